What follows belongs to an exercise in optimizing a design on an open flow for small area; a production flow would make more cautious choices. Function was checked by simulation only, so behaviour that the tests miss may differ from the original. Order is by start time. A run may have started before the one above it ended, and the first run may already hold edits. The series may have gaps, and a smaller design here may also do less where the tests do not look. Power is estimated from default activity; no workload was simulated.

==> design.v <==
module sync_debounce #(
	parameter COUNTER_WIDTH = 15
) (
	input  logic clk, 
	input  logic d, 
	output logic q
);
	logic ff1, ff2;
	logic [COUNTER_WIDTH : 0] counter;
	always_ff @(posedge clk) begin
		ff1 <= d;  
		ff2 <= ff1;  
		if (~(ff1 ^ ff2)) begin  
		  if (~counter[COUNTER_WIDTH]) begin
		      counter <= counter + 1'b1;  
		  end else begin
		      q <= ff2;  
		  end
	    end else begin
	       counter <= '0;  
	    end
	end
endmodule
module load_reg #(
    parameter WIDTH = 8
)(
    input logic clk,
    input logic reset,
    input logic [WIDTH-1:0] data_in,
    input logic ld,
    output logic [WIDTH-1:0] data
);
    always_ff @ (posedge clk)
    begin
        if(reset == 1'b1)
        begin
            data <= {WIDTH{1'b0}};
        end
        else if(ld == 1'b1)
        begin
            data <= data_in;
        end
    end
endmodule
module sequence_checker(
    input logic [7:0] generated,
    input logic [7:0] input_sequence,
    output logic correct
);
assign correct = (input_sequence == generated);
endmodule
module sequence_generator(
    input logic [2:0] index,
    output logic [7:0] seq_out
);
logic [7:0] sequences[0:7];
assign sequences[0] = 8'b11110111;
assign sequences[1] = 8'b00000001;
assign sequences[2] = 8'b10010101;
assign sequences[3] = 8'b01010101;
assign sequences[4] = 8'b10101011;
assign sequences[5] = 8'b10111000;
assign sequences[6] = 8'b10111011;
assign sequences[7] = 8'b10111110;
assign seq_out = sequences[index];
endmodule
module HexDriver (
    input   logic           clk,
    input   logic           reset,
    input   logic   [15:0]  in,  
    output  logic   [7:0]   hex_seg,
    output  logic   [3:0]   hex_grid
);
    logic [7:0] hex [4];
    genvar i;
    generate
        for(i = 0; i < 4; i++) begin
            nibble_to_hex nibble_to_hex_(
                .nibble(in[4*(3-i) +: 4]),  
                .hex(hex[i])
            );
        end
    endgenerate
    logic [16:0] counter;
    always_ff @( posedge clk ) begin
        if (reset) begin
            counter <= '0;
        end else begin
            counter <= counter + 1;
        end
    end
    always_comb begin
        if (reset) begin
            hex_grid = '1;
            hex_seg = '1;
        end else begin
            case (counter [16:15])
            2'b00: begin
                hex_seg = ~hex[0];
                hex_grid = 4'b1110;
            end
            2'b01: begin
                hex_seg = ~hex[1];
                hex_grid = 4'b1101;
            end
            2'b10: begin
                hex_seg = ~hex[2];
                hex_grid = 4'b1011;
            end
            2'b11: begin
                hex_seg = ~hex[3];
                hex_grid = 4'b0111;
            end
            endcase
        end
    end
endmodule
module nibble_to_hex(
    input   logic   [3:0]   nibble,
    output  logic   [7:0]   hex
);
    always_comb begin
    case(nibble)
        4'b0000 : hex = 8'b00111111;  
        4'b0001 : hex = 8'b00000110;  
        4'b0010 : hex = 8'b01011011;  
        4'b0011 : hex = 8'b01001111;  
        4'b0100 : hex = 8'b01100110;  
        4'b0101 : hex = 8'b01101101;  
        4'b0110 : hex = 8'b01111101;  
        4'b0111 : hex = 8'b00000111;  
        4'b1000 : hex = 8'b01111111;  
        4'b1001 : hex = 8'b01101111;  
        4'b1010 : hex = 8'b01110111;  
        4'b1011 : hex = 8'b01111100;  
        4'b1100 : hex = 8'b00111001;  
        4'b1101 : hex = 8'b01011110;  
        4'b1110 : hex = 8'b01111001;  
        4'b1111 : hex = 8'b01110001;  
    endcase
    end
endmodule
module control_with_uart (
    input logic clk,
    input logic reset,
    input logic enter,
    input logic sequence_check,
    input logic [1:0] mistakes,
    output logic score_ld,
    output logic mistakes_ld,
    output logic sequence_ld,
    output logic [4:0] state_out,
    input logic uart_mode_enable,        
    input logic uart_rx_valid,           
    input logic [7:0] uart_rx_byte,      
    output logic uart_rx_ack,            
    output logic uart_tx_send,           
    output logic [7:0] uart_tx_byte,     
    input logic uart_tx_ready            
);
    logic enter_prev;
    logic enter_edge;
    enum logic [4:0] {
		halted = 5'h0,
        generate_sequence = 5'h1,
        pause = 5'h2,
        check_sequence = 5'h3,
        update_score = 5'h4,
        done = 5'h5
    } state, state_nxt;    
    assign state_out = state;
    always_ff @(posedge clk) begin
        if (reset)
            enter_prev <= 1'b0;
        else
            enter_prev <= enter;
    end
    assign enter_edge = enter & ~enter_prev;   
    logic uart_enter_received;      
    logic [7:0] uart_user_input;    
    logic sending_message;           
    logic [3:0] msg_char_index;      
    function automatic logic [7:0] prompt_msg(input logic [3:0] i);
        case (i)
            4'd0: prompt_msg = 8'h45;  
            4'd1: prompt_msg = 8'h6E;  
            4'd2: prompt_msg = 8'h74;  
            4'd3: prompt_msg = 8'h65;  
            4'd4: prompt_msg = 8'h72;  
            4'd5: prompt_msg = 8'h3A;  
            4'd6: prompt_msg = 8'h20;  
            4'd7: prompt_msg = 8'h0A;  
            default: prompt_msg = 8'h00;
        endcase
    endfunction
    function automatic logic [7:0] correct_msg(input logic [3:0] i);
        case (i)
            4'd0: correct_msg = 8'h4F;  
            4'd1: correct_msg = 8'h4B;  
            4'd2: correct_msg = 8'h21;  
            4'd3: correct_msg = 8'h0A;  
            default: correct_msg = 8'h00;
        endcase
    endfunction
    function automatic logic [7:0] wrong_msg(input logic [3:0] i);
        case (i)
            4'd0: wrong_msg = 8'h4E;  
            4'd1: wrong_msg = 8'h4F;  
            4'd2: wrong_msg = 8'h21;  
            4'd3: wrong_msg = 8'h0A;  
            default: wrong_msg = 8'h00;
        endcase
    endfunction
    always_ff @(posedge clk) begin
        if (reset) begin
            uart_enter_received <= 1'b0;
            uart_user_input <= 8'h00;
            uart_rx_ack <= 1'b0;
        end else begin
            uart_enter_received <= 1'b0;   
            uart_rx_ack <= 1'b0;
            if (uart_rx_valid && !uart_rx_ack) begin
                uart_rx_ack <= 1'b1;   
                if (uart_rx_byte == 8'h65 || uart_rx_byte == 8'h45) begin   
                    uart_enter_received <= 1'b1;
                end else begin
                    uart_user_input <= uart_rx_byte;   
                end
            end
        end
    end
    logic start_prompt_msg;
    logic start_correct_msg; 
    logic start_wrong_msg;
    typedef enum logic [1:0] {
        MSG_NONE = 2'b00,
        MSG_PROMPT = 2'b01,
        MSG_CORRECT = 2'b10,
        MSG_WRONG = 2'b11
    } msg_type_t;
    msg_type_t current_msg_type;
    always_ff @(posedge clk) begin
        if (reset) begin
            sending_message <= 1'b0;
            msg_char_index <= 4'd0;
            uart_tx_send <= 1'b0;
            uart_tx_byte <= 8'h00;
            current_msg_type <= MSG_NONE;
        end else begin
            uart_tx_send <= 1'b0;
            if (!sending_message) begin
                if (start_prompt_msg) begin
                    sending_message <= 1'b1;
                    msg_char_index <= 4'd0;
                    current_msg_type <= MSG_PROMPT;
                end else if (start_correct_msg) begin
                    sending_message <= 1'b1;
                    msg_char_index <= 4'd0;
                    current_msg_type <= MSG_CORRECT;
                end else if (start_wrong_msg) begin
                    sending_message <= 1'b1;
                    msg_char_index <= 4'd0;
                    current_msg_type <= MSG_WRONG;
                end
            end
            if (sending_message && uart_tx_ready && !uart_tx_send) begin
                case (current_msg_type)
                    MSG_PROMPT: begin
                        if (msg_char_index < 8) begin
                            uart_tx_byte <= prompt_msg(msg_char_index);
                            uart_tx_send <= 1'b1;
                            msg_char_index <= msg_char_index + 4'd1;
                        end else begin
                            sending_message <= 1'b0;
                            current_msg_type <= MSG_NONE;
                        end
                    end
                    MSG_CORRECT: begin
                        if (msg_char_index < 4 && correct_msg(msg_char_index) != 8'h00) begin
                            uart_tx_byte <= correct_msg(msg_char_index);
                            uart_tx_send <= 1'b1;
                            msg_char_index <= msg_char_index + 4'd1;
                        end else begin
                            sending_message <= 1'b0;
                            current_msg_type <= MSG_NONE;
                        end
                    end
                    MSG_WRONG: begin
                        if (msg_char_index < 4 && wrong_msg(msg_char_index) != 8'h00) begin
                            uart_tx_byte <= wrong_msg(msg_char_index);
                            uart_tx_send <= 1'b1;
                            msg_char_index <= msg_char_index + 4'd1;
                        end else begin
                            sending_message <= 1'b0;
                            current_msg_type <= MSG_NONE;
                        end
                    end
                    default: begin
                        sending_message <= 1'b0;
                        current_msg_type <= MSG_NONE;
                    end
                endcase
            end
        end
    end
    always_comb
    begin
        score_ld = 1'b0;
        mistakes_ld = 1'b0;
        sequence_ld = 1'b0;
        case (state)
            halted: ;
            generate_sequence:
                sequence_ld = 1'b1;
            pause:;
            check_sequence: ;
            update_score: 
                if(sequence_check == 1'b1)
                    score_ld = 1'b1;
                else
                    mistakes_ld = 1'b1;
       endcase
    end
    always_ff @ (posedge clk)  
	begin
		if (reset) 
			state <= halted;
		else 
			state <= state_nxt;
	end
    always_comb  
    begin
        if (reset)
            state_nxt = halted;
        state_nxt = state;
        start_prompt_msg = 1'b0;
        start_correct_msg = 1'b0;
        start_wrong_msg = 1'b0;
        case(state)
            halted: 
                state_nxt = generate_sequence;
            generate_sequence: begin
                state_nxt = pause;
                if (uart_mode_enable && uart_tx_ready && !sending_message) begin
                    start_prompt_msg = 1'b1;
                end
            end
            pause: begin
                if (uart_mode_enable) begin
                    if (uart_enter_received) begin
                        state_nxt = check_sequence;
                    end else begin
                        state_nxt = pause;
                    end
                end else begin
                    if (enter_edge) begin
                        state_nxt = check_sequence;
                    end else begin
                        state_nxt = pause;
                    end
                end
            end
            check_sequence:
                state_nxt = update_score;
            update_score: begin
                if (uart_mode_enable && uart_tx_ready && !sending_message) begin
                    if (sequence_check)
                        start_correct_msg = 1'b1;
                    else
                        start_wrong_msg = 1'b1;
                end
                if(mistakes == 2'h3)
                    state_nxt = done;
                else
                    state_nxt = generate_sequence;
            end
            done: begin
                if (uart_mode_enable) begin
                    if (uart_rx_valid && (uart_rx_byte == 8'h72 || uart_rx_byte == 8'h52))  
                        state_nxt = halted;
                    else
                        state_nxt = done;
                end else begin
                    if (enter_edge)
                        state_nxt = halted;
                    else
                        state_nxt = done;
                end
            end
            default: ;
        endcase
    end
endmodule
module sequence_game_top(
    input logic clk,
    input logic reset,
    input logic enter,
    input logic [15:0] sw,   
    input  logic UART_rxd,   
    output logic UART_txd,   
    output logic [7:0] hex_segA,
    output logic [3:0] hex_gridA,
    output logic [7:0] hex_segB,
    output logic [3:0] hex_gridB,
    output logic [15:0] led
);
    parameter CLK_FREQ = 100_000_000;   
    parameter BAUD = 115_200;           
    localparam CLKS_PER_BIT = CLK_FREQ / BAUD;
    localparam HALF_BIT_CLKS = CLKS_PER_BIT / 2;
    logic [7:0] uart_rx_byte;
    logic uart_rx_valid;
    logic uart_rx_ack;
    logic [7:0] uart_tx_byte;
    logic uart_tx_send;
    logic uart_tx_ready;
    logic [7:0] computer_sequence;
    logic sequence_check;
    logic [4:0] state;
    logic reset_db;
    logic enter_db;
    logic [7:0] user_sequence_db;
    logic [7:0] score;
    logic [7:0] score_next;
    logic score_ld;
    assign score_next = score + 8'b1;
    logic [1:0] mistakes;
    logic [1:0] mistakes_next;
    logic mistakes_ld;
    assign mistakes_next = mistakes + 2'b1;
    logic [2:0] index;
    logic [2:0] index_next;
    logic sequence_ld;
    assign index_next = index + 3'b1;
    assign led = {sw[15],7'b0,computer_sequence};
    logic uart_mode;
    assign uart_mode = sw[15];   
    typedef enum logic [2:0] {
        TX_IDLE,
        TX_START_BIT,
        TX_DATA_BITS,
        TX_STOP_BIT,
        TX_CLEANUP
    } tx_state_t;
    tx_state_t tx_state;
    logic [15:0] tx_clk_cnt;
    logic [2:0] tx_bit_idx;
    logic [7:0] tx_data_latch;
    assign uart_tx_ready = (tx_state == TX_IDLE);
    always_ff @(posedge clk) begin
        if (reset) begin
            tx_state <= TX_IDLE;
            tx_clk_cnt <= '0;
            tx_bit_idx <= 3'd0;
            tx_data_latch <= 8'h00;
        end else begin
            case (tx_state)
                TX_IDLE: begin
                    if (uart_tx_send) begin
                        tx_data_latch <= uart_tx_byte;
                        tx_state <= TX_START_BIT;
                        tx_clk_cnt <= CLKS_PER_BIT - 1;
                        tx_bit_idx <= 3'd0;
                    end
                end
                TX_START_BIT: begin
                    if (tx_clk_cnt == 0) begin
                        tx_state <= TX_DATA_BITS;
                        tx_clk_cnt <= CLKS_PER_BIT - 1;
                    end else begin
                        tx_clk_cnt <= tx_clk_cnt - 1;
                    end
                end
                TX_DATA_BITS: begin
                    if (tx_clk_cnt == 0) begin
                        if (tx_bit_idx == 7) begin
                            tx_state <= TX_STOP_BIT;
                            tx_clk_cnt <= CLKS_PER_BIT - 1;
                        end else begin
                            tx_bit_idx <= tx_bit_idx + 3'd1;
                            tx_clk_cnt <= CLKS_PER_BIT - 1;
                        end
                    end else begin
                        tx_clk_cnt <= tx_clk_cnt - 1;
                    end
                end
                TX_STOP_BIT: begin
                    if (tx_clk_cnt == 0) begin
                        tx_state <= TX_CLEANUP;
                    end else begin
                        tx_clk_cnt <= tx_clk_cnt - 1;
                    end
                end
                TX_CLEANUP: begin
                    tx_state <= TX_IDLE;
                end
            endcase
        end
    end
    always_comb begin
        case (tx_state)
            TX_START_BIT: UART_txd = 1'b0;
            TX_DATA_BITS: UART_txd = tx_data_latch[tx_bit_idx];
            default:      UART_txd = 1'b1;
        endcase
    end
    typedef enum logic [2:0] {
        RX_IDLE,
        RX_START_HALF,
        RX_SAMPLE_BITS,
        RX_STOP_BIT,
        RX_DONE
    } rx_state_t;
    rx_state_t rx_state;
    logic [15:0] rx_clk_cnt;
    logic [2:0] rx_bit_idx;
    logic [7:0] rx_shift_reg;
    always_ff @(posedge clk) begin
        if (reset) begin
            rx_state <= RX_IDLE;
            rx_clk_cnt <= '0;
            rx_bit_idx <= 3'd0;
            rx_shift_reg <= 8'h00;
            uart_rx_byte <= 8'h00;
            uart_rx_valid <= 1'b0;
        end else begin
            if (uart_rx_ack) begin
                uart_rx_valid <= 1'b0;
            end
            case (rx_state)
                RX_IDLE: begin
                    if (UART_rxd == 1'b0) begin
                        rx_state <= RX_START_HALF;
                        rx_clk_cnt <= HALF_BIT_CLKS;
                    end
                end
                RX_START_HALF: begin
                    if (rx_clk_cnt == 0) begin
                        rx_state <= RX_SAMPLE_BITS;
                        rx_clk_cnt <= CLKS_PER_BIT - 1;
                        rx_bit_idx <= 3'd0;
                    end else begin
                        rx_clk_cnt <= rx_clk_cnt - 1;
                    end
                end
                RX_SAMPLE_BITS: begin
                    if (rx_clk_cnt == 0) begin
                        rx_shift_reg <= {UART_rxd, rx_shift_reg[7:1]};
                        if (rx_bit_idx == 3'd7) begin
                            rx_state <= RX_STOP_BIT;
                            rx_clk_cnt <= CLKS_PER_BIT - 1;
                        end else begin
                            rx_bit_idx <= rx_bit_idx + 3'd1;
                            rx_clk_cnt <= CLKS_PER_BIT - 1;
                        end
                    end else begin
                        rx_clk_cnt <= rx_clk_cnt - 1;
                    end
                end
                RX_STOP_BIT: begin
                    if (rx_clk_cnt == 0) begin
                        rx_state <= RX_DONE;
                        uart_rx_byte <= rx_shift_reg;
                        uart_rx_valid <= 1'b1;
                    end else begin
                        rx_clk_cnt <= rx_clk_cnt - 1;
                    end
                end
                RX_DONE: begin
                    rx_state <= RX_IDLE;
                end
            endcase
        end
    end
    logic [7:0] uart_user_sequence;
    always_ff @(posedge clk) begin
        if (reset) begin
            uart_user_sequence <= 8'h00;
        end else begin
            if (uart_rx_valid && uart_mode) begin
                if (uart_rx_byte >= 8'h30 && uart_rx_byte <= 8'h37) begin
                    uart_user_sequence[uart_rx_byte[2:0]] <= ~uart_user_sequence[uart_rx_byte[2:0]];
                end
                else if (uart_rx_byte != 8'h65 && uart_rx_byte != 8'h45 &&   
                         uart_rx_byte != 8'h72 && uart_rx_byte != 8'h52) begin   
                    uart_user_sequence <= uart_rx_byte;
                end
            end
        end
    end
    sync_debounce reset_debounce(
        .clk(clk),
        .d(reset),
        .q(reset_db)
    );
    sync_debounce enter_debounce(
        .clk(clk),
        .d(enter),
        .q(enter_db)
    );
    generate
        genvar i;
        for (i = 0; i < 8; i++) begin : user_seq_debounce
            sync_debounce switch_debounce(
                .clk(clk),
                .d(sw[i]),
                .q(user_sequence_db[i])
            );
        end
    endgenerate
    logic [7:0] final_user_sequence;
    assign final_user_sequence = user_sequence_db;   
    control_with_uart control_unit(
        .clk(clk),
        .reset(reset_db),
        .enter(enter_db),
        .sequence_check(sequence_check),
        .mistakes(mistakes),
        .score_ld(score_ld),
        .mistakes_ld(mistakes_ld),
        .sequence_ld(sequence_ld),
        .state_out(state),
        .uart_mode_enable(uart_mode),
        .uart_rx_valid(uart_rx_valid),
        .uart_rx_byte(uart_rx_byte),
        .uart_rx_ack(uart_rx_ack),
        .uart_tx_send(uart_tx_send),
        .uart_tx_byte(uart_tx_byte),
        .uart_tx_ready(uart_tx_ready)
    );
    sequence_generator seq_gen(
        .index(index),
        .seq_out(computer_sequence)
    );
    sequence_checker check(
        .generated(computer_sequence),
        .input_sequence(final_user_sequence),
        .correct(sequence_check)
    );
    load_reg #(.WIDTH(8)) score_reg(
        .clk(clk),
        .reset(reset_db),
        .data_in(score_next),
        .ld(score_ld),
        .data(score)
    );
    load_reg #(.WIDTH(2)) mistakes_reg(
        .clk(clk),
        .reset(reset_db),
        .data_in(mistakes_next),
        .ld(mistakes_ld),
        .data(mistakes)
    );
    load_reg #(.WIDTH(3)) index_reg(
        .clk(clk),
        .reset(reset_db),
        .data_in(index_next),
        .ld(sequence_ld),
        .data(index)
    );
    HexDriver hexA(
        .clk(clk),
        .reset(reset_db),
        .in({4'h0, 4'h0, score[7:4], score[3:0]}),
        .hex_seg(hex_segA),
        .hex_grid(hex_gridA)
    );
    HexDriver hexB(
        .clk(clk),
        .reset(reset_db),
        .in({4'h0, 4'h0, 4'h0, state[3:0]}),
        .hex_seg(hex_segB),
        .hex_grid(hex_gridB)
    );
endmodule
==> run.sh <==
#!/bin/bash
# synth_recipe.tcl (not shown) runs the flow's synth.tcl, then flattens the netlist and writes it again
# the make line also repeats each setting of config.mk as NAME=value (left out here)
make -C /OpenROAD-flow-scripts/flow DESIGN_CONFIG=/design/flow/config.mk WORK_HOME=/design/flow/orfs CLKGATE_MAP_FILE= SYNTH_SCRIPT=/design/flow/synth_recipe.tcl finish
==> config.mk <==
export PLATFORM = sky130hd
export DESIGN_NAME = sequence_game_top
export DESIGN_NICKNAME = sequence_game_top
export VERILOG_FILES = /design/flow/design.v
export SDC_FILE = /design/flow/constraint.sdc
export NUM_CORES = 4
export LEC_CHECK = 0
export CAP_MARGIN = 20
export CORE_MARGIN = 2
export CORE_UTILIZATION = 40
export SLEW_MARGIN = 20
==> constraint.sdc <==
create_clock -name core_clock -period 10.0 [get_ports {clk}]
set_input_delay 2.0000 -clock core_clock [delete_from_list [all_inputs] [get_ports {clk}]]
set_output_delay 2.0000 -clock core_clock [all_outputs]
set_load 0.01 [all_outputs]
==> results of run 1 <==
cells in the mapped netlist (5+ instances only):
library cell and number:
nand2b_1 22, a211oi_1 11, buf_1 5, mux2_2 10, mux2i_1 41, nor3b_1 6
and3_1 38, xor2_1 139, and4_1 12, clkbuf_1 58, nand3b_1 6, dfxtp_1 343
nor2_1 297, o21bai_1 8, inv_1 54, or3_1 28, a31oi_1 13, edfxtp_1 10
nand3_1 84, or2_2 13, o31a_1 7, xnor2_1 55, and2_1 17, o21a_1 5
nor4_1 11, or4_1 5, nand2_1 146, o21ai_0 40, nand4_1 34, a21oi_1 75
buf_4 12, a21o_1 9, nor2b_1 31, nor3_1 37, ha_1 56
kinds of logic (layout without fill, tap and decap cells):
| logic type | after synthesis | in the layout |
|---|---|---|
| DFF | 353 | 353 |
| AOI/OAI and AO/OA | 209 | 209 |
| muxes | 52 | 52 |
| buffers and inverters | 135 | 173 |
| and+or+nand+nor | 807 | 807 |
| other | 2 | 9 |
| xor gates and xnor gates | 194 | 194 |
| adders and majority gates | 56 | 56 |
path summary, 6_finish.rpt:
kind | startpoint | endpoint | slack (ns)
setup / recovery | sw[15] | led[15] | 4.76
hold / removal | user_seq_debounce[7].switch_debounce.ff1$_DFF_P_ | user_seq_debounce[7].switch_debounce.ff2$_DFF_P_ | 0.38
setup reg to reg | index_reg.data[2]$_SDFFE_PP0P_ | hexA.hex[2][6]$_DFF_P_ | 5.48
hold reg to reg | user_seq_debounce[7].switch_debounce.ff1$_DFF_P_ | user_seq_debounce[7].switch_debounce.ff2$_DFF_P_ | 0.38
final cells by class:
class | count | area (um2)
Timing Repair Buffer | 49 | 473
Sequential cell | 353 | 7170
Inverter | 54 | 203
Clock inverter | 5 | 65.1
Fill cell | 3813 | 21500
Tap cell | 525 | 657
Clock buffer | 65 | 1220
Multi-Input combinational cell | 1327 | 8290
power by group through the flow:
stage | logic, W | registers (W) | clock network (W)
after CTS | 0.000157 | 0.00148 | 0.00147
after global placement | 0.000151 | 0.00151 | 0
after global routing | 0.000179 | 0.00149 | 0.00152
after floorplan | 0.000128 | 0.00150 | 0
final | 0.000154 | 0.00148 | 0.00141
after detailed placement | 0.000156 | 0.00151 | 0
stage by stage:
| step | hold slack, ns | utilization [%] |
|---|---|---|
| after floorplan | 0.349 | - |
| after global placement | 0.353 | 42.3 |
| after CTS | 0.361 | 45.7 |
| final | 0.382 | 45.7 |
| after detailed placement | 0.354 | 42.4 |
| after global routing | 0.394 | 45.7 |
routing by layer:
layer  track usage, %  wire (um)
met5                0          0
met3             3.13       1150
met2             25.0      13900
met4             3.96        526
met1             18.5      14200
worst register-to-register path, cell delays in order (launching register included):
cell       delay [ns]
dfxtp_1          0.58
inv_1            0.16
ha_1             0.33
or4_1            0.52
a21o_1           0.17
a311oi_2         0.28
nor2b_1          0.65
and3_1           0.32
nand2_1          0.08
xor2_1           0.27
nor2_1           0.13
ha_1             0.32
inv_1            0.13
nand2_1          0.07
o31a_1           0.13
a2bb2oi_1        0.13
a31oi_1          0.18
==> impl_metrics.env, run 1 <==
export IMPL_status="finished clean"
export IMPL_grt_usage_pct=14.6
export IMPL_drc=0
export IMPL_slew_headroom_pct=40.2
export IMPL_power_frac_seq_pct=48.6
export IMPL_synth_top_family_by_area="simple AND/OR/NAND/NOR gates"
export IMPL_cts_sinks=353
export IMPL_final_cell_mix="dfxtp_1, nor2_1, nand2_1"
export IMPL_io_buffers=44
export IMPL_endpoint_kind="output port"
export IMPL_tns_ns=0
export IMPL_crit_fanout=5
export IMPL_cts_tree="yes"
export IMPL_yosys_area_top_type="dfxtp_1"
export IMPL_p_switching_w=0.000684
export IMPL_drt_iter0_drc=554
export IMPL_seq_area_frac_synth_pct=45.0
export IMPL_skew_ns=0.0220
export IMPL_criticalPathCategory="in -> out"
export IMPL_synth_cells=1808
export IMPL_cts_buffers=39
export IMPL_finalHoldViolCount=0
export IMPL_largest_register_ffs=128
export IMPL_post_place_ws_ns=4.78
export IMPL_clk_latency_ns=0.53
export IMPL_post_cts_buffers=0
export IMPL_wl_per_cell_um=12.5
export IMPL_dpl_cell_count=2308
export IMPL_drive_above_1_share_pct=5.88
export IMPL_p_clk_share_pct=46.3
export IMPL_hpwlAfterDp_um=20200
export IMPL_synth_area_per_cell_um2=8.81
export IMPL_max_freq_mhz=191
export IMPL_yosys_warnings=11
export IMPL_top_regs="user_seq_debounce.switch_debounce.counter (128), hexA.counter (17), hexB.counter (17)"
export IMPL_synth_edf_count=10
export IMPL_gp_congestion=0.771
export IMPL_crit_arrival_ns=3.24
export IMPL_firstDrtPassIters=4
export IMPL_die_w_um=204
export IMPL_fin_ws_ns=4.76
export IMPL_ys_types=72
export IMPL_cap_violations=0
export IMPL_synth_compound_area_share_pct=8.31
export IMPL_dieArea_um2=41400
export IMPL_fp_coreArea_um2=39500
export IMPL_placementRows=73
export IMPL_hold_path_class="reg -> reg"
export IMPL_power_density_nw_per_um2=169
export IMPL_p_leak_nw=6.77
export IMPL_crit_required_ns=8.00
export IMPL_dpl_instance_area_um2=16800
export IMPL_finalPower_w=0.00305
export IMPL_ys_ff_latch=353
export IMPL_synthMuxAreaShare_pct=3.43
export IMPL_cts_root_buf="clkbuf_16"
export IMPL_vias=11700
export IMPL_cts_hold_buffers=0
export IMPL_clk_path_buf_depth=3
export IMPL_grt_overflow_total=0
export IMPL_antenna_found_initial=0
export IMPL_synthTopCellsByArea="dfxtp_1, xor2_1, nor2_1"
export IMPL_crit_path_max_incr_delay_ns=0.64
export IMPL_crit_family="buffers and inverters"
export IMPL_drv_slew=0
export IMPL_nets=1900
export IMPL_p_int_w=0.00237
export IMPL_clkTransAtPathRegs_ns=0.05
export IMPL_wl_um=29700
export IMPL_switching_share_pct=22.4
export IMPL_cts_htree_levels=2
export IMPL_rsz0062_at_grt="no"
export IMPL_antenna_left=0
export IMPL_final_cells=2378
export IMPL_diodes=0
export IMPL_finalCriticalPeriod_ns=5.24
export IMPL_grt_max_degree=84
export IMPL_setup_viol=0
export IMPL_pwr_share_comb_pct=5.1
export IMPL_layout_commonest_cell="dfxtp_1"
export IMPL_initial_core_util_pct=40.3
export IMPL_vias_per_cell=4.94
export IMPL_top_level_ports=61
export IMPL_synthAdderAreaFrac_pct=4.40
export IMPL_finalCritPeriodShare_pct=52.4
export IMPL_async_flop_share_pct=0
export IMPL_stdcell_area_um2=18100
export IMPL_cpMaxStageDelayCell="clkdlybuf4s50_1"
export IMPL_hold_depth=0
export IMPL_synth_xor_area_share_pct=10.7
export IMPL_regMostFlops="user_seq_debounce.switch_debounce.counter"
export IMPL_ir_drop_mv=0.122
export IMPL_cp_buffers_inverters=2
export IMPL_grt_pass1_wl_um=51600
export IMPL_ff2ff_path_depth=16
export IMPL_ctsResizeCount=0
export IMPL_worst_pin_slew_ns=0.874
export IMPL_syn_to_final_growth_pct=13.5
export IMPL_grt_pass1_vias=11400
export IMPL_syn_area_um2=15900
export IMPL_synth_simple_gate_area_share_pct=24.6
export IMPL_die_h_um=204
export IMPL_critPathLaunchType="primary input"
export IMPL_synth_main_ff_cell="dfxtp_1"
export IMPL_crit_path_frequent_cell="clkdlybuf4s50_1"
export IMPL_path_cells="clkdlybuf4s50_1 -> clkdlybuf4s50_1"
export IMPL_cp_depth=2
export IMPL_yosysTopAreaCellShare_pct=43.1
==> run 2: changes to the inputs <==
==> design.v (replaced) <==
module sync_debounce (
	input  logic clk,
	input  logic d,
	output logic q
);
	localparam logic [15:0] CLR  = 16'h05a7;
	localparam logic [15:0] MASK = 16'heabe;
	localparam logic [15:0] VAL  = 16'haaaa;
	logic ff1;
	logic [15:0] y;
	always_ff @(posedge clk) begin
		ff1 <= d;
		if (d ^ ff1)
			y <= CLR;
		else
			y <= {~y[14:0], ~(y[15] ^ y[13] ^ y[11] ^ y[0])};
		if ((y & MASK) == VAL)
			q <= ff1;
	end
endmodule
module sequence_game_top(
    input  logic        clk,
    input  logic        reset,
    input  logic        enter,
    input  logic [15:0] sw,
    input  logic        UART_rxd,
    output logic        UART_txd,
    output logic [7:0]  hex_segA,
    output logic [3:0]  hex_gridA,
    output logic [7:0]  hex_segB,
    output logic [3:0]  hex_gridB,
    output logic [15:0] led
);
    logic       reset_db, enter_db;
    logic [7:0] sw_db;
    sync_debounce reset_debounce (.clk(clk), .d(reset), .q(reset_db));
    sync_debounce enter_debounce (.clk(clk), .d(enter), .q(enter_db));
    generate
        genvar i;
        for (i = 0; i < 8; i++) begin : user_seq_debounce
            sync_debounce switch_debounce (.clk(clk), .d(sw[i]), .q(sw_db[i]));
        end
    endgenerate
    logic uart_mode;
    assign uart_mode = sw[15];
    localparam logic [9:0] BCLR       = 10'h0fb;
    localparam logic [9:0] BFULL_MASK = 10'h3d7;
    localparam logic [9:0] BFULL_VAL  = 10'h3d3;
    localparam logic [9:0] BHALF_MASK = 10'h03f;
    localparam logic [9:0] BHALF_VAL  = 10'h00f;
    function automatic logic [9:0] bstep(input logic [9:0] x);
        bstep = {~x[8:0], ~(x[9] ^ x[2])};
    endfunction
    localparam logic [2:0] S_HALT  = 3'd0;
    localparam logic [2:0] S_GEN   = 3'd1;
    localparam logic [2:0] S_PAUSE = 3'd2;
    localparam logic [2:0] S_CHECK = 3'd3;
    localparam logic [2:0] S_UPD   = 3'd4;
    localparam logic [2:0] S_DONE  = 3'd5;
    logic [2:0] state;
    logic [7:0] score;
    logic [1:0] mistakes;
    logic [2:0] index;
    logic       enter_prev;
    logic [7:0] pattern;
    logic       sequence_check;
    localparam logic [63:0] PATTERNS = {8'b10111110, 8'b10111011, 8'b10111000, 8'b10101011,
                                        8'b01010101, 8'b10010101, 8'b00000001, 8'b11110111};
    assign pattern = PATTERNS[{index, 3'b000} +: 8];
    assign sequence_check = (sw_db == pattern);
    assign led = {sw[15], 7'b0, pattern};
    localparam logic [3:0] T_IDLE  = 4'd0;
    localparam logic [3:0] T_SEND  = 4'd1;    
    localparam logic [3:0] T_START = 4'd2;
    localparam logic [3:0] T_STOP  = 4'd3;
    localparam logic [3:0] T_CLEAN = 4'd4;
    logic [3:0] tx_ph;
    logic [9:0] tx_cnt;
    logic       tx_term;
    logic       tx_ready;
    assign tx_term  = ((tx_cnt & BFULL_MASK) == BFULL_VAL);
    assign tx_ready = (tx_ph == T_IDLE);
    logic [1:0] mtype;    
    logic [3:0] midx;
    logic       sending;
    logic       msg_more;
    logic       ctl_send;
    logic       start_msg;
    assign sending  = (mtype != 2'd0);
    assign msg_more = (mtype == 2'd1) ? (midx < 4'd8) : (midx < 4'd4);
    assign ctl_send = !reset_db && sending && tx_ready && msg_more;
    assign start_msg = uart_mode && tx_ready && !sending &&
                       (state == S_GEN || state == S_UPD);
    always_ff @(posedge clk) begin
        if (reset_db) begin
            mtype <= 2'd0;
        end else if (!sending) begin
            if (start_msg)
                mtype <= (state == S_GEN) ? 2'd1 : (sequence_check ? 2'd2 : 2'd3);
        end else if (tx_ready && !msg_more) begin
            mtype <= 2'd0;
        end
        if (reset_db || !sending)
            midx <= 4'd0;
        else if (ctl_send)
            midx <= midx + 4'd1;
    end
    localparam logic [511:0] TX_TABLE = 512'h00000000000000000000000a214f4e0000000000000000000000000a214b4f00000000000000000a203a7265746e450000000000000000000000000000000000;
    logic [7:0] tx_byte;
    assign tx_byte = TX_TABLE[{mtype, midx, 3'b000} +: 8];
    always_ff @(posedge clk) begin
        if (ctl_send)
            tx_ph <= T_SEND;
        else if (reset)
            tx_ph <= T_IDLE;
        else begin
            case (tx_ph)
                T_IDLE:  ;
                T_SEND:  tx_ph <= T_START;
                T_START: if (tx_term) tx_ph <= 4'd8;
                T_STOP:  if (tx_term) tx_ph <= T_CLEAN;
                T_CLEAN: tx_ph <= T_IDLE;
                default: if (tx_term) tx_ph <= (tx_ph == 4'd15) ? T_STOP : tx_ph + 4'd1;
            endcase
        end
        if (tx_ph == T_IDLE || tx_ph == T_SEND || tx_term)
            tx_cnt <= BCLR;
        else
            tx_cnt <= bstep(tx_cnt);
    end
    always_comb begin
        if (tx_ph[3])
            UART_txd = tx_byte[tx_ph[2:0]];
        else
            UART_txd = (tx_ph != T_START);
    end
    localparam logic [3:0] R_IDLE = 4'd0;
    localparam logic [3:0] R_HALF = 4'd1;
    localparam logic [3:0] R_STOP = 4'd2;
    localparam logic [3:0] R_DONE = 4'd3;
    localparam logic [7:0] PAT_E = 8'h65;
    localparam logic [7:0] PAT_R = 8'h72;
    logic [3:0] rx_ph;
    logic [9:0] rx_cnt;
    logic       rx_term;
    logic       m_e, m_r;       
    logic       rx_is_e, rx_is_r;
    logic       rx_valid;
    logic       rx_ack;
    logic       enter_rcvd;
    assign rx_term = (rx_ph == R_HALF) ? ((rx_cnt & BHALF_MASK) == BHALF_VAL)
                                       : ((rx_cnt & BFULL_MASK) == BFULL_VAL);
    always_ff @(posedge clk) begin
        if (reset) begin
            rx_ph    <= R_IDLE;
            rx_is_e  <= 1'b0;
            rx_is_r  <= 1'b0;
            rx_valid <= 1'b0;
        end else begin
            if (rx_ack)
                rx_valid <= 1'b0;
            case (rx_ph)
                R_IDLE: if (!UART_rxd) rx_ph <= R_HALF;
                R_HALF: if (rx_term) rx_ph <= 4'd8;
                R_STOP: if (rx_term) begin
                    rx_ph    <= R_DONE;
                    rx_is_e  <= m_e;
                    rx_is_r  <= m_r;
                    rx_valid <= 1'b1;
                end
                R_DONE: rx_ph <= R_IDLE;
                default: if (rx_term) rx_ph <= (rx_ph == 4'd15) ? R_STOP : rx_ph + 4'd1;
            endcase
        end
        if (rx_ph == R_HALF) begin
            m_e <= 1'b1;
            m_r <= 1'b1;
        end else if (rx_ph[3] && rx_term && rx_ph[2:0] != 3'd5) begin
            if (UART_rxd != PAT_E[rx_ph[2:0]]) m_e <= 1'b0;
            if (UART_rxd != PAT_R[rx_ph[2:0]]) m_r <= 1'b0;
        end
        if (rx_ph == R_IDLE || rx_term)
            rx_cnt <= BCLR;
        else
            rx_cnt <= bstep(rx_cnt);
    end
    always_ff @(posedge clk) begin
        if (reset_db) begin
            enter_rcvd <= 1'b0;
            rx_ack     <= 1'b0;
        end else begin
            enter_rcvd <= rx_valid && !rx_ack && rx_is_e;
            rx_ack     <= rx_valid && !rx_ack;
        end
    end
    logic enter_edge;
    assign enter_edge = enter_db & ~enter_prev;
    logic [2:0] state_nxt;
    always_comb begin
        state_nxt = state;
        case (state)
            S_HALT:  state_nxt = S_GEN;
            S_GEN:   state_nxt = S_PAUSE;
            S_PAUSE: if (uart_mode ? enter_rcvd : enter_edge) state_nxt = S_CHECK;
            S_CHECK: state_nxt = S_UPD;
            S_UPD:   state_nxt = (mistakes == 2'd3) ? S_DONE : S_GEN;
            S_DONE:  if (uart_mode ? (rx_valid && rx_is_r) : enter_edge) state_nxt = S_HALT;
            default: ;
        endcase
    end
    always_ff @(posedge clk) begin
        if (reset_db) begin
            state      <= S_HALT;
            enter_prev <= 1'b0;
            score      <= 8'd0;
            mistakes   <= 2'd0;
            index      <= 3'd0;
        end else begin
            state      <= state_nxt;
            enter_prev <= enter_db;
            if (state == S_UPD && sequence_check)
                score <= score + 8'd1;
            if (state == S_UPD && !sequence_check)
                mistakes <= mistakes + 2'd1;
            if (state == S_GEN)
                index <= index + 3'd1;
        end
    end
    localparam logic [15:0] HCLR  = 16'h5251;
    localparam logic [15:0] HMASK = 16'heeae;
    localparam logic [15:0] HVAL  = 16'haeaa;
    logic [15:0] hcnt;
    logic [1:0]  digit;
    logic        hterm;
    assign hterm = ((hcnt & HMASK) == HVAL);
    always_ff @(posedge clk) begin
        if (reset_db || hterm)
            hcnt <= HCLR;
        else
            hcnt <= {~hcnt[14:0], ~(hcnt[15] ^ hcnt[13] ^ hcnt[11] ^ hcnt[0])};
        if (reset_db)
            digit <= 2'd0;
        else if (hterm)
            digit <= digit + 2'd1;
    end
    localparam logic [111:0] SEG7 = {
        7'b1110001, 7'b1111001, 7'b1011110, 7'b0111001,    
        7'b1111100, 7'b1110111, 7'b1101111, 7'b1111111,    
        7'b0000111, 7'b1111101, 7'b1101101, 7'b1100110,    
        7'b1001111, 7'b1011011, 7'b0000110, 7'b0111111};   
    function automatic logic [6:0] seg7(input logic [3:0] n);
        seg7 = SEG7[7*n +: 7];
    endfunction
    logic [3:0] nibA;
    assign nibA = digit[0] ? score[3:0] : score[7:4];
    always_comb begin
        if (reset_db) begin
            hex_gridA = 4'hF;
            hex_segA  = 8'hFF;
            hex_segB  = 8'hFF;
        end else begin
            hex_gridA = ~(4'b0001 << digit);
            hex_segA  = {1'b1, ~(digit[1] ? seg7(nibA) : seg7(4'h0))};
            hex_segB  = {1'b1, ~((digit == 2'd3) ? seg7({1'b0, state}) : seg7(4'h0))};
        end
    end
    assign hex_gridB = hex_gridA;
endmodule
==> run 2 against run 1 <==
Net effect: synthesized cell count down 46%; global-route usage shrank 1.5 points; sequential power shrank 18%; sequential share of layout area increased by 7.8 points; largest power group unchanged.
==> impl_metrics.env, run 2 <==
export IMPL_syn_area_um2=9480
export IMPL_die_w_um=158
export IMPL_skew_ns=0.0122
export IMPL_power_frac_seq_pct=50.6
export IMPL_synth_main_ff_cell="dfxtp_1"
export IMPL_final_util_pct=47.0
export IMPL_grt_max_degree=31
export IMPL_finalHoldViolCount=0
export IMPL_setup_viol=0
export IMPL_ff2ff_path_depth=8
export IMPL_crit_required_ns=8.00
export IMPL_pwr_share_comb_pct=10.0
export IMPL_ys_ff_latch=256
export IMPL_endpoint_kind="output port"
export IMPL_dpl_instance_area_um2=10100
export IMPL_async_flop_share_pct=0
export IMPL_wl_met1_um=8060
export IMPL_hold_path_class="reg -> reg"
export IMPL_seq_area_um2=5230
export IMPL_multi_input_area_um2=3960
export IMPL_ir_drop_mv=0.147
export IMPL_initial_core_util_pct=40.5
export IMPL_top_level_ports=61
export IMPL_synth_cells=978
export IMPL_cts_root_buf="clkbuf_16"
export IMPL_regMostFlops="user_seq_debounce.switch_debounce.y"
export IMPL_layout_commonest_cell="dfxtp_1"
export IMPL_finalCritPeriodShare_pct=51.9
export IMPL_crit_arrival_ns=3.19
export IMPL_vias_per_cell=4.72
export IMPL_wl_met2_um=6970
export IMPL_cts_hold_buffers=0
export IMPL_tns_ns=0
export IMPL_rsz0062_at_grt="no"
export IMPL_syn_to_final_growth_pct=16.0
export IMPL_hold_end="user_seq_debounce[6].switch_debounce.y[7]$_SDFF_PP1_"
export IMPL_clk_latency_ns=0.53
export IMPL_antenna_found_initial=0
export IMPL_cap_violations=0
export IMPL_largest_register_ffs=128
export IMPL_wl_per_cell_um=11.9
export IMPL_crit_fanout=12
export IMPL_fin_hold_ws_ns=0.361
export IMPL_slew_headroom_pct=32.0
export IMPL_firstDrtPassIters=4
export IMPL_routed_wl_met3_um=880
export IMPL_drt_iter0_drc=412
export IMPL_hold_depth=1
export IMPL_cts_tree="yes"
export IMPL_cts_htree_levels=1
export IMPL_grt_overflow_total=0
export IMPL_grt_pass1_vias=5947
export IMPL_post_cts_buffers=0
export IMPL_p_clk_share_pct=39.4
export IMPL_cts_buffers=27
export IMPL_synth_area_per_cell_um2=9.69
export IMPL_p_leak_nw=4.27
export IMPL_hp_start="user_seq_debounce[6].switch_debounce.y[6]$_SDFF_PP0_"
export IMPL_synth_edf_count=10
export IMPL_critPathLaunchType="register"
export IMPL_ys_types=64
export IMPL_grt_pass1_wl_um=27600
export IMPL_switching_share_pct=24.4
export IMPL_yosys_area_top_type="dfxtp_1"
export IMPL_antenna_left=0
export IMPL_final_cells=1359
export IMPL_nFillCells=2250
export IMPL_final_cell_mix="dfxtp_1, nor2_1, nand2_1"
export IMPL_criticalPathCategory="reg -> out"
export IMPL_p_int_w=0.00183
export IMPL_yosysMostFrequentCell="dfxtp_1"
export IMPL_drc=0
export IMPL_power_density_nw_per_um2=220
export IMPL_r2r_start="index[0]$_SDFFE_PP0N_"
export IMPL_grt_usage_pct=13.1
export IMPL_dpl_cell_count=1310
export IMPL_fp_coreArea_um2=23400
export IMPL_drv_slew=0
export IMPL_r2r_slack_ns=7.16
export IMPL_synth_common_cells="dfxtp_1, nor2_1, nand2_1"
export IMPL_max_freq_mhz=193
export IMPL_clkTransAtPathRegs_ns=0.06
export IMPL_status="finished clean"
export IMPL_worst_pin_slew_ns=0.992
export IMPL_diodes=0
export IMPL_die_h_um=158
export IMPL_dieArea_um2=25000
export IMPL_timing_rr_end="score[3]$_SDFFE_PP0P_"
export IMPL_yosys_warnings=2
export IMPL_cts_sinks=256
export IMPL_yosysTopAreaCellShare_pct=51.9
export IMPL_p_switching_w=0.000589
export IMPL_stdcell_area_um2=11000
export IMPL_top_layer_used="met4"
export IMPL_wl_um=16200
export IMPL_seq_area_frac_synth_pct=55.1
export IMPL_finalCriticalPeriod_ns=5.19
export IMPL_drive_above_1_share_pct=5.87
export IMPL_nets=1078
export IMPL_io_buffers=44
export IMPL_synthTopCellsByArea="dfxtp_1, nor2_1, nand2_1"
export IMPL_hpwlAfterDp_um=11100
export IMPL_gp_congestion=0.827
export IMPL_placementRows=56
export IMPL_clk_path_buf_depth=3
export IMPL_vias=6411
export IMPL_ctsResizeCount=0
==> run 2: cell types whose count changed in the layout (fill, tap and decap cells not counted), sizes merged, moves of 18 or more <==
cell    delta
a21oi     -44
and3      -37
clkbuf    -30
dfxtp     -97
ha        -18
inv       -23
mux2i     -23
nand3     -73
nand4     -24
nor2     -145
nor2b     -21
nor3      -24
or3       -25
xor2     -115
==> run 2: kinds of logic (layout without fill, tap and decap cells) <==
| family | Yosys count | after routing | synth area share (%) |
|---|---|---|---|
| AOI/OAI and AO/OA | 115 | 115 | 7.65 |
| adders and majority gates | 38 | 38 | 5.01 |
| and+or+nand+nor | 408 | 408 | 19.7 |
| other | 2 | 9 | 0.0792 |
| muxes | 26 | 26 | 3.09 |
| DFF | 256 | 256 | 55.1 |
| buffers and inverters | 69 | 124 | 3.42 |
| xor gates and xnor gates | 64 | 64 | 5.91 |
==> run 2: worst max-delay path by stage <==
stage	startpoint	endpoint	slack, ns	cells after the start
2_1_floorplan	sw[15]	led[15]	5.88	1
6_report	digit[0]$_SDFFE_PP0P_	hex_segA[3]	4.81	5
5_1_grt	digit[0]$_SDFFE_PP0P_	hex_segA[3]	4.62	5
4_1_cts	digit[0]$_SDFFE_PP0P_	hex_segA[3]	4.79	5
3_3_place_gp	sw[15]	led[15]	4.87	2
3_5_place_dp	sw[15]	led[15]	4.87	2
==> run 2: final cells by class <==
| class | instances | area share, % |
|---|---|---|
| well taps | 319 | 3.63 |
| inverters | 30 | 1.02 |
| flip-flops and latches | 256 | 47.5 |
| multi-input cells | 660 | 36.0 |
| clock inverters | 14 | 1.19 |
| clock buffers | 35 | 6.60 |
| repair buffers | 45 | 4.07 |
==> run 2: through the flow <==
step	setup WS [ns]	total power (W)
2_1_floorplan	5.88	0.00143
3_3_place_gp	4.87	0.00148
3_5_place_dp	4.87	0.00149
4_1_cts	4.79	0.00245
5_1_grt	4.62	0.00255
6_report	4.81	0.00242
==> run 2: worst max-delay path, stage by stage (launching register included) <==
cell,delay [ns]
dfxtp_1,0.56
mux2i_1,0.88
mux4_2,0.59
nand2_1,0.08
nand2_1,0.05
clkdlybuf4s50_1,0.50
==> run 2: power groups by stage <==
stage               clock (W)  combinational [W]  sequential, W
global placement            0           0.000239        0.00125
detailed placement          0           0.000244        0.00125
global route          0.00103           0.000279        0.00124
finish               0.000952           0.000242        0.00122
floorplan                   0           0.000204        0.00122
CTS                  0.000984           0.000245        0.00123
==> run 2: per-layer routing <==
metal,global-route usage [%],up-vias
met5,0,-
met4,4.03,0
met3,3.01,23
met2,20.6,105
met1,17.9,2907
li1,-,3376
==> run 3: changes to the inputs <==
--- a/design.v
+++ b/design.v
@@ -144,7 +144,6 @@
     logic [9:0] rx_cnt;
     logic       rx_term;
     logic       m_e, m_r;       
-    logic       rx_is_e, rx_is_r;
     logic       rx_valid;
     logic       rx_ack;
     logic       enter_rcvd;
@@ -153,8 +152,6 @@
     always_ff @(posedge clk) begin
         if (reset) begin
             rx_ph    <= R_IDLE;
-            rx_is_e  <= 1'b0;
-            rx_is_r  <= 1'b0;
             rx_valid <= 1'b0;
         end else begin
             if (rx_ack)
@@ -164,8 +161,6 @@
                 R_HALF: if (rx_term) rx_ph <= 4'd8;
                 R_STOP: if (rx_term) begin
                     rx_ph    <= R_DONE;
-                    rx_is_e  <= m_e;
-                    rx_is_r  <= m_r;
                     rx_valid <= 1'b1;
                 end
                 R_DONE: rx_ph <= R_IDLE;
@@ -185,14 +180,12 @@
             rx_cnt <= bstep(rx_cnt);
     end
     always_ff @(posedge clk) begin
-        if (reset_db) begin
-            enter_rcvd <= 1'b0;
-            rx_ack     <= 1'b0;
-        end else begin
-            enter_rcvd <= rx_valid && !rx_ack && rx_is_e;
-            rx_ack     <= rx_valid && !rx_ack;
-        end
-    end
+        if (reset_db)
+            rx_ack <= 1'b0;
+        else
+            rx_ack <= rx_valid && !rx_ack;
+    end
+    assign enter_rcvd = rx_ack && m_e;
     logic enter_edge;
     assign enter_edge = enter_db & ~enter_prev;
     logic [2:0] state_nxt;
@@ -204,7 +197,7 @@
             S_PAUSE: if (uart_mode ? enter_rcvd : enter_edge) state_nxt = S_CHECK;
             S_CHECK: state_nxt = S_UPD;
             S_UPD:   state_nxt = (mistakes == 2'd3) ? S_DONE : S_GEN;
-            S_DONE:  if (uart_mode ? (rx_valid && rx_is_r) : enter_edge) state_nxt = S_HALT;
+            S_DONE:  if (uart_mode ? (rx_valid && m_r) : enter_edge) state_nxt = S_HALT;
             default: ;
         endcase
     end
==> flow/run.sh (new file) <==
#!/bin/bash
# Layout flow: the standard ORFS flow, with
#  - synthesis: the standard script, but without full/half-adder extraction
#    and with an area-oriented ABC mapping script (flow/area.abc)
#  - port buffers: sky130_fd_sc_hd__buf_1
#  - CTS: small clock buffers, no dummy loads
set -uo pipefail
HERE=$(pwd)
sed "s#log_cmd abc {\*}\$abc_args#log_cmd abc -script $HERE/flow/area.abc {*}[lrange \$abc_args 2 end]#" \
    "$FLOW_HOME/scripts/synth.tcl" > "$HERE/my_orfs_synth.tcl"
grep -q "flow/area.abc" "$HERE/my_orfs_synth.tcl" || { echo "abc hook not found"; exit 1; }
sed "s#source \$::env(SCRIPTS_DIR)/synth.tcl#source $HERE/my_orfs_synth.tcl#" synth_recipe.tcl > "$HERE/my_synth.tcl"
grep -q "my_orfs_synth.tcl" "$HERE/my_synth.tcl" || { echo "synth hook not found"; exit 1; }
source "$HERE/flow/settings.sh"
bash standard.sh SYNTH_SCRIPT="$HERE/my_synth.tcl" ADDER_MAP_FILE= \
    BUFFER_PORTS_ARGS="$PORT_BUF_ARGS" CTS_ARGS="$CTS_ARGS_SET" $EXTRA finish > "$HERE/standard.log" 2>&1
==> flow/area.abc (new file) <==
strash
&get -n
&fraig -x
&put
scorr
dc2
dretime
strash
&get -n
&dch -f
&nf -a -R 1000
&put
==> flow/settings.sh (new file) <==
PORT_BUF_ARGS="-buffer_cell sky130_fd_sc_hd__buf_1"
CTS_ARGS_SET="-sink_clustering_enable -repair_clock_nets -dont_use_dummy_load -buf_list sky130_fd_sc_hd__clkbuf_8 -root_buf sky130_fd_sc_hd__clkbuf_8 -sink_clustering_size 20 -sink_clustering_max_diameter 80"
EXTRA=""
==> standard.sh (new file) <==
#!/bin/bash
# synth_recipe.tcl (not shown) runs the flow's synth.tcl, then flattens the netlist and writes it again
# the make line also repeats each setting of config.mk as NAME=value (left out here)
make -C /OpenROAD-flow-scripts/flow DESIGN_CONFIG=/design/flow/config.mk WORK_HOME=/design/flow/orfs CLKGATE_MAP_FILE= SYNTH_SCRIPT=/design/flow/synth_recipe.tcl "${@:-finish}"
removed: run.sh
==> run 3 against run 2 <==
Net effect: critical path depth grew 1; worst setup slack improved by 0.54 ns; sequential share of layout area grew 9.2 points; total power decreased by 21%; global-route usage is 0.17 points higher; sequential power about the same; area after synthesis shrank 11%; critical path type unchanged; critical endpoint is now hex_segA[5].
==> impl_metrics.env, run 3 <==
export IMPL_status="finished clean"
export IMPL_power_density_nw_per_um2=211
export IMPL_yosysTopAreaCellShare_pct=57.6
export IMPL_skew_ns=0.0703
export IMPL_clkTransAtPathRegs_ns=0.12
export IMPL_clk_latency_ns=0.53
export IMPL_slew_headroom_pct=50.6
export IMPL_grt_pass1_vias=5261
export IMPL_ff2ff_path_depth=12
export IMPL_wl_um=14600
export IMPL_cts_tree="yes"
export IMPL_vias=5795
export IMPL_grt_usage_pct=13.3
export IMPL_ys_ff_latch=253
export IMPL_tns_ns=0
export IMPL_rsz0062_at_grt="no"
export IMPL_p_int_w=0.00140
export IMPL_io_buffers=44
export IMPL_placementRows=53
export IMPL_fin_hold_ws_ns=0.310
export IMPL_p_leak_nw=3.38
export IMPL_top_level_ports=61
export IMPL_setup_viol=0
export IMPL_worst_pin_slew_ns=0.738
export IMPL_layout_commonest_cell="dfxtp_1"
export IMPL_synth_area_per_cell_um2=9.62
export IMPL_firstDrtPassIters=4
export IMPL_grt_use_met3_pct=3.18
export IMPL_yosysMostFrequentCell="dfxtp_1"
export IMPL_synth_cells=878
export IMPL_crit_path_max_incr_delay_ns=0.77
export IMPL_ys_types=44
export IMPL_grt_busiest_layer="met2"
export IMPL_path_cells="mux2i_1 -> nor2_1 -> o21ai_0 -> nand2_1 -> o21ai_0 -> buf_1"
export IMPL_power_frac_seq_pct=63.9
export IMPL_wl_per_cell_um=12.0
export IMPL_ir_drop_mv=0.114
export IMPL_clk_path_buf_depth=3
export IMPL_max_freq_mhz=215
export IMPL_regMostFlops="user_seq_debounce.switch_debounce.y"
export IMPL_r2r_slack_ns=6.72
export IMPL_crit_arrival_ns=2.64
export IMPL_die_h_um=149
export IMPL_synth_edf_count=10
export IMPL_cap_violations=0
export IMPL_nets=955
export IMPL_grt_max_degree=28
export IMPL_met1_usage_pct=18.9
export IMPL_cts_htree_levels=1
export IMPL_drt_iter0_drc=299
export IMPL_crit_required_ns=8.00
export IMPL_finalHoldViolCount=0
export IMPL_post_cts_buffers=0
export IMPL_fp_coreArea_um2=20900
export IMPL_synthTopCellsByArea="dfxtp_1, nor2_1, nand2_1"
export IMPL_pwr_share_comb_pct=12.8
export IMPL_antenna_found_initial=0
export IMPL_drc=0
export IMPL_synth_common_cells="dfxtp_1, nor2_1, nand2_1"
export IMPL_final_cell_mix="dfxtp_1, nor2_1, nand2_1"
export IMPL_drive_above_1_share_pct=2.04
export IMPL_dieArea_um2=22300
export IMPL_synth_main_ff_cell="dfxtp_1"
export IMPL_ctsResizeCount=0
export IMPL_syn_area_um2=8440
export IMPL_crit_start="digit[0]$_SDFFE_PP0P_"
export IMPL_crit_path_frequent_cell="o21ai_0"
export IMPL_grt_pass1_wl_um=24700
export IMPL_grt_overflow_total=0
export IMPL_cpMaxStageDelayCell="dfxtp_1"
export IMPL_gp_congestion=0.785
export IMPL_p_clk_share_pct=23.2
export IMPL_finalCriticalPeriod_ns=4.64
export IMPL_switching_share_pct=27.1
export IMPL_async_flop_share_pct=0
export IMPL_r2r_start="index[0]$_SDFFE_PP0N_"
export IMPL_syn_to_final_growth_pct=7.96
export IMPL_yosys_area_top_type="dfxtp_1"
export IMPL_diodes=0
export IMPL_vias_per_cell=4.80
export IMPL_nFillCells=2068
export IMPL_largest_register_ffs=128
export IMPL_hpwlAfterDp_um=10200
export IMPL_hold_path_class="reg -> reg"
export IMPL_antenna_left=0
export IMPL_timing_rr_end="score[7]$_SDFFE_PP0P_"
export IMPL_endpoint_kind="output port"
export IMPL_cts_root_buf="clkbuf_8"
export IMPL_finalCritPeriodShare_pct=46.4
export IMPL_drv_slew=0
export IMPL_seq_area_frac_synth_pct=61.2
export IMPL_criticalPathCategory="reg -> out"
export IMPL_cts_buffers=17
export IMPL_crit_fanout=15
export IMPL_cts_hold_buffers=0
export IMPL_grt_met2_usage_pct=20.2
export IMPL_critPathLaunchType="register"
export IMPL_yosys_warnings=2
export IMPL_initial_core_util_pct=40.4
export IMPL_p_switching_w=0.000521
export IMPL_cts_sinks=253
export IMPL_cp_endpoint="hex_segA[5]"
export IMPL_die_w_um=149
-- run 3: cell types whose count changed in the layout (fill, tap and decap cells not counted), sizes merged, moves of 7 or more --
cell           before  now
a21oi              31   44
buf                 1   46
clkbuf             35   17
clkdlybuf4s50      44    0
ha                 38    0
inv                32    0
mux2i              18    5
nand2             138  129
nand4b             17   10
nor3               13   28
xor2               24   17
-- run 3: how the worst min path moves through the flow --
stage,start,endpoint,slack [ns],cells past startpoint
6_report,user_seq_debounce[4].switch_debounce.y[12]$_SDFF_PP0_,user_seq_debounce[4].switch_debounce.y[13]$_SDFF_PP0_,0.31,1
3_3_place_gp,user_seq_debounce[7].switch_debounce.y[6]$_SDFF_PP0_,user_seq_debounce[7].switch_debounce.y[7]$_SDFF_PP1_,0.34,1
3_5_place_dp,tx_cnt[3]$_SDFF_PP1_,tx_cnt[4]$_SDFF_PP1_,0.35,1
2_1_floorplan,enter_debounce.y[6]$_SDFF_PP0_,enter_debounce.y[7]$_SDFF_PP1_,0.34,1
5_1_grt,user_seq_debounce[4].switch_debounce.y[12]$_SDFF_PP0_,user_seq_debounce[4].switch_debounce.y[13]$_SDFF_PP0_,0.31,1
4_1_cts,user_seq_debounce[4].switch_debounce.y[12]$_SDFF_PP0_,user_seq_debounce[4].switch_debounce.y[13]$_SDFF_PP0_,0.31,1
-- run 3: power groups by stage --
stage / combinational (W) / clock [W] / sequential [W]
2_1_floorplan: 0.000204 / 0 / 0.00123
3_3_place_gp: 0.000246 / 0 / 0.00125
3_5_place_dp: 0.000252 / 0 / 0.00125
4_1_cts: 0.000252 / 0.000470 / 0.00123
5_1_grt: 0.000290 / 0.000507 / 0.00125
6_report: 0.000247 / 0.000447 / 0.00123
-- run 3: stage by stage --
stage	utilization [%]	power (W)	cell area (um2)	setup slack, ns	std cells
2_1_floorplan	-	0.00143	8470	5.88	885
3_3_place_gp	42.5	0.00150	8880	5.59	1191
3_5_place_dp	42.5	0.00150	8880	5.60	1191
4_1_cts	43.6	0.00195	9110	5.33	1208
5_1_grt	43.6	0.00204	9110	5.06	1208
6_report	43.6	0.00192	9110	5.36	1208
-- run 3: per-layer routing --
| metal | vias to the layer above | share of wire (%) | routed length [um] |
|---|---|---|---|
| li1 | 3059 | - | - |
| met1 | 2648 | 51 | 7420 |
| met2 | 61 | 42 | 6170 |
| met5 | - | 0 | 0 |
| met4 | 0 | 2.2 | 324 |
| met3 | 27 | 4.4 | 641 |
-- run 3: area by class of cell --
cell class / instances / area, um2 / share of cell area [%]
well taps: 275 / 344 / 3.77
clock buffers: 17 / 234 / 2.57
flip-flops and latches: 253 / 5160 / 56.7
inverters: 11 / 41.3 / 0.453
repair buffers: 46 / 180 / 1.98
multi-input cells: 606 / 3150 / 34.6
-- run 3: worst max-delay path: cells and delay by family, from the launching register on --
kind / cells / cell delay, ns
flops: 1 / 0.77
compound gates: 2 / 0.43
mux: 1 / 0.55
simple gates: 2 / 0.19
buf+inv: 1 / 0.20
-- run 3: logic make-up (layout without fill, tap and decap cells) --
family,after synthesis,in the layout,synth area share (%)
buffers and inverters,26,74,1.82
other,2,9,0.0889
flip-flops,253,253,61.2
AO/OA/AOI/OAI,118,118,8.02
XOR/XNOR,53,53,5.50
AND/OR/NAND/NOR,417,417,22.3
multiplexers,9,9,1.13
==> run 4: changes to the inputs <==
==> flow/settings.sh (replaced) <==
PORT_BUF_ARGS="-buffer_cell sky130_fd_sc_hd__buf_1"
CTS_ARGS_SET="-sink_clustering_enable -repair_clock_nets -dont_use_dummy_load -buf_list sky130_fd_sc_hd__clkbuf_4 -root_buf sky130_fd_sc_hd__clkbuf_8 -sink_clustering_size 10 -sink_clustering_max_diameter 50"
EXTRA=""
==> run 4 against run 3 <==
Net effect: still clean; routed wire length grew 0.41%; core utilization is essentially flat; first-iteration DRC count shrank 5.4%; sequential cell count is the same; total power grew 0.19%; highest routed layer unchanged.
==> impl_metrics.env, run 4 <==
export IMPL_synth_cells=878
export IMPL_yosysTopAreaCellShare_pct=57.6
export IMPL_die_w_um=149
export IMPL_dpl_cell_count=1191
export IMPL_rsz0062_at_grt="no"
export IMPL_top_level_ports=61
export IMPL_r2r_start="index[0]$_SDFFE_PP0N_"
export IMPL_layout_commonest_cell="dfxtp_1"
export IMPL_fin_hold_ws_ns=0.340
export IMPL_max_freq_mhz=215
export IMPL_synth_area_per_cell_um2=9.62
export IMPL_io_buffers=44
export IMPL_seq_area_frac_synth_pct=61.2
export IMPL_fp_coreArea_um2=20900
export IMPL_post_cts_buffers=0
export IMPL_cts_sinks=253
export IMPL_yosys_warnings=2
export IMPL_synth_common_cells="dfxtp_1, nor2_1, nand2_1"
export IMPL_vias=5828
export IMPL_crit_fanout=15
export IMPL_vias_per_cell=4.77
export IMPL_status="finished clean"
export IMPL_dpl_instance_area_um2=8880
export IMPL_gp_congestion=0.785
export IMPL_final_cells=1221
export IMPL_placementRows=53
export IMPL_cts_htree_levels=1
export IMPL_ys_types=44
export IMPL_syn_to_final_growth_pct=8.08
export IMPL_crit_arrival_ns=2.66
export IMPL_critPathLaunchType="register"
export IMPL_yosysMostFrequentCell="dfxtp_1"
export IMPL_drt_iter0_drc=283
export IMPL_ctsResizeCount=0
export IMPL_fin_ws_ns=5.34
export IMPL_diodes=0
export IMPL_cts_hold_buffers=0
export IMPL_synth_main_ff_cell="dfxtp_1"
export IMPL_regMostFlops="user_seq_debounce.switch_debounce.y"
export IMPL_drv_slew=0
export IMPL_clk_path_buf_depth=3
export IMPL_wl_um=14600
export IMPL_syn_area_um2=8440
export IMPL_cap_violations=0
export IMPL_p_leak_nw=3.40
export IMPL_synth_edf_count=10
export IMPL_crit_required_ns=8.00
export IMPL_skew_ns=0.0314
export IMPL_cts_root_buf="clkbuf_8"
export IMPL_finalCritPeriodShare_pct=46.6
export IMPL_grt_pass1_wl_um=25000
export IMPL_hpwlAfterDp_um=10200
export IMPL_dieArea_um2=22300
export IMPL_firstDrtPassIters=4
export IMPL_antenna_left=0
export IMPL_finalHoldViolCount=0
export IMPL_power_density_nw_per_um2=211
export IMPL_hold_path_class="reg -> reg"
export IMPL_die_h_um=149
export IMPL_antenna_found_initial=0
export IMPL_ir_drop_mv=0.124
export IMPL_cts_tree="yes"
export IMPL_drc=0
export IMPL_drive_above_1_share_pct=3.38
export IMPL_endpoint_kind="output port"
export IMPL_synthTopCellsByArea="dfxtp_1, nor2_1, nand2_1"
export IMPL_clkTransAtPathRegs_ns=0.11
export IMPL_finalCriticalPeriod_ns=4.66
export IMPL_slew_headroom_pct=50.5
export IMPL_grt_overflow_total=0
export IMPL_initial_core_util_pct=40.4
export IMPL_clk_latency_ns=0.53
export IMPL_hp_start="hcnt[8]$_SDFF_PP0_"
export IMPL_nets=968
export IMPL_wl_per_cell_um=12.0
export IMPL_cts_buffers=30
export IMPL_final_cell_mix="dfxtp_1, nor2_1, nand2_1"
export IMPL_ys_ff_latch=253
export IMPL_post_place_ws_ns=5.60
export IMPL_grt_usage_pct=13.4
export IMPL_tns_ns=0
export IMPL_setup_viol=0
export IMPL_async_flop_share_pct=0
export IMPL_largest_register_ffs=128
export IMPL_stdcell_area_um2=9130
export IMPL_worst_pin_slew_ns=0.739
export IMPL_grt_max_degree=28
export IMPL_crit_start="digit[0]$_SDFFE_PP0P_"
export IMPL_yosys_area_top_type="dfxtp_1"
export IMPL_criticalPathCategory="reg -> out"
export IMPL_grt_pass1_vias=5407
## run 4: cell counts after synthesis
Identical to the previous run, type by type.
## run 4: worst paths after layout
kind | cells past startpoint | slack [ns] | endpoint
worst max-delay path | 7 | 5.34 | hex_segA[3]
worst min-delay path | 1 | 0.34 | hcnt[9]$_SDFF_PP1_
worst max register to register | 12 | 6.76 | score[7]$_SDFFE_PP0P_
worst min register to register | 1 | 0.34 | hcnt[9]$_SDFF_PP1_
## run 4: power by group
part / internal (W) / total (W) / switching [W]
Clock: 0.000153 / 0.000450 / 0.000298
Sequential: 0.00114 / 0.00123 / 0.0000845
Combinational: 0.000103 / 0.000247 / 0.000144
Total: 0.00140 / 0.00193 / 0.000526
## run 4: kinds of logic (layout without fill, tap and decap cells)
family                    after synthesis  after routing  synth area share [%]
DFF                                   253            253                  61.2
xor gates and xnor gates               53             53                  5.50
other                                   2              9                0.0889
and+or+nand+nor                       417            417                  22.3
AOI/OAI and AO/OA                     118            118                  8.02
muxes                                   9              9                  1.13
buffers and inverters                  26             87                  1.82
## run 4: metal layers
| metal | share of wire (%) | GRT usage (%) | wire length, um | vias up |
|---|---|---|---|---|
| met5 | 0 | 0 | 0 | - |
| met4 | 1.7 | 3.57 | 252 | 0 |
| met3 | 5.5 | 3.21 | 810 | 30 |
| met2 | 42 | 20.3 | 6150 | 78 |
| met1 | 51 | 19.1 | 7390 | 2623 |
| li1 | - | - | - | 3097 |
## run 4: layout make-up
class / count / area [um2]
Tap cell: 275 / 344
Inverter: 11 / 41.3
Fill cell: 2065 / 11800
Timing Repair Buffer: 46 / 180
Sequential cell: 253 / 5160
Clock buffer: 30 / 244
Multi-Input combinational cell: 606 / 3150
## run 4: through the flow
step                total power [W]  util (%)
floorplan                   0.00143         -
global placement            0.00150      42.5
detailed placement          0.00150      42.5
CTS                         0.00196      43.7
global route                0.00206      43.7
finish                      0.00193      43.7
## run 4: worst max-delay path, cell delays in order (launching register included)
cell	delay, ns
dfxtp_1	0.76
mux2_1	0.40
nor2_1	0.24
o21ai_0	0.15
o22ai_1	0.21
nand2_1	0.10
nand2_1	0.10
buf_1	0.16
==> run 5: changes to the inputs <==
==> flow/settings.sh (replaced) <==
PORT_BUF_ARGS="-buffer_cell sky130_fd_sc_hd__buf_1"
CTS_ARGS_SET="-sink_clustering_enable -repair_clock_nets -dont_use_dummy_load -buf_list sky130_fd_sc_hd__clkbuf_4 -root_buf sky130_fd_sc_hd__clkbuf_16 -sink_clustering_size 12 -sink_clustering_max_diameter 60"
EXTRA="SKIP_REPAIR_TIE_FANOUT=1"
==> run 5 against run 4 <==
Net effect: first-iteration DRC count rose by 13%; synthesized cell count did not move; largest cell class unchanged; sequential share of layout area rose by 0.19 points; still clean; total power fell by 0.12%.
==> impl_metrics.env, run 5 <==
export IMPL_power_frac_seq_pct=63.9
export IMPL_finalCriticalPeriod_ns=4.62
export IMPL_synth_cells=878
export IMPL_nets=956
export IMPL_crit_arrival_ns=2.62
export IMPL_yosys_area_top_type="dfxtp_1"
export IMPL_seq_area_frac_synth_pct=61.2
export IMPL_largest_register_ffs=128
export IMPL_clk_latency_ns=0.49
export IMPL_die_w_um=149
export IMPL_drc=0
export IMPL_yosys_warnings=2
export IMPL_final_util_pct=43.5
export IMPL_drt_iter0_drc=320
export IMPL_top_level_ports=61
export IMPL_switching_share_pct=27.0
export IMPL_fp_coreArea_um2=20900
export IMPL_dpl_cell_count=1184
export IMPL_cts_buffers=25
export IMPL_fin_hold_ws_ns=0.373
export IMPL_gp_congestion=0.801
export IMPL_yosysTopAreaCellShare_pct=57.6
export IMPL_p_switching_w=0.000520
export IMPL_async_flop_share_pct=0
export IMPL_worst_pin_slew_ns=0.735
export IMPL_dieArea_um2=22300
export IMPL_vias=5880
export IMPL_cts_sinks=253
export IMPL_grt_pass1_wl_um=24800
export IMPL_diodes=0
export IMPL_synth_common_cells="dfxtp_1, nor2_1, nand2_1"
export IMPL_ys_types=44
export IMPL_post_cts_buffers=0
export IMPL_yosysMostFrequentCell="dfxtp_1"
export IMPL_layout_commonest_cell="dfxtp_1"
export IMPL_grt_busiest_layer="met2"
export IMPL_r2r_slack_ns=6.61
export IMPL_tns_ns=0
export IMPL_drive_above_1_share_pct=2.89
export IMPL_setup_viol=0
export IMPL_met1_usage_pct=18.7
export IMPL_drv_slew=0
export IMPL_crit_fanout=15
export IMPL_cts_root_buf="clkbuf_16"
export IMPL_wl_um=14700
export IMPL_criticalPathCategory="reg -> out"
export IMPL_placementRows=53
export IMPL_hold_path_class="reg -> reg"
export IMPL_p_int_w=0.00140
export IMPL_power_density_nw_per_um2=211
export IMPL_wl_per_cell_um=12.2
export IMPL_grt_usage_pct=13.3
export IMPL_critPathLaunchType="register"
export IMPL_endpoint_kind="output port"
export IMPL_status="finished clean"
export IMPL_finalCritPeriodShare_pct=46.2
export IMPL_die_h_um=149
export IMPL_grt_pass1_vias=5379
export IMPL_ctsResizeCount=0
export IMPL_rsz0062_at_grt="no"
export IMPL_synthTopCellsByArea="dfxtp_1, nor2_1, nand2_1"
export IMPL_antenna_left=0
export IMPL_synth_area_per_cell_um2=9.62
export IMPL_cts_tree="yes"
export IMPL_hpwlAfterDp_um=10300
export IMPL_finalHoldViolCount=0
export IMPL_slew_headroom_pct=50.6
export IMPL_finalPower_w=0.00192
export IMPL_regMostFlops="user_seq_debounce.switch_debounce.y"
export IMPL_cts_hold_buffers=0
export IMPL_syn_to_final_growth_pct=7.72
export IMPL_pwr_share_comb_pct=12.8
export IMPL_p_clk_share_pct=23.3
export IMPL_final_cells=1209
export IMPL_grt_use_met3_pct=2.63
export IMPL_syn_area_um2=8440
export IMPL_ys_ff_latch=253
export IMPL_clk_path_buf_depth=3
export IMPL_cts_htree_levels=1
export IMPL_cap_violations=0
export IMPL_vias_per_cell=4.86
export IMPL_grt_met2_usage_pct=20.9
export IMPL_io_buffers=44
export IMPL_grt_max_degree=27
export IMPL_crit_required_ns=8.00
export IMPL_max_freq_mhz=216
export IMPL_skew_ns=0.0761
export IMPL_ir_drop_mv=0.116
export IMPL_initial_core_util_pct=40.4
export IMPL_firstDrtPassIters=4
export IMPL_synth_main_ff_cell="dfxtp_1"
export IMPL_p_leak_nw=3.37
export IMPL_grt_overflow_total=0
export IMPL_antenna_found_initial=0
export IMPL_final_cell_mix="dfxtp_1, nor2_1, nand2_1"
export IMPL_synth_edf_count=10
export IMPL_clkTransAtPathRegs_ns=0.12
run 5: cell count changes in the layout (fill, tap and decap cells not counted):
cell and delta:
clkbuf_8 -3, conb_1 -7, clkbuf_16 +3, clkbuf_4 -5
run 5: worst max-delay path, cell delays in order (launching register included):
cell	delay [ns]
dfxtp_1	0.74
mux2i_1	0.55
nor2_1	0.12
o21ai_0	0.18
nand2_1	0.06
o21ai_0	0.28
buf_1	0.19
run 5: through the flow:
step,setup WS (ns),cell area (um2)
2_1_floorplan,5.88,8440
3_5_place_dp,5.58,8850
4_1_cts,5.29,9090
3_3_place_gp,5.57,8850
5_1_grt,5.17,9090
6_report,5.38,9090
run 5: final timing paths:
kind | endpoint | startpoint | cells after the start
max | hex_segA[5] | digit[0]$_SDFFE_PP0P_ | 6
min | user_seq_debounce[2].switch_debounce.y[7]$_SDFF_PP1_ | user_seq_debounce[2].switch_debounce.y[6]$_SDFF_PP0_ | 1
max reg2reg | score[7]$_SDFFE_PP0P_ | index[2]$_SDFFE_PP0N_ | 11
min reg2reg | user_seq_debounce[2].switch_debounce.y[7]$_SDFF_PP1_ | user_seq_debounce[2].switch_debounce.y[6]$_SDFF_PP0_ | 1
run 5: logic make-up (layout without fill, tap and decap cells):
group                     after synthesis  after routing  synth area share (%)
AOI/OAI and AO/OA                     118            118                  8.02
DFF                                   253            253                  61.2
xor gates and xnor gates               53             53                  5.50
and+or+nand+nor                       417            417                  22.3
muxes                                   9              9                  1.13
other                                   2              2                0.0889
buffers and inverters                  26             82                  1.82
run 5: per-layer routing:
metal  share of wire [%]  up-vias
li1                    -     3065
met1                  51     2719
met2                  43       72
met3                 3.3       24
met4                 2.1        0
met5                   0        -
run 5: power by group through the flow:
stage               sequential (W)  combinational (W)  clock [W]
floorplan                  0.00123           0.000204          0
global placement           0.00125           0.000245          0
detailed placement         0.00125           0.000250          0
CTS                        0.00123           0.000251   0.000473
global route               0.00125           0.000291   0.000509
finish                     0.00123           0.000247   0.000449
run 5: area by class of cell:
class                      instances  area (um2)
fill                            2040       11800
sequential                       253        5160
multi-input combinational        599        3120
tap                              275         344
clock buffer                      25         240
timing repair buffer              46         180
inverter                          11        41.3
==> run 6: changes to the inputs <==
==> flow/area.abc (replaced) <==
strash
&get -n
&fraig -x
&put
scorr
dc2
dretime
strash
&get -n
&deepsyn -T 120
&dch -f
&nf -a -R 1000
&put
==> flow/settings.sh (replaced) <==
PORT_BUF_ARGS="-buffer_cell sky130_fd_sc_hd__buf_1"
CTS_ARGS_SET="-sink_clustering_enable -repair_clock_nets -dont_use_dummy_load -buf_list sky130_fd_sc_hd__clkbuf_4 -root_buf sky130_fd_sc_hd__clkbuf_8 -sink_clustering_size 10 -sink_clustering_max_diameter 50"
EXTRA="SKIP_REPAIR_TIE_FANOUT=1"
==> run 6 against run 5 <==
Net effect: still clean on timing, DRC and antenna; count of clock-buffer cells in the layout up 6; first-iteration DRC count shrank 31%; sequential cell count unchanged; non-clock buffer count shrank 1; maximum frequency increased by 0.56%; sequential share of layout area is 1.4 points higher; synthesized cell count fell by 3.6%; via count down 4.4%; critical path depth up 3; core utilization increased by 0.32 points; area after synthesis is 2.6% lower; register-to-register slack better by 0.25 ns; critical path type unchanged; largest cell class unchanged; highest routed layer unchanged.
==> impl_metrics.env, run 6 <==
export IMPL_status="finished clean"
export IMPL_crit_required_ns=8.00
export IMPL_seq_area_frac_synth_pct=62.8
export IMPL_p_leak_nw=3.40
export IMPL_synth_main_ff_cell="dfxtp_1"
export IMPL_ff2ff_path_depth=11
export IMPL_nFillCells=2040
export IMPL_finalCriticalPeriod_ns=4.59
export IMPL_worst_pin_slew_ns=0.761
export IMPL_grt_overflow_total=0
export IMPL_hold_path_class="reg -> reg"
export IMPL_grt_use_met3_pct=3.24
export IMPL_nets=929
export IMPL_criticalPathCategory="reg -> out"
export IMPL_crit_arrival_ns=2.59
export IMPL_synth_cells=846
export IMPL_hpwlAfterDp_um=9600
export IMPL_clkTransAtPathRegs_ns=0.10
export IMPL_met1_usage_pct=17.3
export IMPL_synthAdderAreaFrac_pct=0
export IMPL_cap_violations=0
export IMPL_post_place_ws_ns=5.62
export IMPL_yosys_warnings=2
export IMPL_fin_ws_ns=5.41
export IMPL_finalCritPeriodShare_pct=45.9
export IMPL_async_flop_share_pct=0
export IMPL_diodes=0
export IMPL_initial_core_util_pct=40.7
export IMPL_post_cts_buffers=0
export IMPL_cts_root_buf="clkbuf_8"
export IMPL_synth_edf_count=10
export IMPL_grt_pass1_vias=5329
export IMPL_die_h_um=147
export IMPL_drive_above_1_share_pct=3.53
export IMPL_multi_input_area_um2=2900
export IMPL_ys_types=41
export IMPL_skew_ns=0.0472
export IMPL_cts_sinks=253
export IMPL_p_int_w=0.00131
export IMPL_fp_coreArea_um2=20200
export IMPL_cts_tree="yes"
export IMPL_switching_share_pct=23.8
export IMPL_largest_register_ffs=128
export IMPL_seq_area_um2=5160
export IMPL_grt_max_degree=32
export IMPL_regMostFlops="user_seq_debounce.switch_debounce.y"
export IMPL_crit_fanout=13
export IMPL_grt_met2_usage_pct=20.8
export IMPL_vias=5623
export IMPL_synth_simple_gate_area_share_pct=21.0
export IMPL_drt_iter0_drc=220
export IMPL_antenna_left=0
export IMPL_final_cell_mix="dfxtp_1, nor2_1, nand2_1"
export IMPL_p_clk_share_pct=26.4
export IMPL_cts_hold_buffers=0
export IMPL_drc=0
export IMPL_grt_pass1_wl_um=24100
export IMPL_synth_compound_area_share_pct=7.97
export IMPL_layout_commonest_cell="dfxtp_1"
export IMPL_synth_common_cells="dfxtp_1, nor2_1, nand2_1"
export IMPL_gp_congestion=0.762
export IMPL_placementRows=52
export IMPL_hold_depth=1
export IMPL_rsz0062_at_grt="no"
export IMPL_grt_busiest_layer="met2"
export IMPL_ctsResizeCount=0
export IMPL_grt_usage_pct=13.0
export IMPL_synth_xor_area_share_pct=5.43
export IMPL_die_w_um=147
export IMPL_power_density_nw_per_um2=194
export IMPL_vias_per_cell=4.78
export IMPL_wl_per_cell_um=11.8
export IMPL_firstDrtPassIters=4
export IMPL_power_frac_seq_pct=67.5
export IMPL_tns_ns=0
export IMPL_cts_buffers=31
export IMPL_drv_slew=0
export IMPL_p_switching_w=0.000410
export IMPL_ys_ff_latch=253
export IMPL_synthTopCellsByArea="dfxtp_1, nor2_1, nand2_1"
export IMPL_ir_drop_mv=0.103
export IMPL_synth_top_family_by_area="simple AND/OR/NAND/NOR gates"
export IMPL_cts_htree_levels=1
export IMPL_io_buffers=44
export IMPL_yosysTopAreaCellShare_pct=59.1
export IMPL_syn_to_final_growth_pct=7.89
export IMPL_critPathLaunchType="register"
export IMPL_synthMuxAreaShare_pct=0.806
export IMPL_antenna_found_initial=0
export IMPL_endpoint_kind="output port"
export IMPL_wl_um=13900
export IMPL_finalPower_w=0.00172
export IMPL_dieArea_um2=21700
export IMPL_pwr_share_comb_pct=6.1
export IMPL_setup_viol=0
export IMPL_yosysMostFrequentCell="dfxtp_1"
export IMPL_finalHoldViolCount=0
export IMPL_max_freq_mhz=218
export IMPL_synth_area_per_cell_um2=9.72
export IMPL_yosys_area_top_type="dfxtp_1"
export IMPL_top_level_ports=61
export IMPL_syn_area_um2=8230
export IMPL_clk_latency_ns=0.55
export IMPL_clk_path_buf_depth=3
export IMPL_slew_headroom_pct=49.1
-- run 6: changes by cell type in the layout (fill, tap and decap cells not counted), sizes merged, moves of 5 or more --
cell	before	now
clkbuf	25	31
nand2b	14	8
nor3	28	22
o21ai	43	38
xnor2	36	17
xor2	17	34
-- run 6: kinds of logic (layout without fill, tap and decap cells) --
| group | count (synthesis) | count (layout) |
|---|---|---|
| other cells | 2 | 2 |
| buf+inv | 27 | 88 |
| mux | 6 | 6 |
| flops | 253 | 253 |
| xor+xnor | 51 | 51 |
| compound gates | 113 | 113 |
| simple gates | 394 | 394 |
-- run 6: per-layer routing --
metal,wire (um),share of wire [%]
met1,6890,50
met2,6000,43
met3,634,4.6
met4,358,2.6
met5,0,0
-- run 6: area by class of cell --
class                           instances  share of cell area [%]
Multi-Input combinational cell        566                    32.7
Tap cell                              270                    3.81
Sequential cell                       253                    58.2
Clock buffer                           31                    2.83
Timing Repair Buffer                   45                    1.95
Inverter                               12                   0.508
-- run 6: path summary, 6_finish.rpt --
check | from | to | slack, ns
max | digit[0]$_SDFFE_PP0P_ | hex_segA[0] | 5.41
min | user_seq_debounce[3].switch_debounce.y[7]$_SDFF_PP1_ | user_seq_debounce[3].switch_debounce.y[8]$_SDFF_PP1_ | 0.35
max reg2reg | index[0]$_SDFFE_PP0N_ | score[7]$_SDFFE_PP0P_ | 6.86
min reg2reg | user_seq_debounce[3].switch_debounce.y[7]$_SDFF_PP1_ | user_seq_debounce[3].switch_debounce.y[8]$_SDFF_PP1_ | 0.35
-- run 6: worst max-delay path, stage by stage, from the launching register on --
cell and delay (ns):
dfxtp_1 0.61, mux2_1 0.41, nor2_1 0.31, nor3_1 0.08, nand2_1 0.08, nand2_1 0.07, nand2_1 0.08, o21ai_0 0.09
o21ai_0 0.16, buf_1 0.17
-- run 6: through the flow --
step                      util, %  std cells  hold WS (ns)  instance area, um2
after floorplan                 -        846         0.343                8230
after global placement       42.6       1146         0.344                8620
after detailed placement     42.6       1146         0.348                8620
after CTS                    43.9       1177         0.347                8870
after global routing         43.9       1177         0.353                8870
final                        43.9       1177         0.347                8870
-- run 6: power by group through the flow --
stage               clock network, W   logic, W  registers (W)
floorplan                          0  0.0000868        0.00117
global placement                   0   0.000103        0.00118
detailed placement                 0   0.000107        0.00118
CTS                         0.000480   0.000107        0.00116
global route                0.000521   0.000124        0.00117
finish                      0.000454   0.000105        0.00116
==> run 7: changes to the inputs <==
==> flow/area.abc (replaced) <==
strash
&get -n
&fraig -x
&put
scorr
dc2
dretime
strash
&get -n
&dch -f
&nf -a -R 1000
&put
==> flow/settings.sh (replaced) <==
PORT_BUF_ARGS="-buffer_cell sky130_fd_sc_hd__buf_1"
CTS_ARGS_SET="-sink_clustering_enable -repair_clock_nets -dont_use_dummy_load -buf_list sky130_fd_sc_hd__clkbuf_4 -root_buf sky130_fd_sc_hd__clkbuf_8 -sink_clustering_size 11 -sink_clustering_max_diameter 50"
EXTRA="SKIP_REPAIR_TIE_FANOUT=1 SYNTH_INSBUF=0"
==> run 7 against run 6 <==
Net effect: via count increased by 5.0%; critical path depth decreased by 3; count of clock-buffer cells in the layout decreased by 3; sequential power increased by 6%; largest cell class unchanged; largest power group unchanged.
==> impl_metrics.env, run 7 <==
export IMPL_status="finished clean"
export IMPL_syn_to_final_growth_pct=8.97
export IMPL_ff2ff_path_depth=12
export IMPL_cts_root_buf="clkbuf_8"
export IMPL_cts_tree="yes"
export IMPL_multi_input_area_um2=3120
export IMPL_initial_core_util_pct=40.9
export IMPL_synth_cells=863
export IMPL_io_buffers=44
export IMPL_endpoint_kind="output port"
export IMPL_regMostFlops="user_seq_debounce.switch_debounce.y"
export IMPL_p_leak_nw=3.37
export IMPL_yosysMostFrequentCell="dfxtp_1"
export IMPL_wl_per_cell_um=12.2
export IMPL_diodes=0
export IMPL_drv_slew=0
export IMPL_cts_buffers=28
export IMPL_power_density_nw_per_um2=211
export IMPL_nFillCells=2045
export IMPL_synth_common_cells="dfxtp_1, nor2_1, nand2_1"
export IMPL_nets=959
export IMPL_seq_area_frac_synth_pct=62.0
export IMPL_rsz0062_at_grt="no"
export IMPL_cts_sinks=253
export IMPL_grt_overflow_total=0
export IMPL_timing_rr_end="score[7]$_SDFFE_PP0P_"
export IMPL_yosys_warnings=2
export IMPL_async_flop_share_pct=0
export IMPL_antenna_found_initial=0
export IMPL_gp_congestion=0.786
export IMPL_crit_fanout=15
export IMPL_clk_path_buf_depth=3
export IMPL_syn_area_um2=8330
export IMPL_ir_drop_mv=0.117
export IMPL_drc=0
export IMPL_drt_iter0_drc=297
export IMPL_drive_above_1_share_pct=3.20
export IMPL_wl_um=14700
export IMPL_yosysTopAreaCellShare_pct=58.4
export IMPL_ctsResizeCount=0
export IMPL_grt_pass1_vias=5475
export IMPL_firstDrtPassIters=4
export IMPL_cap_violations=0
export IMPL_ys_types=43
export IMPL_ys_ff_latch=253
export IMPL_clkTransAtPathRegs_ns=0.11
export IMPL_clk_latency_ns=0.53
export IMPL_vias_per_cell=4.89
export IMPL_r2r_slack_ns=6.69
export IMPL_tns_ns=0
export IMPL_finalCriticalPeriod_ns=4.59
export IMPL_r2r_start="index[0]$_SDFFE_PP0N_"
export IMPL_skew_ns=0.0422
export IMPL_crit_arrival_ns=2.59
export IMPL_final_cell_mix="dfxtp_1, nor2_1, nand2_1"
export IMPL_finalHoldViolCount=0
export IMPL_synthTopCellsByArea="dfxtp_1, nor2_1, nand2_1"
export IMPL_cp_endpoint="hex_segA[4]"
export IMPL_hold_path_class="reg -> reg"
export IMPL_hpwlAfterDp_um=10200
export IMPL_slew_headroom_pct=50.2
export IMPL_post_place_ws_ns=5.58
export IMPL_finalCritPeriodShare_pct=45.9
export IMPL_seq_area_um2=5160
export IMPL_synth_area_per_cell_um2=9.65
export IMPL_crit_path_max_incr_delay_ns=0.71
export IMPL_antenna_left=0
export IMPL_fp_coreArea_um2=20400
export IMPL_max_freq_mhz=218
export IMPL_crit_start="digit[0]$_SDFFE_PP0P_"
export IMPL_finalPower_w=0.00191
export IMPL_dieArea_um2=22000
export IMPL_grt_pass1_wl_um=25100
export IMPL_fin_ws_ns=5.41
export IMPL_crit_required_ns=8.00
export IMPL_die_w_um=148
export IMPL_critPathLaunchType="register"
export IMPL_yosys_area_top_type="dfxtp_1"
export IMPL_largest_register_ffs=128
export IMPL_synth_main_ff_cell="dfxtp_1"
export IMPL_criticalPathCategory="reg -> out"
export IMPL_worst_pin_slew_ns=0.744
export IMPL_grt_usage_pct=13.5
export IMPL_crit_path_frequent_cell="nand2_1"
export IMPL_cpMaxStageDelayCell="dfxtp_1"
export IMPL_cts_hold_buffers=0
export IMPL_path_cells="mux2i_1 -> nand2_1 -> a211oi_1 -> nand2_1 -> nand2_1 -> buf_1"
export IMPL_setup_viol=0
export IMPL_hold_depth=1
export IMPL_cts_htree_levels=1
export IMPL_layout_commonest_cell="dfxtp_1"
export IMPL_grt_max_degree=27
export IMPL_top_level_ports=61
export IMPL_post_cts_buffers=0
export IMPL_die_h_um=148
export IMPL_placementRows=52
export IMPL_vias=5902
export IMPL_synth_edf_count=10
[run 7: logic make-up after synthesis]
| family | share of synthesized area [%] |
|---|---|
| xor+xnor | 5.57 |
| other cells | 0.0902 |
| buf+inv | 0.496 |
| compound gates | 8.13 |
| simple gates | 22.6 |
| mux | 1.14 |
| flops | 62.0 |
[run 7: how the worst min path moves through the flow]
stage	from	to	slack (ns)
floorplan	enter_debounce.y[6]$_SDFF_PP0_	enter_debounce.y[7]$_SDFF_PP1_	0.34
global placement	tx_cnt[3]$_SDFF_PP1_	tx_cnt[4]$_SDFF_PP1_	0.35
detailed placement	user_seq_debounce[5].switch_debounce.y[6]$_SDFF_PP0_	user_seq_debounce[5].switch_debounce.y[7]$_SDFF_PP1_	0.35
CTS	user_seq_debounce[4].switch_debounce.y[12]$_SDFF_PP0_	user_seq_debounce[4].switch_debounce.y[13]$_SDFF_PP0_	0.34
global route	reset_debounce.y[6]$_SDFF_PP0_	reset_debounce.y[7]$_SDFF_PP1_	0.35
finish	user_seq_debounce[4].switch_debounce.y[12]$_SDFF_PP0_	user_seq_debounce[4].switch_debounce.y[13]$_SDFF_PP0_	0.33
[run 7: final cells by class]
cell class,instances,area share (%)
tap,270,3.72
clock buffer,28,2.52
timing repair buffer,46,1.98
inverter,11,0.455
multi-input combinational,599,34.4
sequential,253,56.9
[run 7: where the power goes]
group | total, W | switching (W) | internal [W]
registers | 0.00123 | 0.0000853 | 0.00114
clock network | 0.000436 | 0.000292 | 0.000144
logic | 0.000249 | 0.000146 | 0.000103
total | 0.00191 | 0.000524 | 0.00139
[run 7: stage by stage]
step	util [%]	hold WS [ns]	cells	cell area, um2
2_1_floorplan	-	0.343	863	8330
3_3_place_gp	43.5	0.345	1179	8850
3_5_place_dp	43.5	0.349	1179	8850
4_1_cts	44.6	0.338	1207	9080
5_1_grt	44.6	0.345	1207	9080
6_report	44.6	0.331	1207	9080
[run 7: routing by layer]
| metal | up-vias | routed length, um | global-route usage (%) |
|---|---|---|---|
| li1 | 3089 | - | - |
| met1 | 2697 | 7400 | 18.5 |
| met2 | 88 | 6270 | 21.4 |
| met3 | 28 | 716 | 2.85 |
| met4 | 0 | 301 | 4.52 |
| met5 | - | 0 | 0 |
[run 7: critical path, delay by kind of cell, from the launching register on]
family / cells / cell delay, ns
AO/OA/AOI/OAI: 1 / 0.28
buffers and inverters: 1 / 0.16
flip-flops: 1 / 0.71
multiplexers: 1 / 0.56
AND/OR/NAND/NOR: 3 / 0.33
==> run 8: changes to the inputs <==
==> flow/settings.sh (replaced) <==
PORT_BUF_ARGS="-buffer_cell sky130_fd_sc_hd__buf_1"
CTS_ARGS_SET="-sink_clustering_enable -repair_clock_nets -dont_use_dummy_load -buf_list sky130_fd_sc_hd__clkbuf_4 -root_buf sky130_fd_sc_hd__clkbuf_8 -sink_clustering_size 12 -sink_clustering_max_diameter 40"
EXTRA="SKIP_REPAIR_TIE_FANOUT=1 SYNTH_INSBUF=0"
==> run 8 against run 7 <==
Net effect: still clean; critical path depth unchanged; first-iteration DRC count down 7.7%; via count down 0.22%; worst setup slack worse by 0.014 ns; maximum frequency down 0.31%; sequential power about the same; area after synthesis unchanged; clock power up 3%; total power up 0.69%; cell area up 0.17%; core utilization up 0.074 points; count of clock-buffer cells in the layout up 2; critical endpoint unchanged; highest routed layer unchanged.
==> impl_metrics.env, run 8 <==
export IMPL_hpwlAfterDp_um=10200
export IMPL_die_h_um=148
export IMPL_clk_path_buf_depth=3
export IMPL_synth_main_ff_cell="dfxtp_1"
export IMPL_antenna_found_initial=0
export IMPL_seq_area_frac_synth_pct=62.0
export IMPL_dieArea_um2=22000
export IMPL_cap_violations=0
export IMPL_tns_ns=0
export IMPL_clkTransAtPathRegs_ns=0.09
export IMPL_placementRows=52
export IMPL_ir_drop_mv=0.129
export IMPL_yosys_warnings=2
export IMPL_syn_area_um2=8330
export IMPL_hp_start="user_seq_debounce[5].switch_debounce.y[6]$_SDFF_PP0_"
export IMPL_r2r_slack_ns=6.73
export IMPL_finalCriticalPeriod_ns=4.60
export IMPL_grt_busiest_layer="met2"
export IMPL_nFillCells=2030
export IMPL_io_buffers=44
export IMPL_grt_pass1_vias=5538
export IMPL_synth_edf_count=10
export IMPL_hold_path_class="reg -> reg"
export IMPL_crit_arrival_ns=2.60
export IMPL_endpoint_kind="output port"
export IMPL_post_cts_buffers=0
export IMPL_vias=5889
export IMPL_drc=0
export IMPL_grt_pass1_wl_um=25100
export IMPL_criticalPathCategory="reg -> out"
export IMPL_die_w_um=148
export IMPL_finalPower_w=0.00193
export IMPL_met1_usage_pct=18.3
export IMPL_multi_input_area_um2=3120
export IMPL_cts_root_buf="clkbuf_8"
export IMPL_antenna_left=0
export IMPL_firstDrtPassIters=6
export IMPL_top_level_ports=61
export IMPL_grt_overflow_total=0
export IMPL_r2r_start="index[0]$_SDFFE_PP0N_"
export IMPL_drv_slew=0
export IMPL_grt_use_met3_pct=3.22
export IMPL_finalCritPeriodShare_pct=46.0
export IMPL_ys_ff_latch=253
export IMPL_grt_met2_usage_pct=21.4
export IMPL_wl_um=14700
export IMPL_cts_htree_levels=1
export IMPL_wl_per_cell_um=12.1
export IMPL_setup_viol=0
export IMPL_syn_to_final_growth_pct=9.15
export IMPL_critPathLaunchType="register"
export IMPL_worst_pin_slew_ns=0.752
export IMPL_ff2ff_path_depth=12
export IMPL_crit_fanout=15
export IMPL_final_cell_mix="dfxtp_1, nor2_1, nand2_1"
export IMPL_skew_ns=0.0492
export IMPL_synth_cells=863
export IMPL_initial_core_util_pct=40.9
export IMPL_nets=961
export IMPL_grt_max_degree=27
export IMPL_cts_hold_buffers=0
export IMPL_crit_required_ns=8.00
export IMPL_cts_buffers=30
export IMPL_clk_latency_ns=0.56
export IMPL_timing_rr_end="score[7]$_SDFFE_PP0P_"
export IMPL_cts_tree="yes"
export IMPL_ctsResizeCount=0
export IMPL_status="finished clean"
export IMPL_ys_types=43
export IMPL_regMostFlops="user_seq_debounce.switch_debounce.y"
export IMPL_max_freq_mhz=217
export IMPL_drive_above_1_share_pct=3.41
export IMPL_rsz0062_at_grt="no"
export IMPL_power_density_nw_per_um2=212
export IMPL_synthTopCellsByArea="dfxtp_1, nor2_1, nand2_1"
export IMPL_synth_common_cells="dfxtp_1, nor2_1, nand2_1"
export IMPL_largest_register_ffs=128
export IMPL_synth_area_per_cell_um2=9.65
export IMPL_yosysMostFrequentCell="dfxtp_1"
export IMPL_slew_headroom_pct=49.7
export IMPL_vias_per_cell=4.87
export IMPL_layout_commonest_cell="dfxtp_1"
export IMPL_diodes=0
export IMPL_cts_sinks=253
export IMPL_async_flop_share_pct=0
export IMPL_seq_area_um2=5160
export IMPL_hold_depth=1
export IMPL_yosys_area_top_type="dfxtp_1"
export IMPL_grt_usage_pct=13.5
export IMPL_drt_iter0_drc=274
export IMPL_hold_end="user_seq_debounce[5].switch_debounce.y[7]$_SDFF_PP1_"
export IMPL_fp_coreArea_um2=20400
export IMPL_gp_congestion=0.786
export IMPL_yosysTopAreaCellShare_pct=58.4
export IMPL_finalHoldViolCount=0
export IMPL_p_leak_nw=3.38
-- run 8: cell counts after synthesis --
No cell type changed its count.
-- run 8: layout make-up --
class | count | share of cell area [%]
well taps | 270 | 3.72
clock buffers | 30 | 2.68
multi-input cells | 599 | 34.4
repair buffers | 46 | 1.98
flip-flops and latches | 253 | 56.8
inverters | 11 | 0.454
-- run 8: cells by family (layout without fill, tap and decap cells) --
logic type             count (synthesis)  after routing  synth area share (%)
AND/OR/NAND/NOR                      417            417                  22.6
flip-flops                           253            253                  62.0
AO/OA/AOI/OAI                        118            118                  8.13
XOR/XNOR                              53             53                  5.57
buffers and inverters                 11             87                 0.496
multiplexers                           9              9                  1.14
other                                  2              2                0.0902
-- run 8: stage by stage --
stage / instances / worst slack, ns / util, % / cell area (um2) / hold WS, ns
2_1_floorplan: 863 / 6.00 / - / 8330 / 0.343
6_report: 1209 / 5.40 / 44.6 / 9090 / 0.340
4_1_cts: 1209 / 5.29 / 44.6 / 9090 / 0.341
3_3_place_gp: 1179 / 5.57 / 43.5 / 8850 / 0.345
3_5_place_dp: 1179 / 5.58 / 43.5 / 8850 / 0.349
5_1_grt: 1209 / 5.13 / 44.6 / 9090 / 0.353
-- run 8: how the worst max path moves through the flow --
stage                          startpoint     endpoint  slack, ns
floorplan                          sw[15]      led[15]       6.00
global placement                   sw[15]      led[15]       5.57
detailed placement                 sw[15]      led[15]       5.58
CTS                 digit[0]$_SDFFE_PP0P_  hex_segA[5]       5.29
global route         midx[1]$_SDFFE_PP0P_     UART_txd       5.13
finish              digit[0]$_SDFFE_PP0P_  hex_segA[4]       5.40
-- run 8: per-layer routing --
layer  wire length (um)  share of wire (%)
met1               7390                 50
met2               6220                 42
met3                726                5.0
met4                336                2.3
met5                  0                  0
-- run 8: where the power goes --
part	internal [W]	switching, W	leakage [nW]
Sequential	0.00114	0.0000849	2.11
Combinational	0.000103	0.000146	1.13
Clock	0.000153	0.000297	0.146
Total	0.00140	0.000528	3.38
-- run 8: critical path: stages, from the launching register on --
cell and delay (ns):
dfxtp_1 0.72, mux2i_1 0.57, nand2_1 0.17, a211oi_1 0.28, nand2_1 0.09, nand2_1 0.08, buf_1 0.16
==> run 9: changes to the inputs <==
==> flow/area.abc (replaced) <==
strash
&get -n
&fraig -x
&put
scorr
dc2
dretime
strash
&get -n
&deepsyn -T 300
&dch -f
&nf -a -R 1000
&put
==> flow/settings.sh (replaced) <==
PORT_BUF_ARGS="-buffer_cell sky130_fd_sc_hd__buf_1"
CTS_ARGS_SET="-sink_clustering_enable -repair_clock_nets -dont_use_dummy_load -buf_list sky130_fd_sc_hd__clkbuf_4 -root_buf sky130_fd_sc_hd__clkbuf_8 -sink_clustering_size 11 -sink_clustering_max_diameter 50"
EXTRA="SKIP_REPAIR_TIE_FANOUT=1 SYNTH_INSBUF=0"
==> run 9 against run 8 <==
Net effect: worst setup slack improved by 0.023 ns; first-iteration DRC count fell by 18%; via count fell by 4.5%; clock skew rose by 0.0081 ns; non-clock buffer count did not move; area after synthesis fell by 2.6%; maximum frequency rose by 0.50%; critical endpoint is now hex_segA[0].
==> impl_metrics.env, run 9 <==
export IMPL_cts_htree_levels=1
export IMPL_dieArea_um2=21400
export IMPL_fp_coreArea_um2=20000
export IMPL_seq_area_frac_synth_pct=63.7
export IMPL_post_cts_buffers=0
export IMPL_met1_usage_pct=17.7
export IMPL_cts_sinks=253
export IMPL_wl_per_cell_um=11.5
export IMPL_syn_area_um2=8110
export IMPL_layout_commonest_cell="dfxtp_1"
export IMPL_dpl_cell_count=1147
export IMPL_skew_ns=0.0572
export IMPL_yosys_area_top_type="dfxtp_1"
export IMPL_initial_core_util_pct=40.5
export IMPL_wl_um=13500
export IMPL_final_cells=1174
export IMPL_final_cell_mix="dfxtp_1, nor2_1, nand2_1"
export IMPL_ir_drop_mv=0.110
export IMPL_grt_overflow_total=0
export IMPL_crit_fanout=13
export IMPL_crit_required_ns=8.00
export IMPL_antenna_found_initial=0
export IMPL_status="finished clean"
export IMPL_die_h_um=146
export IMPL_synth_common_cells="dfxtp_1, nor2_1, nand2_1"
export IMPL_finalCritPeriodShare_pct=45.8
export IMPL_drt_iter0_drc=226
export IMPL_grt_busiest_layer="met2"
export IMPL_hold_path_class="reg -> reg"
export IMPL_cts_hold_buffers=0
export IMPL_endpoint_kind="output port"
export IMPL_critPathLaunchType="register"
export IMPL_die_w_um=146
export IMPL_fin_hold_ws_ns=0.372
export IMPL_finalHoldViolCount=0
export IMPL_syn_to_final_growth_pct=9.11
export IMPL_grt_pass1_wl_um=23700
export IMPL_yosysTopAreaCellShare_pct=60.0
export IMPL_cts_buffers=27
export IMPL_rsz0062_at_grt="no"
export IMPL_cap_violations=0
export IMPL_regMostFlops="user_seq_debounce.switch_debounce.y"
export IMPL_p_leak_nw=3.39
export IMPL_fin_ws_ns=5.42
export IMPL_slew_headroom_pct=50.3
export IMPL_max_freq_mhz=218
export IMPL_synth_area_per_cell_um2=9.76
export IMPL_ys_ff_latch=253
export IMPL_synthTopCellsByArea="dfxtp_1, nor2_1, nand2_1"
export IMPL_cts_root_buf="clkbuf_8"
export IMPL_cts_tree="yes"
export IMPL_tns_ns=0
export IMPL_synth_main_ff_cell="dfxtp_1"
export IMPL_placementRows=52
export IMPL_clk_latency_ns=0.53
export IMPL_diodes=0
export IMPL_grt_pass1_vias=5288
export IMPL_criticalPathCategory="reg -> out"
export IMPL_yosysMostFrequentCell="dfxtp_1"
export IMPL_ys_types=40
export IMPL_finalCriticalPeriod_ns=4.58
export IMPL_grt_met2_usage_pct=20.5
export IMPL_async_flop_share_pct=0
export IMPL_vias_per_cell=4.79
export IMPL_worst_pin_slew_ns=0.743
export IMPL_synth_edf_count=10
export IMPL_vias=5626
export IMPL_drive_above_1_share_pct=3.21
export IMPL_finalPower_w=0.00169
export IMPL_setup_viol=0
export IMPL_ctsResizeCount=0
export IMPL_largest_register_ffs=128
export IMPL_r2r_slack_ns=6.87
export IMPL_power_density_nw_per_um2=191
export IMPL_hpwlAfterDp_um=9320
export IMPL_top_level_ports=61
export IMPL_grt_usage_pct=12.9
export IMPL_clkTransAtPathRegs_ns=0.11
export IMPL_io_buffers=44
export IMPL_yosys_warnings=2
export IMPL_grt_max_degree=32
export IMPL_drv_slew=0
export IMPL_gp_congestion=0.774
export IMPL_grt_use_met3_pct=3.13
export IMPL_drc=0
export IMPL_nets=926
export IMPL_antenna_left=0
export IMPL_crit_arrival_ns=2.58
export IMPL_firstDrtPassIters=4
export IMPL_post_place_ws_ns=5.64
export IMPL_clk_path_buf_depth=3
export IMPL_synth_cells=831
==> run 9: changes by cell type in the layout (fill, tap and decap cells not counted), sizes merged, moves of 4 or more <==
cell and delta:
mux2i -4, nand2b -6, nand3 +4, nand3b -4
nand4 -4, nor3 -6, o21ai -5, xnor2 -19
xor2 +17
==> run 9: final timing paths <==
| check | start | end | depth (start not counted) |
|---|---|---|---|
| max | digit[0]$_SDFFE_PP0P_ | hex_segA[0] | 9 |
| min | user_seq_debounce[4].switch_debounce.y[6]$_SDFF_PP0_ | user_seq_debounce[4].switch_debounce.y[7]$_SDFF_PP1_ | 1 |
| max reg2reg | index[0]$_SDFFE_PP0N_ | score[7]$_SDFFE_PP0P_ | 11 |
| min reg2reg | user_seq_debounce[4].switch_debounce.y[6]$_SDFF_PP0_ | user_seq_debounce[4].switch_debounce.y[7]$_SDFF_PP1_ | 1 |
==> run 9: cell families (layout without fill, tap and decap cells) <==
kind of cell / count (synthesis) / after routing / share of synthesized area [%]
and+or+nand+nor: 394 / 394 / 21.3
DFF: 253 / 253 / 63.7
AOI/OAI and AO/OA: 113 / 113 / 8.08
xor gates and xnor gates: 51 / 51 / 5.51
buffers and inverters: 12 / 85 / 0.555
muxes: 6 / 6 / 0.817
other: 2 / 2 / 0.0926
==> run 9: stage by stage <==
step	instance area (um2)	utilization [%]
6_report	8850	44.2
5_1_grt	8850	44.2
4_1_cts	8850	44.2
3_5_place_dp	8630	43.1
3_3_place_gp	8630	43.1
2_1_floorplan	8110	-
==> run 9: final cells by class <==
type                    count  area, um2
inverters                  12       45.0
multi-input cells         566       2900
clock buffers              27        221
repair buffers             46        180
fillers                  2030      11200
well taps                 270        338
flip-flops and latches    253       5160
==> run 9: report_power, final <==
group,internal [W],switching (W),leakage (nW)
clock network,0.000139,0.000290,0.132
logic,0.0000444,0.0000596,1.15
registers,0.00111,0.0000510,2.10
total,0.00129,0.000400,3.39
==> run 9: worst max-delay path, cell delays in order (launching register included) <==
cell	delay, ns
dfxtp_1	0.63
mux2_1	0.43
nor2_1	0.32
nor3_1	0.08
nand2_1	0.08
nand2_1	0.07
nand2_1	0.08
o21ai_0	0.07
o21ai_0	0.14
buf_1	0.17
==> run 9: routing by layer <==
metal,share of wire (%),vias to the layer above,routed length [um]
met5,0,-,0
met4,2.1,0,279
met3,4.0,23,535
met2,43,76,5800
met1,51,2563,6850
li1,-,2964,-
==> run 10: changes to the inputs <==
==> flow/area.abc (replaced) <==
strash
&get -n
&fraig -x
&put
scorr
dc2
dretime
strash
&get -n
&dch -f
&nf -a -R 1000
&put
==> flow/settings.sh (replaced) <==
PORT_BUF_ARGS="-buffer_cell sky130_fd_sc_hd__buf_1"
CTS_ARGS_SET="-sink_clustering_enable -repair_clock_nets -dont_use_dummy_load -buf_list sky130_fd_sc_hd__clkbuf_4 -root_buf sky130_fd_sc_hd__clkbuf_8 -sink_clustering_size 12 -sink_clustering_max_diameter 35"
EXTRA="SKIP_REPAIR_TIE_FANOUT=1 SYNTH_INSBUF=0 CORE_UTILIZATION=55 PLACE_DENSITY=0.7"
==> run 10 against run 9 <==
Net effect: sequential cell count is the same; maximum frequency up 0.35%; total power up 14%; cell area increased by 1.5%; area after synthesis rose by 2.7%; clock power increased by 4%; largest cell class unchanged.
==> impl_metrics.env, run 10 <==
export IMPL_layout_commonest_cell="dfxtp_1"
export IMPL_largest_register_ffs=128
export IMPL_yosys_warnings=2
export IMPL_status="finished clean"
export IMPL_p_int_w=0.00140
export IMPL_hold_path_class="reg -> reg"
export IMPL_skew_ns=0.0568
export IMPL_finalCritPeriodShare_pct=45.6
export IMPL_cts_root_buf="clkbuf_8"
export IMPL_cts_tree="yes"
export IMPL_clk_path_buf_depth=3
export IMPL_ctsResizeCount=0
export IMPL_tns_ns=0
export IMPL_power_density_nw_per_um2=214
export IMPL_crit_fanout=10
export IMPL_clk_latency_ns=0.55
export IMPL_worst_pin_slew_ns=0.951
export IMPL_p_clk_share_pct=23.1
export IMPL_dieArea_um2=16100
export IMPL_hold_end="user_seq_debounce[5].switch_debounce.y[13]$_SDFF_PP0_"
export IMPL_pwr_share_comb_pct=12.9
export IMPL_firstDrtPassIters=6
export IMPL_async_flop_share_pct=0
export IMPL_antenna_found_initial=0
export IMPL_timing_rr_end="score[7]$_SDFFE_PP0P_"
export IMPL_final_util_pct=61.4
export IMPL_wl_per_cell_um=13.2
export IMPL_drt_iter0_drc=200
export IMPL_synth_area_per_cell_um2=9.65
export IMPL_hp_start="user_seq_debounce[5].switch_debounce.y[12]$_SDFF_PP0_"
export IMPL_critPathLaunchType="register"
export IMPL_synth_main_ff_cell="dfxtp_1"
export IMPL_ir_drop_mv=0.134
export IMPL_cts_buffers=31
export IMPL_clkTransAtPathRegs_ns=0.12
export IMPL_switching_share_pct=27.2
export IMPL_finalPower_w=0.00192
export IMPL_cts_hold_buffers=0
export IMPL_crit_required_ns=8.00
export IMPL_grt_usage_pct=18.6
export IMPL_ys_types=43
export IMPL_synthTopCellsByArea="dfxtp_1, nor2_1, nand2_1"
export IMPL_criticalPathCategory="reg -> out"
export IMPL_initial_core_util_pct=56.9
export IMPL_yosysTopAreaCellShare_pct=58.4
export IMPL_r2r_slack_ns=6.90
export IMPL_hpwlAfterDp_um=10600
export IMPL_gp_congestion=0.887
export IMPL_nets=961
export IMPL_antenna_left=0
export IMPL_cap_violations=0
export IMPL_synth_common_cells="dfxtp_1, nor2_1, nand2_1"
export IMPL_power_frac_seq_pct=64.0
export IMPL_vias=5928
export IMPL_drv_slew=0
export IMPL_yosysMostFrequentCell="dfxtp_1"
export IMPL_p_leak_nw=3.38
export IMPL_max_freq_mhz=219
export IMPL_diodes=0
export IMPL_io_buffers=44
export IMPL_vias_per_cell=5.28
export IMPL_grt_pass1_wl_um=25400
export IMPL_wl_um=14900
export IMPL_top_level_ports=61
export IMPL_drc=0
export IMPL_synth_edf_count=10
export IMPL_p_switching_w=0.000524
export IMPL_setup_viol=0
export IMPL_grt_overflow_total=0
export IMPL_ff2ff_path_depth=12
export IMPL_yosys_area_top_type="dfxtp_1"
export IMPL_seq_area_frac_synth_pct=62.0
export IMPL_post_cts_buffers=0
export IMPL_slew_headroom_pct=36.0
export IMPL_drive_above_1_share_pct=3.41
export IMPL_nFillCells=1282
export IMPL_syn_area_um2=8330
export IMPL_syn_to_final_growth_pct=7.86
export IMPL_dpl_instance_area_um2=8730
export IMPL_finalCriticalPeriod_ns=4.56
export IMPL_endpoint_kind="output port"
export IMPL_grt_max_degree=28
export IMPL_final_cell_mix="dfxtp_1, nor2_1, nand2_1"
export IMPL_finalHoldViolCount=0
export IMPL_hold_depth=1
export IMPL_rsz0062_at_grt="no"
export IMPL_cts_htree_levels=1
export IMPL_regMostFlops="user_seq_debounce.switch_debounce.y"
export IMPL_ys_ff_latch=253
export IMPL_die_w_um=127
export IMPL_placementRows=44
export IMPL_fp_coreArea_um2=14600
export IMPL_stdcell_area_um2=8980
export IMPL_synth_cells=863
export IMPL_r2r_start="index[0]$_SDFFE_PP0N_"
export IMPL_cts_sinks=253
export IMPL_die_h_um=127
export IMPL_crit_arrival_ns=2.56
export IMPL_grt_pass1_vias=5735
-- run 10: final cells by class --
class / instances / area, um2 / area share [%]
Tap cell: 184 / 230 / 2.56
Sequential cell: 253 / 5160 / 57.5
Multi-Input combinational cell: 599 / 3120 / 34.8
Inverter: 11 / 41.3 / 0.460
Timing Repair Buffer: 45 / 173 / 1.92
Clock buffer: 31 / 251 / 2.80
-- run 10: cell families after synthesis --
logic type,Yosys count,share of synthesized area (%)
multiplexers,9,1.14
buffers and inverters,11,0.496
other,2,0.0902
flip-flops,253,62.0
XOR/XNOR,53,5.57
AND/OR/NAND/NOR,417,22.6
AO/OA/AOI/OAI,118,8.13
-- run 10: power by group through the flow --
stage	sequential [W]	combinational, W	clock (W)
3_5_place_dp	0.00125	0.000251	0
4_1_cts	0.00123	0.000252	0.000464
5_1_grt	0.00125	0.000287	0.000504
2_1_floorplan	0.00123	0.000201	0
3_3_place_gp	0.00125	0.000236	0
6_report	0.00123	0.000249	0.000445
-- run 10: how the worst max path moves through the flow --
stage                    startpoint        to  slack, ns  depth (start not counted)
3_3_place_gp                 sw[15]   led[15]       5.61                          2
6_report       midx[0]$_SDFFE_PP0P_  UART_txd       5.44                         11
5_1_grt        midx[0]$_SDFFE_PP0P_  UART_txd       5.16                         11
2_1_floorplan                sw[15]   led[15]       6.00                          0
4_1_cts        midx[0]$_SDFFE_PP0P_  UART_txd       5.39                         11
3_5_place_dp                 sw[15]   led[15]       5.60                          2
-- run 10: critical path: stages (launching register included) --
cell      delay (ns)
dfxtp_1         0.50
or2_0           0.28
a21oi_1         0.10
a2111o_1        0.39
nand3_1         0.07
nand2_1         0.05
nand4_1         0.09
a21oi_1         0.04
o21ai_0         0.15
a21oi_1         0.06
a21oi_1         0.13
buf_1           0.19
-- run 10: metrics by stage --
stage	cells	worst slack (ns)	hold slack [ns]
finish	1123	5.44	0.331
global route	1123	5.16	0.358
CTS	1123	5.39	0.338
detailed placement	1092	5.60	0.347
global placement	1092	5.61	0.346
floorplan	863	6.00	0.343
-- run 10: layer usage --
metal | share of wire (%) | global-route usage, % | routed length (um)
met5 | 0 | 0 | 0
met4 | 1.2 | 5.24 | 180
met3 | 5.4 | 4.36 | 810
met2 | 47 | 32.1 | 6990
met1 | 46 | 23.5 | 6880
==> run 11: changes to the inputs <==
==> flow/settings.sh (replaced) <==
PORT_BUF_ARGS="-buffer_cell sky130_fd_sc_hd__buf_1"
CTS_ARGS_SET="-sink_clustering_enable -repair_clock_nets -dont_use_dummy_load -buf_list sky130_fd_sc_hd__clkbuf_4 -root_buf sky130_fd_sc_hd__clkbuf_4 -sink_clustering_size 11 -sink_clustering_max_diameter 50"
EXTRA="SKIP_REPAIR_TIE_FANOUT=1 SYNTH_INSBUF=0"
==> run 11 against run 10 <==
Net effect: still clean on timing, DRC and antenna; synthesized cell count unchanged; first-iteration DRC count increased by 38%; via count decreased by 0.34%; die area increased by 36%; worst setup slack got worse by 0.14 ns; hold slack improved by 0.0011 ns; non-clock buffer count increased by 1; routed wire length decreased by 0.94%; critical endpoint unchanged; largest cell class unchanged.
==> impl_metrics.env, run 11 <==
export IMPL_status="finished clean"
export IMPL_hpwlAfterDp_um=10200
export IMPL_vias_per_cell=4.89
export IMPL_synth_common_cells="dfxtp_1, nor2_1, nand2_1"
export IMPL_synth_cells=863
export IMPL_seq_area_frac_synth_pct=62.0
export IMPL_r2r_slack_ns=6.69
export IMPL_crit_required_ns=8.00
export IMPL_initial_core_util_pct=40.9
export IMPL_async_flop_share_pct=0
export IMPL_largest_register_ffs=128
export IMPL_critPathLaunchType="register"
export IMPL_cts_sinks=253
export IMPL_nets=959
export IMPL_dpl_cell_count=1179
export IMPL_finalHoldViolCount=0
export IMPL_rsz0062_at_grt="no"
export IMPL_power_density_nw_per_um2=210
export IMPL_ctsResizeCount=0
export IMPL_switching_share_pct=27.6
export IMPL_drive_above_1_share_pct=3.20
export IMPL_yosysMostFrequentCell="dfxtp_1"
export IMPL_cap_violations=0
export IMPL_hold_path_class="reg -> reg"
export IMPL_ys_types=43
export IMPL_p_int_w=0.00138
export IMPL_ys_ff_latch=253
export IMPL_path_cells="or2_0 -> a21oi_1 -> a2111o_1 -> nand3_1 -> nand2_1 -> nand4_1 -> a21oi_1 -> o21ai_0 -> a21oi_1 -> a21oi_1 -> buf_1"
export IMPL_nFillCells=2047
export IMPL_grt_max_degree=27
export IMPL_endpoint_kind="output port"
export IMPL_drv_slew=0
export IMPL_drt_iter0_drc=275
export IMPL_power_frac_seq_pct=64.7
export IMPL_post_cts_buffers=0
export IMPL_p_switching_w=0.000524
export IMPL_synthTopCellsByArea="dfxtp_1, nor2_1, nand2_1"
export IMPL_die_h_um=148
export IMPL_dieArea_um2=22000
export IMPL_yosys_area_top_type="dfxtp_1"
export IMPL_r2r_start="index[0]$_SDFFE_PP0N_"
export IMPL_synth_area_per_cell_um2=9.65
export IMPL_slew_headroom_pct=50.2
export IMPL_synth_main_ff_cell="dfxtp_1"
export IMPL_final_cell_mix="dfxtp_1, nor2_1, nand2_1"
export IMPL_gp_congestion=0.786
export IMPL_top_level_ports=61
export IMPL_fp_coreArea_um2=20400
export IMPL_drc=0
export IMPL_grt_overflow_total=0
export IMPL_placementRows=52
export IMPL_hp_start="user_seq_debounce[4].switch_debounce.y[12]$_SDFF_PP0_"
export IMPL_firstDrtPassIters=4
export IMPL_criticalPathCategory="reg -> out"
export IMPL_ir_drop_mv=0.120
export IMPL_syn_area_um2=8330
export IMPL_post_place_ws_ns=5.58
export IMPL_finalCriticalPeriod_ns=4.70
export IMPL_io_buffers=44
export IMPL_yosysTopAreaCellShare_pct=58.4
export IMPL_grt_usage_pct=13.4
export IMPL_clk_latency_ns=0.64
export IMPL_cts_buffers=28
export IMPL_tns_ns=0
export IMPL_wl_um=14700
export IMPL_skew_ns=0.0441
export IMPL_crit_family="compound AO/OA/AOI/OAI gates"
export IMPL_crit_fanout=11
export IMPL_grt_pass1_wl_um=25000
export IMPL_clk_path_buf_depth=3
export IMPL_setup_viol=0
export IMPL_final_cells=1208
export IMPL_crit_path_max_incr_delay_ns=0.54
export IMPL_max_freq_mhz=213
export IMPL_crit_arrival_ns=2.70
export IMPL_cpMaxStageDelayCell="dfxtp_1"
export IMPL_grt_pass1_vias=5479
export IMPL_syn_to_final_growth_pct=8.77
export IMPL_worst_pin_slew_ns=0.745
export IMPL_antenna_found_initial=1
export IMPL_finalCritPeriodShare_pct=47.0
export IMPL_layout_commonest_cell="dfxtp_1"
export IMPL_crit_start="midx[1]$_SDFFE_PP0P_"
export IMPL_pwr_share_comb_pct=13.1
export IMPL_cts_hold_buffers=0
export IMPL_wl_per_cell_um=12.2
export IMPL_cts_tree="yes"
export IMPL_cp_buffers_inverters=1
export IMPL_vias=5908
export IMPL_p_clk_share_pct=22.2
export IMPL_synth_edf_count=10
export IMPL_cts_root_buf="clkbuf_4"
export IMPL_die_w_um=148
export IMPL_fin_ws_ns=5.30
export IMPL_clkTransAtPathRegs_ns=0.11
export IMPL_cts_htree_levels=1
export IMPL_crit_path_frequent_cell="a21oi_1"
export IMPL_antenna_left=0
export IMPL_regMostFlops="user_seq_debounce.switch_debounce.y"
export IMPL_p_leak_nw=3.36
export IMPL_final_util_pct=44.5
export IMPL_yosys_warnings=2
## run 11: area by class of cell
class                           count  area [um2]  share of cell area, %
Antenna cell                        1        2.50                 0.0276
Multi-Input combinational cell    599        3120                   34.5
Clock buffer                       28         210                   2.32
Sequential cell                   253        5160                   57.0
Tap cell                          270         338                   3.73
Timing Repair Buffer               46         180                   1.99
Inverter                           11        41.3                  0.456
## run 11: power groups by stage
stage	clock network (W)	registers [W]	logic (W)
2_1_floorplan	0	0.00123	0.000201
3_3_place_gp	0	0.00125	0.000246
3_5_place_dp	0	0.00125	0.000252
4_1_cts	0.000444	0.00123	0.000253
5_1_grt	0.000477	0.00125	0.000292
6_report	0.000421	0.00123	0.000249
## run 11: cells by family (layout without fill, tap and decap cells)
logic type             after synthesis  after routing  synth area share, %
flip-flops                         253            253                 62.0
buffers and inverters               11             85                0.496
AND/OR/NAND/NOR                    417            417                 22.6
other                                2              3               0.0902
XOR/XNOR                            53             53                 5.57
AO/OA/AOI/OAI                      118            118                 8.13
multiplexers                         9              9                 1.14
## run 11: metrics by stage
step	power, W	hold WS [ns]	area [um2]
after global placement	0.00150	0.345	8850
after CTS	0.00193	0.339	9060
after detailed placement	0.00150	0.349	8850
after global routing	0.00202	0.343	9060
after floorplan	0.00143	0.343	8330
final	0.00190	0.332	9060
## run 11: layer usage
| layer | up-vias | part of all wire [%] | wire, um | track usage (%) |
|---|---|---|---|---|
| met5 | - | 0 | 0 | 0 |
| met4 | 0 | 2.0 | 301 | 3.95 |
| met3 | 31 | 4.5 | 661 | 2.85 |
| met2 | 83 | 42 | 6250 | 21.4 |
| li1 | 3090 | - | - | - |
| met1 | 2704 | 51 | 7510 | 18.5 |
## run 11: path summary, 6_finish.rpt
| check | depth (start not counted) | end |
|---|---|---|
| worst max-delay path | 11 | UART_txd |
| worst min-delay path | 1 | user_seq_debounce[4].switch_debounce.y[13]$_SDFF_PP0_ |
| worst max register to register | 12 | score[7]$_SDFFE_PP0P_ |
| worst min register to register | 1 | user_seq_debounce[4].switch_debounce.y[13]$_SDFF_PP0_ |
## run 11: worst reg2reg max path, stage by stage, from the launching register on
cell and delay (ns):
dfxtp_1 0.51, nor2_1 0.14, or3_1 0.32, a22o_1 0.21
a21oi_1 0.12, o2111ai_1 0.12, nor4_1 0.54, and2_0 0.30
and3_1 0.23, and2_0 0.24, and3_1 0.27, and3_1 0.18
nor3_1 0.04
==> run 12: changes to the inputs <==
--- a/flow/run.sh
+++ b/flow/run.sh
@@ -4,6 +4,10 @@
 #    and with an area-oriented ABC mapping script (flow/area.abc)
 #  - port buffers: sky130_fd_sc_hd__buf_1
 #  - CTS: small clock buffers, no dummy loads
+#  - one tie cell per constant (no tie fan-out repair), no pass-through
+#    buffers in synthesis (the port buffers take their place)
+# Settings are in flow/settings.sh.  standard.sh's output goes to
+# standard.log; ORFS keeps each step's log under orfs/logs/.
 set -uo pipefail
 HERE=$(pwd)
 sed "s#log_cmd abc {\*}\$abc_args#log_cmd abc -script $HERE/flow/area.abc {*}[lrange \$abc_args 2 end]#" \
==> flow/area.abc (replaced) <==
strash
&get -n
&fraig -x
&put
scorr
dc2
dretime
strash
&get -n
&deepsyn -T 300
&dch -f
&nf -a -R 1000
&put
==> run 12 against run 11 <==
Net effect: critical path type unchanged; largest power group unchanged; clock power fell by 2%; global-route usage fell by 0.50 points; critical path depth fell by 2; still clean; area after synthesis fell by 2.6%; die area fell by 2.5%; largest cell class unchanged.
==> impl_metrics.env, run 12 <==
export IMPL_wl_per_cell_um=11.5
export IMPL_max_freq_mhz=214
export IMPL_antenna_found_initial=1
export IMPL_stdcell_area_um2=8840
export IMPL_drc=0
export IMPL_routed_wl_met3_um=543
export IMPL_tns_ns=0
export IMPL_dieArea_um2=21400
export IMPL_yosysTopAreaCellShare_pct=60.0
export IMPL_final_cell_mix="dfxtp_1, nor2_1, nand2_1"
export IMPL_top_layer_used="met4"
export IMPL_placementRows=52
export IMPL_layout_commonest_cell="dfxtp_1"
export IMPL_ir_drop_mv=0.110
export IMPL_dpl_instance_area_um2=8630
export IMPL_synth_area_per_cell_um2=9.76
export IMPL_crit_path_frequent_cell="nand2_1"
export IMPL_status="finished clean"
export IMPL_io_buffers=44
export IMPL_hpwlAfterDp_um=9320
export IMPL_cts_hold_buffers=0
export IMPL_synthTopCellsByArea="dfxtp_1, nor2_1, nand2_1"
export IMPL_grt_overflow_total=0
export IMPL_grt_pass1_wl_um=23700
export IMPL_initial_core_util_pct=40.5
export IMPL_finalCriticalPeriod_ns=4.68
export IMPL_nets=926
export IMPL_dpl_cell_count=1147
export IMPL_vias=5626
export IMPL_synth_cells=831
export IMPL_drive_above_1_share_pct=3.21
export IMPL_drv_slew=0
export IMPL_cts_sinks=253
export IMPL_cpMaxStageDelayCell="dfxtp_1"
export IMPL_firstDrtPassIters=4
export IMPL_cap_violations=0
export IMPL_yosys_area_top_type="dfxtp_1"
export IMPL_slew_headroom_pct=50.2
export IMPL_hold_path_class="reg -> reg"
export IMPL_power_density_nw_per_um2=190
export IMPL_regMostFlops="user_seq_debounce.switch_debounce.y"
export IMPL_cts_buffers=27
export IMPL_clkTransAtPathRegs_ns=0.11
export IMPL_endpoint_kind="output port"
export IMPL_path_cells="mux2_1 -> nor2_1 -> nor3_1 -> nand2_1 -> nand2_1 -> nand2_1 -> o21ai_0 -> o21ai_0 -> buf_1"
export IMPL_synth_main_ff_cell="dfxtp_1"
export IMPL_post_cts_buffers=0
export IMPL_wl_met2_um=5810
export IMPL_p_leak_nw=3.38
export IMPL_fin_hold_ws_ns=0.362
export IMPL_die_w_um=146
export IMPL_cts_tree="yes"
export IMPL_grt_usage_pct=12.9
export IMPL_crit_arrival_ns=2.68
export IMPL_gp_congestion=0.774
export IMPL_seq_area_frac_synth_pct=63.7
export IMPL_finalHoldViolCount=0
export IMPL_vias_per_cell=4.78
export IMPL_finalPower_w=0.00168
export IMPL_critPathLaunchType="register"
export IMPL_final_cells=1178
export IMPL_die_h_um=146
export IMPL_criticalPathCategory="reg -> out"
export IMPL_grt_pass1_vias=5294
export IMPL_wl_met1_um=6880
export IMPL_crit_family="flip-flops"
export IMPL_largest_register_ffs=128
export IMPL_wl_um=13500
export IMPL_yosys_warnings=2
export IMPL_clk_latency_ns=0.66
export IMPL_syn_to_final_growth_pct=9.01
export IMPL_ys_ff_latch=253
export IMPL_drt_iter0_drc=231
export IMPL_cp_buffers_inverters=1
export IMPL_skew_ns=0.0817
export IMPL_antenna_left=0
export IMPL_ctsResizeCount=0
export IMPL_syn_area_um2=8110
export IMPL_async_flop_share_pct=0
export IMPL_grt_max_degree=32
export IMPL_cts_root_buf="clkbuf_4"
export IMPL_cts_htree_levels=1
export IMPL_top_level_ports=61
export IMPL_setup_viol=0
export IMPL_worst_pin_slew_ns=0.745
export IMPL_clk_path_buf_depth=3
export IMPL_synth_edf_count=10
export IMPL_fp_coreArea_um2=20000
export IMPL_finalCritPeriodShare_pct=46.8
export IMPL_crit_fanout=13
export IMPL_rsz0062_at_grt="no"
export IMPL_ys_types=40
export IMPL_crit_path_max_incr_delay_ns=0.63
export IMPL_crit_required_ns=8.00
export IMPL_synth_common_cells="dfxtp_1, nor2_1, nand2_1"
export IMPL_yosysMostFrequentCell="dfxtp_1"
[run 12: cell types whose count changed after synthesis, sizes merged, moves of 5 or more]
cell,before,now
xnor2,36,17
xor2,17,34
nand2b,14,8
nor3,28,22
o21ai,43,38
[run 12: final timing paths]
| kind | start | endpoint | slack, ns | cells past startpoint |
|---|---|---|---|---|
| max | digit[0]$_SDFFE_PP0P_ | hex_segA[0] | 5.32 | 9 |
| min | tx_cnt[6]$_SDFF_PP1_ | tx_cnt[7]$_SDFF_PP1_ | 0.36 | 1 |
| max reg2reg | index[0]$_SDFFE_PP0N_ | score[7]$_SDFFE_PP0P_ | 6.87 | 11 |
| min reg2reg | tx_cnt[6]$_SDFF_PP1_ | tx_cnt[7]$_SDFF_PP1_ | 0.36 | 1 |
[run 12: layout make-up]
cell class                 count  area (um2)
antenna                        4        10.0
clock buffer                  27         203
fill                        2035       11200
inverter                      12        45.0
multi-input combinational    566        2900
sequential                   253        5160
tap                          270         338
timing repair buffer          46         180
[run 12: where the power goes]
| group | leakage [nW] | internal, W | switching, W |
|---|---|---|---|
| clock network | 0.124 | 0.000124 | 0.000290 |
| logic | 1.15 | 0.0000444 | 0.0000596 |
| registers | 2.10 | 0.00111 | 0.0000510 |
| total | 3.38 | 0.00128 | 0.000400 |
[run 12: metrics by stage]
step | util [%] | worst slack (ns)
final | 44.1 | 5.32
after global routing | 44.1 | 5.03
after CTS | 44.1 | 5.27
after detailed placement | 43.1 | 5.64
after global placement | 43.1 | 5.65
after floorplan | - | 6.00
[run 12: cell families (layout without fill, tap and decap cells)]
logic type	Yosys count	in the layout	synth area share [%]
simple gates	394	394	21.3
buf+inv	12	85	0.555
other cells	2	6	0.0926
xor+xnor	51	51	5.51
compound gates	113	113	8.08
mux	6	6	0.817
flops	253	253	63.7
[run 12: routing by layer]
metal,global-route usage [%],up-vias
met5,0,-
met4,3.59,0
met3,3.06,26
met2,20.6,73
met1,17.7,2562
li1,-,2965
==> run 13: changes to the inputs <==
--- a/flow/run.sh
+++ b/flow/run.sh
@@ -4,7 +4,7 @@
 #    and with an area-oriented ABC mapping script (flow/area.abc)
 #  - port buffers: sky130_fd_sc_hd__buf_1
 #  - CTS: small clock buffers, no dummy loads
-#  - one tie cell per constant (no tie fan-out repair), no pass-through
+#  - tie cells shared by their loads (no tie fan-out repair), no pass-through
 #    buffers in synthesis (the port buffers take their place)
 # Settings are in flow/settings.sh.  standard.sh's output goes to
 # standard.log; ORFS keeps each step's log under orfs/logs/.
==> flow/area.abc (replaced) <==
strash
&get -n
&fraig -x
&put
scorr
dc2
dretime
strash
&get -n
&dch -f
&nf -a -R 1000
&put
==> flow/settings.sh (replaced) <==
PORT_BUF_ARGS="-buffer_cell sky130_fd_sc_hd__buf_1"
CTS_ARGS_SET="-sink_clustering_enable -repair_clock_nets -dont_use_dummy_load -buf_list sky130_fd_sc_hd__clkbuf_4 -root_buf sky130_fd_sc_hd__clkbuf_4 -sink_clustering_size 11 -sink_clustering_max_diameter 50"
EXTRA="SKIP_REPAIR_TIE_FANOUT=1 SYNTH_INSBUF=0 GPL_TIMING_DRIVEN=0 CAP_MARGIN=0 SLEW_MARGIN=0"
==> run 13 against run 12 <==
Net effect: synthesized cell count up 3.9%; global-route usage grew 0.83 points; cell area is 2.3% higher; combinational power rose by 140%; clock skew fell by 0.029 ns; non-clock buffer count down 2; area after synthesis grew 2.7%; hold slack got worse by 0.037 ns; core utilization increased by 0.29 points; first-iteration DRC count is 6.9% lower; die area grew 2.6%; routed wire length grew 9.0%; critical path type unchanged; largest power group unchanged; highest routed layer unchanged.
==> impl_metrics.env, run 13 <==
export IMPL_drc=0
export IMPL_top_level_ports=61
export IMPL_skew_ns=0.0523
export IMPL_cpMaxStageDelayCell="edfxtp_1"
export IMPL_wl_um=14700
export IMPL_post_place_ws_ns=5.59
export IMPL_path_cells="clkinv_1 -> nand3_1 -> nand2b_1 -> buf_1"
export IMPL_r2r_slack_ns=6.75
export IMPL_synthMuxAreaShare_pct=1.14
export IMPL_hp_start="user_seq_debounce[4].switch_debounce.y[8]$_SDFF_PP1_"
export IMPL_timing_rr_end="score[7]$_SDFFE_PP0P_"
export IMPL_cts_buffers=28
export IMPL_syn_area_um2=8330
export IMPL_fp_coreArea_um2=20400
export IMPL_largest_register_ffs=128
export IMPL_dpl_instance_area_um2=8830
export IMPL_hold_end="user_seq_debounce[4].switch_debounce.y[9]$_SDFF_PP0_"
export IMPL_synth_cells=863
export IMPL_antenna_left=0
export IMPL_critPathLaunchType="register"
export IMPL_async_flop_share_pct=0
export IMPL_r2r_start="index[0]$_SDFFE_PP0N_"
export IMPL_grt_pass1_vias=5539
export IMPL_hpwlAfterDp_um=10500
export IMPL_die_h_um=148
export IMPL_grt_overflow_total=0
export IMPL_drt_iter0_drc=215
export IMPL_synth_top_family_by_area="simple AND/OR/NAND/NOR gates"
export IMPL_ys_ff_latch=253
export IMPL_hold_depth=1
export IMPL_ir_drop_mv=0.132
export IMPL_cap_violations=0
export IMPL_cts_sinks=253
export IMPL_finalCritPeriodShare_pct=49.0
export IMPL_dieArea_um2=22000
export IMPL_initial_core_util_pct=40.9
export IMPL_setup_viol=0
export IMPL_slew_headroom_pct=30.1
export IMPL_synth_simple_gate_area_share_pct=22.6
export IMPL_post_cts_buffers=0
export IMPL_gp_congestion=0.805
export IMPL_rsz0062_at_grt="no"
export IMPL_final_cell_mix="dfxtp_1, nor2_1, nand2_1"
export IMPL_io_buffers=44
export IMPL_nets=957
export IMPL_vias_per_cell=4.89
export IMPL_drv_slew=0
export IMPL_wl_per_cell_um=12.2
export IMPL_crit_path_max_incr_delay_ns=0.97
export IMPL_clk_latency_ns=0.66
export IMPL_cts_htree_levels=1
export IMPL_cts_root_buf="clkbuf_4"
export IMPL_grt_pass1_wl_um=25500
export IMPL_endpoint_kind="output port"
export IMPL_criticalPathCategory="reg -> out"
export IMPL_seq_area_frac_synth_pct=62.0
export IMPL_crit_fanout=27
export IMPL_crit_arrival_ns=2.90
export IMPL_hold_path_class="reg -> reg"
export IMPL_firstDrtPassIters=4
export IMPL_synth_compound_area_share_pct=8.13
export IMPL_crit_family="flip-flops"
export IMPL_antenna_found_initial=1
export IMPL_status="finished clean"
export IMPL_finalHoldViolCount=0
export IMPL_syn_to_final_growth_pct=8.59
export IMPL_yosys_warnings=2
export IMPL_layout_commonest_cell="dfxtp_1"
export IMPL_clkTransAtPathRegs_ns=0.11
export IMPL_power_density_nw_per_um2=209
export IMPL_ff2ff_path_depth=12
export IMPL_ctsResizeCount=0
export IMPL_max_freq_mhz=204
export IMPL_finalCriticalPeriod_ns=4.90
export IMPL_worst_pin_slew_ns=1.04
export IMPL_regMostFlops="user_seq_debounce.switch_debounce.y"
export IMPL_placementRows=52
export IMPL_yosysMostFrequentCell="dfxtp_1"
export IMPL_synthTopCellsByArea="dfxtp_1, nor2_1, nand2_1"
export IMPL_synth_area_per_cell_um2=9.65
export IMPL_crit_required_ns=8.00
export IMPL_cts_tree="yes"
export IMPL_cts_hold_buffers=0
export IMPL_synth_xor_area_share_pct=5.57
export IMPL_die_w_um=148
export IMPL_synth_main_ff_cell="dfxtp_1"
export IMPL_synth_edf_count=10
export IMPL_synth_common_cells="dfxtp_1, nor2_1, nand2_1"
export IMPL_drive_above_1_share_pct=2.99
export IMPL_yosysTopAreaCellShare_pct=58.4
export IMPL_clk_path_buf_depth=3
export IMPL_stdcell_area_um2=9050
export IMPL_tns_ns=0
export IMPL_grt_usage_pct=13.8
export IMPL_ys_types=43
export IMPL_yosys_area_top_type="dfxtp_1"
export IMPL_vias=5893
export IMPL_fin_ws_ns=5.10
export IMPL_grt_max_degree=28
export IMPL_cp_buffers_inverters=2
export IMPL_synthAdderAreaFrac_pct=0
export IMPL_cp_depth=4
export IMPL_p_leak_nw=3.36
==> run 13: changes by cell type after synthesis, sizes merged, moves of 4 or more <==
| cell | delta |
|---|---|
| o21ai | +5 |
| nand4 | +4 |
| xor2 | -17 |
| nand3 | -4 |
| nand3b | +4 |
| xnor2 | +19 |
| nor3 | +6 |
| mux2i | +4 |
| nand2b | +6 |
==> run 13: metal layers <==
layer | global-route usage (%) | up-vias | wire (um)
li1 | - | 3080 | -
met1 | 19.5 | 2695 | 7430
met2 | 21.1 | 91 | 6290
met3 | 3.28 | 27 | 720
met4 | 3.71 | 0 | 301
met5 | 0 | - | 0
==> run 13: cell families (layout without fill, tap and decap cells) <==
kind of cell,after synthesis,after routing
AOI/OAI and AO/OA,118,118
xor gates and xnor gates,53,53
muxes,9,9
and+or+nand+nor,417,417
DFF,253,253
other,2,3
buffers and inverters,11,83
==> run 13: final cells by class <==
type                    count  area, um2
repair buffers             44        165
diodes                      1       2.50
flip-flops and latches    253       5160
fillers                  2037      11300
clock buffers              28        210
well taps                 270        338
inverters                  11       41.3
multi-input cells         599       3120
==> run 13: report_power, final <==
group	total, W	switching [W]	internal, W
registers	0.00123	0.0000849	0.00114
logic	0.000245	0.000145	0.000100
clock network	0.000420	0.000291	0.000129
==> run 13: per-stage QoR <==
stage	hold WS, ns	instances	power [W]	util, %
5_1_grt	0.329	1206	0.00202	44.4
6_report	0.326	1206	0.00189	44.4
3_3_place_gp	0.345	1177	0.00149	43.4
2_1_floorplan	0.343	863	0.00143	-
4_1_cts	0.325	1205	0.00193	44.4
3_5_place_dp	0.347	1177	0.00150	43.4
==> run 13: worst max path at each step <==
stage	end	slack (ns)	from
finish	hex_segB[6]	5.10	reset_debounce.q$_DFFE_PN_
global route	hex_segB[6]	4.68	reset_debounce.q$_DFFE_PN_
CTS	hex_segB[6]	4.93	reset_debounce.q$_DFFE_PN_
detailed placement	led[15]	5.59	sw[15]
global placement	led[15]	5.58	sw[15]
floorplan	led[15]	6.00	sw[15]
==> run 13: worst register-to-register path: stages (launching register included) <==
cell	delay, ns
dfxtp_1	0.52
nor2_1	0.14
or3_1	0.32
a22o_1	0.22
a21oi_1	0.13
o2111ai_1	0.12
nor4_1	0.44
and2_0	0.28
and3_1	0.22
and2_0	0.24
and3_1	0.26
and3_1	0.17
nor3_1	0.04
==> run 14: changes to the inputs <==
--- a/flow/run.sh
+++ b/flow/run.sh
@@ -6,6 +6,8 @@
 #  - CTS: small clock buffers, no dummy loads
 #  - tie cells shared by their loads (no tie fan-out repair), no pass-through
 #    buffers in synthesis (the port buffers take their place)
+#  - placement without timing-driven mode, repair without extra cap/slew
+#    margins (the design has over 5 ns of slack)
 # Settings are in flow/settings.sh.  standard.sh's output goes to
 # standard.log; ORFS keeps each step's log under orfs/logs/.
 set -uo pipefail
==> flow/area.abc (replaced) <==
strash
&get -n
&fraig -x
&put
scorr
dc2
dretime
strash
&get -n
&deepsyn -T 300
&dch -f
&nf -a -R 1000
&put
mfs3 -ae -R 4 -H 6
&get -n
&st
&dch -f
&nf -a -R 1000
&put
mfs3 -ae -R 4 -H 6
==> run 14 against run 13 <==
Net effect: still clean on timing, DRC and antenna; count of clock-buffer cells in the layout decreased by 1; maximum frequency increased by 2.5%; first-iteration DRC count decreased by 7.9%; hold slack improved by 0.027 ns; cell area decreased by 2.7%; core utilization decreased by 0.48 points; cell count decreased by 2.5%; synthesized cell count decreased by 3.5%; clock power decreased by 1%; via count decreased by 5.0%; clock skew decreased by 0.021 ns; global-route usage decreased by 0.72 points; largest power group unchanged; highest routed layer unchanged.
==> impl_metrics.env, run 14 <==
export IMPL_synth_common_cells="dfxtp_1, nor2_1, nand2_1"
export IMPL_grt_met2_usage_pct=20.4
export IMPL_clk_latency_ns=0.64
export IMPL_fp_coreArea_um2=20000
export IMPL_synth_top_family_by_area="simple AND/OR/NAND/NOR gates"
export IMPL_ctsResizeCount=0
export IMPL_grt_pass1_wl_um=24000
export IMPL_criticalPathCategory="reg -> out"
export IMPL_final_cell_mix="dfxtp_1, nor2_1, nand2_1"
export IMPL_synth_simple_gate_area_share_pct=21.0
export IMPL_synthMuxAreaShare_pct=0.665
export IMPL_ff2ff_path_depth=12
export IMPL_hp_start="user_seq_debounce[5].switch_debounce.y[12]$_SDFF_PP0_"
export IMPL_drv_slew=0
export IMPL_die_h_um=146
export IMPL_synth_cells=833
export IMPL_crit_path_max_incr_delay_ns=1.00
export IMPL_antenna_found_initial=1
export IMPL_regMostFlops="user_seq_debounce.switch_debounce.y"
export IMPL_layout_commonest_cell="dfxtp_1"
export IMPL_nFillCells=2062
export IMPL_clkTransAtPathRegs_ns=0.11
export IMPL_p_leak_nw=3.31
export IMPL_cpMaxStageDelayCell="edfxtp_1"
export IMPL_grt_pass1_vias=5288
export IMPL_ys_ff_latch=253
export IMPL_cts_root_buf="clkbuf_4"
export IMPL_die_w_um=146
export IMPL_hpwlAfterDp_um=9500
export IMPL_rsz0062_at_grt="no"
export IMPL_placementRows=52
export IMPL_crit_required_ns=8.00
export IMPL_cts_sinks=253
export IMPL_power_frac_seq_pct=68.9
export IMPL_io_buffers=44
export IMPL_drive_above_1_share_pct=2.99
export IMPL_synth_area_per_cell_um2=9.72
export IMPL_grt_usage_pct=13.0
export IMPL_finalCritPeriodShare_pct=47.9
export IMPL_post_cts_buffers=0
export IMPL_path_cells="clkinv_1 -> o2111ai_1 -> buf_1"
export IMPL_p_clk_share_pct=24.7
export IMPL_slew_headroom_pct=36.2
export IMPL_grt_use_met3_pct=3.31
export IMPL_synth_xor_area_share_pct=5.30
export IMPL_crit_arrival_ns=2.79
export IMPL_synthTopCellsByArea="dfxtp_1, nor2_1, nand2_1"
export IMPL_switching_share_pct=23.9
export IMPL_largest_register_ffs=128
export IMPL_final_cells=1176
export IMPL_hold_path_class="reg -> reg"
export IMPL_cts_buffers=27
export IMPL_drc=0
export IMPL_syn_to_final_growth_pct=8.78
export IMPL_p_switching_w=0.000401
export IMPL_dieArea_um2=21400
export IMPL_synthAdderAreaFrac_pct=0
export IMPL_grt_busiest_layer="met2"
export IMPL_async_flop_share_pct=0
export IMPL_yosysMostFrequentCell="dfxtp_1"
export IMPL_synth_main_ff_cell="dfxtp_1"
export IMPL_crit_fanout=27
export IMPL_worst_pin_slew_ns=0.958
export IMPL_met1_usage_pct=18.0
export IMPL_synth_edf_count=10
export IMPL_nets=926
export IMPL_max_freq_mhz=209
export IMPL_power_density_nw_per_um2=191
export IMPL_grt_overflow_total=0
export IMPL_wl_um=13700
export IMPL_wl_per_cell_um=11.6
export IMPL_hold_depth=1
export IMPL_firstDrtPassIters=4
export IMPL_cap_violations=0
export IMPL_grt_max_degree=28
export IMPL_syn_area_um2=8090
export IMPL_endpoint_kind="output port"
export IMPL_yosysTopAreaCellShare_pct=60.1
export IMPL_r2r_start="index[0]$_SDFFE_PP0N_"
export IMPL_yosys_area_top_type="dfxtp_1"
export IMPL_critPathLaunchType="register"
export IMPL_drt_iter0_drc=198
export IMPL_tns_ns=0
export IMPL_p_int_w=0.00128
export IMPL_initial_core_util_pct=40.4
export IMPL_vias=5598
export IMPL_dpl_cell_count=1147
export IMPL_skew_ns=0.0309
export IMPL_pwr_share_comb_pct=6.4
export IMPL_clk_path_buf_depth=3
export IMPL_vias_per_cell=4.76
export IMPL_top_level_ports=61
export IMPL_seq_area_frac_synth_pct=63.8
export IMPL_yosys_warnings=2
export IMPL_cts_hold_buffers=0
export IMPL_ys_types=43
export IMPL_setup_viol=0
export IMPL_finalCriticalPeriod_ns=4.79
export IMPL_hold_end="user_seq_debounce[5].switch_debounce.y[13]$_SDFF_PP0_"
export IMPL_antenna_left=0
export IMPL_finalHoldViolCount=0
export IMPL_status="finished clean"
export IMPL_synth_compound_area_share_pct=8.55
export IMPL_timing_rr_end="score[7]$_SDFFE_PP0P_"
export IMPL_cts_htree_levels=1
export IMPL_r2r_slack_ns=6.93
export IMPL_gp_congestion=0.795
export IMPL_cts_tree="yes"
export IMPL_ir_drop_mv=0.109
-- run 14: cell count changes after synthesis, moves of 4 or more --
cell / before / now
nand2_1: 129 / 133
a211oi_1: 5 / 1
xnor2_1: 36 / 28
a31oi_1: 3 / 9
a21oi_1: 44 / 40
nand4_1: 16 / 12
nand2b_1: 14 / 8
nand4b_1: 10 / 6
nor3_1: 28 / 17
xor2_1: 17 / 21
-- run 14: worst max-delay path: cells and delay by family, from the launching register on --
kind	cells	cell delay, ns
buffers and inverters	2	0.85
AO/OA/AOI/OAI	1	0.30
flip-flops	1	1.00
-- run 14: metrics by stage --
step	setup WS [ns]	hold slack [ns]	util, %	cell area [um2]	power (W)
floorplan	6.00	0.343	-	8090	0.00126
global placement	5.62	0.345	42.9	8600	0.00129
detailed placement	5.63	0.348	42.9	8600	0.00129
CTS	5.11	0.364	43.9	8800	0.00171
global route	4.89	0.384	43.9	8800	0.00178
finish	5.21	0.353	43.9	8800	0.00168
-- run 14: worst max-delay path by stage --
| stage | from | to |
|---|---|---|
| after floorplan | sw[15] | led[15] |
| after global placement | sw[15] | led[15] |
| after detailed placement | sw[15] | led[15] |
| after CTS | reset_debounce.q$_DFFE_PN_ | hex_segB[6] |
| after global routing | reset_debounce.q$_DFFE_PN_ | hex_segB[6] |
| final | reset_debounce.q$_DFFE_PN_ | hex_segB[6] |
-- run 14: cells by family (layout without fill, tap and decap cells) --
family          Yosys count  in the layout
simple gates            392            392
xor+xnor                 49             49
other cells               2              4
mux                       5              5
flops                   253            253
compound gates          120            120
buf+inv                  12             83
-- run 14: final cells by class --
class	count	area (um2)	share of cell area, %
antenna	2	5.00	0.0568
clock buffer	27	203	2.30
inverter	12	45.0	0.512
multi-input combinational	568	2880	32.8
sequential	253	5160	58.7
tap	270	338	3.84
timing repair buffer	44	165	1.88
-- run 14: power groups by stage --
stage           logic, W  registers, W  clock network (W)
2_1_floorplan  0.0000875       0.00117                  0
3_3_place_gp    0.000107       0.00118                  0
3_5_place_dp    0.000110       0.00118                  0
4_1_cts         0.000110       0.00116           0.000444
5_1_grt         0.000127       0.00117           0.000484
6_report        0.000108       0.00116           0.000415
-- run 14: routing by layer --
layer / vias up / wire [um]
li1: 2958 / -
met1: 2516 / 6950
met2: 91 / 5710
met3: 33 / 717
met4: 0 / 313
met5: - / 0
==> run 15: changes to the inputs <==
--- a/flow/run.sh
+++ b/flow/run.sh
@@ -6,8 +6,6 @@
 #  - CTS: small clock buffers, no dummy loads
 #  - tie cells shared by their loads (no tie fan-out repair), no pass-through
 #    buffers in synthesis (the port buffers take their place)
-#  - placement without timing-driven mode, repair without extra cap/slew
-#    margins (the design has over 5 ns of slack)
 # Settings are in flow/settings.sh.  standard.sh's output goes to
 # standard.log; ORFS keeps each step's log under orfs/logs/.
 set -uo pipefail
==> flow/area.abc (replaced) <==
strash
&get -n
&fraig -x
&put
scorr
dc2
dretime
strash
&get -n
&dch -f
&nf -a -R 1000
&put
==> flow/settings.sh (replaced) <==
PORT_BUF_ARGS="-buffer_cell sky130_fd_sc_hd__buf_1"
CTS_ARGS_SET="-sink_clustering_enable -repair_clock_nets -dont_use_dummy_load -buf_list sky130_fd_sc_hd__clkbuf_4 -root_buf sky130_fd_sc_hd__clkbuf_4 -sink_clustering_size 12 -sink_clustering_max_diameter 45"
EXTRA="SKIP_REPAIR_TIE_FANOUT=1 SYNTH_INSBUF=0 GPL_TIMING_DRIVEN=0 CAP_MARGIN=0 SLEW_MARGIN=0"
==> run 15 against run 14 <==
Net effect: area after synthesis is 2.9% higher; combinational power increased by 130%; maximum frequency fell by 2.2%; total power increased by 12%.
==> impl_metrics.env, run 15 <==
export IMPL_status="finished clean"
export IMPL_criticalPathCategory="reg -> out"
export IMPL_drv_slew=0
export IMPL_endpoint_kind="output port"
export IMPL_fin_ws_ns=5.11
export IMPL_synthTopCellsByArea="dfxtp_1, nor2_1, nand2_1"
export IMPL_yosysTopAreaCellShare_pct=58.4
export IMPL_syn_area_um2=8330
export IMPL_crit_arrival_ns=2.89
export IMPL_grt_met2_usage_pct=21.0
export IMPL_final_cells=1206
export IMPL_post_cts_buffers=0
export IMPL_clk_path_buf_depth=3
export IMPL_ys_ff_latch=253
export IMPL_gp_congestion=0.805
export IMPL_synth_compound_area_share_pct=8.13
export IMPL_multi_input_area_um2=3120
export IMPL_async_flop_share_pct=0
export IMPL_synth_top_family_by_area="simple AND/OR/NAND/NOR gates"
export IMPL_switching_share_pct=27.4
export IMPL_drt_iter0_drc=259
export IMPL_die_w_um=148
export IMPL_post_place_ws_ns=5.59
export IMPL_yosys_area_top_type="dfxtp_1"
export IMPL_skew_ns=0.0443
export IMPL_wl_um=14700
export IMPL_synth_common_cells="dfxtp_1, nor2_1, nand2_1"
export IMPL_largest_register_ffs=128
export IMPL_placementRows=52
export IMPL_io_buffers=44
export IMPL_dpl_cell_count=1177
export IMPL_drive_above_1_share_pct=2.99
export IMPL_seq_area_frac_synth_pct=62.0
export IMPL_clk_latency_ns=0.64
export IMPL_die_h_um=148
export IMPL_antenna_found_initial=1
export IMPL_yosysMostFrequentCell="dfxtp_1"
export IMPL_met1_usage_pct=19.6
export IMPL_ir_drop_mv=0.121
export IMPL_stdcell_area_um2=9050
export IMPL_worst_pin_slew_ns=1.05
export IMPL_drc=0
export IMPL_seq_area_um2=5160
export IMPL_clkTransAtPathRegs_ns=0.10
export IMPL_cts_tree="yes"
export IMPL_p_leak_nw=3.36
export IMPL_syn_to_final_growth_pct=8.59
export IMPL_synth_xor_area_share_pct=5.57
export IMPL_hold_path_class="reg -> reg"
export IMPL_firstDrtPassIters=6
export IMPL_setup_viol=0
export IMPL_synth_main_ff_cell="dfxtp_1"
export IMPL_top_level_ports=61
export IMPL_synthAdderAreaFrac_pct=0
export IMPL_finalCriticalPeriod_ns=4.89
export IMPL_cts_hold_buffers=0
export IMPL_finalHoldViolCount=0
export IMPL_cts_buffers=28
export IMPL_crit_fanout=27
export IMPL_synth_edf_count=10
export IMPL_pwr_share_comb_pct=13.0
export IMPL_synth_area_per_cell_um2=9.65
export IMPL_cts_root_buf="clkbuf_4"
export IMPL_finalCritPeriodShare_pct=48.9
export IMPL_wl_per_cell_um=12.2
export IMPL_synth_simple_gate_area_share_pct=22.6
export IMPL_final_cell_mix="dfxtp_1, nor2_1, nand2_1"
export IMPL_grt_use_met3_pct=2.91
export IMPL_initial_core_util_pct=40.9
export IMPL_grt_max_degree=28
export IMPL_nFillCells=2039
export IMPL_power_density_nw_per_um2=209
export IMPL_grt_pass1_vias=5514
export IMPL_ys_types=43
export IMPL_vias_per_cell=4.87
export IMPL_p_int_w=0.00137
export IMPL_dieArea_um2=22000
export IMPL_slew_headroom_pct=29.6
export IMPL_cap_violations=0
export IMPL_nets=957
export IMPL_synthMuxAreaShare_pct=1.14
export IMPL_grt_pass1_wl_um=25500
export IMPL_critPathLaunchType="register"
export IMPL_cts_sinks=253
export IMPL_fp_coreArea_um2=20400
export IMPL_ctsResizeCount=0
export IMPL_yosys_warnings=2
export IMPL_layout_commonest_cell="dfxtp_1"
export IMPL_grt_overflow_total=0
export IMPL_antenna_left=0
export IMPL_p_switching_w=0.000518
export IMPL_hpwlAfterDp_um=10500
export IMPL_tns_ns=0
export IMPL_max_freq_mhz=204
export IMPL_grt_busiest_layer="met2"
export IMPL_cts_htree_levels=1
export IMPL_vias=5869
export IMPL_dpl_instance_area_um2=8830
export IMPL_synth_cells=863
export IMPL_finalPower_w=0.00189
export IMPL_rsz0062_at_grt="no"
export IMPL_p_clk_share_pct=22.1
export IMPL_power_frac_seq_pct=65.0
export IMPL_crit_required_ns=8.00
export IMPL_grt_usage_pct=13.7
export IMPL_regMostFlops="user_seq_debounce.switch_debounce.y"
[run 15: cell types whose count changed in the layout (fill, tap and decap cells not counted), moves of 6 or more]
cell | before | now
nor3_1 | 17 | 28
xnor2_1 | 28 | 36
a31oi_1 | 9 | 3
nand2b_1 | 8 | 14
[run 15: cells by family after synthesis]
group / after synthesis
other cells: 2
simple gates: 417
buf+inv: 11
flops: 253
xor+xnor: 53
compound gates: 118
mux: 9
[run 15: final timing paths]
check | from | end | slack, ns | cells after the start
min reg2reg | enter_debounce.y[12]$_SDFF_PP0_ | enter_debounce.y[13]$_SDFF_PP0_ | 0.34 | 1
max reg2reg | index[0]$_SDFFE_PP0N_ | score[7]$_SDFFE_PP0P_ | 6.75 | 12
max | reset_debounce.q$_DFFE_PN_ | hex_segB[6] | 5.11 | 4
min | enter_debounce.y[12]$_SDFF_PP0_ | enter_debounce.y[13]$_SDFF_PP0_ | 0.34 | 1
[run 15: area by class of cell]
cell class | instances | share of cell area [%]
sequential | 253 | 57.1
clock buffer | 28 | 2.32
multi-input combinational | 599 | 34.5
antenna | 1 | 0.0277
timing repair buffer | 44 | 1.83
inverter | 11 | 0.456
tap | 270 | 3.73
[run 15: power groups by stage]
stage	combinational, W	sequential (W)	clock (W)
global placement	0.000244	0.00125	0
CTS	0.000250	0.00123	0.000441
detailed placement	0.000250	0.00125	0
floorplan	0.000201	0.00123	0
finish	0.000245	0.00123	0.000417
global route	0.000286	0.00125	0.000485
[run 15: per-layer routing]
layer,wire length (um),share of wire (%)
met5,0,0
met2,6270,43
met4,286,1.9
met3,658,4.5
met1,7470,51
[run 15: through the flow]
step	hold WS, ns	utilization, %
5_1_grt	0.347	44.4
6_report	0.339	44.4
4_1_cts	0.342	44.4
3_3_place_gp	0.345	43.4
2_1_floorplan	0.343	-
3_5_place_dp	0.347	43.4
[run 15: worst max-delay path, stage by stage (launching register included)]
cell and delay, ns:
edfxtp_1 0.97, clkinv_1 0.71, nand3_1 0.31, nand2b_1 0.13
buf_1 0.14
==> run 16: changes to the inputs <==
==> flow/settings.sh (replaced) <==
PORT_BUF_ARGS="-buffer_cell sky130_fd_sc_hd__buf_1"
CTS_ARGS_SET="-sink_clustering_enable -repair_clock_nets -dont_use_dummy_load -buf_list sky130_fd_sc_hd__clkbuf_4 -root_buf sky130_fd_sc_hd__clkbuf_4 -sink_clustering_size 13 -sink_clustering_max_diameter 40"
EXTRA="SKIP_REPAIR_TIE_FANOUT=1 SYNTH_INSBUF=0 GPL_TIMING_DRIVEN=0 CAP_MARGIN=0 SLEW_MARGIN=0"
==> run 16 against run 15 <==
Net effect: critical endpoint unchanged; via count about the same; synthesized cell count unchanged; largest power group unchanged; worst setup slack got worse by 0.018 ns; count of clock-buffer cells in the layout up 1; core utilization about the same; highest routed layer unchanged; total power grew 0.18%; cell count is essentially flat; maximum frequency shrank 0.36%; non-clock buffer count stayed put; routed wire length decreased by 0.35%; register-to-register slack improved by 0.02 ns.
==> impl_metrics.env, run 16 <==
export IMPL_yosysMostFrequentCell="dfxtp_1"
export IMPL_antenna_found_initial=1
export IMPL_cts_hold_buffers=0
export IMPL_clk_latency_ns=0.63
export IMPL_r2r_slack_ns=6.77
export IMPL_slew_headroom_pct=30.1
export IMPL_drive_above_1_share_pct=3.10
export IMPL_synth_area_per_cell_um2=9.65
export IMPL_die_w_um=148
export IMPL_grt_pass1_wl_um=25300
export IMPL_wl_um=14600
export IMPL_finalHoldViolCount=0
export IMPL_vias=5873
export IMPL_dpl_instance_area_um2=8830
export IMPL_grt_pass1_vias=5530
export IMPL_final_cell_mix="dfxtp_1, nor2_1, nand2_1"
export IMPL_dieArea_um2=22000
export IMPL_final_util_pct=44.5
export IMPL_cts_root_buf="clkbuf_4"
export IMPL_synth_main_ff_cell="dfxtp_1"
export IMPL_initial_core_util_pct=40.9
export IMPL_synth_edf_count=10
export IMPL_syn_area_um2=8330
export IMPL_clkTransAtPathRegs_ns=0.12
export IMPL_die_h_um=148
export IMPL_hold_end="user_seq_debounce[4].switch_debounce.y[13]$_SDFF_PP0_"
export IMPL_syn_to_final_growth_pct=8.68
export IMPL_cpMaxStageDelayCell="edfxtp_1"
export IMPL_finalCritPeriodShare_pct=49.1
export IMPL_hpwlAfterDp_um=10500
export IMPL_ff2ff_path_depth=12
export IMPL_io_buffers=44
export IMPL_cts_sinks=253
export IMPL_tns_ns=0
export IMPL_status="finished clean"
export IMPL_post_cts_buffers=0
export IMPL_rsz0062_at_grt="no"
export IMPL_cap_violations=0
export IMPL_ir_drop_mv=0.124
export IMPL_max_freq_mhz=204
export IMPL_ys_types=43
export IMPL_regMostFlops="user_seq_debounce.switch_debounce.y"
export IMPL_drv_slew=0
export IMPL_r2r_start="index[0]$_SDFFE_PP0N_"
export IMPL_grt_overflow_total=0
export IMPL_synthTopCellsByArea="dfxtp_1, nor2_1, nand2_1"
export IMPL_layout_commonest_cell="dfxtp_1"
export IMPL_crit_required_ns=8.00
export IMPL_wl_per_cell_um=12.1
export IMPL_finalCriticalPeriod_ns=4.91
export IMPL_critPathLaunchType="register"
export IMPL_hold_path_class="reg -> reg"
export IMPL_endpoint_kind="output port"
export IMPL_synth_common_cells="dfxtp_1, nor2_1, nand2_1"
export IMPL_nets=958
export IMPL_path_cells="clkinv_1 -> nand3_1 -> nand2b_1 -> buf_1"
export IMPL_worst_pin_slew_ns=1.04
export IMPL_grt_usage_pct=13.6
export IMPL_yosys_warnings=2
export IMPL_drc=0
export IMPL_criticalPathCategory="reg -> out"
export IMPL_placementRows=52
export IMPL_drt_iter0_drc=231
export IMPL_synth_cells=863
export IMPL_antenna_left=0
export IMPL_cts_tree="yes"
export IMPL_crit_path_max_incr_delay_ns=0.97
export IMPL_ctsResizeCount=0
export IMPL_power_density_nw_per_um2=209
export IMPL_firstDrtPassIters=4
export IMPL_crit_fanout=27
export IMPL_seq_area_frac_synth_pct=62.0
export IMPL_cts_buffers=29
export IMPL_stdcell_area_um2=9050
export IMPL_yosys_area_top_type="dfxtp_1"
export IMPL_hp_start="user_seq_debounce[4].switch_debounce.y[12]$_SDFF_PP0_"
export IMPL_p_leak_nw=3.36
export IMPL_cts_htree_levels=1
export IMPL_skew_ns=0.0556
export IMPL_clk_path_buf_depth=3
export IMPL_crit_arrival_ns=2.91
export IMPL_gp_congestion=0.805
export IMPL_vias_per_cell=4.87
export IMPL_grt_max_degree=28
export IMPL_async_flop_share_pct=0
export IMPL_timing_rr_end="score[7]$_SDFFE_PP0P_"
export IMPL_largest_register_ffs=128
export IMPL_ys_ff_latch=253
export IMPL_top_level_ports=61
export IMPL_yosysTopAreaCellShare_pct=58.4
export IMPL_setup_viol=0
export IMPL_hold_depth=1
export IMPL_fp_coreArea_um2=20400
-- run 16: cell types whose count changed in the layout (fill, tap and decap cells not counted) --
cell      change
clkbuf_4      +1
-- run 16: power by group --
| group | switching (W) | internal (W) | total, W | leakage (nW) |
|---|---|---|---|---|
| registers | 0.0000847 | 0.00114 | 0.00123 | 2.11 |
| clock network | 0.000287 | 0.000133 | 0.000420 | 0.133 |
| logic | 0.000145 | 0.0000999 | 0.000245 | 1.12 |
-- run 16: critical path, delay by kind of cell, from the launching register on --
family	cells	cell delay [ns]
DFF	1	0.97
buffers and inverters	2	0.86
and+or+nand+nor	2	0.45
-- run 16: how the worst max path moves through the flow --
stage	start	cells past startpoint	slack, ns	end
5_1_grt	reset_debounce.q$_DFFE_PN_	4	4.68	hex_segB[6]
6_report	reset_debounce.q$_DFFE_PN_	4	5.09	hex_segB[6]
4_1_cts	reset_debounce.q$_DFFE_PN_	4	4.94	hex_segB[6]
2_1_floorplan	sw[15]	0	6.00	led[15]
3_5_place_dp	sw[15]	2	5.59	led[15]
3_3_place_gp	sw[15]	2	5.58	led[15]
-- run 16: cells by family after synthesis --
family          synth area share, %
simple gates                   22.6
flops                          62.0
compound gates                 8.13
xor+xnor                       5.57
buf+inv                       0.496
mux                            1.14
other cells                  0.0902
-- run 16: through the flow --
step,hold WS [ns],power [W],setup WS (ns),std cells
detailed placement,0.347,0.00150,5.59,1177
global route,0.325,0.00202,4.68,1207
floorplan,0.343,0.00143,6.00,863
finish,0.321,0.00189,5.09,1207
CTS,0.324,0.00193,4.94,1206
global placement,0.345,0.00149,5.58,1177
-- run 16: per-layer routing --
metal | part of all wire (%) | track usage, %
met5 | 0 | 0
met4 | 1.5 | 3.81
met1 | 51 | 19.4
met2 | 43 | 20.9
met3 | 4.6 | 3.07
-- run 16: final cells by class --
cell class / count / area, um2
diodes: 1 / 2.50
clock buffers: 29 / 218
fillers: 2033 / 11300
inverters: 11 / 41.3
multi-input cells: 599 / 3120
flip-flops and latches: 253 / 5160
well taps: 270 / 338
repair buffers: 44 / 165

-- re-timing with driven ports --
No port has a modelled driver above. Below, the same layouts with a new extraction and two added sets of constraints.
Step 1, drivers: a clkbuf_16 drives clk and a buf_2 each remaining input, both assumed.
Step 2 also shifts input and output timing later by t, the mid clock arrival at the registers, as if the neighbouring blocks saw the same clock.
Three values: ideal ports, drivers, drivers and shift; two values: the first two.
run	shift t [ns]	setup slack, ns	latest minus earliest clock arrival (ns)	slew at the worst register clock pin (ns)	pins driven straight from the clock port
run 1	0.573	4.761 / 4.737 / 4.737	0.022 / 0.023	0.06 / 0.06	1
run 2	0.566	4.811 / 4.765 / 4.837	0.015 / 0.014	0.06 / 0.06	1
run 3	0.537	5.356 / 5.315 / 5.581	0.070 / 0.071	0.12 / 0.12	1
run 4	0.556	5.339 / 5.302 / 5.576	0.031 / 0.032	0.11 / 0.11	1
run 5	0.497	5.381 / 5.336 / 5.555	0.076 / 0.076	0.13 / 0.13	1
run 6	0.553	5.406 / 5.367 / 5.613	0.064 / 0.064	0.11 / 0.11	1
run 7	0.552	5.413 / 5.372 / 5.559	0.043 / 0.043	0.11 / 0.11	1
run 8	0.562	5.399 / 5.360 / 5.560	0.069 / 0.069	0.12 / 0.12	1
run 9	0.540	5.422 / 5.382 / 5.631	0.059 / 0.059	0.11 / 0.11	1
run 10	0.556	5.438 / 5.398 / 5.583	0.061 / 0.061	0.12 / 0.12	1
run 11	0.655	5.298 / 5.261 / 5.559	0.044 / 0.044	0.11 / 0.11	1
run 12	0.657	5.319 / 5.278 / 5.631	0.083 / 0.084	0.11 / 0.11	1
run 13	0.663	5.095 / 5.057 / 5.569	0.065 / 0.065	0.11 / 0.11	1
run 14	0.669	5.213 / 5.175 / 5.599	0.033 / 0.034	0.12 / 0.12	1
run 15	0.650	5.106 / 5.067 / 5.559	0.064 / 0.064	0.12 / 0.12	1
run 16	0.649	5.088 / 5.049 / 5.563	0.068 / 0.069	0.12 / 0.12	1
After both steps every run listed still meets setup and hold. The setup slack of run 1, which loses most, moves by -0.024 ns with the drivers and by -0.024 ns with both steps.
